Context: an optimization exercise on an open-source flow, tuned for small area, a short achievable clock period and few clock cycles. The choices shown serve that exercise and are no tape-out recipe.
RTL that was checked went through simulation tests only; none was proved equivalent to the original.
Runs are listed by start time; runs that overlapped did not see each other's results, and the first one shown may already differ from the original design.
Not every run is shown, and edits may drop behaviour that the tests do not exercise.
Only the layout flow was run in runs 2 to 6 and 11 to 15; the RTL was not checked for function there.

===== flow/config.mk =====
export PLATFORM = sky130hd
export DESIGN_NAME = nmcu
export DESIGN_NICKNAME = nmcu
export VERILOG_FILES = /design/flow/design.v
export SDC_FILE = /design/flow/constraint.sdc
export NUM_CORES = 8
export LEC_CHECK = 0
export CAP_MARGIN = 20
export CORE_MARGIN = 2
export CORE_UTILIZATION = 25
export PLACE_DENSITY = 0.3
export SLEW_MARGIN = 20

===== flow/constraint.sdc =====
create_clock -name core_clock -period 16.0 [get_ports {clk}]
set_input_delay 3.2000 -clock core_clock [delete_from_list [all_inputs] [get_ports {clk}]]
set_output_delay 3.2000 -clock core_clock [all_outputs]
set_load 0.01 [all_outputs]

===== flow/design.v =====
module relu #(
    parameter DATA_WIDTH = 8
)(
    input  signed [DATA_WIDTH-1:0] in,
    output signed [DATA_WIDTH-1:0] out
);
    assign out = (in > 0) ? in : 0;
endmodule
module maxpool2 #(
    parameter DATA_WIDTH = 8
)(
    input  wire [4*DATA_WIDTH-1:0] in,
    output wire [DATA_WIDTH-1:0] out
);
    wire [DATA_WIDTH-1:0] in00 = in[0*DATA_WIDTH +: DATA_WIDTH];
    wire [DATA_WIDTH-1:0] in01 = in[1*DATA_WIDTH +: DATA_WIDTH];
    wire [DATA_WIDTH-1:0] in10 = in[2*DATA_WIDTH +: DATA_WIDTH];
    wire [DATA_WIDTH-1:0] in11 = in[3*DATA_WIDTH +: DATA_WIDTH];
    wire [DATA_WIDTH-1:0] max_ab;
    wire [DATA_WIDTH-1:0] max_cd;
    assign max_ab = (in00 > in01) ? in00 : in01;
    assign max_cd = (in10 > in11) ? in10 : in11;
    assign out = (max_ab > max_cd) ? max_ab : max_cd;
endmodule
module conv_for_nmcu #(
    parameter MAX_INPUT_DIM=4,
    parameter MAX_KERNEL_DIM=3,
    parameter DATABUS_WIDTH=32
)(
    input wire clk,
    input wire rst,
    input wire start,
    output reg done,
    input wire [$clog2(MAX_INPUT_DIM):0] input_width,
    input wire [$clog2(MAX_INPUT_DIM):0] input_height,
    input wire [$clog2(MAX_KERNEL_DIM):0] kernel_size,
    input wire [MAX_KERNEL_DIM*MAX_KERNEL_DIM*DATABUS_WIDTH-1:0] local_kernel,
    input wire [MAX_INPUT_DIM*MAX_INPUT_DIM*DATABUS_WIDTH-1:0] local_activation_in,
    output wire [MAX_INPUT_DIM*MAX_INPUT_DIM*DATABUS_WIDTH-1:0] local_activation_out
);
    localparam W  = DATABUS_WIDTH;
    localparam M  = MAX_INPUT_DIM;
    localparam KD = MAX_KERNEL_DIM;
    wire [DATABUS_WIDTH-1:0] local_kernel_a [0:MAX_KERNEL_DIM-1][0:MAX_KERNEL_DIM-1];
    wire [DATABUS_WIDTH-1:0] local_activation_in_a [0:MAX_INPUT_DIM-1][0:MAX_INPUT_DIM-1];
    (* mem2reg *) reg [DATABUS_WIDTH-1:0] local_activation_out_a [0:MAX_INPUT_DIM-1][0:MAX_INPUT_DIM-1];
    genvar gr, gc;
    generate
        for (gr = 0; gr < KD; gr = gr + 1) begin : UNPACK_K
            for (gc = 0; gc < KD; gc = gc + 1) begin : UNPACK_KC
                assign local_kernel_a[gr][gc] = local_kernel[(gr*KD + gc)*W +: W];
            end
        end
        for (gr = 0; gr < M; gr = gr + 1) begin : UNPACK_A
            for (gc = 0; gc < M; gc = gc + 1) begin : UNPACK_AC
                assign local_activation_in_a[gr][gc] = local_activation_in[(gr*M + gc)*W +: W];
                assign local_activation_out[(gr*M + gc)*W +: W] = local_activation_out_a[gr][gc];
            end
        end
    endgenerate
    wire [$clog2(MAX_INPUT_DIM):0] out_width  = input_width  - kernel_size + 1;
    wire [$clog2(MAX_INPUT_DIM):0] out_height = input_height - kernel_size + 1;
    reg [$clog2(MAX_KERNEL_DIM):0] i, j;
    reg [$clog2(MAX_INPUT_DIM):0] x, y;
    reg signed [DATABUS_WIDTH-1:0] acc;
    typedef enum logic [1:0] {
        IDLE,
        COMPUTE,
        NEXT,
        FINISHED
    } state_t;
    (* fsm_encoding = "none" *) state_t state;
    always @(posedge clk) begin
        if (rst) begin
            state     <= IDLE;
            x         <= 0;
            y         <= 0;
            i         <= 0;
            j         <= 0;
            acc       <= 0;
            done      <= 0;
        end else begin
            case (state)
                IDLE: begin
                    done      <= 0;
                    if (start) begin
                        x <= 0;
                        y <= 0;
                        acc <= 0;
                        state <= COMPUTE;
                    end
                end
                COMPUTE: begin
                    acc <= acc + local_activation_in_a[y+i][x+j] * local_kernel_a[i][j];
                    if (i == kernel_size-1 & j == kernel_size-1) begin
                        i <= 0;
                        j <= 0;
                        local_activation_out_a[y][x] <= acc + local_activation_in_a[y+i][x+j] * local_kernel_a[i][j];
                        state <= NEXT;
                    end else if (j == kernel_size-1) begin
                        i <= i + 1;
                        j <= 0;
                    end else begin
                        j <= j + 1;
                    end
                end
                NEXT: begin
                    acc <= 0;
                    if (x < out_width - 1) begin
                        x <= x + 1;
                        state <= COMPUTE;
                    end else begin
                        x <= 0;
                        if (y < out_height - 1) begin
                            y <= y + 1;
                            state <= COMPUTE;
                        end else begin
                            state <= FINISHED;
                        end
                    end
                end
                FINISHED: begin
                    done <= 1;
                end
            endcase
        end
    end
endmodule
module nmcu #(
    parameter ADDR_WIDTH = 16,
    parameter DATABUS_WIDTH = 32,
    parameter MAX_DESCS = 4,
    parameter MAX_INPUT_DIM=4,
    parameter MAX_KERNEL_DIM=3
) (
    input wire clk,
    input wire rst,
    input wire start,
    output reg done,
    input wire [ADDR_WIDTH-1:0] nmcu_desc,  
    input wire [ADDR_WIDTH-1:0] input_addr,  
    input wire [ADDR_WIDTH-1:0] output_addr,  
    input wire [$clog2(MAX_INPUT_DIM):0] full_input_width,
    input wire [$clog2(MAX_INPUT_DIM):0] full_input_height,
    input wire [$clog2(MAX_INPUT_DIM):0] full_output_width,
    input wire [$clog2(MAX_INPUT_DIM):0] full_output_height,
    output reg mem_w,
    output reg mem_sel,
    output wire [ADDR_WIDTH-1:0] address_bus,
    input wire [DATABUS_WIDTH-1:0] data_bus_in,
    output wire [DATABUS_WIDTH-1:0] data_bus_out,
    input wire ready
);
    localparam W  = DATABUS_WIDTH;
    localparam M  = MAX_INPUT_DIM;
    localparam KD = MAX_KERNEL_DIM;
    typedef enum logic [3:0] {
        IDLE,
        READ_DESCS,
        READ_INPUTS,
        READ_KERNELS,
        NOP,
        CONV,
        MAXP,
        RELU,
        FINISHED
    } state_t;
    typedef enum logic [1:0] {
        NOP_TYPE,
        CONV_TYPE,
        MAXP_TYPE,
        RELU_TYPE
    } layer_type_t;
    (* fsm_encoding = "none" *) state_t state;
    reg [31:0] descriptors [0:MAX_DESCS-1];
    reg [$clog2(MAX_DESCS):0] desc_iter;
    wire [31:0] curr_desc = descriptors[desc_iter];
    wire [1:0] layer_type = curr_desc[1:0];
    wire [3:0] inp_width = curr_desc[5:2];
    wire [3:0] inp_height = curr_desc[9:6];
    wire [2:0] kernel_size = curr_desc[12:10];
    wire [15:0] kernel_addr = curr_desc[31:16];
    wire [31:0] next_desc = descriptors[desc_iter+1];
    wire [1:0] next_layer_type = next_desc[1:0];
    wire [3:0] next_inp_width = next_desc[5:2];
    wire [3:0] next_inp_height = next_desc[9:6];
    wire [2:0] next_kernel_size = next_desc[12:10];
    wire [15:0] next_kernel_addr = next_desc[31:16];
    reg [$clog2(MAX_INPUT_DIM)-1:0] x, y;
    reg [$clog2(MAX_KERNEL_DIM)-1:0] i, j;
    reg mem_stall;
    reg [ADDR_WIDTH-1:0] address;
    assign address_bus = address;
    reg [DATABUS_WIDTH-1:0] data;
    assign data_bus_out = data;
    (* mem2reg *) reg [DATABUS_WIDTH-1:0] local_kernels [0:MAX_DESCS-1][0:MAX_KERNEL_DIM-1][0:MAX_KERNEL_DIM-1];
    reg local_activation_inp_ind;
    (* mem2reg *) reg [DATABUS_WIDTH-1:0] local_activations [0:1][0:MAX_INPUT_DIM-1][0:MAX_INPUT_DIM-1];
    reg conv_pe_rst;
    reg conv_pe_start;
    wire conv_pe_done;
    reg [$clog2(MAX_INPUT_DIM):0] conv_pe_input_width;
    reg [$clog2(MAX_INPUT_DIM):0] conv_pe_input_height;
    reg [$clog2(MAX_KERNEL_DIM):0] conv_pe_kernel_size;
    (* mem2reg *) reg [DATABUS_WIDTH-1:0] conv_pe_local_kernel [0:MAX_KERNEL_DIM-1][0:MAX_KERNEL_DIM-1];
    (* mem2reg *) reg [DATABUS_WIDTH-1:0] conv_pe_local_activation_in [0:MAX_INPUT_DIM-1][0:MAX_INPUT_DIM-1];
    wire [KD*KD*W-1:0] conv_pe_local_kernel_p;
    wire [M*M*W-1:0] conv_pe_local_activation_in_p;
    wire [M*M*W-1:0] conv_pe_local_activation_out;
    genvar gr, gc;
    generate
        for (gr = 0; gr < KD; gr = gr + 1) begin : PACK_K
            for (gc = 0; gc < KD; gc = gc + 1) begin : PACK_KC
                assign conv_pe_local_kernel_p[(gr*KD + gc)*W +: W] = conv_pe_local_kernel[gr][gc];
            end
        end
        for (gr = 0; gr < M; gr = gr + 1) begin : PACK_A
            for (gc = 0; gc < M; gc = gc + 1) begin : PACK_AC
                assign conv_pe_local_activation_in_p[(gr*M + gc)*W +: W] = conv_pe_local_activation_in[gr][gc];
            end
        end
    endgenerate
    conv_for_nmcu #(
        .MAX_INPUT_DIM(MAX_INPUT_DIM),
        .MAX_KERNEL_DIM(MAX_KERNEL_DIM),
        .DATABUS_WIDTH(DATABUS_WIDTH)
    ) conv_pe (
        .clk(clk),
        .rst(conv_pe_rst),
        .start(conv_pe_start),
        .done(conv_pe_done),
        .input_width(conv_pe_input_width),
        .input_height(conv_pe_input_height),
        .kernel_size(conv_pe_kernel_size),
        .local_kernel(conv_pe_local_kernel_p),
        .local_activation_in(conv_pe_local_activation_in_p),
        .local_activation_out(conv_pe_local_activation_out)
    );
    reg [4*DATABUS_WIDTH-1:0] maxp_pe_in;
    wire [DATABUS_WIDTH-1:0] maxp_pe_out;
    reg maxp_stall;
    maxpool2 #(
        .DATA_WIDTH(DATABUS_WIDTH)
    ) maxp_pe (
        .in(maxp_pe_in),
        .out(maxp_pe_out)
    );
    reg [DATABUS_WIDTH-1:0] relu_pe_in;
    wire [DATABUS_WIDTH-1:0] relu_pe_out;
    reg relu_stall;
    relu #(
        .DATA_WIDTH(DATABUS_WIDTH)
    ) relu_pe (
        .in(relu_pe_in),
        .out(relu_pe_out)
    );
    wire la_w_buf = (state == READ_INPUTS) ? local_activation_inp_ind : ~local_activation_inp_ind;
    wire [DATABUS_WIDTH-1:0] la_w_data = (state == READ_INPUTS) ? data_bus_in :
                                         (state == MAXP) ? maxp_pe_out : relu_pe_out;
    integer kd, ki, kj, xi, yj;
    always @(posedge clk or posedge rst) begin 
        if (rst) begin
            state <= IDLE;
            desc_iter <= 0;
            x <= 0;
            y <= 0;
            i <= 0;
            j <= 0;
            mem_sel <= 0;
            mem_w <= 0;
            mem_stall <= 0;
            address <= 0;
            data <= 0;
            local_activation_inp_ind <= 0;
            done <= 0;
            conv_pe_rst <= 0;
            conv_pe_start <= 0;
            maxp_stall <= 0;
            relu_stall <= 0;
       end else begin
            if (mem_stall) begin 
                mem_sel <= 0;
                mem_w <= 0;
                mem_stall <= 0;
            end else begin
                case (state)
                    IDLE: begin 
                        state <= IDLE;
                        done <= 0;
                        i <= 0;
                        if (start) begin 
                            i <= 0;
                            address <= nmcu_desc;
                            state <= READ_DESCS;
                        end
                    end
                    READ_DESCS: begin 
                        mem_sel <= 1;
                        mem_w <= 0;
                        if (ready) begin 
                            descriptors[desc_iter] <= data_bus_in;
                            mem_stall <= 1;
                            if (desc_iter == MAX_DESCS-1 || data_bus_in[1:0] == NOP_TYPE) begin
                                state <= READ_INPUTS;
                                desc_iter <= 0;
                                address <= input_addr;
                            end else begin
                                address <= address + 1;
                                desc_iter <= desc_iter + 1;
                            end
                        end
                    end
                    READ_INPUTS: begin 
                        mem_sel <= 1;
                        mem_w <= 0;
                        if (ready) begin
                            local_activations[la_w_buf][x][y] <= la_w_data;
                            mem_stall <= 1;
                            if (x == inp_height - 1 && y == inp_width - 1) begin
                                x <= 0;
                                y <= 0;
                                mem_sel <= 0;
                                mem_w <= 0;
                                address <= kernel_addr;
                                state <= READ_KERNELS;
                            end else if (y == inp_width - 1) begin
                                x <= x + 1;
                                y <= 0;
                                address <= address + (full_input_width - inp_width + 1);
                            end else begin 
                                y <= y+1;
                                address <= address + 1;
                            end
                        end
                    end
                    READ_KERNELS: begin 
                        if (layer_type == CONV_TYPE) begin 
                            mem_sel <= 1;
                            mem_w <= 0;
                            if (ready) begin
                                local_kernels[desc_iter][i][j] <= data_bus_in;
                                mem_stall <= 1;
                                if (i == kernel_size - 1 && j == kernel_size - 1) begin 
                                    i <= 0;
                                    j <= 0;
                                    mem_sel <= 0;
                                    mem_w <= 0;
                                    desc_iter <= desc_iter + 1;
                                    address <= next_kernel_addr;  
                                end else if (j == kernel_size - 1) begin 
                                    i <= i + 1;
                                    j <= 0;
                                    address <= address + 1;
                                end else begin 
                                    j <= j + 1;
                                    address <= address + 1;
                                end
                            end
                        end
                        if (layer_type == NOP_TYPE || desc_iter == MAX_DESCS-1) begin 
                            desc_iter <= 0;
                            mem_sel <= 0;
                            mem_w <= 0;
                            x <= 0;
                            y <= 0;
                            case (descriptors[0][1:0])
                                NOP_TYPE: begin 
                                    state <= NOP;
                                    address <= output_addr;
                                end
                                CONV_TYPE: state <= CONV;
                                MAXP_TYPE: state <= MAXP;
                                RELU_TYPE: state <= RELU;
                            endcase
                        end else if (layer_type != CONV_TYPE) begin 
                            desc_iter <= desc_iter + 1;
                            address <= next_kernel_addr;  
                        end
                    end
                    NOP: begin
                        mem_sel <= 1;
                        mem_w <= 1;
                        data <= local_activations[local_activation_inp_ind][x][y];
                        if (ready) begin 
                            mem_stall <= 1;
                            if (x == inp_height - 1 && y == inp_width - 1) begin 
                                x <= 0;
                                y <= 0;
                                state <= FINISHED;
                            end else if (y == inp_width - 1) begin 
                                x <= x + 1;
                                y <= 0;
                                address <= address + 1;
                            end else begin 
                                y <= y + 1;
                                address <= address + 1;
                            end
                        end
                    end
                    CONV: begin
                        conv_pe_input_width   <= inp_width;
                        conv_pe_input_height  <= inp_height;
                        conv_pe_kernel_size   <= kernel_size;
                        if (conv_pe_rst == 0  && conv_pe_start == 0) begin
                            for (kd = 0; kd < MAX_DESCS; kd = kd + 1) begin
                                for (ki = 0; ki < KD; ki = ki + 1) begin
                                    for (kj = 0; kj < KD; kj = kj + 1) begin
                                        if (desc_iter == kd && ki < kernel_size && kj < kernel_size)
                                            conv_pe_local_kernel[ki][kj] <=
                                                local_kernels[kd][ki][kj];
                                    end
                                end
                            end
                            for (xi = 0; xi < M; xi = xi + 1) begin
                                for (yj = 0; yj < M; yj = yj + 1) begin
                                    if (xi < inp_height && yj < inp_width)
                                        conv_pe_local_activation_in[xi][yj] <=
                                            local_activation_inp_ind ? local_activations[1][xi][yj]
                                                                     : local_activations[0][xi][yj];
                                end
                            end
                            conv_pe_rst   <= 1;
                            conv_pe_start <= 0;
                        end else if (conv_pe_rst == 1 && conv_pe_start == 0) begin 
                            conv_pe_rst   <= 0;
                            conv_pe_start <= 1;
                        end else if (conv_pe_rst == 0 && conv_pe_start == 1) begin
                            if (conv_pe_done == 1) begin 
                                for (xi = 0; xi < M; xi = xi + 1)
                                    for (yj = 0; yj < M; yj = yj + 1)
                                        if (local_activation_inp_ind)
                                            local_activations[0][xi][yj] <=
                                                conv_pe_local_activation_out[(xi*M + yj)*W +: W];
                                        else
                                            local_activations[1][xi][yj] <=
                                                conv_pe_local_activation_out[(xi*M + yj)*W +: W];
                                local_activation_inp_ind <= ~local_activation_inp_ind;
                                conv_pe_start <= 0;
                                desc_iter <= desc_iter + 1;
                                x <= 0;
                                y <= 0;
                                case (next_layer_type)
                                    NOP_TYPE: begin 
                                        state <= NOP;
                                        address <= output_addr;
                                    end
                                    CONV_TYPE: state <= CONV;
                                    MAXP_TYPE: state <= MAXP;
                                    RELU_TYPE: state <= RELU;
                                endcase
                            end
                        end
                    end
                    MAXP: begin 
                        if (maxp_stall == 0) begin
                            maxp_pe_in[0*W +: W] <= local_activations[local_activation_inp_ind][x << 1][y << 1];
                            maxp_pe_in[1*W +: W] <= local_activations[local_activation_inp_ind][x << 1][(y << 1) + 1];
                            maxp_pe_in[2*W +: W] <= local_activations[local_activation_inp_ind][(x << 1) + 1][y << 1];
                            maxp_pe_in[3*W +: W] <= local_activations[local_activation_inp_ind][(x << 1) + 1][(y << 1) + 1];
                            maxp_stall <= 1;
                        end else begin
                            local_activations[la_w_buf][x][y] <= la_w_data;
                            maxp_stall <= 0;
                            if (x == next_inp_height - 1 && y == next_inp_width - 1) begin 
                                local_activation_inp_ind <= ~local_activation_inp_ind;
                                desc_iter <= desc_iter + 1;
                                x <= 0;
                                y <= 0;
                                case (next_layer_type)
                                    NOP_TYPE: begin 
                                        state <= NOP;
                                        address <= output_addr;
                                    end
                                    CONV_TYPE: state <= CONV;
                                    MAXP_TYPE: state <= MAXP;
                                    RELU_TYPE: state <= RELU;
                                endcase
                            end else if (y == next_inp_width - 1) begin 
                                x <= x + 1;
                                y <= 0;
                            end else begin 
                                y <= y + 1;
                            end
                        end
                    end
                    RELU: begin 
                        if (relu_stall == 0) begin
                            relu_pe_in <= local_activations[local_activation_inp_ind][x][y];
                            relu_stall <= 1;
                        end else begin
                            local_activations[la_w_buf][x][y] <= la_w_data;
                            relu_stall <= 0;
                            if (x == next_inp_height - 1 && y == next_inp_width - 1) begin
                                local_activation_inp_ind <= ~local_activation_inp_ind;
                                desc_iter <= desc_iter + 1;
                                x <= 0;
                                y <= 0;
                                case (next_layer_type)
                                    NOP_TYPE: begin 
                                        state <= NOP;
                                        address <= output_addr;
                                    end
                                    CONV_TYPE: state <= CONV;
                                    MAXP_TYPE: state <= MAXP;
                                    RELU_TYPE: state <= RELU;
                                endcase
                            end else if (y == next_inp_width - 1) begin 
                                x <= x + 1;
                                y <= 0;
                            end else begin
                                y <= y + 1;
                            end
                        end
                    end
                    FINISHED: begin 
                        mem_sel <= 0;
                        mem_w <= 0;
                        done <= 1;
                    end
                endcase
            end
        end
    end
endmodule

===== flow/run.sh =====
#!/bin/bash
# synth_recipe.tcl (not shown) runs the flow's synth.tcl, then flattens the netlist and writes it again
# the make line also repeats each setting of config.mk as NAME=value (left out here)
make -C /OpenROAD-flow-scripts/flow DESIGN_CONFIG=/design/flow/config.mk WORK_HOME=/design/flow/orfs CLKGATE_MAP_FILE= SYNTH_SCRIPT=/design/flow/synth_recipe.tcl finish

==> parameters.txt, run 1 <==
Parameter                              Value

Detailed routing
  WL/cell    ~46 µm
  Number of design rule violations left after detail routing    0
  Antenna Violating Nets Remaining    0
  Total via count after detailed routing    143908
  Wire length reported by the detailed router    around 1100 mm
  Vias/cell    5.80
  Number of optimization iterations in the first detailed-route pass    14
  DRC marker count from the first detailed-route iteration    about 25000

STA
  Final Skew    around 0.18 ns
  Highest clock rate    72.8 MHz
  RSZ-0062 raised after global routing    false
  Sum of negative setup slack    0 ns
  Final number of max-transition violations    0
  Fin crit share    0.859
  Fin. Hold Viols    0
  # setup viols final    0
  Worst slew margin relative to its limit    0.0845
  Final critical delay including setup and external delays    13.75 ns
  Worst-margin pin slew    1.37 ns

Synth
  Share of synthesized area occupied by flip-flops and latches    0.621
  Asr flop ratio synth    0.0185
  Simple-gate share of the synthesized area    0.0665
  Mean post-synth cell area    13.3 µm²
  Synthesized-area fraction occupied by adder cells    0.0690
  Total of flip-flops plus latches after synthesis    between 3000 and 4000
  Primary FF master, synth    edfxtp_1
  Gate count after technology mapping    14027
  Compound-Gate Fraction of Synth Area    0.139
  Dominant combinational cell family by area after synthesis    compound AO/OA/AOI/OAI gates
  Xor-xnor portion of the synthesized cell area    0.00825
  Post-synth EDFFs    3773
  Warnings from Yosys    3
  Synthesized area    187000 µm²
  Net Count, Synth    roughly 15000
  Number of unique standard cell types used by synthesis    roughly 110
  Multiplexer share of the synthesized area    0.0622

Layout
  Area growth from synthesis to layout    17.8%
  Share of post-route cells with drive strength above 1    0.171
  Number of nets at the end of the flow    15281
  Multi-input gate area in the final layout    66700 µm²
  Final-layout fill cell count    roughly 75000
  Seq. cell area    ~120000 µm²

Clocking
  Number of setup buffers added after CTS    0
  H-tree depth    5
  CTS tree    done
  Number of hold buffers added after CTS    0
  Post-CTS sizing    0
  CTS clk-pin slew, worst paths    0.06 ns
  Max Buffers Root-to-Sink    4
  Root Buffer Master    clkbuf_16
  Number of CTS-inserted buffers    473
  Number of clock sinks seen by CTS    3892
  Worst-skew pair later-pin latency    1.14 ns

GRT
  Largest net degree at the start of global routing    100
  Leftover overflow at the end of global routing    0
  Global-route track usage on met1    0.392
  Antenna violations before repair    190
  Via count of the first global-routing pass    139295
  First-pass GRT wire length    1460 mm
  Busiest layer in global routing    met2
  Overall routing resource usage    0.293
  Met3 routing resource usage after global routing    0.0803
  Grt met2 use    0.442

Min path
  Path type of the worst min-delay path    flip-flop to flip-flop
  Hold Startpoint    conv_pe.acc[2]$_SDFFE_PP0P_
  Worst hold stages    2
  Hold EP    conv_pe.acc[2]$_SDFFE_PP0P_

Die
  Area of the placeable core    745000 µm²
  # rows    317
  Initial core utilization    0.251
  Vertical die dimension    868 µm
  Die Footprint    approximately 750000 µm²
  # IOs    147
  DIE WIDTH    868 µm

Worst setup path
  Critical Setup Path Class    flip-flop to flip-flop
  Reg-to-reg setup timing slack    2.25 ns
  Maximum fanout along the worst path    17
  Worst-case reg-to-reg path depth    36
  CP bufs+invs    9
  Critical path capture point type    flip-flop
  Family with the most delay on the worst path    adder cells
  Cell type with the highest occurrence count on the critical path    fa_1
  Slowest cell on the critical path    a222oi_1
  Peak per-stage delay on the critical path    between 0.9 and 1 ns
  Startpoint of the lowest-slack register-to-register path    conv_pe.i[1]$_SDFFE_PP0P_
  CP required    16.78 ns
  Critical path data arrival time    14.52 ns
  Worst reg2reg path endpoint    conv_pe.local_activation_out_a[15][25]$_DFFE_PP_
  Kind of launch point of the worst setup path    flip-flop

Job
  Max-cap check violation count    0

Outcome
  Outcome  no timing/DRC/antenna violations

Place
  GP Congestion    0.914
  Number of buffers inserted by port buffering    137
  Placed wire-length estimate after detailed placement    745 mm
-- per-layer routing --
metal | part of all wire | wire [µm]
met1 | 0.42 | 475000
met2 | 0.43 | 497000
met3 | 0.096 | 110000
met4 | 0.052 | 59900
met5 | 0.00056 | 645
-- tightest hold or removal path, cell delays in order (launching register included) --
cell and delay, ns:
dfxtp_1 0.30, nand2_1 0.06, a21oi_1 0.05
-- how the worst max path moves through the flow --
stage	start	to	slack, ns	depth (start not counted)
after floorplan	rst	maxp_pe_in[0]$_DFFE_PP_	5.23	1
after global placement	conv_pe.j[1]$_SDFFE_PP0P_	conv_pe.local_activation_out_a[1][25]$_DFFE_PP_	2.08	36
after detailed placement	conv_pe.i[1]$_SDFFE_PP0P_	conv_pe.local_activation_out_a[7][25]$_DFFE_PP_	2.15	36
after CTS	conv_pe.i[1]$_SDFFE_PP0P_	conv_pe.local_activation_out_a[8][25]$_DFFE_PP_	2.03	36
after global routing	conv_pe.i[1]$_SDFFE_PP0P_	conv_pe.acc[25]$_SDFFE_PP0P_	1.75	38
final	conv_pe.i[1]$_SDFFE_PP0P_	conv_pe.local_activation_out_a[15][25]$_DFFE_PP_	2.25	36
-- cell usage after synthesis (55+ instances only) --
cell / n / area share
and2_1: 55 / 0.0018
nand2b_1: 91 / 0.0030
a21oi_1: 369 / 0.0099
a221oi_1: 240 / 0.011
nand2_1: 1123 / 0.023
and3_1: 92 / 0.0031
clkbuf_1: 768 / 0.015
buf_1: 94 / 0.0019
inv_1: 717 / 0.014
nand4_1: 161 / 0.0054
dfrtp_1: 72 / 0.0096
ha_1: 313 / 0.021
a22oi_1: 1067 / 0.043
xnor2_1: 120 / 0.0056
o21ai_0: 988 / 0.026
mux2i_1: 380 / 0.020
nor3_1: 91 / 0.0024
nor2_1: 804 / 0.016
a222oi_1: 219 / 0.012
buf_2: 63 / 0.0017
nand3_1: 182 / 0.0049
a211oi_1: 96 / 0.0039
a31oi_1: 69 / 0.0023
a22o_1: 248 / 0.012
fa_1: 448 / 0.048
mux2_2: 640 / 0.039
edfxtp_1: 3773 / 0.61
-- stage by stage --
step,setup WS (ns),hold slack [ns],instance area [µm²],cells,util
floorplan,5.23,0.432,187000,14027,-
global placement,2.08,0.448,205000,23826,0.275
detailed placement,2.15,0.447,205000,23834,0.275
CTS,2.03,0.454,220000,24712,0.295
global route,1.75,0.491,220000,24724,0.295
finish,2.25,0.456,220000,24817,0.295
-- flip-flops by register name, summed over array words and instances (netlist names), 3 cells and up --
name / cells
address: 16
conv_pe.acc: 32
conv_pe.i: 3
conv_pe.j: 3
conv_pe.local_activation_out_a: 512
conv_pe.x: 3
conv_pe.y: 3
conv_pe_input_height: 3
conv_pe_input_width: 3
conv_pe_kernel_size: 3
conv_pe_local_activation_in: 512
conv_pe_local_kernel: 288
data: 32
desc_iter: 3
descriptors: 116
local_activations: 1024
local_kernels: 1152
maxp_pe_in: 128
relu_pe_in: 32
state: 4
-- cells by family (layout without fill, tap and decap cells) --
family | Yosys count | count (layout)
AOI/OAI and AO/OA | 3708 | 3708
xor gates and xnor gates | 166 | 166
adders and majority gates | 761 | 761
buffers and inverters | 1664 | 2464
DFF | 3892 | 3892
muxes | 1049 | 1049
other | 0 | 101
and+or+nand+nor | 2787 | 2787
-- cell type report --
cell class	count	area share
Clock inverter	278	0.0114
Multi-Input combinational cell	8471	0.303
Timing Repair Buffer	867	0.0319
Clock buffer	600	0.0569
Sequential cell	3892	0.527
Tap cell	9889	0.0562
Antenna cell	101	0.00115
Inverter	719	0.0123
-- cells in the final DEF, fill, tap and decap left out, drive strengths merged, types with 380 or more instances in the layout --
master and instances:
o21ai 1007, nand2 1124, clkbuf 601, nor2 806, a22oi 1067, buf 761
edfxtp 3773, inv 741, fa 448, mux2 644, mux2i 380
Testbench counts, summed over its fixed seeds: cycles 22,676.
Power of run 1 is left out: the tool's default activity adds up to more than one toggle a clock period on the data nets, which glitch-free logic cannot reach.
==> inputs of run 2 (changes only) <==
==> flow/design.v (replaced) <==
module relu #(
    parameter DATA_WIDTH = 32
)(
    input  wire                  en,
    input  wire [DATA_WIDTH-1:0] in,
    output wire [DATA_WIDTH-1:0] out
);
    assign out = (en && in[DATA_WIDTH-1]) ? {DATA_WIDTH{1'b0}} : in;
endmodule
module maxpool2 #(
    parameter DATA_WIDTH = 32
)(
    input  wire                  first,
    input  wire [DATA_WIDTH-1:0] acc,
    input  wire [DATA_WIDTH-1:0] in,
    output wire [DATA_WIDTH-1:0] out
);
    assign out = (first || in > acc) ? in : acc;
endmodule
module conv_for_nmcu #(
    parameter DATABUS_WIDTH = 32,
    parameter DIGIT = 8
)(
    input  wire [DATABUS_WIDTH-1:0] s_in,
    input  wire [DATABUS_WIDTH-1:0] c_in,
    input  wire [DATABUS_WIDTH-1:0] a,
    input  wire [DIGIT-1:0]         d,
    output wire [DATABUS_WIDTH-1:0] s_out,
    output wire [DATABUS_WIDTH-1:0] c_out
);
    localparam W = DATABUS_WIDTH;
    function automatic [2*W-1:0] csa(input [W-1:0] x, input [W-1:0] y, input [W-1:0] z);
        reg [W-1:0] maj;
        begin
            maj = (x & y) | (x & z) | (y & z);
            csa = {x ^ y ^ z, maj[W-2:0], 1'b0};
        end
    endfunction
    wire [W-1:0] pp [0:7];
    genvar g;
    generate
        for (g = 0; g < 8; g = g + 1) begin : PP
            assign pp[g] = (a << g) & {W{d[g]}};
        end
    endgenerate
    wire [W-1:0] a1, b1, a2, b2, a3, b3;
    assign {a1, b1} = csa(s_in, c_in, pp[0]);
    assign {a2, b2} = csa(pp[1], pp[2], pp[3]);
    assign {a3, b3} = csa(pp[4], pp[5], pp[6]);
    wire [W-1:0] c1, d1, c2, d2;
    assign {c1, d1} = csa(a1, b1, a2);
    assign {c2, d2} = csa(b2, a3, b3);
    wire [W-1:0] e1, f1;
    assign {e1, f1} = csa(c1, d1, c2);
    wire [W-1:0] g1, h1;
    assign {g1, h1} = csa(e1, f1, d2);
    assign {s_out, c_out} = csa(g1, h1, pp[7]);
endmodule
module nmcu #(
    parameter ADDR_WIDTH = 16,
    parameter DATABUS_WIDTH = 32,
    parameter MAX_DESCS = 4,
    parameter MAX_INPUT_DIM=4,
    parameter MAX_KERNEL_DIM=3
) (
    input wire clk,
    input wire rst,
    input wire start,
    output reg done,
    input wire [ADDR_WIDTH-1:0] nmcu_desc,
    input wire [ADDR_WIDTH-1:0] input_addr,
    input wire [ADDR_WIDTH-1:0] output_addr,
    input wire [$clog2(MAX_INPUT_DIM):0] full_input_width,
    input wire [$clog2(MAX_INPUT_DIM):0] full_input_height,
    input wire [$clog2(MAX_INPUT_DIM):0] full_output_width,
    input wire [$clog2(MAX_INPUT_DIM):0] full_output_height,
    output reg mem_w,
    output reg mem_sel,
    output wire [ADDR_WIDTH-1:0] address_bus,
    input wire [DATABUS_WIDTH-1:0] data_bus_in,
    output wire [DATABUS_WIDTH-1:0] data_bus_out,
    input wire ready
);
    localparam [2:0] S_IDLE  = 3'd0,
                     S_DESC  = 3'd1,    
                     S_KLOAD = 3'd2,    
                     S_CONV  = 3'd3,    
                     S_LOAD  = 3'd4,    
                     S_MAXP  = 3'd5,    
                     S_WB    = 3'd6,    
                     S_FIN   = 3'd7;
    localparam [1:0] T_NOP = 2'd0, T_CONV = 2'd1, T_MAXP = 2'd2, T_RELU = 2'd3;
    (* fsm_encoding = "none" *) reg [2:0] st;
    reg        got;        
    reg        l0;         
    reg  [1:0] typ;        
    reg  [2:0] hh, ww;     
    reg  [1:0] kk;         
    reg  [2:0] fiw;        
    reg        pend;       
    reg  [1:0] r, c, i, j;
    reg  [15:0] address, ptr;
    reg  [31:0] xin;       
    reg  [31:0] bd;        
    reg  [31:0] s, cy;     
    (* mem2reg *) reg [31:0] buf_q [0:15];
    reg        run;        
    reg  [1:0] stp;
    reg        mlast;      
    reg  [3:0] opos;       
    reg        fin;        
    reg  [3:0] wpos;
    reg        mx_v, mx_first, mx_last;
    reg  [3:0] mx_pos;
    assign address_bus  = address;
    assign data_bus_out = bd;
    wire [1:0] kb = (st == S_CONV || st == S_KLOAD) ? kk - 2'd1 :
                    (st == S_MAXP) ? 2'd1 : 2'd0;
    wire [2:0] hk = hh - {1'b0, kk};
    wire [2:0] wk = ww - {1'b0, kk};
    wire [1:0] rb = (st == S_CONV)  ? hk[1:0] :
                    (st == S_KLOAD) ? 2'd0 :
                    (st == S_MAXP)  ? hh[2:1] - 2'd1 : hh[1:0] - 2'd1;
    wire [1:0] cb = (st == S_CONV)  ? wk[1:0] :
                    (st == S_KLOAD) ? 2'd0 :
                    (st == S_MAXP)  ? ww[2:1] - 2'd1 : ww[1:0] - 2'd1;
    wire j_end = (j == kb);
    wire i_end = (i == kb);
    wire c_end = (c == cb);
    wire r_end = (r == rb);
    wire iter_end = j_end && i_end && c_end && r_end;
    wire [1:0] nj = j_end ? 2'd0 : j + 2'd1;
    wire [1:0] ni = j_end ? (i_end ? 2'd0 : i + 2'd1) : i;
    wire [1:0] nc = (j_end && i_end) ? (c_end ? 2'd0 : c + 2'd1) : c;
    wire [1:0] nr = (j_end && i_end && c_end) ? (r_end ? 2'd0 : r + 2'd1) : r;
    wire [3:0] k2 = (kk == 2'd1) ? 4'd1 : (kk == 2'd2) ? 4'd4 : 4'd9;
    wire kwalk = (st == S_KLOAD) || (st == S_CONV && !l0);
    wire [2:0] m = (st == S_WB) ? ww : fiw;
    wire [3:0] kbm = (kb == 2'd0) ? 4'd0 : (kb == 2'd1) ? {1'b0, m} : {m, 1'b0};
    wire [5:0] d_i = kwalk ? 6'd1 : {3'd0, m} - {4'd0, kb};
    wire [5:0] d_c = kwalk ? 6'd1 - {2'd0, k2} : 6'd1 - {2'd0, kbm} - {4'd0, kb};
    wire [5:0] d_r = kwalk ? 6'd1 - {2'd0, k2} : {3'd0, m} - {2'd0, kbm} - {4'd0, cb} - {4'd0, kb};
    wire [5:0] delta = !j_end ? 6'd1 : !i_end ? d_i : !c_end ? d_c : d_r;
    wire [15:0] addr_step = address + ((st == S_DESC) ? 16'd1 : {{10{delta[5]}}, delta});
    wire [3:0] kpos = 4'd0 - k2 + i * kk + j;
    wire [1:0] rrow = ((st == S_MAXP) ? {r[0], 1'b0} : r) + i;
    wire [1:0] rcol = ((st == S_MAXP) ? {c[0], 1'b0} : c) + j;
    wire [3:0] rpos = (st == S_CONV && l0) ? kpos : {rrow, rcol};
    wire [31:0] rd_raw = buf_q[rpos];
    wire [31:0] rd;
    relu #(.DATA_WIDTH(32)) u_relu (.en(pend), .in(rd_raw), .out(rd));
    wire step0    = (st == S_CONV) && got;
    wire stepping = step0 || run;
    wire mfirst0  = (i == 2'd0) && (j == 2'd0);
    wire gate     = step0 && mfirst0;
    wire [31:0] s_o, c_o;
    conv_for_nmcu u_mac (
        .s_in (gate ? 32'd0 : s),
        .c_in (gate ? 32'd0 : cy),
        .a    (xin),
        .d    (bd[7:0]),
        .s_out(s_o),
        .c_out(c_o)
    );
    wire [31:0] mx_o;
    maxpool2 #(.DATA_WIDTH(32)) u_max (.first(mx_first), .acc(s), .in(bd), .out(mx_o));
    wire [31:0] sum = s + cy;
    always @(posedge clk) begin
        if (ready)
            xin <= data_bus_in;
        else
            xin <= {xin[23:0], 8'd0};
        if (stepping && !(run && stp == 2'd3))
            bd <= {8'd0, bd[31:8]};
        else
            bd <= rd;
        if (stepping) begin
            s  <= s_o;
            cy <= c_o;
        end else if (mx_v) begin
            s  <= mx_o;
            cy <= 32'd0;
        end
        if (got && st == S_KLOAD)
            buf_q[kpos] <= xin;
        else if (got && st == S_LOAD)
            buf_q[{r, c}] <= xin;
        else if (fin)
            buf_q[wpos] <= sum;
    end
    always @(posedge clk or posedge rst) begin
        if (rst) begin
            st <= S_IDLE;
            done <= 1'b0;
            mem_sel <= 1'b0;
            mem_w <= 1'b0;
            got <= 1'b0;
            l0 <= 1'b1;
            typ <= T_NOP;
            hh <= 3'd0;
            ww <= 3'd0;
            kk <= 2'd0;
            fiw <= 3'd0;
            pend <= 1'b0;
            r <= 2'd0;
            c <= 2'd0;
            i <= 2'd0;
            j <= 2'd0;
            address <= 16'd0;
            ptr <= 16'd0;
            run <= 1'b0;
            stp <= 2'd0;
            mlast <= 1'b0;
            opos <= 4'd0;
            fin <= 1'b0;
            wpos <= 4'd0;
            mx_v <= 1'b0;
            mx_first <= 1'b0;
            mx_last <= 1'b0;
            mx_pos <= 4'd0;
        end else begin
            got <= mem_sel && ready;
            if (mem_sel && ready)
                mem_sel <= 1'b0;
            if (st == S_WB && mem_sel && ready && iter_end)
                done <= 1'b1;
            fin <= 1'b0;
            if (step0) begin
                run <= 1'b1;
                stp <= 2'd1;
                mlast <= i_end && j_end;
                opos <= {r, c};
            end else if (run) begin
                stp <= stp + 2'd1;
                if (stp == 2'd3) begin
                    run <= 1'b0;
                    if (mlast) begin
                        fin <= 1'b1;
                        wpos <= opos;
                    end
                end
            end
            mx_v <= 1'b0;
            if (mx_v && mx_last) begin
                fin <= 1'b1;
                wpos <= mx_pos;
            end
            case (st)
                S_IDLE: begin
                    if (start) begin
                        address <= nmcu_desc;
                        fiw <= full_input_width;
                        mem_sel <= 1'b1;
                        st <= S_DESC;
                    end
                end
                S_DESC: begin
                    if (got) begin
                        typ <= xin[1:0];
                        ww <= xin[4:2];
                        hh <= xin[8:6];
                        kk <= xin[11:10];
                        ptr <= addr_step;
                        r <= 2'd0;
                        c <= 2'd0;
                        i <= 2'd0;
                        j <= 2'd0;
                        if (xin[1:0] == T_CONV) begin
                            address <= xin[31:16];
                            mem_sel <= 1'b1;
                            st <= l0 ? S_KLOAD : S_CONV;
                        end else if (l0) begin
                            address <= input_addr;
                            mem_sel <= 1'b1;
                            st <= S_LOAD;
                            if (xin[1:0] == T_RELU)
                                pend <= 1'b1;
                        end else if (xin[1:0] == T_NOP) begin
                            address <= output_addr;
                            mem_w <= 1'b1;
                            mem_sel <= 1'b1;
                            st <= S_WB;
                        end else if (xin[1:0] == T_RELU) begin
                            pend <= 1'b1;
                            address <= addr_step;
                            mem_sel <= 1'b1;
                        end else begin
                            st <= S_MAXP;
                        end
                    end
                end
                S_KLOAD: begin
                    if (got) begin
                        mem_sel <= 1'b1;
                        if (iter_end) begin
                            address <= input_addr;
                            i <= 2'd0;
                            j <= 2'd0;
                            st <= S_CONV;
                        end else begin
                            address <= addr_step;
                            i <= ni;
                            j <= nj;
                        end
                    end
                end
                S_CONV: begin
                    if (got) begin
                        mem_sel <= 1'b1;
                        if (iter_end) begin
                            address <= ptr;
                            l0 <= 1'b0;
                            pend <= 1'b0;
                            st <= S_DESC;
                        end else begin
                            address <= addr_step;
                        end
                        r <= nr;
                        c <= nc;
                        i <= ni;
                        j <= nj;
                    end
                end
                S_LOAD: begin
                    if (got) begin
                        r <= nr;
                        c <= nc;
                        if (iter_end) begin
                            if (typ == T_MAXP) begin
                                st <= S_MAXP;
                            end else if (typ == T_NOP) begin
                                address <= output_addr;
                                mem_w <= 1'b1;
                                mem_sel <= 1'b1;
                                st <= S_WB;
                            end else begin
                                address <= ptr;
                                l0 <= 1'b0;
                                mem_sel <= 1'b1;
                                st <= S_DESC;
                            end
                        end else begin
                            address <= addr_step;
                            mem_sel <= 1'b1;
                        end
                    end
                end
                S_MAXP: begin
                    mx_v <= 1'b1;
                    mx_first <= (i == 2'd0) && (j == 2'd0);
                    mx_last <= i_end && j_end;
                    mx_pos <= {r, c};
                    r <= nr;
                    c <= nc;
                    i <= ni;
                    j <= nj;
                    if (iter_end) begin
                        address <= ptr;
                        l0 <= 1'b0;
                        pend <= 1'b0;
                        mem_sel <= 1'b1;
                        st <= S_DESC;
                    end
                end
                S_WB: begin
                    if (got) begin
                        r <= nr;
                        c <= nc;
                        address <= addr_step;
                        if (iter_end)
                            st <= S_FIN;
                        else
                            mem_sel <= 1'b1;
                    end
                end
                default: begin
                    mem_sel <= 1'b0;
                end
            endcase
        end
    end
endmodule
==> parameters.txt, run 2 <==
Parameter                              Value

Outcome
  Outcome  no timing/DRC/antenna violations

Clocking
  Max Buffers Root-to-Sink    3 (-1)
  Number of clock sinks seen by CTS    717 (-82%)
  CTS tree    done
  Post-CTS sizing    0 (unchanged)
  Worst-skew pair later-pin latency    0.71 ns (-0.43 ns)
  Root Buffer Master    clkbuf_16
  Number of setup buffers added after CTS    0 (unchanged)
  Number of CTS-inserted buffers    90 (-81%)
  Number of hold buffers added after CTS    0 (unchanged)
  CTS clk-pin slew, worst paths    0.06 ns (about the same)
  H-tree depth    3 (-2)

Layout
  Number of flip-flops in the largest register    512 (-56%)
  Share of post-route cells with drive strength above 1    0.103 (-0.0686)
  Register bank with the most flops    buf_q
  Final-layout fill cell count    16205 (-78%)
  Number of nets at the end of the flow    3998 (-74%)
  Area growth from synthesis to layout    17.9% (about the same)
  Leading cell type in the layout, fill and taps excluded    edfxtp_1
  Most used cells in the layout excluding fill and tap cells    571 x edfxtp_1, 353 x nand2_1, 244 x inv_1, 220 x fa_1, 199 x a22oi_1
  Filler-free cell count of the finished design    5712 (-77%)

Die
  Die Footprint    163000 µm² (-78%)
  # rows    146 (-54%)
  DIE WIDTH    404 µm (-54%)
  Vertical die dimension    404 µm (-54%)
  Initial core utilization    0.252 (+0.00108)
  # IOs    147 (unchanged)
  Area of the placeable core    159000 µm² (-79%)

STA
  Fin crit share    0.444 (-0.415)
  Worst-case hold slack    0.483 ns (+0.0268 ns)
  RSZ-0062 raised after global routing    false
  Final critical delay including setup and external delays    7.11 ns (-6.63 ns)
  # setup viols final    0 (unchanged)
  Final Skew    0.0401 ns (-0.137 ns)
  Sum of negative setup slack    0 ns (unchanged)
  Fin. Hold Viols    0 (unchanged)
  Worst-margin pin slew    1.21 ns (-0.161 ns)
  Highest clock rate    141 MHz (+93%)
  Worst slew margin relative to its limit    0.193 (+0.109)
  Final number of max-transition violations    0 (unchanged)

GRT
  First-pass GRT wire length    235 mm (-84%)
  Busiest layer in global routing    met2
  Via count of the first global-routing pass    29823 (-79%)
  Grt met2 use    0.330 (-0.111)
  Antenna violations before repair    16 (-92%)
  Global-route track usage on met1    0.292 (-0.100)
  Met3 routing resource usage after global routing    0.0248 (-0.0555)
  Largest net degree at the start of global routing    68 (-32%)
  Overall routing resource usage    0.203 (-0.0896)
  Leftover overflow at the end of global routing    0 (unchanged)

Place
  GP Congestion    0.799 (-13%)
  Number of buffers inserted by port buffering    137 (unchanged)
  Placed wire-length estimate after detailed placement    105 mm (-86%)
  Dpl cells    5543 (-77%)

Worst setup path
  Worst-case reg-to-reg path depth    21 (-42%)
  Kind of launch point of the worst setup path    flip-flop
  Launching instance or port of the critical path    st[2]$_DFFE_PP0P_
  Critical path capture point type    flip-flop
  Startpoint of the lowest-slack register-to-register path    st[2]$_DFFE_PP0P_
  CP required    16.57 ns (-0.21 ns)
  Worst reg2reg path endpoint    address[15]$_DFFE_PP0P_
  Critical path data arrival time    7.68 ns (-6.84 ns)
  Reg-to-reg setup timing slack    8.89 ns (+6.63 ns)
  Critical Setup Path Class    flip-flop to flip-flop
  Maximum fanout along the worst path    33 (+16)

Synth
  Most repeated cell in the gate-level netlist after synthesis    edfxtp_1
  Total of flip-flops plus latches after synthesis    717 (-82%)
  Warnings from Yosys    2 (-1)
  Synthesized area    39900 µm² (-79%)
  Share of synthesized area occupied by flip-flops and latches    0.513 (-0.108)
  Post-synth EDFFs    571 (-85%)
  Gate count after technology mapping    3422 (-76%)
  Most used standard cells in the synthesized netlist    571 x edfxtp_1, 354 x nand2_1, 245 x inv_1
  Mean post-synth cell area    11.7 µm² (-12%)
  Number of unique standard cell types used by synthesis    92 (-14%)
  Most area-consuming cells after synthesis    edfxtp_1 43%, fa_1 11%, dfrtp_1 5.1%, a22oi_1 3.7%, ha_1 3.7%
  Primary FF master, synth    edfxtp_1
  Cell accounting for the most synthesized area    edfxtp_1
  Portion of synthesized cell area occupied by the leading cell type    0.429 (-0.177)
  Asr flop ratio synth    0.114 (+0.0959)
  Net Count, Synth    3857 (-74%)

Detailed routing
  Vias/cell    4.98 (-14%)
  Antenna Violating Nets Remaining    0 (unchanged)
  Number of optimization iterations in the first detailed-route pass    7 (-7)
  Total via count after detailed routing    28433 (-80%)
  Number of design rule violations left after detail routing    0 (unchanged)
  Wire length reported by the detailed router    166 mm (-85%)
  WL/cell    29.1 µm (-37%)
  DRC marker count from the first detailed-route iteration    2096 (-92%)

Min path
  Hold EP    done$_DFFE_PP0P_
  Hold Startpoint    done$_DFFE_PP0P_
  Worst hold stages    1 (-1)
  Path type of the worst min-delay path    flip-flop to flip-flop

Job
  Max-cap check violation count    0 (unchanged)
## run 2: cell count changes in the layout (fill, tap and decap cells not counted), moves of 520 or more
cell,delta
edfxtp_1,-3202
nand2_1,-764
buf_4,-608
o21ai_0,-858
nor2_1,-520
mux2_2,-587
a22oi_1,-868
## run 2: kinds of logic after synthesis
group	synth area share
and+or+nand+nor	0.122
AOI/OAI and AO/OA	0.135
DFF	0.513
buffers and inverters	0.0448
adders and majority gates	0.148
xor gates and xnor gates	0.0181
muxes	0.0192
other	0.0000939
## run 2: area by class of cell
class | count | area [µm²] | share of cell area
Antenna cell | 1 | 2.50 | 0.0000531
Tap cell | 2072 | 2590 | 0.0551
Clock buffer | 131 | 2620 | 0.0556
Clock inverter | 37 | 345 | 0.00733
Sequential cell | 717 | 20500 | 0.435
Multi-Input combinational cell | 2258 | 17900 | 0.380
Timing Repair Buffer | 248 | 2200 | 0.0468
Inverter | 248 | 933 | 0.0198
## run 2: critical path, cell delays in order, from the launching register on
cell and delay, ns:
dfrtp_1 0.35, buf_4 0.34, nand3b_1 0.66, mux2i_1 0.73, o22a_1 0.25, inv_1 0.11, fa_1 0.52, fa_1 0.50
a21oi_1 0.22, nor2_1 0.06, a2111oi_0 0.44, buf_4 0.21, ha_1 0.22, a21oi_1 0.30, o211ai_1 0.23, o311ai_0 0.56
nand3_1 0.18, a41oi_1 0.48, o21ai_0 0.21, a21oi_1 0.20, o21ba_2 0.14, o22ai_1 0.06
## run 2: worst max-delay path by stage
stage / end / cells after the start
3_3_place_gp: address[15]$_DFFE_PP0P_ / 21
3_5_place_dp: address[15]$_DFFE_PP0P_ / 23
5_1_grt: address[15]$_DFFE_PP0P_ / 21
4_1_cts: address[15]$_DFFE_PP0P_ / 23
6_report: address[15]$_DFFE_PP0P_ / 21
2_1_floorplan: ptr[15]$_DFFE_PP0P_ / 19
## run 2: through the flow
step,utilization,worst slack [ns],area (µm²)
6_report,0.297,8.89,47100
5_1_grt,0.297,8.39,47100
4_1_cts,0.297,8.89,47100
3_5_place_dp,0.278,8.92,44100
3_3_place_gp,0.278,8.98,44100
2_1_floorplan,-,10.61,39900
## run 2: routing by layer
| layer | vias up | share of wire |
|---|---|---|
| met3 | 157 | 0.040 |
| met1 | 14950 | 0.48 |
| met5 | - | 0 |
| met4 | 0 | 0.016 |
| met2 | 699 | 0.46 |
| li1 | 12627 | - |
Power of run 2 is not shown: the default activity estimate is doubtful for this run.
==> inputs of run 3 (changes only) <==
--- a/flow/design.v
+++ b/flow/design.v
@@ -92,11 +92,11 @@
     localparam [1:0] T_NOP = 2'd0, T_CONV = 2'd1, T_MAXP = 2'd2, T_RELU = 2'd3;
     (* fsm_encoding = "none" *) reg [2:0] st;
-    reg        got;        
     reg        l0;         
+    reg        pend;       
+    reg        got;        
     reg  [1:0] typ;        
     reg  [2:0] hh, ww;     
     reg  [1:0] kk;         
     reg  [2:0] fiw;        
-    reg        pend;       
     reg  [1:0] r, c, i, j;
     reg  [15:0] address, ptr;
@@ -105,14 +105,17 @@
     reg  [31:0] s, cy;     
     (* mem2reg *) reg [31:0] buf_q [0:15];
-    reg        run;        
-    reg  [1:0] stp;
+    reg        step0;      
+    reg        gate;       
+    reg  [3:1] ph;         
     reg        mlast;      
     reg  [3:0] opos;       
-    reg        fin;        
-    reg  [3:0] wpos;
     reg        mx_v, mx_first, mx_last;
     reg  [3:0] mx_pos;
+    reg        we_q;       
+    reg  [3:0] wa_q;
+    reg  [5:0] delta_q;
     assign address_bus  = address;
     assign data_bus_out = bd;
+    wire xfer = mem_sel && ready;
     wire [1:0] kb = (st == S_CONV || st == S_KLOAD) ? kk - 2'd1 :
                     (st == S_MAXP) ? 2'd1 : 2'd0;
@@ -141,6 +144,6 @@
     wire [5:0] d_c = kwalk ? 6'd1 - {2'd0, k2} : 6'd1 - {2'd0, kbm} - {4'd0, kb};
     wire [5:0] d_r = kwalk ? 6'd1 - {2'd0, k2} : {3'd0, m} - {2'd0, kbm} - {4'd0, cb} - {4'd0, kb};
-    wire [5:0] delta = !j_end ? 6'd1 : !i_end ? d_i : !c_end ? d_c : d_r;
-    wire [15:0] addr_step = address + ((st == S_DESC) ? 16'd1 : {{10{delta[5]}}, delta});
+    wire [5:0] delta = (st == S_DESC || !j_end) ? 6'd1 : !i_end ? d_i : !c_end ? d_c : d_r;
+    wire [15:0] addr_step = address + {{10{delta_q[5]}}, delta_q};
     wire [3:0] kpos = 4'd0 - k2 + i * kk + j;
     wire [1:0] rrow = ((st == S_MAXP) ? {r[0], 1'b0} : r) + i;
@@ -150,8 +153,5 @@
     wire [31:0] rd;
     relu #(.DATA_WIDTH(32)) u_relu (.en(pend), .in(rd_raw), .out(rd));
-    wire step0    = (st == S_CONV) && got;
-    wire stepping = step0 || run;
-    wire mfirst0  = (i == 2'd0) && (j == 2'd0);
-    wire gate     = step0 && mfirst0;
+    wire stepping = step0 || (|ph);
     wire [31:0] s_o, c_o;
     conv_for_nmcu u_mac (
@@ -167,9 +167,11 @@
     wire [31:0] sum = s + cy;
     always @(posedge clk) begin
+        got <= xfer;
+        delta_q <= delta;
         if (ready)
             xin <= data_bus_in;
         else
             xin <= {xin[23:0], 8'd0};
-        if (stepping && !(run && stp == 2'd3))
+        if (stepping && !ph[3])
             bd <= {8'd0, bd[31:8]};
         else
@@ -182,10 +184,98 @@
             cy <= 32'd0;
         end
-        if (got && st == S_KLOAD)
-            buf_q[kpos] <= xin;
-        else if (got && st == S_LOAD)
-            buf_q[{r, c}] <= xin;
-        else if (fin)
-            buf_q[wpos] <= sum;
+        if (we_q)
+            buf_q[wa_q] <= (st == S_KLOAD || st == S_LOAD) ? xin : sum;
+        step0 <= xfer && st == S_CONV;
+        gate  <= xfer && st == S_CONV && i == 2'd0 && j == 2'd0;
+        ph    <= {ph[2:1], step0};
+        if (step0) begin
+            mlast <= i_end && j_end;
+            opos  <= {r, c};
+        end
+        mx_v     <= st == S_MAXP;
+        mx_first <= (i == 2'd0) && (j == 2'd0);
+        mx_last  <= i_end && j_end;
+        mx_pos   <= {r, c};
+        we_q <= 1'b0;
+        if (xfer && st == S_KLOAD) begin
+            we_q <= 1'b1;
+            wa_q <= kpos;
+        end else if (xfer && st == S_LOAD) begin
+            we_q <= 1'b1;
+            wa_q <= {r, c};
+        end else if (ph[3] && mlast) begin
+            we_q <= 1'b1;
+            wa_q <= opos;
+        end else if (mx_v && mx_last) begin
+            we_q <= 1'b1;
+            wa_q <= mx_pos;
+        end
+        case (st)
+            S_IDLE: begin
+                address <= nmcu_desc;
+                fiw <= full_input_width;
+            end
+            S_DESC: begin
+                if (got) begin
+                    typ <= xin[1:0];
+                    ww <= xin[4:2];
+                    hh <= xin[8:6];
+                    kk <= xin[11:10];
+                    ptr <= addr_step;
+                    r <= 2'd0;
+                    c <= 2'd0;
+                    i <= 2'd0;
+                    j <= 2'd0;
+                    if (xin[1:0] == T_CONV)
+                        address <= xin[31:16];
+                    else if (l0)
+                        address <= input_addr;
+                    else if (xin[1:0] == T_NOP)
+                        address <= output_addr;
+                    else
+                        address <= addr_step;
+                end
+            end
+            S_KLOAD: begin
+                if (got) begin
+                    i <= ni;
+                    j <= nj;
+                    address <= iter_end ? input_addr : addr_step;
+                end
+            end
+            S_CONV: begin
+                if (got) begin
+                    r <= nr;
+                    c <= nc;
+                    i <= ni;
+                    j <= nj;
+                    address <= iter_end ? ptr : addr_step;
+                end
+            end
+            S_LOAD: begin
+                if (got) begin
+                    r <= nr;
+                    c <= nc;
+                    address <= !iter_end ? addr_step :
+                               (typ == T_NOP) ? output_addr : ptr;
+                end
+            end
+            S_MAXP: begin
+                r <= nr;
+                c <= nc;
+                i <= ni;
+                j <= nj;
+                if (iter_end)
+                    address <= ptr;
+            end
+            S_WB: begin
+                if (got) begin
+                    r <= nr;
+                    c <= nc;
+                    address <= addr_step;
+                end
+            end
+            default: ;
+        endcase
     end
     always @(posedge clk or posedge rst) begin
@@ -195,60 +285,14 @@
             mem_sel <= 1'b0;
             mem_w <= 1'b0;
-            got <= 1'b0;
             l0 <= 1'b1;
-            typ <= T_NOP;
-            hh <= 3'd0;
-            ww <= 3'd0;
-            kk <= 2'd0;
-            fiw <= 3'd0;
             pend <= 1'b0;
-            r <= 2'd0;
-            c <= 2'd0;
-            i <= 2'd0;
-            j <= 2'd0;
-            address <= 16'd0;
-            ptr <= 16'd0;
-            run <= 1'b0;
-            stp <= 2'd0;
-            mlast <= 1'b0;
-            opos <= 4'd0;
-            fin <= 1'b0;
-            wpos <= 4'd0;
-            mx_v <= 1'b0;
-            mx_first <= 1'b0;
-            mx_last <= 1'b0;
-            mx_pos <= 4'd0;
         end else begin
-            got <= mem_sel && ready;
-            if (mem_sel && ready)
+            if (xfer)
                 mem_sel <= 1'b0;
-            if (st == S_WB && mem_sel && ready && iter_end)
+            if (st == S_WB && xfer && iter_end)
                 done <= 1'b1;
-            fin <= 1'b0;
-            if (step0) begin
-                run <= 1'b1;
-                stp <= 2'd1;
-                mlast <= i_end && j_end;
-                opos <= {r, c};
-            end else if (run) begin
-                stp <= stp + 2'd1;
-                if (stp == 2'd3) begin
-                    run <= 1'b0;
-                    if (mlast) begin
-                        fin <= 1'b1;
-                        wpos <= opos;
-                    end
-                end
-            end
-            mx_v <= 1'b0;
-            if (mx_v && mx_last) begin
-                fin <= 1'b1;
-                wpos <= mx_pos;
-            end
             case (st)
                 S_IDLE: begin
                     if (start) begin
-                        address <= nmcu_desc;
-                        fiw <= full_input_width;
                         mem_sel <= 1'b1;
                         st <= S_DESC;
@@ -257,19 +301,8 @@
                 S_DESC: begin
                     if (got) begin
-                        typ <= xin[1:0];
-                        ww <= xin[4:2];
-                        hh <= xin[8:6];
-                        kk <= xin[11:10];
-                        ptr <= addr_step;
-                        r <= 2'd0;
-                        c <= 2'd0;
-                        i <= 2'd0;
-                        j <= 2'd0;
                         if (xin[1:0] == T_CONV) begin
-                            address <= xin[31:16];
                             mem_sel <= 1'b1;
                             st <= l0 ? S_KLOAD : S_CONV;
                         end else if (l0) begin
-                            address <= input_addr;
                             mem_sel <= 1'b1;
                             st <= S_LOAD;
@@ -277,5 +310,4 @@
                                 pend <= 1'b1;
                         end else if (xin[1:0] == T_NOP) begin
-                            address <= output_addr;
                             mem_w <= 1'b1;
                             mem_sel <= 1'b1;
@@ -283,5 +315,4 @@
                         end else if (xin[1:0] == T_RELU) begin
                             pend <= 1'b1;
-                            address <= addr_step;
                             mem_sel <= 1'b1;
                         end else begin
@@ -293,14 +324,6 @@
                     if (got) begin
                         mem_sel <= 1'b1;
-                        if (iter_end) begin
-                            address <= input_addr;
-                            i <= 2'd0;
-                            j <= 2'd0;
+                        if (iter_end)
                             st <= S_CONV;
-                        end else begin
-                            address <= addr_step;
-                            i <= ni;
-                            j <= nj;
-                        end
                     end
                 end
@@ -309,31 +332,20 @@
                         mem_sel <= 1'b1;
                         if (iter_end) begin
-                            address <= ptr;
                             l0 <= 1'b0;
                             pend <= 1'b0;
                             st <= S_DESC;
-                        end else begin
-                            address <= addr_step;
                         end
-                        r <= nr;
-                        c <= nc;
-                        i <= ni;
-                        j <= nj;
                     end
                 end
                 S_LOAD: begin
                     if (got) begin
-                        r <= nr;
-                        c <= nc;
                         if (iter_end) begin
                             if (typ == T_MAXP) begin
                                 st <= S_MAXP;
                             end else if (typ == T_NOP) begin
-                                address <= output_addr;
                                 mem_w <= 1'b1;
                                 mem_sel <= 1'b1;
                                 st <= S_WB;
                             end else begin
-                                address <= ptr;
                                 l0 <= 1'b0;
                                 mem_sel <= 1'b1;
@@ -341,5 +353,4 @@
                             end
                         end else begin
-                            address <= addr_step;
                             mem_sel <= 1'b1;
                         end
@@ -347,14 +358,5 @@
                 end
                 S_MAXP: begin
-                    mx_v <= 1'b1;
-                    mx_first <= (i == 2'd0) && (j == 2'd0);
-                    mx_last <= i_end && j_end;
-                    mx_pos <= {r, c};
-                    r <= nr;
-                    c <= nc;
-                    i <= ni;
-                    j <= nj;
                     if (iter_end) begin
-                        address <= ptr;
                         l0 <= 1'b0;
                         pend <= 1'b0;
@@ -365,7 +367,4 @@
                 S_WB: begin
                     if (got) begin
-                        r <= nr;
-                        c <= nc;
-                        address <= addr_step;
                         if (iter_end)
                             st <= S_FIN;
@@ -374,7 +373,5 @@
                     end
                 end
-                default: begin
-                    mem_sel <= 1'b0;
-                end
+                default: ;
             endcase
         end
--- a/flow/config.mk
+++ b/flow/config.mk
@@ -6,4 +6,5 @@
 export NUM_CORES = 8
 export LEC_CHECK = 0
+export ABC_CLOCK_PERIOD_IN_PS = 3500
 export CAP_MARGIN = 20
 export CORE_MARGIN = 2
==> parameters.txt, run 3 <==
Parameter                              Value

Detailed routing
  Highest metal used    met5
  M1 WL    77.4 mm (-3.1%)
  WL/cell    29.1 µm (+0.21%)
  Total via count after detailed routing    27634 (-2.8%)
  Number of optimization iterations in the first detailed-route pass    5 (-2)
  DRC marker count from the first detailed-route iteration    1965 (-6.3%)
  Met3 routed wirelength    5.50 mm (-18%)
  Met2 Wirelength    77.7 mm (+1.2%)
  Wire length reported by the detailed router    164 mm (-1.2%)
  Number of design rule violations left after detail routing    0 (unchanged)
  Antenna Violating Nets Remaining    0 (unchanged)
  Vias/cell    4.91 (-1.4%)

GRT
  Overall routing resource usage    0.203 (about the same)
  First-pass GRT wire length    232 mm (-1.2%)
  Via count of the first global-routing pass    29251 (-1.9%)
  Largest net degree at the start of global routing    64 (-5.9%)
  Antenna violations before repair    13 (-3)
  Leftover overflow at the end of global routing    0 (unchanged)

STA
  Worst slew margin relative to its limit    0.207 (+0.0139)
  RSZ-0062 raised after global routing    false
  Worst-margin pin slew    1.18 ns (-0.0286 ns)
  Final number of max-transition violations    0 (unchanged)
  # setup viols final    0 (unchanged)
  Fin crit share    0.371 (-0.0735)
  Final Skew    0.0544 ns (+0.0143 ns)
  Worst-case hold slack    0.374 ns (-0.109 ns)
  Highest clock rate    168 MHz (+20%)
  Fin. Hold Viols    0 (unchanged)
  Sum of negative setup slack    0 ns (unchanged)
  Final critical delay including setup and external delays    5.94 ns (-1.18 ns)

Layout
  Most used cells in the layout excluding fill and tap cells    633 x edfxtp_1, 400 x nand2_1, 246 x inv_1, 221 x fa_1, 195 x and2_1
  Share of post-route cells with drive strength above 1    0.0992 (-0.00326)
  Number of flip-flops in the largest register    512 (unchanged)
  Area growth from synthesis to layout    19.1%
  Leading cell type in the layout, fill and taps excluded    edfxtp_1
  Number of nets at the end of the flow    3918 (-2.0%)
  Final-layout fill cell count    15960 (-1.5%)
  Register bank with the most flops    buf_q

Worst setup path
  CP required    16.55 ns (-0.02 ns)
  Critical Setup Path Class    flip-flop to flip-flop
  CP cell instances    nand2_1 > ha_1 > fa_1 > inv_1 > ha_1 > inv_1 > fa_1 > inv_1 > mux2i_4 > buf_4 > nor2_1 > and4_1 > buf_4 > a22oi_1 > and3_1 > a21oi_4 > buf_4 > a2bb2oi_1 > a31oi_1
  Kind of launch point of the worst setup path    flip-flop
  Peak per-stage delay on the critical path    0.64 ns (-0.09 ns)
  Critical path data arrival time    6.48 ns (-1.20 ns)
  Critical path capture point type    flip-flop
  Family with the most delay on the worst path    buffers and inverters
  Slowest cell on the critical path    edfxtp_1
  CP bufs+invs    6 (+3)
  Maximum fanout along the worst path    33 (unchanged)

Die
  # rows    145 (-0.68%)
  Area of the placeable core    156000 µm² (-1.4%)
  # IOs    147 (unchanged)
  Initial core utilization    0.252 (about the same)
  Die Footprint    161000 µm² (-1.4%)
  DIE WIDTH    401 µm (-0.69%)
  Vertical die dimension    401 µm (-0.69%)

Clocking
  Root Buffer Master    clkbuf_16
  H-tree depth    3 (unchanged)
  Number of CTS-inserted buffers    90 (unchanged)
  CTS tree    done
  CTS clk-pin slew, worst paths    0.06 ns (about the same)
  Max Buffers Root-to-Sink    3 (unchanged)
  Number of hold buffers added after CTS    0 (unchanged)
  Number of setup buffers added after CTS    0 (unchanged)
  Worst-skew pair later-pin latency    0.72 ns (about the same)
  Post-CTS sizing    0 (unchanged)
  Number of clock sinks seen by CTS    725 (+1.1%)

Synth
  Post-synth EDFFs    633 (+11%)
  Most used standard cells in the synthesized netlist    633 x edfxtp_1, 401 x nand2_1, 246 x inv_1
  Asr flop ratio synth    0.0110 (-0.103)
  Number of unique standard cell types used by synthesis    92 (unchanged)
  Net Count, Synth    3757 (-2.6%)
  Gate count after technology mapping    3328 (-2.7%)
  Primary FF master, synth    edfxtp_1
  Synthesized area    39400 µm² (-1.4%)
  Cell accounting for the most synthesized area    edfxtp_1
  Share of synthesized area occupied by flip-flops and latches    0.530 (+0.0176)
  Most area-consuming cells after synthesis    edfxtp_1 48%, fa_1 11%, dfxtp_1 4.3%, nand2_1 3.8%, ha_1 3.6%
  Portion of synthesized cell area occupied by the leading cell type    0.483 (+0.0533)
  Warnings from Yosys    2 (unchanged)
  Most repeated cell in the gate-level netlist after synthesis    edfxtp_1
  Mean post-synth cell area    11.8 µm² (+1.4%)
  Total of flip-flops plus latches after synthesis    725 (+1.1%)

Place
  Placed wire-length estimate after detailed placement    105 mm (about the same)
  GP Congestion    0.809 (+1.4%)
  Number of buffers inserted by port buffering    137 (unchanged)

Min path
  Path type of the worst min-delay path    flip-flop to flip-flop

Outcome
  Outcome  no timing/DRC/antenna violations

Job
  Max-cap check violation count    0 (unchanged)
[run 3: changes by cell type after synthesis, sizes merged, moves of 19 or more]
cell,change
dfxtp,+20
mux2,-26
edfxtp,+62
dfrtp,-74
clkbuf,-20
mux2i,+26
nor2b,-30
a22oi,-111
o31ai,-19
nand2,+47
[run 3: path summary, 6_finish.rpt]
kind	start	endpoint	slack, ns	cells past startpoint
worst min register to register	ph[1]$_DFF_P_	ph[2]$_DFF_P_	0.37	0
worst max register to register	kk[0]$_DFFE_PP_	bd[14]$_DFF_P_	10.06	19
min in group asynchronous	rst	done$_DFFE_PP0P_	2.78	2
worst max-delay path	kk[0]$_DFFE_PP_	bd[14]$_DFF_P_	10.06	19
worst min-delay path	ph[1]$_DFF_P_	ph[2]$_DFF_P_	0.37	0
max in group asynchronous	rst	l0$_DFFE_PP1P_	12.89	2
[run 3: cell type report]
type / instances / area (µm²) / area share
inverter: 250 / 938 / 0.0200
clock inverter: 36 / 415 / 0.00886
sequential: 725 / 20900 / 0.445
timing repair buffer: 243 / 2170 / 0.0463
multi-input combinational: 2179 / 17200 / 0.367
antenna: 6 / 15.0 / 0.000320
clock buffer: 134 / 2690 / 0.0573
tap: 2058 / 2570 / 0.0549
[run 3: worst register-to-register path, delay by kind of cell, from the launching register on]
family	cells	cell delay, ns
AO/OA/AOI/OAI	4	0.95
flip-flops	1	0.64
multiplexers	1	0.08
buffers and inverters	6	1.43
adder cells (fa/ha/maj)	4	1.39
AND/OR/NAND/NOR	4	1.30
[run 3: cell families after synthesis]
group / share of synthesized area
XOR/XNOR: 0.0161
multiplexers: 0.0196
adder cells (fa/ha/maj): 0.148
buffers and inverters: 0.0417
AND/OR/NAND/NOR: 0.126
flip-flops: 0.530
AO/OA/AOI/OAI: 0.118
[run 3: layer usage]
layer,up-vias,track usage
li1,12300,-
met1,14505,0.286
met2,655,0.335
met3,172,0.0226
met4,2,0.0455
met5,-,0
[run 3: metrics by stage]
step	cells	cell area [µm²]	setup slack, ns	utilization
CTS	5625	46900	10.04	0.300
detailed placement	5455	43800	10.09	0.280
floorplan	3328	39400	11.64	-
finish	5631	46900	10.06	0.300
global placement	5454	43800	10.02	0.280
global route	5625	46900	9.86	0.300
Power of run 3 is not shown: the default activity estimate is doubtful for this run.
==> inputs of run 4 (changes only) <==
--- a/flow/config.mk
+++ b/flow/config.mk
@@ -9,5 +9,6 @@
 export CAP_MARGIN = 20
 export CORE_MARGIN = 2
-export CORE_UTILIZATION = 25
-export PLACE_DENSITY = 0.3
+export CORE_UTILIZATION = 55
+export CTS_BUF_LIST = sky130_fd_sc_hd__clkbuf_8
+export PLACE_DENSITY = 0.65
 export SLEW_MARGIN = 20
==> parameters.txt, run 4 <==
Parameter                              Value

Clocking
  H-tree depth    3 (unchanged)
  Post-CTS sizing    0 (unchanged)
  Number of CTS-inserted buffers    115 (+28%)
  Worst-skew pair later-pin latency    0.78 ns (+0.06 ns)
  CTS clk-pin slew, worst paths    0.06 ns (about the same)
  CTS tree    done
  Number of hold buffers added after CTS    0 (unchanged)
  Max Buffers Root-to-Sink    3 (unchanged)
  Root Buffer Master    clkbuf_8
  Number of clock sinks seen by CTS    725 (unchanged)
  Number of setup buffers added after CTS    0 (unchanged)

Place
  Placed standard-cell area    42200 µm² (-3.6%)
  Number of buffers inserted by port buffering    137 (unchanged)
  Placed wire-length estimate after detailed placement    81.9 mm (-22%)
  GP Congestion    0.936 (+16%)
  Place WS    10.01 ns (-0.0792 ns)
  Dpl cells    4324 (-21%)

Worst setup path
  Critical path capture point type    flip-flop
  Cell type with the highest occurrence count on the critical path    inv_1
  Peak per-stage delay on the critical path    0.91 ns (+0.27 ns)
  Slowest cell on the critical path    a21oi_4
  CP required    16.59 ns (+0.04 ns)
  Critical path data arrival time    6.65 ns (+0.17 ns)
  Critical Setup Path Class    flip-flop to flip-flop
  Family with the most delay on the worst path    adder cells
  Kind of launch point of the worst setup path    flip-flop
  CP bufs+invs    5 (-1)
  Maximum fanout along the worst path    33 (unchanged)
  CP cell instances    nand2_1 > ha_1 > fa_1 > inv_1 > ha_1 > inv_1 > fa_1 > inv_1 > mux2i_4 > buf_4 > nor2_1 > and4_1 > buf_4 > a22oi_1 > and3_1 > a21oi_4 > a2bb2oi_1 > a21oi_1

STA
  Worst slew margin relative to its limit    0.218 (+0.0105)
  Fin. Hold Viols    0 (unchanged)
  Fin crit share    0.379 (+0.00766)
  Final Worst Setup Slack    9.94 ns (-0.123 ns)
  Highest clock rate    165 MHz (-2.0%)
  Worst-margin pin slew    1.17 ns (-0.00924 ns)
  Sum of negative setup slack    0 ns (unchanged)
  Final number of max-transition violations    0 (unchanged)
  RSZ-0062 raised after global routing    false
  Final critical delay including setup and external delays    6.06 ns (+0.123 ns)
  Final Skew    0.0786 ns (+0.0242 ns)
  # setup viols final    0 (unchanged)

GRT
  Leftover overflow at the end of global routing    0 (unchanged)
  Overall routing resource usage    0.346 (+0.143)
  First-pass GRT wire length    188 mm (-19%)
  Antenna violations before repair    2 (-11)
  Largest net degree at the start of global routing    64 (unchanged)
  Via count of the first global-routing pass    28821 (-1.5%)

Synth
  Multiplexer share of the synthesized area    0.0196 (unchanged)
  Gate count after technology mapping    3328 (unchanged)
  Primary FF master, synth    edfxtp_1
  Simple-gate share of the synthesized area    0.126 (unchanged)
  Cell accounting for the most synthesized area    edfxtp_1
  Total of flip-flops plus latches after synthesis    725 (unchanged)
  Share of synthesized area occupied by flip-flops and latches    0.530 (unchanged)
  Xor-xnor portion of the synthesized cell area    0.0161 (unchanged)
  Asr flop ratio synth    0.0110 (unchanged)
  Mean post-synth cell area    11.8 µm² (unchanged)
  Most area-consuming cells after synthesis    edfxtp_1 48%, fa_1 11%, dfxtp_1 4.3%, nand2_1 3.8%, ha_1 3.6%
  Most repeated cell in the gate-level netlist after synthesis    edfxtp_1
  Net Count, Synth    3757 (unchanged)
  Dominant combinational cell family by area after synthesis    adder cells
  Synthesized-area fraction occupied by adder cells    0.148 (unchanged)
  Portion of synthesized cell area occupied by the leading cell type    0.483 (unchanged)
  Synthesized area    39400 µm² (unchanged)
  Number of unique standard cell types used by synthesis    92 (unchanged)
  Warnings from Yosys    2 (unchanged)
  Compound-Gate Fraction of Synth Area    0.118 (unchanged)
  Post-synth EDFFs    633 (unchanged)
  Most used standard cells in the synthesized netlist    633 x edfxtp_1, 401 x nand2_1, 246 x inv_1

Detailed routing
  Antenna Violating Nets Remaining    0 (unchanged)
  Wire length reported by the detailed router    127 mm (-23%)
  Total via count after detailed routing    28786 (+4.2%)
  DRC marker count from the first detailed-route iteration    3351 (+71%)
  Number of design rule violations left after detail routing    0 (unchanged)
  Vias/cell    6.33 (+29%)
  WL/cell    27.8 µm (-4.4%)
  Number of optimization iterations in the first detailed-route pass    8 (+3)

Die
  Vertical die dimension    272 µm (-32%)
  Initial core utilization    0.553 (+0.301)
  Die Footprint    73800 µm² (-54%)
  Area of the placeable core    71200 µm² (-54%)
  DIE WIDTH    272 µm (-32%)
  # rows    98 (-32%)
  # IOs    147 (unchanged)

Layout
  Area growth from synthesis to layout    13.4%
  Number of flip-flops in the largest register    512 (unchanged)
  Number of nets at the end of the flow    3921 (+0.077%)
  Share of post-route cells with drive strength above 1    0.0999 (+0.000646)
  Post-route cell area    44700 µm² (-4.7%)
  Most used cells in the layout excluding fill and tap cells    633 x edfxtp_1, 400 x nand2_1, 285 x inv_1, 221 x fa_1, 194 x and2_1
  Filler-free cell count of the finished design    4550 (-19%)
  Leading cell type in the layout, fill and taps excluded    edfxtp_1
  Register bank with the most flops    buf_q

Min path
  Path type of the worst min-delay path    flip-flop to flip-flop

Job
  Max-cap check violation count    0 (unchanged)

Outcome
  Outcome  no timing/DRC/antenna violations
## run 4: final timing paths
kind / start / endpoint / slack, ns / cells after the start
max in group asynchronous: rst / l0$_DFFE_PP1P_ / 12.95 / 2
min in group asynchronous: rst / st[0]$_DFFE_PP0P_ / 2.73 / 2
min: ph[1]$_DFF_P_ / ph[2]$_DFF_P_ / 0.38 / 0
min reg2reg: ph[1]$_DFF_P_ / ph[2]$_DFF_P_ / 0.38 / 0
max reg2reg: kk[0]$_DFFE_PP_ / bd[4]$_DFF_P_ / 9.94 / 18
max: kk[0]$_DFFE_PP_ / bd[4]$_DFF_P_ / 9.94 / 18
## run 4: final cells by class
| class | count | area (µm²) |
|---|---|---|
| inverters | 250 | 938 |
| clock inverters | 85 | 563 |
| repair buffers | 221 | 2010 |
| diodes | 6 | 15.0 |
| fillers | 5583 | 26600 |
| well taps | 950 | 1190 |
| clock buffers | 134 | 1840 |
| multi-input cells | 2179 | 17200 |
| flip-flops and latches | 725 | 20900 |
## run 4: routing by layer
| metal | wire length [µm] | vias up | global-route usage |
|---|---|---|---|
| met5 | 0 | - | 0 |
| met1 | 51100 | 14500 | 0.490 |
| met4 | 4710 | 0 | 0.122 |
| li1 | - | 12318 | - |
| met2 | 58700 | 1665 | 0.548 |
| met3 | 12200 | 303 | 0.0548 |
## run 4: logic make-up (layout without fill, tap and decap cells)
kind of cell | after synthesis | in the layout
xor+xnor | 71 | 71
compound gates | 676 | 676
fa+ha+maj | 333 | 333
buf+inv | 424 | 690
mux | 71 | 71
flops | 725 | 725
simple gates | 1028 | 1028
other cells | 0 | 6
## run 4: stage by stage
step | util | hold WS [ns]
2_1_floorplan | - | 0.344
4_1_cts | 0.626 | 0.378
5_1_grt | 0.627 | 0.381
3_5_place_dp | 0.592 | 0.370
3_3_place_gp | 0.592 | 0.361
6_report | 0.627 | 0.378
## run 4: worst register-to-register path, delay by kind of cell (launching register included)
family / cells / cell delay [ns]
flip-flops: 1 / 0.58
AND/OR/NAND/NOR: 4 / 1.40
AO/OA/AOI/OAI: 4 / 1.35
buffers and inverters: 5 / 1.08
adder cells (fa/ha/maj): 4 / 1.40
multiplexers: 1 / 0.08
Power of run 4 is not shown: the default activity estimate is doubtful for this run.
==> inputs of run 5 (changes only) <==
--- a/flow/design.v
+++ b/flow/design.v
@@ -110,6 +110,10 @@
     reg        mlast;      
     reg  [3:0] opos;       
+    reg        ma_v, ma_first, ma_last;
+    reg  [3:0] ma_pos;
     reg        mx_v, mx_first, mx_last;
     reg  [3:0] mx_pos;
+    reg        mgo;        
+    reg        mend;       
     reg        we_q;       
     reg  [3:0] wa_q;
@@ -118,14 +122,17 @@
     assign data_bus_out = bd;
     wire xfer = mem_sel && ready;
-    wire [1:0] kb = (st == S_CONV || st == S_KLOAD) ? kk - 2'd1 :
-                    (st == S_MAXP) ? 2'd1 : 2'd0;
     wire [2:0] hk = hh - {1'b0, kk};
     wire [2:0] wk = ww - {1'b0, kk};
-    wire [1:0] rb = (st == S_CONV)  ? hk[1:0] :
-                    (st == S_KLOAD) ? 2'd0 :
-                    (st == S_MAXP)  ? hh[2:1] - 2'd1 : hh[1:0] - 2'd1;
-    wire [1:0] cb = (st == S_CONV)  ? wk[1:0] :
-                    (st == S_KLOAD) ? 2'd0 :
-                    (st == S_MAXP)  ? ww[2:1] - 2'd1 : ww[1:0] - 2'd1;
+    reg  [1:0] kb, rb, cb;
+    always @(posedge clk) begin
+        kb <= (st == S_CONV || st == S_KLOAD) ? kk - 2'd1 :
+              (st == S_MAXP) ? 2'd1 : 2'd0;
+        rb <= (st == S_CONV)  ? hk[1:0] :
+              (st == S_KLOAD) ? 2'd0 :
+              (st == S_MAXP)  ? hh[2:1] - 2'd1 : hh[1:0] - 2'd1;
+        cb <= (st == S_CONV)  ? wk[1:0] :
+              (st == S_KLOAD) ? 2'd0 :
+              (st == S_MAXP)  ? ww[2:1] - 2'd1 : ww[1:0] - 2'd1;
+    end
     wire j_end = (j == kb);
     wire i_end = (i == kb);
@@ -150,5 +157,8 @@
     wire [1:0] rcol = ((st == S_MAXP) ? {c[0], 1'b0} : c) + j;
     wire [3:0] rpos = (st == S_CONV && l0) ? kpos : {rrow, rcol};
-    wire [31:0] rd_raw = buf_q[rpos];
+    reg  [3:0] rpos_q;
+    always @(posedge clk)
+        rpos_q <= rpos;
+    wire [31:0] rd_raw = buf_q[rpos_q];
     wire [31:0] rd;
     relu #(.DATA_WIDTH(32)) u_relu (.en(pend), .in(rd_raw), .out(rd));
@@ -193,26 +203,23 @@
             opos  <= {r, c};
         end
-        mx_v     <= st == S_MAXP;
-        mx_first <= (i == 2'd0) && (j == 2'd0);
-        mx_last  <= i_end && j_end;
-        mx_pos   <= {r, c};
-        we_q <= 1'b0;
-        if (xfer && st == S_KLOAD) begin
-            we_q <= 1'b1;
-            wa_q <= kpos;
-        end else if (xfer && st == S_LOAD) begin
-            we_q <= 1'b1;
-            wa_q <= {r, c};
-        end else if (ph[3] && mlast) begin
-            we_q <= 1'b1;
-            wa_q <= opos;
-        end else if (mx_v && mx_last) begin
-            we_q <= 1'b1;
-            wa_q <= mx_pos;
-        end
+        ma_v     <= st == S_MAXP && mgo;
+        mend     <= st == S_MAXP && mgo && iter_end;
+        ma_first <= (i == 2'd0) && (j == 2'd0);
+        ma_last  <= i_end && j_end;
+        ma_pos   <= {r, c};
+        mx_v     <= ma_v;
+        mx_first <= ma_first;
+        mx_last  <= ma_last;
+        mx_pos   <= ma_pos;
+        we_q <= (xfer && (st == S_KLOAD || st == S_LOAD)) ||
+                (ph[3] && mlast) || (mx_v && mx_last);
+        wa_q <= (st == S_KLOAD) ? kpos :
+                (st == S_LOAD)  ? {r, c} :
+                ph[3] ? opos : mx_pos;
         case (st)
             S_IDLE: begin
                 address <= nmcu_desc;
                 fiw <= full_input_width;
+                mgo <= 1'b0;
             end
             S_DESC: begin
@@ -262,10 +269,15 @@
             end
             S_MAXP: begin
-                r <= nr;
-                c <= nc;
-                i <= ni;
-                j <= nj;
-                if (iter_end)
-                    address <= ptr;
+                mgo <= 1'b1;
+                if (mgo) begin
+                    r <= nr;
+                    c <= nc;
+                    i <= ni;
+                    j <= nj;
+                    if (iter_end) begin
+                        address <= ptr;
+                        mgo <= 1'b0;
+                    end
+                end
             end
             S_WB: begin
@@ -288,4 +300,6 @@
             pend <= 1'b0;
         end else begin
+            if (mend)
+                pend <= 1'b0;    
             if (xfer)
                 mem_sel <= 1'b0;
@@ -358,7 +372,6 @@
                 end
                 S_MAXP: begin
-                    if (iter_end) begin
+                    if (mgo && iter_end) begin
                         l0 <= 1'b0;
-                        pend <= 1'b0;
                         mem_sel <= 1'b1;
                         st <= S_DESC;
--- a/flow/config.mk
+++ b/flow/config.mk
@@ -10,5 +10,7 @@
 export CORE_MARGIN = 2
 export CORE_UTILIZATION = 55
-export CTS_BUF_LIST = sky130_fd_sc_hd__clkbuf_8
+export CTS_BUF_LIST = sky130_fd_sc_hd__clkbuf_16
+export CTS_CLUSTER_DIAMETER = 80
+export CTS_CLUSTER_SIZE = 20
 export PLACE_DENSITY = 0.65
 export SLEW_MARGIN = 20
==> parameters.txt, run 5 <==
Parameter                              Value

Layout
  Number of flip-flops in the largest register    512 (unchanged)
  Share of post-route cells with drive strength above 1    0.0730 (-0.0269)
  Area growth from synthesis to layout    10.9%
  Leading cell type in the layout, fill and taps excluded    edfxtp_1
  Register bank with the most flops    buf_q
  Number of nets at the end of the flow    3797 (-3.2%)
  Most used cells in the layout excluding fill and tap cells    630 x edfxtp_1, 265 x nand2_1, 222 x inv_1, 221 x fa_1, 190 x and2_1
  Final-layout fill cell count    5656 (+1.3%)

Worst setup path
  Maximum fanout along the worst path    33 (unchanged)
  Critical path data arrival time    2.02 ns (-4.63 ns)
  Worst-case reg-to-reg path depth    15 (-3)
  Critical path capture point type    output port
  Critical Setup Path Class    flip-flop to output port
  CP required    12.80 ns (-3.79 ns)
  Launching instance or port of the critical path    bd[0]$_DFF_P_
  Startpoint of the lowest-slack register-to-register path    st[2]$_DFFE_PP0P_
  Kind of launch point of the worst setup path    flip-flop

GRT
  Met3 routing resource usage after global routing    0.0579 (+0.00317)
  Global-route track usage on met1    0.477 (-0.0130)
  Largest net degree at the start of global routing    63 (-1.6%)
  Via count of the first global-routing pass    27930 (-3.1%)
  Grt met2 use    0.530 (-0.0181)
  Leftover overflow at the end of global routing    0 (unchanged)
  Busiest layer in global routing    met2
  First-pass GRT wire length    183 mm (-2.4%)
  Antenna violations before repair    4 (+2)
  Overall routing resource usage    0.334 (-0.0122)

Synth
  Asr flop ratio synth    0.0108 (-0.000282)
  Portion of synthesized cell area occupied by the leading cell type    0.478 (-0.00494)
  Gate count after technology mapping    3271 (-1.7%)
  Primary FF master, synth    edfxtp_1
  Total of flip-flops plus latches after synthesis    744 (+2.6%)
  Post-synth EDFFs    630 (-0.47%)
  Number of unique standard cell types used by synthesis    87 (-5.4%)
  Warnings from Yosys    2 (unchanged)
  Synthesized area    39600 µm² (+0.56%)
  Most repeated cell in the gate-level netlist after synthesis    edfxtp_1
  Cell accounting for the most synthesized area    edfxtp_1
  Most used standard cells in the synthesized netlist    630 x edfxtp_1, 265 x nand2_1, 221 x fa_1
  Mean post-synth cell area    12.1 µm² (+2.3%)
  Most area-consuming cells after synthesis    edfxtp_1 48%, fa_1 11%, dfxtp_1 5.4%, ha_1 3.5%, and2_1 3.0%
  Net Count, Synth    3699 (-1.5%)
  Share of synthesized area occupied by flip-flops and latches    0.536 (+0.00591)

Clocking
  Number of hold buffers added after CTS    0 (unchanged)
  Post-CTS sizing    0 (unchanged)
  Number of CTS-inserted buffers    49 (-57%)
  Worst-skew pair later-pin latency    0.66 ns (-0.12 ns)
  Number of setup buffers added after CTS    0 (unchanged)
  Number of clock sinks seen by CTS    744 (+2.6%)
  Max Buffers Root-to-Sink    3 (unchanged)
  CTS clk-pin slew, worst paths    0.08 ns (+0.02 ns)
  CTS tree    done
  H-tree depth    2 (-1)
  Root Buffer Master    clkbuf_16

Detailed routing
  Number of optimization iterations in the first detailed-route pass    9 (+1)
  Vias/cell    6.50 (+2.7%)
  WL/cell    28.5 µm (+2.2%)
  Total via count after detailed routing    28327 (-1.6%)
  Wire length reported by the detailed router    124 mm (-2.0%)
  Antenna Violating Nets Remaining    0 (unchanged)
  Number of design rule violations left after detail routing    0 (unchanged)
  DRC marker count from the first detailed-route iteration    3296 (-1.6%)

Min path
  Path type of the worst min-delay path    flip-flop to flip-flop
  Worst hold stages    0 (unchanged)
  Hold Startpoint    ma_pos[2]$_DFF_P_

STA
  Fin. Hold Viols    0 (unchanged)
  RSZ-0062 raised after global routing    false
  Final number of max-transition violations    0 (unchanged)
  Sum of negative setup slack    0 ns (unchanged)
  Final critical delay including setup and external delays    5.22 ns (-0.834 ns)
  Worst slew margin relative to its limit    0.256 (+0.0386)
  Final Skew    0.0568 ns (-0.0218 ns)
  Fin crit share    0.327 (-0.0521)
  # setup viols final    0 (unchanged)
  Highest clock rate    191 MHz (+16%)
  Worst-margin pin slew    1.11 ns (-0.0655 ns)

Die
  Initial core utilization    0.555 (+0.00212)
  DIE WIDTH    272 µm (+0.27%)
  Die Footprint    74200 µm² (+0.55%)
  # rows    98 (unchanged)
  Area of the placeable core    71400 µm² (+0.17%)
  Vertical die dimension    272 µm (+0.27%)
  # IOs    147 (unchanged)

Job
  Max-cap check violation count    0 (unchanged)

Place
  GP Congestion    0.931 (-0.61%)
  Number of buffers inserted by port buffering    137 (unchanged)
  Placed wire-length estimate after detailed placement    80.0 mm (-2.4%)

Outcome
  Outcome  no timing/DRC/antenna violations
run 5: changes by cell type after synthesis, sizes merged, moves of 22 or more:
cell    previous run  this run
nor2             169       211
inv              248       196
o21ai            129       158
a21oi            142       169
nand3             68        44
a22oi             89       117
nand2b            12        66
nand2            401       265
dfxtp             84       106
run 5: worst paths after layout:
kind,to,slack (ns)
worst max-delay path,data_bus_out[0],10.78
worst min-delay path,mx_pos[2]$_DFF_P_,0.33
worst max register to register,delta_q[4]$_SDFF_PP0_,11.28
worst min register to register,mx_pos[2]$_DFF_P_,0.33
max in group asynchronous,l0$_DFFE_PP1P_,12.77
min in group asynchronous,mem_sel$_DFF_PP0_,2.93
run 5: per-layer routing:
metal	wire, µm	up-vias
li1	-	12064
met3	13000	244
met5	0	-
met1	49200	14356
met4	3680	0
met2	58200	1663
run 5: kinds of logic (layout without fill, tap and decap cells):
kind of cell | after synthesis | count (layout) | synth area share
other | 0 | 1 | 0
DFF | 744 | 744 | 0.536
xor gates and xnor gates | 68 | 68 | 0.0152
and+or+nand+nor | 911 | 911 | 0.114
adders and majority gates | 332 | 332 | 0.147
buffers and inverters | 372 | 511 | 0.0366
muxes | 77 | 77 | 0.0205
AOI/OAI and AO/OA | 767 | 767 | 0.131
run 5: stage by stage:
step | utilization | hold slack [ns] | worst slack (ns) | cells | instance area, µm²
after global placement | 0.593 | 0.311 | 10.94 | 4267 | 42300
after global routing | 0.615 | 0.333 | 10.73 | 4361 | 43900
final | 0.615 | 0.331 | 10.78 | 4361 | 43900
after floorplan | - | 0.310 | 11.56 | 3271 | 39600
after detailed placement | 0.593 | 0.312 | 10.93 | 4267 | 42300
after CTS | 0.615 | 0.328 | 10.77 | 4359 | 43900
run 5: layout make-up:
class                   count  area (µm²)  area share
clock inverters            42         285     0.00650
clock buffers              50        1250      0.0285
repair buffers            221        2010      0.0458
well taps                 950        1190      0.0271
diodes                      1        2.50   0.0000570
flip-flops and latches    744       21200       0.484
multi-input cells        2155       17200       0.392
inverters                 198         743      0.0169
run 5: worst max-delay path: stages, from the launching register on:
cell	delay, ns
dfxtp_1	0.32
buf_4	0.40
clkdlybuf4s50_1	0.63
Power of run 5 is not shown: the default activity estimate is doubtful for this run.
==> inputs of run 6 (changes only) <==
--- a/flow/config.mk
+++ b/flow/config.mk
@@ -10,7 +10,7 @@
 export CORE_MARGIN = 2
 export CORE_UTILIZATION = 55
-export CTS_BUF_LIST = sky130_fd_sc_hd__clkbuf_16
-export CTS_CLUSTER_DIAMETER = 80
-export CTS_CLUSTER_SIZE = 20
+export CTS_BUF_LIST = sky130_fd_sc_hd__clkbuf_8
+export CTS_CLUSTER_DIAMETER = 60
+export CTS_CLUSTER_SIZE = 14
 export PLACE_DENSITY = 0.65
 export SLEW_MARGIN = 20
==> parameters.txt, run 6 <==
Parameter                              Value

Worst setup path
  Peak per-stage delay on the critical path    0.63 ns (about the same)
  Worst-case reg-to-reg path depth    15 (unchanged)
  Startpoint of the lowest-slack register-to-register path    st[2]$_DFFE_PP0P_
  Kind of launch point of the worst setup path    flip-flop
  Worst reg2reg path endpoint    delta_q[4]$_SDFF_PP0_
  Launching instance or port of the critical path    bd[1]$_DFF_P_
  Capture point of the worst path    data_bus_out[1]
  Critical path data arrival time    2.11 ns (+0.09 ns)
  Critical Setup Path Class    flip-flop to output port
  Maximum fanout along the worst path    34 (+3.0%)
  CP cell instances    buf_4 > clkdlybuf4s50_1
  Critical path capture point type    output port
  Reg-to-reg setup timing slack    11.21 ns (-0.07 ns)
  CP required    12.80 ns (about the same)
  Slowest cell on the critical path    clkdlybuf4s50_1

GRT
  Antenna violations before repair    8 (+4)
  Leftover overflow at the end of global routing    0 (unchanged)
  Via count of the first global-routing pass    28294 (+1.3%)
  Overall routing resource usage    0.337 (+0.00269)
  First-pass GRT wire length    184 mm (+0.56%)
  Largest net degree at the start of global routing    63 (unchanged)

STA
  Sum of negative setup slack    0 ns (unchanged)
  Final critical delay including setup and external delays    5.31 ns (+0.0829 ns)
  Final number of max-transition violations    0 (unchanged)
  Fin crit share    0.332 (+0.00518)
  RSZ-0062 raised after global routing    false
  Final Skew    0.0511 ns (-0.00575 ns)
  Worst slew margin relative to its limit    0.234 (-0.0223)
  Highest clock rate    188 MHz (-1.6%)
  # setup viols final    0 (unchanged)
  Worst-margin pin slew    1.14 ns (+0.0394 ns)
  Worst-case hold slack    0.310 ns (-0.0202 ns)
  Fin. Hold Viols    0 (unchanged)

Min path
  Path type of the worst min-delay path    flip-flop to flip-flop
  Worst hold stages    0 (unchanged)

Synth
  Dominant combinational cell family by area after synthesis    adder cells
  Most used standard cells in the synthesized netlist    630 x edfxtp_1, 265 x nand2_1, 221 x fa_1
  Multiplexer share of the synthesized area    0.0205 (unchanged)
  Total of flip-flops plus latches after synthesis    744 (unchanged)
  Number of unique standard cell types used by synthesis    87 (unchanged)
  Asr flop ratio synth    0.0108 (unchanged)
  Primary FF master, synth    edfxtp_1
  Compound-Gate Fraction of Synth Area    0.131 (unchanged)
  Xor-xnor portion of the synthesized cell area    0.0152 (unchanged)
  Share of synthesized area occupied by flip-flops and latches    0.536 (unchanged)
  Net Count, Synth    3699 (unchanged)
  Simple-gate share of the synthesized area    0.114 (unchanged)
  Post-synth EDFFs    630 (unchanged)
  Most area-consuming cells after synthesis    edfxtp_1 48%, fa_1 11%, dfxtp_1 5.4%, ha_1 3.5%, and2_1 3.0%
  Warnings from Yosys    2 (unchanged)
  Cell accounting for the most synthesized area    edfxtp_1
  Most repeated cell in the gate-level netlist after synthesis    edfxtp_1
  Gate count after technology mapping    3271 (unchanged)
  Portion of synthesized cell area occupied by the leading cell type    0.478 (unchanged)
  Synthesized-area fraction occupied by adder cells    0.147 (unchanged)
  Mean post-synth cell area    12.1 µm² (unchanged)
  Synthesized area    39600 µm² (unchanged)

Layout
  Area growth from synthesis to layout    10.7%
  Post-layout utilization of the core    0.615 (-0.000859)
  Leading cell type in the layout, fill and taps excluded    edfxtp_1
  Register bank with the most flops    buf_q
  Share of post-route cells with drive strength above 1    0.0837 (+0.0107)
  Final-layout fill cell count    5669 (+0.23%)
  Most used cells in the layout excluding fill and tap cells    630 x edfxtp_1, 265 x nand2_1, 221 x fa_1, 215 x inv_1, 190 x and2_1
  Number of nets at the end of the flow    3823 (+0.68%)
  Number of flip-flops in the largest register    512 (unchanged)

Clocking
  CTS clk-pin slew, worst paths    0.10 ns (+0.02 ns)
  CTS tree    done
  Number of clock sinks seen by CTS    744 (unchanged)
  Max Buffers Root-to-Sink    3 (unchanged)
  Number of hold buffers added after CTS    0 (unchanged)
  Post-CTS sizing    0 (unchanged)
  Number of CTS-inserted buffers    74 (+51%)
  Worst-skew pair later-pin latency    0.73 ns (+0.07 ns)
  Number of setup buffers added after CTS    0 (unchanged)
  H-tree depth    3 (+1)
  Root Buffer Master    clkbuf_8

Detailed routing
  Antenna Violating Nets Remaining    0 (unchanged)
  DRC marker count from the first detailed-route iteration    3358 (+1.9%)
  Wire length reported by the detailed router    125 mm (+0.67%)
  Total via count after detailed routing    28378 (+0.18%)
  Number of optimization iterations in the first detailed-route pass    6 (-3)
  WL/cell    28.4 µm (about the same)
  Number of design rule violations left after detail routing    0 (unchanged)
  Vias/cell    6.46 (-0.55%)

Die
  # rows    98 (unchanged)
  Area of the placeable core    71400 µm² (unchanged)
  # IOs    147 (unchanged)
  Vertical die dimension    272 µm (unchanged)
  Die Footprint    74200 µm² (unchanged)
  Initial core utilization    0.555 (unchanged)
  DIE WIDTH    272 µm (unchanged)

Job
  Max-cap check violation count    0 (unchanged)

Place
  Placed wire-length estimate after detailed placement    80.0 mm (unchanged)
  Number of buffers inserted by port buffering    137 (unchanged)
  GP Congestion    0.931 (unchanged)

Outcome
  Outcome  no timing/DRC/antenna violations
run 6: cell count changes in the layout (fill, tap and decap cells not counted), moves of 2 or more:
cell / before / now
clkinv_8: 0 / 2
inv_16: 2 / 0
inv_1: 222 / 215
clkinv_2: 3 / 1
inv_8: 1 / 4
clkinvlp_4: 1 / 5
buf_6: 0 / 2
clkbuf_8: 0 / 76
clkinv_4: 1 / 3
bufinv_16: 1 / 5
clkbuf_16: 50 / 0
run 6: through the flow:
stage	worst slack, ns	instance area [µm²]	cells
5_1_grt	10.66	43900	4393
3_5_place_dp	10.93	42300	4267
4_1_cts	10.67	43800	4389
2_1_floorplan	11.56	39600	3271
6_report	10.69	43900	4393
3_3_place_gp	10.94	42300	4267
run 6: area by class of cell:
type	count	area, µm²	share of cell area
Timing Repair Buffer	222	2020	0.0460
Sequential cell	744	21200	0.484
Clock inverter	46	424	0.00967
Inverter	198	743	0.0169
Tap cell	950	1190	0.0271
Clock buffer	76	1050	0.0239
Antenna cell	2	5.00	0.000114
Multi-Input combinational cell	2155	17200	0.392
run 6: metal layers:
layer | GRT usage | wire length, µm | share of wire | vias up
met2 | 0.530 | 58000 | 0.46 | 1695
met1 | 0.478 | 49600 | 0.40 | 14301
met5 | 0 | 13 | 0.00010 | -
met3 | 0.0621 | 13400 | 0.11 | 284
li1 | - | - | - | 12096
met4 | 0.106 | 3970 | 0.032 | 2
run 6: how the worst min path moves through the flow:
stage / start / end / slack, ns
floorplan: ma_first$_DFF_P_ / mx_first$_DFF_P_ / 0.31
global placement: ma_pos[3]$_DFF_P_ / mx_pos[3]$_DFF_P_ / 0.31
detailed placement: ma_pos[1]$_DFF_P_ / mx_pos[1]$_DFF_P_ / 0.31
CTS: ma_pos[2]$_DFF_P_ / mx_pos[2]$_DFF_P_ / 0.32
global route: ma_pos[2]$_DFF_P_ / mx_pos[2]$_DFF_P_ / 0.32
finish: ma_pos[2]$_DFF_P_ / mx_pos[2]$_DFF_P_ / 0.31
run 6: critical path: cells and delay by family (launching register included):
| family | cells | cell delay (ns) |
|---|---|---|
| buffers and inverters | 2 | 1.05 |
| DFF | 1 | 0.32 |
run 6: logic make-up (layout without fill, tap and decap cells):
family	after synthesis	after routing
other cells	0	2
buf+inv	372	542
xor+xnor	68	68
flops	744	744
mux	77	77
simple gates	911	911
compound gates	767	767
fa+ha+maj	332	332
Power of run 6 is not shown: the default activity estimate is doubtful for this run.
==> inputs of run 7 (changes only) <==
--- a/flow/design.v
+++ b/flow/design.v
@@ -157,8 +157,14 @@
     wire [1:0] rcol = ((st == S_MAXP) ? {c[0], 1'b0} : c) + j;
     wire [3:0] rpos = (st == S_CONV && l0) ? kpos : {rrow, rcol};
-    reg  [3:0] rpos_q;
+    reg  [15:0] rsel;
     always @(posedge clk)
-        rpos_q <= rpos;
-    wire [31:0] rd_raw = buf_q[rpos_q];
+        rsel <= 16'd1 << rpos;
+    reg  [31:0] rd_raw;
+    integer q;
+    always @(*) begin
+        rd_raw = 32'd0;
+        for (q = 0; q < 16; q = q + 1)
+            rd_raw = rd_raw | (buf_q[q] & {32{rsel[q]}});
+    end
     wire [31:0] rd;
     relu #(.DATA_WIDTH(32)) u_relu (.en(pend), .in(rd_raw), .out(rd));
--- a/flow/config.mk
+++ b/flow/config.mk
@@ -10,7 +10,7 @@
 export CORE_MARGIN = 2
 export CORE_UTILIZATION = 55
-export CTS_BUF_LIST = sky130_fd_sc_hd__clkbuf_8
-export CTS_CLUSTER_DIAMETER = 60
-export CTS_CLUSTER_SIZE = 14
+export CTS_BUF_LIST = sky130_fd_sc_hd__clkbuf_16
+export CTS_CLUSTER_DIAMETER = 80
+export CTS_CLUSTER_SIZE = 20
 export PLACE_DENSITY = 0.65
 export SLEW_MARGIN = 20
==> parameters.txt, run 7 <==
Parameter                              Value

Outcome
  Outcome  no timing/DRC/antenna violations

Synth
  Asr flop ratio synth    0.0106 (-0.000171)
  Total of flip-flops plus latches after synthesis    756 (+1.6%)
  Synthesized area    39000 µm² (-1.4%)
  Most repeated cell in the gate-level netlist after synthesis    edfxtp_1
  Mean post-synth cell area    12.4 µm² (+2.4%)
  Share of synthesized area occupied by flip-flops and latches    0.550 (+0.0140)
  Portion of synthesized cell area occupied by the leading cell type    0.485 (+0.00697)
  Most area-consuming cells after synthesis    edfxtp_1 48%, fa_1 11%, dfxtp_1 6.1%, ha_1 3.6%, and2_1 2.9%
  Post-synth EDFFs    630 (unchanged)
  Warnings from Yosys    2 (unchanged)
  Most used standard cells in the synthesized netlist    630 x edfxtp_1, 250 x nand2_1, 221 x fa_1
  Primary FF master, synth    edfxtp_1
  Cell accounting for the most synthesized area    edfxtp_1
  Number of unique standard cell types used by synthesis    84 (-3.4%)
  Net Count, Synth    3575 (-3.4%)
  Gate count after technology mapping    3147 (-3.8%)

STA
  Final Worst Setup Slack    10.81 ns (+0.118 ns)
  Final Skew    0.0632 ns (+0.0121 ns)
  Highest clock rate    193 MHz (+2.3%)
  Fin. Hold Viols    0 (unchanged)
  Worst-margin pin slew    1.19 ns (+0.0465 ns)
  Worst slew margin relative to its limit    0.200 (-0.0343)
  Final number of max-transition violations    0 (unchanged)
  Sum of negative setup slack    0 ns (unchanged)
  # setup viols final    0 (unchanged)
  Final critical delay including setup and external delays    5.19 ns (-0.118 ns)
  RSZ-0062 raised after global routing    false
  Fin crit share    0.324 (-0.00739)

Die
  Vertical die dimension    270 µm (-0.71%)
  # rows    97 (-1.0%)
  # IOs    147 (unchanged)
  Area of the placeable core    70100 µm² (-1.7%)
  DIE WIDTH    270 µm (-0.71%)
  Initial core utilization    0.557 (+0.00149)
  Die Footprint    73100 µm² (-1.4%)

Clocking
  Number of CTS-inserted buffers    47 (-36%)
  Root Buffer Master    clkbuf_16
  CTS clk-pin slew, worst paths    0.09 ns (about the same)
  CTS tree    done
  Post-CTS sizing    0 (unchanged)
  Max Buffers Root-to-Sink    3 (unchanged)
  Number of setup buffers added after CTS    0 (unchanged)
  Worst-skew pair later-pin latency    0.66 ns (-0.07 ns)
  Number of hold buffers added after CTS    0 (unchanged)
  Number of clock sinks seen by CTS    756 (+1.6%)
  H-tree depth    2 (-1)

Layout
  Leading cell type in the layout, fill and taps excluded    edfxtp_1
  Antenna cell count    0 (-2)
  Post-layout utilization of the core    0.617 (+0.00207)
  Number of nets at the end of the flow    3683 (-3.7%)
  Area growth from synthesis to layout    10.8% (about the same)
  Share of post-route cells with drive strength above 1    0.0698 (-0.0139)
  Filler-free cell count of the finished design    4234 (-3.6%)
  Most used cells in the layout excluding fill and tap cells    630 x edfxtp_1, 250 x nand2_1, 221 x fa_1, 212 x inv_1, 182 x nor2_1
  Number of flip-flops in the largest register    512 (unchanged)
  Register bank with the most flops    buf_q

Place
  Place WS    10.74 ns (-0.194 ns)
  GP Congestion    0.947 (+1.8%)
  Dpl cells    4146 (-2.8%)
  Number of buffers inserted by port buffering    137 (unchanged)
  Placed wire-length estimate after detailed placement    73.7 mm (-7.9%)

Detailed routing
  Antenna Violating Nets Remaining    0 (unchanged)
  Vias/cell    6.38 (-1.2%)
  DRC marker count from the first detailed-route iteration    2994 (-11%)
  WL/cell    27.6 µm (-3.1%)
  Wire length reported by the detailed router    117 mm (-6.6%)
  Total via count after detailed routing    27026 (-4.8%)
  Number of optimization iterations in the first detailed-route pass    8 (+2)
  Number of design rule violations left after detail routing    0 (unchanged)

Min path
  Hold EP    mx_last$_DFF_P_
  Hold Startpoint    ma_last$_DFF_P_
  Path type of the worst min-delay path    flip-flop to flip-flop
  Worst hold stages    0 (unchanged)

Worst setup path
  Slowest cell on the critical path    clkdlybuf4s50_1
  Critical path capture point type    output port
  Worst-case reg-to-reg path depth    12 (-3)
  Peak per-stage delay on the critical path    0.63 ns (about the same)
  Critical path data arrival time    1.99 ns (-0.12 ns)
  CP cell instances    buf_4 > clkdlybuf4s50_1
  Maximum fanout along the worst path    28 (-18%)
  Critical Setup Path Class    flip-flop to output port
  Reg-to-reg setup timing slack    11.71 ns (+0.50 ns)
  Startpoint of the lowest-slack register-to-register path    st[0]$_DFFE_PP0P_
  CP required    12.80 ns (about the same)
  Worst reg2reg path endpoint    delta_q[4]$_SDFF_PP0_
  Kind of launch point of the worst setup path    flip-flop

GRT
  Via count of the first global-routing pass    27326 (-3.4%)
  Largest net degree at the start of global routing    65 (+3.2%)
  Leftover overflow at the end of global routing    0 (unchanged)
  First-pass GRT wire length    173 mm (-6.1%)
  Antenna violations before repair    1 (-7)
  Overall routing resource usage    0.318 (-0.0191)

Job
  Max-cap check violation count    0 (unchanged)
## run 7: cell count changes in the layout (fill, tap and decap cells not counted), moves of 27 or more
cell,before,now
o22ai_1,38,10
a21oi_1,166,127
clkbuf_16,0,47
a22oi_1,117,144
a22o_1,22,60
clkbuf_8,76,0
## run 7: routing by layer
layer  wire length (µm)  GRT usage  vias up
li1                   -          -    11600
met1              46700      0.446    13782
met2              55500      0.514     1391
met3              10500     0.0466      253
met4               3940      0.101        0
met5                  0          0        -
## run 7: worst max path at each step
stage | from | to
after CTS | bd[24]$_SDFF_PP0_ | data_bus_out[24]
final | bd[7]$_DFF_P_ | data_bus_out[7]
after detailed placement | ready | mem_sel$_DFF_PP0_
after floorplan | ready | mem_sel$_DFF_PP0_
after global placement | ready | mem_sel$_DFF_PP0_
after global routing | bd[7]$_DFF_P_ | data_bus_out[7]
## run 7: layout make-up
| class | instances | area [µm²] |
|---|---|---|
| fill | 5530 | 26900 |
| sequential | 756 | 21500 |
| multi-input combinational | 2032 | 16400 |
| timing repair buffer | 230 | 2070 |
| clock buffer | 47 | 1180 |
| tap | 940 | 1180 |
| inverter | 188 | 706 |
| clock inverter | 41 | 295 |
## run 7: kinds of logic (layout without fill, tap and decap cells)
family / after synthesis / in the layout / share of synthesized area
simple gates: 863 / 863 / 0.109
compound gates: 709 / 709 / 0.125
xor+xnor: 78 / 78 / 0.0175
mux: 50 / 50 / 0.0138
buf+inv: 359 / 506 / 0.0348
fa+ha+maj: 332 / 332 / 0.149
flops: 756 / 756 / 0.550
## run 7: stage by stage
stage               hold slack, ns  instance area, µm²
floorplan                    0.310               39000
detailed placement           0.312               41800
finish                       0.332               43300
CTS                          0.331               43300
global route                 0.335               43300
global placement             0.310               41800
## run 7: critical path: cells and delay by family, from the launching register on
family	cells	cell delay, ns
flip-flops	1	0.31
buffers and inverters	2	1.02
Testbench counts for the RTL of run 7, summed over its fixed seeds: cycles 16,367.
Power of run 7 is not shown: the default activity estimate is doubtful for this run.
==> inputs of run 8 (changes only) <==
==> flow/flow/run.sh (new file) <==
#!/bin/bash
# Layout flow: the standard flow, with the port buffers chosen
# explicitly and timing repair aiming for more setup slack.
set -e
export BUFFER_PORTS_ARGS="-buffer_cell sky130_fd_sc_hd__buf_2"
bash standard.sh SETUP_SLACK_MARGIN=11.3 finish > standard.log 2>&1
==> flow/standard.sh (new file) <==
#!/bin/bash
# synth_recipe.tcl (not shown) runs the flow's synth.tcl, then flattens the netlist and writes it again
# the make line also repeats each setting of config.mk as NAME=value (left out here)
make -C /OpenROAD-flow-scripts/flow DESIGN_CONFIG=/design/flow/config.mk WORK_HOME=/design/flow/orfs CLKGATE_MAP_FILE= SYNTH_SCRIPT=/design/flow/synth_recipe.tcl "${@:-finish}"
removed: flow/run.sh
==> parameters.txt, run 8 <==
Parameter                              Value

Layout
  Number of flip-flops in the largest register    512 (unchanged)
  Number of nets at the end of the flow    3678 (-0.14%)
  Area growth from synthesis to layout    9.31%
  Share of post-route cells with drive strength above 1    0.112 (+0.0427)
  Leading cell type in the layout, fill and taps excluded    edfxtp_1
  Most used cells in the layout excluding fill and tap cells    630 x edfxtp_1, 250 x nand2_1, 221 x fa_1, 211 x inv_1, 182 x nor2_1
  Register bank with the most flops    buf_q
  Filler-free cell count of the finished design    4230 (-0.094%)

Worst setup path
  Peak per-stage delay on the critical path    0.63 ns (about the same)
  CP bufs+invs    1 (-1)
  Startpoint of the lowest-slack register-to-register path    st[2]$_DFFE_PP0P_
  Capture point of the worst path    data_bus_out[8]
  Reg-to-reg setup timing slack    11.75 ns (+0.04 ns)
  Launching instance or port of the critical path    bd[8]$_DFF_P_
  Kind of launch point of the worst setup path    flip-flop
  Critical path data arrival time    1.51 ns (-0.48 ns)
  Slowest cell on the critical path    dfxtp_1
  Crit path depth    1 (-1)
  Worst reg2reg path endpoint    delta_q[4]$_SDFF_PP0_
  CP cell instances    buf_2
  Worst-case reg-to-reg path depth    12 (unchanged)
  Maximum fanout along the worst path    4 (-86%)
  Family with the most delay on the worst path    flip-flops
  Critical path capture point type    output port
  Critical Setup Path Class    flip-flop to output port
  CP required    12.80 ns (about the same)

Synth
  Total of flip-flops plus latches after synthesis    756 (unchanged)
  Synthesized area    39000 µm² (unchanged)
  Post-synth EDFFs    630 (unchanged)
  Share of synthesized area occupied by flip-flops and latches    0.550 (unchanged)
  Most used standard cells in the synthesized netlist    630 x edfxtp_1, 250 x nand2_1, 221 x fa_1
  Cell accounting for the most synthesized area    edfxtp_1
  Warnings from Yosys    2 (unchanged)
  Net Count, Synth    3575 (unchanged)
  Gate count after technology mapping    3147 (unchanged)
  Most repeated cell in the gate-level netlist after synthesis    edfxtp_1
  Most area-consuming cells after synthesis    edfxtp_1 48%, fa_1 11%, dfxtp_1 6.1%, ha_1 3.6%, and2_1 2.9%
  Asr flop ratio synth    0.0106 (unchanged)
  Mean post-synth cell area    12.4 µm² (unchanged)
  Primary FF master, synth    edfxtp_1
  Number of unique standard cell types used by synthesis    84 (unchanged)
  Portion of synthesized cell area occupied by the leading cell type    0.485 (unchanged)

Clocking
  Number of hold buffers added after CTS    0 (unchanged)
  Number of clock sinks seen by CTS    756 (unchanged)
  Root Buffer Master    clkbuf_16
  Number of CTS-inserted buffers    47 (unchanged)
  CTS tree    done
  Number of setup buffers added after CTS    0 (unchanged)
  Post-CTS sizing    12 (+12)
  CTS clk-pin slew, worst paths    0.08 ns (about the same)
  Worst-skew pair later-pin latency    0.64 ns (-0.02 ns)
  H-tree depth    2 (unchanged)
  Max Buffers Root-to-Sink    3 (unchanged)

STA
  Final Skew    0.0283 ns (-0.0349 ns)
  Final critical delay including setup and external delays    4.71 ns (-0.481 ns)
  Fin crit share    0.294 (-0.0301)
  Highest clock rate    212 MHz (+10%)
  Sum of negative setup slack    0 ns (unchanged)
  Final number of max-transition violations    0 (unchanged)
  # setup viols final    0 (unchanged)
  Fin. Hold Viols    0 (unchanged)
  Worst-margin pin slew    1.04 ns (-0.153 ns)
  RSZ-0062 raised after global routing    false
  Worst slew margin relative to its limit    0.305 (+0.105)
  Final Worst Setup Slack    11.29 ns (+0.481 ns)

Die
  Area of the placeable core    70100 µm² (unchanged)
  Initial core utilization    0.557 (unchanged)
  Vertical die dimension    270 µm (unchanged)
  Die Footprint    73100 µm² (unchanged)
  # rows    97 (unchanged)
  DIE WIDTH    270 µm (unchanged)
  # IOs    147 (unchanged)

Place
  Place WS    10.96 ns (+0.219 ns)
  Placed wire-length estimate after detailed placement    72.9 mm (-1.1%)
  GP Congestion    0.913 (-3.6%)
  Number of buffers inserted by port buffering    137 (unchanged)
  Dpl cells    4141 (-0.12%)

GRT
  Overall routing resource usage    0.316 (-0.00170)
  Leftover overflow at the end of global routing    0 (unchanged)
  Antenna violations before repair    4 (+3)
  First-pass GRT wire length    171 mm (-0.93%)
  Largest net degree at the start of global routing    65 (unchanged)
  Via count of the first global-routing pass    27175 (-0.55%)

Detailed routing
  Total via count after detailed routing    26973 (-0.20%)
  Number of optimization iterations in the first detailed-route pass    5 (-3)
  Antenna Violating Nets Remaining    0 (unchanged)
  WL/cell    27.4 µm (-0.49%)
  Number of design rule violations left after detail routing    0 (unchanged)
  Vias/cell    6.38 (-0.10%)
  Wire length reported by the detailed router    116 mm (-0.58%)
  DRC marker count from the first detailed-route iteration    2916 (-2.6%)

Job
  Max-cap check violation count    0 (unchanged)

Min path
  Path type of the worst min-delay path    flip-flop to flip-flop

Outcome
  Outcome  no timing/DRC/antenna violations
-- run 8: metal layers --
metal,up-vias,part of all wire,track usage
li1,11602,-,-
met1,13734,0.40,0.442
met2,1367,0.47,0.503
met3,270,0.090,0.0470
met4,0,0.043,0.123
met5,-,0,0
-- run 8: worst reg2reg max path, delay by kind of cell, from the launching register on --
kind            cells  cell delay [ns]
simple gates        4             1.03
fa+ha+maj           2             1.00
compound gates      2             0.63
buf+inv             2             0.52
mux                 1             0.47
flops               1             0.34
xor+xnor            1             0.14
-- run 8: worst min-delay path by stage --
stage / slack (ns) / from / endpoint / cells after the start
floorplan: 0.31 / ma_first$_DFF_P_ / mx_first$_DFF_P_ / 0
CTS: 0.33 / ma_pos[3]$_DFF_P_ / mx_pos[3]$_DFF_P_ / 0
global route: 0.34 / ma_pos[3]$_DFF_P_ / mx_pos[3]$_DFF_P_ / 0
detailed placement: 0.31 / ma_pos[1]$_DFF_P_ / mx_pos[1]$_DFF_P_ / 0
finish: 0.31 / ma_pos[3]$_DFF_P_ / mx_pos[3]$_DFF_P_ / 0
global placement: 0.31 / ma_pos[2]$_DFF_P_ / mx_pos[2]$_DFF_P_ / 0
-- run 8: cell families after synthesis --
kind of cell               count (synthesis)  share of synthesized area
and+or+nand+nor                          863                      0.109
DFF                                      756                      0.550
AOI/OAI and AO/OA                        709                      0.125
buffers and inverters                    359                     0.0348
adders and majority gates                332                      0.149
xor gates and xnor gates                  78                     0.0175
muxes                                     50                     0.0138
-- run 8: area by class of cell --
type,count,area [µm²]
fill,5630,27500
sequential,756,21500
multi-input combinational,2032,16400
timing repair buffer,225,1390
clock buffer,50,1250
tap,940,1180
inverter,188,706
clock inverter,38,290
antenna,1,2.50
-- run 8: through the flow --
step,util,cell area [µm²],hold WS [ns]
final,0.608,42700,0.314
after global routing,0.608,42700,0.336
after CTS,0.608,42700,0.326
after detailed placement,0.586,41100,0.312
after global placement,0.585,41100,0.311
after floorplan,-,39000,0.310
Power of run 8 is not shown: the default activity estimate is doubtful for this run.
==> inputs of run 9 (changes only) <==
--- a/flow/flow/run.sh
+++ b/flow/flow/run.sh
@@ -4,3 +4,3 @@
 set -e
 export BUFFER_PORTS_ARGS="-buffer_cell sky130_fd_sc_hd__buf_2"
-bash standard.sh SETUP_SLACK_MARGIN=11.3 finish > standard.log 2>&1
+bash standard.sh SETUP_SLACK_MARGIN=11.8 finish > standard.log 2>&1
==> parameters.txt, run 9 <==
Parameter                              Value

Layout
  Number of nets at the end of the flow    3746 (+1.8%)
  Share of post-route cells with drive strength above 1    0.141 (+0.0281)
  Post-route cell area    43800 µm² (+2.6%)
  Filler-free cell count of the finished design    4300 (+1.7%)
  Leading cell type in the layout, fill and taps excluded    edfxtp_1
  Register bank with the most flops    buf_q
  Most used cells in the layout excluding fill and tap cells    630 x edfxtp_1, 250 x nand2_1, 221 x fa_1, 210 x inv_1, 182 x nor2_1
  Area growth from synthesis to layout    12.1%
  Number of flip-flops in the largest register    512 (unchanged)

Worst setup path
  CP bufs+invs    1 (unchanged)
  Slowest cell on the critical path    edfxtp_1
  Peak per-stage delay on the critical path    0.45 ns (-0.18 ns)
  Critical path capture point type    output port
  Critical Setup Path Class    flip-flop to output port
  Maximum fanout along the worst path    2 (-2)
  CP required    12.80 ns (about the same)
  Kind of launch point of the worst setup path    flip-flop
  Family with the most delay on the worst path    flip-flops
  Critical path data arrival time    1.27 ns (-0.24 ns)
  CP cell instances    buf_2

STA
  Final critical delay including setup and external delays    4.47 ns (-0.241 ns)
  Fin crit share    0.279 (-0.0151)
  Worst-margin pin slew    1.13 ns (+0.0916 ns)
  Final number of max-transition violations    0 (unchanged)
  Final Worst Setup Slack    11.53 ns (+0.241 ns)
  RSZ-0062 raised after global routing    true
  Highest clock rate    224 MHz (+5.4%)
  Final Skew    0.0493 ns (+0.0210 ns)
  # setup viols final    0 (unchanged)
  Worst slew margin relative to its limit    0.242 (-0.0626)
  Sum of negative setup slack    0 ns (unchanged)
  Fin. Hold Viols    0 (unchanged)

Die
  Vertical die dimension    270 µm (unchanged)
  # IOs    147 (unchanged)
  # rows    97 (unchanged)
  DIE WIDTH    270 µm (unchanged)
  Initial core utilization    0.557 (unchanged)
  Area of the placeable core    70100 µm² (unchanged)
  Die Footprint    73100 µm² (unchanged)

Detailed routing
  Wire length reported by the detailed router    121 mm (+4.3%)
  Vias/cell    6.41 (+0.50%)
  DRC marker count from the first detailed-route iteration    3153 (+8.1%)
  Antenna Violating Nets Remaining    0 (unchanged)
  Number of optimization iterations in the first detailed-route pass    8 (+3)
  Number of design rule violations left after detail routing    0 (unchanged)
  WL/cell    28.1 µm (+2.6%)
  Total via count after detailed routing    27557 (+2.2%)

GRT
  Leftover overflow at the end of global routing    0 (unchanged)
  Antenna violations before repair    1 (-3)
  Via count of the first global-routing pass    27684 (+1.9%)
  Largest net degree at the start of global routing    65 (unchanged)
  First-pass GRT wire length    177 mm (+3.2%)
  Overall routing resource usage    0.329 (+0.0127)

Place
  Dpl cells    4142 (+0.024%)
  Placed wire-length estimate after detailed placement    72.0 mm (-1.2%)
  Placed standard-cell area    41100 µm² (about the same)
  Place WS    10.96 ns (+0.00520 ns)
  GP Congestion    0.936 (+2.6%)
  Number of buffers inserted by port buffering    137 (unchanged)

Synth
  Most used standard cells in the synthesized netlist    630 x edfxtp_1, 250 x nand2_1, 221 x fa_1
  Mean post-synth cell area    12.4 µm² (unchanged)
  Synthesized area    39000 µm² (unchanged)
  Warnings from Yosys    2 (unchanged)
  Asr flop ratio synth    0.0106 (unchanged)
  Share of synthesized area occupied by flip-flops and latches    0.550 (unchanged)
  Most repeated cell in the gate-level netlist after synthesis    edfxtp_1
  Post-synth EDFFs    630 (unchanged)
  Net Count, Synth    3575 (unchanged)
  Portion of synthesized cell area occupied by the leading cell type    0.485 (unchanged)
  Cell accounting for the most synthesized area    edfxtp_1
  Total of flip-flops plus latches after synthesis    756 (unchanged)
  Most area-consuming cells after synthesis    edfxtp_1 48%, fa_1 11%, dfxtp_1 6.1%, ha_1 3.6%, and2_1 2.9%
  Gate count after technology mapping    3147 (unchanged)
  Primary FF master, synth    edfxtp_1
  Number of unique standard cell types used by synthesis    84 (unchanged)

Clocking
  H-tree depth    2 (unchanged)
  Number of hold buffers added after CTS    0 (unchanged)
  CTS tree    done
  CTS clk-pin slew, worst paths    0.09 ns (about the same)
  Worst-skew pair later-pin latency    0.67 ns (+0.03 ns)
  Root Buffer Master    clkbuf_16
  Number of clock sinks seen by CTS    756 (unchanged)
  Max Buffers Root-to-Sink    3 (unchanged)
  Number of CTS-inserted buffers    48 (+2.1%)

Outcome
  Outcome  no timing/DRC/antenna violations

Job
  Max-cap check violation count    0 (unchanged)

Min path
  Path type of the worst min-delay path    flip-flop to flip-flop
-- run 9: cell count changes in the layout (fill, tap and decap cells not counted), sizes merged --
cell    delta
buf       +59
inv        +5
bufinv     -1
bufbuf     +8
clkbuf     -2
diode      +1
-- run 9: kinds of logic after synthesis --
family | after synthesis | share of synthesized area
DFF | 756 | 0.550
and+or+nand+nor | 863 | 0.109
AOI/OAI and AO/OA | 709 | 0.125
buffers and inverters | 359 | 0.0348
muxes | 50 | 0.0138
xor gates and xnor gates | 78 | 0.0175
adders and majority gates | 332 | 0.149
-- run 9: final timing paths --
path,end,cells past startpoint,start,slack [ns]
max,address_bus[4],1,address[4]$_DFFE_PP_,11.53
min,mx_pos[2]$_DFF_P_,0,ma_pos[2]$_DFF_P_,0.33
max reg2reg,s[12]$_DFFE_PP_,8,xin[7]$_SDFF_PN0_,11.91
min reg2reg,mx_pos[2]$_DFF_P_,0,ma_pos[2]$_DFF_P_,0.33
max in group asynchronous,l0$_DFFE_PP1P_,2,rst,13.16
min in group asynchronous,st[2]$_DFFE_PP0P_,2,rst,2.53
-- run 9: layer usage --
metal	global-route usage	up-vias	share of wire
li1	-	11765	-
met1	0.443	13873	0.38
met2	0.535	1597	0.47
met3	0.0549	322	0.097
met4	0.131	0	0.046
met5	0	-	0
-- run 9: per-stage QoR --
step / hold slack [ns] / util
after floorplan: 0.310 / -
after global placement: 0.310 / 0.586
after detailed placement: 0.312 / 0.586
after CTS: 0.331 / 0.623
after global routing: 0.337 / 0.624
final: 0.333 / 0.624
-- run 9: area by class of cell --
class                      count  area, µm²
timing repair buffer         292       2380
clock buffer                  48       1200
fill                        5492      26400
inverter                     188        706
antenna                        2       5.00
multi-input combinational   2032      16400
clock inverter                42        308
sequential                   756      21600
tap                          940       1180
-- run 9: repair_timing --
item                       CTS  global route
buffers inserted            54             4
cloned                       8             0
setup endpoints to repair   52            56
resized for setup          120             9
Power of run 9 is not shown: the default activity estimate is doubtful for this run.
==> inputs of run 10 (changes only) <==
--- a/flow/design.v
+++ b/flow/design.v
@@ -174,6 +174,6 @@
         .s_in (gate ? 32'd0 : s),
         .c_in (gate ? 32'd0 : cy),
-        .a    (xin),
-        .d    (bd[7:0]),
+        .a    (bd),
+        .d    (xin[7:0]),
         .s_out(s_o),
         .c_out(c_o)
@@ -188,7 +188,7 @@
             xin <= data_bus_in;
         else
-            xin <= {xin[23:0], 8'd0};
+            xin <= {8'd0, xin[31:8]};
         if (stepping && !ph[3])
-            bd <= {8'd0, bd[31:8]};
+            bd <= {bd[23:0], 8'd0};
         else
             bd <= rd;
==> parameters.txt, run 10 <==
Parameter                              Value

Outcome
  Outcome  no timing/DRC/antenna violations

Synth
  Most used standard cells in the synthesized netlist    630 x edfxtp_1, 241 x nand2_1, 221 x fa_1
  Warnings from Yosys    2 (unchanged)
  Most area-consuming cells after synthesis    edfxtp_1 49%, fa_1 11%, dfxtp_1 6.1%, ha_1 3.6%, a22oi_1 3.2%
  Primary FF master, synth    edfxtp_1
  Mean post-synth cell area    12.4 µm² (+0.22%)
  Post-synth EDFFs    630 (unchanged)
  Most repeated cell in the gate-level netlist after synthesis    edfxtp_1
  Simple-gate share of the synthesized area    0.107 (-0.00238)
  Cell accounting for the most synthesized area    edfxtp_1
  Xor-xnor portion of the synthesized cell area    0.0171 (-0.000415)
  Total of flip-flops plus latches after synthesis    756 (unchanged)
  Synthesized-area fraction occupied by adder cells    0.149 (+0.000553)
  Share of synthesized area occupied by flip-flops and latches    0.551 (+0.00110)
  Asr flop ratio synth    0.0106 (unchanged)
  Dominant combinational cell family by area after synthesis    adder cells
  Synthesized area    39000 µm² (-0.20%)
  Portion of synthesized cell area occupied by the leading cell type    0.486 (+0.000965)
  Number of unique standard cell types used by synthesis    84 (unchanged)
  Compound-Gate Fraction of Synth Area    0.126 (+0.000699)
  Gate count after technology mapping    3134 (-0.41%)
  Multiplexer share of the synthesized area    0.0130 (-0.000808)
  Net Count, Synth    3562 (-0.36%)

Detailed routing
  DRC marker count from the first detailed-route iteration    2930 (-7.1%)
  Number of optimization iterations in the first detailed-route pass    5 (-3)
  Vias/cell    6.37 (-0.57%)
  WL/cell    28.5 µm (+1.1%)
  Total via count after detailed routing    27247 (-1.1%)
  Number of design rule violations left after detail routing    0 (unchanged)
  Antenna Violating Nets Remaining    0 (unchanged)
  Wire length reported by the detailed router    122 mm (+0.51%)

Die
  Vertical die dimension    270 µm (about the same)
  Area of the placeable core    70000 µm² (-0.17%)
  # IOs    147 (unchanged)
  Initial core utilization    0.556 (about the same)
  Die Footprint    73000 µm² (-0.20%)
  # rows    97 (unchanged)
  DIE WIDTH    270 µm (about the same)

Worst setup path
  Peak per-stage delay on the critical path    0.48 ns (+0.03 ns)
  Launching instance or port of the critical path    address[0]$_DFFE_PP_
  Critical path data arrival time    1.30 ns (+0.03 ns)
  CP required    12.80 ns (about the same)
  Startpoint of the lowest-slack register-to-register path    bd[9]$_DFF_P_
  CP cell instances    buf_2
  Kind of launch point of the worst setup path    flip-flop
  Critical Setup Path Class    flip-flop to output port
  Maximum fanout along the worst path    2 (unchanged)
  Family with the most delay on the worst path    flip-flops
  Slowest cell on the critical path    edfxtp_1
  CP bufs+invs    1 (unchanged)
  Critical path capture point type    output port

Layout
  Post-route cell area    43300 µm² (-1.0%)
  Area growth from synthesis to layout    11.2%
  Most used cells in the layout excluding fill and tap cells    630 x edfxtp_1, 241 x nand2_1, 221 x fa_1, 215 x inv_1, 186 x and2_1
  Register bank with the most flops    buf_q
  Share of post-route cells with drive strength above 1    0.139 (-0.00139)
  Leading cell type in the layout, fill and taps excluded    edfxtp_1
  Number of flip-flops in the largest register    512 (unchanged)
  Number of nets at the end of the flow    3723 (-0.61%)

Clocking
  CTS tree    done
  CTS clk-pin slew, worst paths    0.09 ns (about the same)
  Worst-skew pair later-pin latency    0.66 ns (about the same)
  H-tree depth    2 (unchanged)
  Max Buffers Root-to-Sink    3 (unchanged)
  Number of hold buffers added after CTS    0 (unchanged)
  Root Buffer Master    clkbuf_16
  Number of clock sinks seen by CTS    756 (unchanged)
  Number of CTS-inserted buffers    47 (-2.1%)

Place
  GP Congestion    1.00 (+7.0%)
  Placed standard-cell area    40900 µm² (-0.35%)
  Placed wire-length estimate after detailed placement    75.3 mm (+4.6%)
  Number of buffers inserted by port buffering    137 (unchanged)

STA
  RSZ-0062 raised after global routing    true
  Final Skew    0.0505 ns (+0.00126 ns)
  Sum of negative setup slack    0 ns (unchanged)
  Highest clock rate    222 MHz (-0.84%)
  Final critical delay including setup and external delays    4.50 ns (+0.0377 ns)
  Worst-margin pin slew    1.11 ns (-0.0211 ns)
  Fin. Hold Viols    0 (unchanged)
  Worst slew margin relative to its limit    0.256 (+0.0141)
  # setup viols final    0 (unchanged)
  Final number of max-transition violations    0 (unchanged)
  Fin crit share    0.281 (+0.00236)

GRT
  First-pass GRT wire length    178 mm (+0.76%)
  Largest net degree at the start of global routing    62 (-4.6%)
  Antenna violations before repair    2 (+1)
  Leftover overflow at the end of global routing    0 (unchanged)
  Overall routing resource usage    0.332 (+0.00358)
  Via count of the first global-routing pass    27296 (-1.4%)

Job
  Max-cap check violation count    0 (unchanged)

Min path
  Path type of the worst min-delay path    flip-flop to flip-flop
  Hold Startpoint    ma_last$_DFF_P_
[run 10: cell types whose count changed after synthesis, sizes merged, moves of 6 or more]
cell and change:
nand4 +6, buf +18, a221oi -7, or2 -6, nand2 -10, xnor2 -8, xor2 +6, mux2i -6
a22oi +21, o21ai -7, clkbuf -18, a21o +13, and2 +6
[run 10: final cells by class]
type,instances,area [µm²]
antenna,2,5.00
timing repair buffer,283,2070
inverter,191,719
sequential,756,21600
tap,940,1180
multi-input combinational,2016,16300
fill,5468,26700
clock buffer,47,1180
clock inverter,41,303
[run 10: worst paths after layout]
| check | cells past startpoint | slack, ns | to |
|---|---|---|---|
| min reg2reg | 0 | 0.33 | mx_last$_DFF_P_ |
| min | 0 | 0.33 | mx_last$_DFF_P_ |
| min in group asynchronous | 2 | 2.52 | pend$_DFF_PP0_ |
| max in group asynchronous | 2 | 13.15 | l0$_DFFE_PP1P_ |
| max reg2reg | 11 | 11.99 | s[15]$_DFFE_PP_ |
| max | 1 | 11.50 | address_bus[0] |
[run 10: through the flow]
step	hold slack [ns]	cells	util	worst slack (ns)
after floorplan	0.310	3134	-	11.63
after global placement	0.311	4124	0.585	11.38
after detailed placement	0.314	4124	0.585	11.37
after CTS	0.330	4264	0.617	11.50
after global routing	0.335	4274	0.619	11.47
final	0.330	4276	0.619	11.50
[run 10: kinds of logic after synthesis]
family                   after synthesis
multiplexers                          45
flip-flops                           756
buffers and inverters                362
XOR/XNOR                              76
AND/OR/NAND/NOR                      850
AO/OA/AOI/OAI                        712
adder cells (fa/ha/maj)              333
[run 10: worst reg2reg max path: stages, from the launching register on]
cell,delay (ns)
dfxtp_2,0.33
buf_8,0.13
buf_4,0.12
buf_4,0.19
and2_1,0.19
fa_1,0.55
fa_1,0.55
inv_1,0.06
fa_1,0.55
fa_1,0.42
fa_1,0.54
a21oi_1,0.07
[run 10: per-layer routing]
layer	part of all wire	global-route usage
met5	0	0
met4	0.044	0.130
met3	0.092	0.0504
met2	0.46	0.528
met1	0.40	0.464
[run 10: repair_timing]
item,in CTS,in global routing
resized for setup,113,7
setup endpoints to repair,53,54
setup buffers,52,9
hold endpoints to repair,0,0
Testbench counts for the RTL of run 10, summed over its fixed seeds: cycles 16,367.
Power of run 10 is not shown: the default activity estimate is doubtful for this run.
==> inputs of run 11 (changes only) <==
==> flow/design.v (replaced) <==
module relu #(
    parameter DATA_WIDTH = 8
)(
    input  wire                  zero,
    input  wire [DATA_WIDTH-1:0] in,
    output wire [DATA_WIDTH-1:0] out
);
    assign out = zero ? {DATA_WIDTH{1'b0}} : in;
endmodule
module maxpool2 #(
    parameter DATA_WIDTH = 8
)(
    input  wire                  first,
    input  wire                  gt_in,
    input  wire [DATA_WIDTH-1:0] acc,
    input  wire [DATA_WIDTH-1:0] in,
    output wire                  gt_out
);
    assign gt_out = (in > acc) || (in == acc && gt_in && !first);
endmodule
module conv_for_nmcu #(
    parameter DATABUS_WIDTH = 32
)(
    input  wire [DATABUS_WIDTH-9:0] s_in,
    input  wire [DATABUS_WIDTH-9:0] c_in,
    input  wire [7:0]               p_in,
    input  wire [DATABUS_WIDTH-1:0] a,
    input  wire [7:0]               d,
    output wire [DATABUS_WIDTH-1:0] u,
    output wire [DATABUS_WIDTH-1:0] v
);
    localparam W = DATABUS_WIDTH;
    function automatic [2*W-1:0] csa(input [W-1:0] x, input [W-1:0] y, input [W-1:0] z);
        reg [W-1:0] maj;
        begin
            maj = (x & y) | (x & z) | (y & z);
            csa = {x ^ y ^ z, maj[W-2:0], 1'b0};
        end
    endfunction
    wire [W-1:0] pp [0:7];
    genvar g;
    generate
        for (g = 0; g < 8; g = g + 1) begin : PP
            assign pp[g] = (a << g) & {W{d[g]}};
        end
    endgenerate
    wire [W-1:0] rs = {8'd0, s_in};
    wire [W-1:0] rc = {8'd0, c_in};
    wire [W-1:0] rp = {{(W-8){1'b0}}, p_in};
    wire [W-1:0] a1, b1, a2, b2, a3, b3;
    assign {a1, b1} = csa(rs, rc, rp);
    assign {a2, b2} = csa(pp[0], pp[1], pp[2]);
    assign {a3, b3} = csa(pp[3], pp[4], pp[5]);
    wire [W-1:0] c1, d1, c2, d2;
    assign {c1, d1} = csa(a1, b1, a2);
    assign {c2, d2} = csa(b2, a3, b3);
    wire [W-1:0] e1, f1, e2, f2;
    assign {e1, f1} = csa(c1, d1, c2);
    assign {e2, f2} = csa(d2, pp[6], pp[7]);
    wire [W-1:0] g1, h1;
    assign {g1, h1} = csa(e1, f1, e2);
    assign {u, v} = csa(g1, h1, f2);
endmodule
module nmcu #(
    parameter ADDR_WIDTH = 16,
    parameter DATABUS_WIDTH = 32,
    parameter MAX_DESCS = 4,
    parameter MAX_INPUT_DIM=4,
    parameter MAX_KERNEL_DIM=3
) (
    input wire clk,
    input wire rst,
    input wire start,
    output reg done,
    input wire [ADDR_WIDTH-1:0] nmcu_desc,
    input wire [ADDR_WIDTH-1:0] input_addr,
    input wire [ADDR_WIDTH-1:0] output_addr,
    input wire [$clog2(MAX_INPUT_DIM):0] full_input_width,
    input wire [$clog2(MAX_INPUT_DIM):0] full_input_height,
    input wire [$clog2(MAX_INPUT_DIM):0] full_output_width,
    input wire [$clog2(MAX_INPUT_DIM):0] full_output_height,
    output reg mem_w,
    output reg mem_sel,
    output wire [ADDR_WIDTH-1:0] address_bus,
    input wire [DATABUS_WIDTH-1:0] data_bus_in,
    output wire [DATABUS_WIDTH-1:0] data_bus_out,
    input wire ready
);
    localparam [2:0] S_IDLE  = 3'd0,
                     S_DESC  = 3'd1,    
                     S_KLOAD = 3'd2,    
                     S_CONV  = 3'd3,    
                     S_LOAD  = 3'd4,    
                     S_MAXP  = 3'd5,    
                     S_WB    = 3'd6,    
                     S_FIN   = 3'd7;
    localparam [1:0] T_NOP = 2'd0, T_CONV = 2'd1, T_MAXP = 2'd2, T_RELU = 2'd3;
    (* fsm_encoding = "none" *) reg [2:0] st;
    reg  [1:0] ph;         
    reg        ph0;        
    reg        l0;         
    reg        pend;       
    reg        got;        
    reg        pnd;        
    reg  [1:0] typ;        
    reg  [2:0] hh, ww;     
    reg  [1:0] kk;         
    reg  [2:0] fiw;        
    reg  [1:0] r, c, i, j;
    reg  [15:0] address, ptr;
    reg  [31:0] xin;       
    reg  [31:0] bd;        
    reg  [7:0] bq [0:15][0:3];
    reg  [7:0] rq [0:3];   
    reg  [23:0] s, cy;     
    reg        cb;         
    reg  [5:0] delta_q;
    reg  [7:0] ob;
    reg        we_q;
    reg  [15:0] wsel_q;
    reg        rins, rzero;
    reg  [15:0] rsel;
    reg  [7:0] hbq;
    reg        zq;         
    reg        mrun, mfirst, mlast;      
    reg  [3:0] opos;
    reg        lrun;                     
    reg  [3:0] lpos;
    reg        xact, xfirst, xhasprev;   
    reg        xcommit, xdone, hasout, take, gt;
    reg  [3:0] xpos, xprev;
    reg        wb_go, wb_full, wasm_done, wr_out, wlast;    
    assign address_bus  = address;
    assign data_bus_out = bd;
    wire xfer = mem_sel && ready;
    wire rdst = (st == S_DESC) || (st == S_KLOAD) || (st == S_CONV) || (st == S_LOAD);
    reg  proc;
    wire [2:0] hk = hh - {1'b0, kk};
    wire [2:0] wk = ww - {1'b0, kk};
    reg  [1:0] kb, rb, cb_;
    always @(posedge clk) begin
        kb <= (st == S_CONV || st == S_KLOAD) ? kk - 2'd1 :
              (st == S_MAXP) ? 2'd1 : 2'd0;
        rb <= (st == S_CONV)  ? hk[1:0] :
              (st == S_KLOAD) ? 2'd0 :
              (st == S_MAXP)  ? hh[2:1] - 2'd1 : hh[1:0] - 2'd1;
        cb_ <= (st == S_CONV)  ? wk[1:0] :
               (st == S_KLOAD) ? 2'd0 :
               (st == S_MAXP)  ? ww[2:1] - 2'd1 : ww[1:0] - 2'd1;
    end
    wire j_end = (j == kb);
    wire i_end = (i == kb);
    wire c_end = (c == cb_);
    wire r_end = (r == rb);
    wire iter_end = j_end && i_end && c_end && r_end;
    wire [1:0] nj = j_end ? 2'd0 : j + 2'd1;
    wire [1:0] ni = j_end ? (i_end ? 2'd0 : i + 2'd1) : i;
    wire [1:0] nc = (j_end && i_end) ? (c_end ? 2'd0 : c + 2'd1) : c;
    wire [1:0] nr = (j_end && i_end && c_end) ? (r_end ? 2'd0 : r + 2'd1) : r;
    wire [3:0] k2 = (kk == 2'd1) ? 4'd1 : (kk == 2'd2) ? 4'd4 : 4'd9;
    wire kwalk = (st == S_KLOAD) || (st == S_CONV && !l0);
    wire [2:0] m = fiw;
    wire [3:0] kbm = (kb == 2'd0) ? 4'd0 : (kb == 2'd1) ? {1'b0, m} : {m, 1'b0};
    wire [5:0] d_i = kwalk ? 6'd1 : {3'd0, m} - {4'd0, kb};
    wire [5:0] d_c = kwalk ? 6'd1 - {2'd0, k2} : 6'd1 - {2'd0, kbm} - {4'd0, kb};
    wire [5:0] d_r = kwalk ? 6'd1 - {2'd0, k2} : {3'd0, m} - {2'd0, kbm} - {4'd0, cb_} - {4'd0, kb};
    wire [5:0] delta = (st == S_DESC || !j_end) ? 6'd1 : !i_end ? d_i : !c_end ? d_c : d_r;
    wire [15:0] addr_step = address + {{10{delta_q[5]}}, delta_q};
    wire [3:0] kpos = 4'd0 - k2 + i * kk + j;
    wire [1:0] rrow = ((st == S_MAXP) ? {r[0], 1'b0} : r) + i;
    wire [1:0] rcol = ((st == S_MAXP) ? {c[0], 1'b0} : c) + j;
    wire [3:0] rp_next = (st == S_CONV && l0) ? kpos :
                         (st == S_WB && wb_go) ? {nr, nc} : {rrow, rcol};
    wire [15:0] rsel_next = 16'd1 << rp_next;
    reg  [7:0] hb_c;       
    reg        sg_c;       
    integer w;
    always @(*) begin
        hb_c = 8'd0;
        sg_c = 1'b0;
        for (w = 0; w < 16; w = w + 1) begin
            hb_c = hb_c | (bq[w][1] & {8{rsel[w]}});
            sg_c = sg_c | (bq[w][0][7] & rsel[w]);
        end
    end
    wire [7:0] hb;
    relu #(.DATA_WIDTH(8)) u_relu (.zero(zq), .in(hbq), .out(hb));
    always @(posedge clk) begin
        for (w = 0; w < 16; w = w + 1) begin
            bq[w][0] <= bq[w][1];
            bq[w][1] <= bq[w][2];
            bq[w][2] <= (we_q && wsel_q[w]) ? wdata : bq[w][3];
            bq[w][3] <= bq[w][0];
        end
        rq[0] <= rq[1];
        rq[1] <= rq[2];
        rq[2] <= rins ? (rzero ? 8'd0 : wdata) : rq[3];
        rq[3] <= rq[0];
        hbq <= hb_c;
        if (ph == 2'd2)
            rsel <= rsel_next;
        if (ph == 2'd3)
            zq <= pend && sg_c;
    end
    wire mac0  = (st == S_CONV) && proc;
    wire mstep = mac0 || mrun;
    reg  first_q;          
    wire first_now = ph0 ? first_q : mfirst;
    wire last_now  = mac0 ? (i_end && j_end) : mlast;
    wire [3:0] opos_now = mac0 ? {r, c} : opos;
    wire [31:0] mu, mv;
    conv_for_nmcu u_mac (
        .s_in (ph0 ? 24'd0 : s),
        .c_in (ph0 ? 24'd0 : cy),
        .p_in (first_now ? 8'd0 : rq[0]),
        .a    (xin),
        .d    (hb),
        .u    (mu),
        .v    (mv)
    );
    reg  [7:0] ul, vl;
    reg        mac_q;      
    reg        ph1;
    wire [8:0] mbyte = {1'b0, ul} + {1'b0, vl} + {8'd0, cb && !ph1};
    wire [7:0] wdata = mac_q ? mbyte[7:0] : ob;
    wire lw0  = (st == S_KLOAD || st == S_LOAD) && proc;
    wire lstep = lw0 || lrun;
    wire [3:0] lpos_now = lw0 ? ((st == S_KLOAD) ? kpos : {r, c}) : lpos;
    wire [7:0] xbyte = xin[{ph, 3'b000} +: 8];
    wire xs0  = (st == S_DESC) && proc && xin[1:0] == T_MAXP && !l0;
    wire xstep = xs0 || xact;
    wire xfirst_now = xs0 || xfirst;
    wire xhasprev_now = !xs0 && xhasprev;
    wire [7:0] fbyte = take ? bd[7:0] : rq[0];      
    wire [7:0] rn = xfirst_now ? 8'd0 : fbyte;
    wire gt_new;
    maxpool2 #(.DATA_WIDTH(8)) u_max (.first(ph == 2'd0), .gt_in(gt), .acc(rn), .in(hbq), .gt_out(gt_new));
    wire wstart = (st == S_WB) && ph == 2'd0 && !wasm_done && (!wb_full || xfer);
    wire bshift = (st == S_DESC) || xstep || xcommit || wstart || (st == S_WB && wb_go);
    always @(posedge clk) begin
        proc <= rdst && (xfer || got || pnd) && ph == 2'd3;
        first_q <= (i == 2'd0 && j == 2'd0);
        got <= xfer;
        pnd <= rdst && (got || pnd) && ph != 2'd0;
        delta_q <= delta;
        if (ready)
            xin <= data_bus_in;
        if (bshift)
            bd <= (st == S_WB && wb_go && ph == 2'd3 && pend && hbq[7]) ? 32'd0 :
                  {hbq, bd[31:8]};
        s  <= mu[31:8];
        cy <= mv[31:8];
        ul <= mu[7:0];
        vl <= mv[7:0];
        cb <= mbyte[8];
        mac_q <= mstep;
        ph1 <= ph0;
        rins  <= 1'b0;
        rzero <= 1'b0;
        we_q  <= 1'b0;
        wsel_q <= 16'd1 << opos_now;
        if (mstep) begin
            rins <= 1'b1;
            we_q <= last_now;
            wsel_q <= 16'd1 << opos_now;
        end else if (lstep) begin
            ob <= xbyte;
            we_q <= 1'b1;
            wsel_q <= 16'd1 << lpos_now;
        end else if (xstep) begin
            ob <= xfirst_now ? fbyte : rn;
            rins <= 1'b1;
            rzero <= xfirst_now;
            we_q <= xfirst_now && xhasprev_now;
            wsel_q <= 16'd1 << xprev;
        end else if (xcommit) begin
            ob <= fbyte;
            we_q <= 1'b1;
            wsel_q <= 16'd1 << xpos;
        end
        if (ph0)
            mfirst <= first_q;
        if (mac0) begin
            mrun <= 1'b1;
            mlast <= last_now;
            opos <= {r, c};
        end else if (ph == 2'd3) begin
            mrun <= 1'b0;
        end
        if (lw0) begin
            lrun <= 1'b1;
            lpos <= lpos_now;
        end else if (ph == 2'd3) begin
            lrun <= 1'b0;
        end
        if (xstep) begin
            gt <= gt_new;
            if (ph == 2'd3)
                take <= gt_new && !(pend && hbq[7]);    
        end
        if (ph == 2'd3)
            xcommit <= xact && xdone;
        if (xs0) begin
            xact <= 1'b1;       
            xfirst <= 1'b1;
            xhasprev <= 1'b0;
            xpos <= 4'd0;
            hasout <= 1'b1;
            xdone <= 1'b0;
        end
        if (xfer)
            wb_full <= 1'b0;
        if (wstart)
            wb_go <= 1'b1;
        if (st == S_WB && wb_go && ph == 2'd3) begin
            wb_go <= 1'b0;
            wb_full <= 1'b1;
        end
        if (xfer)
            wr_out <= 1'b0;
        case (st)
            S_IDLE: begin
                address <= nmcu_desc;
                fiw <= full_input_width;
            end
            S_DESC: begin
                if (proc) begin
                    typ <= xin[1:0];
                    ww <= xin[4:2];
                    hh <= xin[8:6];
                    kk <= xin[11:10];
                    ptr <= addr_step;
                    r <= 2'd0;
                    c <= 2'd0;
                    i <= 2'd0;
                    j <= (xin[1:0] == T_MAXP && !l0) ? 2'd1 : 2'd0;
                    if (xin[1:0] == T_CONV)
                        address <= xin[31:16];
                    else if (l0)
                        address <= input_addr;
                    else if (xin[1:0] == T_NOP)
                        address <= output_addr;
                    else
                        address <= addr_step;
                    wb_go <= 1'b1;        
                    wb_full <= 1'b0;
                    wasm_done <= 1'b0;
                    wr_out <= 1'b0;
                end
            end
            S_KLOAD: begin
                if (proc) begin
                    i <= ni;
                    j <= nj;
                    address <= iter_end ? input_addr : addr_step;
                end
            end
            S_CONV: begin
                if (proc) begin
                    r <= nr;
                    c <= nc;
                    i <= ni;
                    j <= nj;
                    address <= iter_end ? ptr : addr_step;
                end
            end
            S_LOAD: begin
                if (proc) begin
                    r <= nr;
                    c <= nc;
                    address <= !iter_end ? addr_step :
                               (typ == T_NOP) ? output_addr : ptr;
                    hasout <= 1'b0;
                    xdone <= 1'b0;
                    wb_go <= 1'b0;
                    wb_full <= 1'b0;
                    wasm_done <= 1'b0;
                    wr_out <= 1'b0;
                end
            end
            S_MAXP: begin
                if (ph == 2'd3) begin
                    xact <= !xdone;
                    if (!xdone) begin
                        xfirst <= (i == 2'd0) && (j == 2'd0);
                        if (i == 2'd0 && j == 2'd0) begin
                            xhasprev <= hasout;
                            xprev <= xpos;
                            xpos <= {r, c};
                            hasout <= 1'b1;
                        end
                        r <= nr;
                        c <= nc;
                        i <= ni;
                        j <= nj;
                        if (iter_end)
                            xdone <= 1'b1;
                    end
                end
                if (xcommit && ph == 2'd0)
                    address <= ptr;
            end
            S_WB: begin
                if (wb_go && ph == 2'd3) begin
                    r <= nr;
                    c <= nc;
                    wlast <= iter_end;
                    if (iter_end)
                        wasm_done <= 1'b1;
                end
                if (wb_go && ph == 2'd1 && !wr_out)
                    wr_out <= 1'b1;
                if (got)
                    address <= address + 16'd1;
            end
            default: ;
        endcase
        if (st != S_MAXP && !xs0)
            xact <= 1'b0;
        if (st == S_IDLE) begin
            mrun <= 1'b0;
            lrun <= 1'b0;
            xcommit <= 1'b0;
        end
    end
    always @(posedge clk or posedge rst) begin
        if (rst) begin
            st <= S_IDLE;
            ph <= 2'd0;
            ph0 <= 1'b1;
            done <= 1'b0;
            mem_sel <= 1'b0;
            mem_w <= 1'b0;
            l0 <= 1'b1;
            pend <= 1'b0;
        end else begin
            ph <= (st == S_IDLE && !start) ? 2'd0 : ph + 2'd1;
            ph0 <= (st == S_IDLE && !start) || ph == 2'd3;
            if (xfer)
                mem_sel <= 1'b0;
            if (st == S_WB && xfer && wlast)
                done <= 1'b1;
            case (st)
                S_IDLE: begin
                    if (start) begin
                        mem_sel <= 1'b1;
                        st <= S_DESC;
                    end
                end
                S_DESC: begin
                    if (proc) begin
                        if (xin[1:0] == T_CONV) begin
                            mem_sel <= 1'b1;
                            st <= l0 ? S_KLOAD : S_CONV;
                        end else if (l0) begin
                            mem_sel <= 1'b1;
                            st <= S_LOAD;
                            if (xin[1:0] == T_RELU)
                                pend <= 1'b1;
                        end else if (xin[1:0] == T_NOP) begin
                            mem_w <= 1'b1;
                            st <= S_WB;
                        end else if (xin[1:0] == T_RELU) begin
                            pend <= 1'b1;
                            mem_sel <= 1'b1;
                        end else begin
                            st <= S_MAXP;
                        end
                    end
                end
                S_KLOAD: begin
                    if (proc) begin
                        mem_sel <= 1'b1;
                        if (iter_end)
                            st <= S_CONV;
                    end
                end
                S_CONV: begin
                    if (proc) begin
                        mem_sel <= 1'b1;
                        if (iter_end) begin
                            l0 <= 1'b0;
                            pend <= 1'b0;
                            st <= S_DESC;
                        end
                    end
                end
                S_LOAD: begin
                    if (proc) begin
                        if (iter_end) begin
                            if (typ == T_MAXP) begin
                                st <= S_MAXP;
                            end else if (typ == T_NOP) begin
                                mem_w <= 1'b1;
                                st <= S_WB;
                            end else begin
                                l0 <= 1'b0;
                                mem_sel <= 1'b1;
                                st <= S_DESC;
                            end
                        end else begin
                            mem_sel <= 1'b1;
                        end
                    end
                end
                S_MAXP: begin
                    if (xcommit && ph == 2'd0) begin
                        l0 <= 1'b0;
                        pend <= 1'b0;
                        mem_sel <= 1'b1;
                        st <= S_DESC;
                    end
                end
                S_WB: begin
                    if (wb_go && ph == 2'd1 && !wr_out)
                        mem_sel <= 1'b1;
                    if (got && wlast)
                        st <= S_FIN;
                end
                default: ;
            endcase
        end
    end
endmodule
==> parameters.txt, run 11 <==
Parameter                              Value

Outcome
  Outcome  no timing/DRC/antenna violations

Min path
  Hold EP    bq[63][7]$_DFF_P_
  Hold Startpoint    bq[60][7]$_DFF_P_
  Path type of the worst min-delay path    flip-flop to flip-flop
  Worst hold stages    0 (unchanged)

Synth
  Post-synth EDFFs    155 (-75%)
  Cell accounting for the most synthesized area    dfxtp_1
  Asr flop ratio synth    0.0132 (+0.00258)
  Synthesized area    35400 µm² (-9.1%)
  Warnings from Yosys    4 (+2)
  Most repeated cell in the gate-level netlist after synthesis    dfxtp_1
  Most area-consuming cells after synthesis    dfxtp_1 38%, edfxtp_1 13%, fa_1 12%, nand2_1 3.7%, and2_1 3.5%
  Primary FF master, synth    dfxtp_1
  Mean post-synth cell area    11.1 µm² (-11%)
  Portion of synthesized cell area occupied by the leading cell type    0.379 (-0.107)
  Total of flip-flops plus latches after synthesis    836 (+11%)
  Gate count after technology mapping    3201 (+2.1%)
  Most used standard cells in the synthesized netlist    670 x dfxtp_1, 347 x nand2_1, 276 x inv_1
  Number of unique standard cell types used by synthesis    95 (+13%)
  Net Count, Synth    3609 (+1.3%)
  Share of synthesized area occupied by flip-flops and latches    0.518 (-0.0332)

STA
  Fin crit share    0.284 (+0.00231)
  Worst slew margin relative to its limit    0.228 (-0.0280)
  Sum of negative setup slack    0 ns (unchanged)
  Fin. Hold Viols    0 (unchanged)
  Final Skew    0.0723 ns (+0.0218 ns)
  RSZ-0062 raised after global routing    true
  # setup viols final    0 (unchanged)
  Worst-margin pin slew    1.15 ns (+0.0438 ns)
  Final critical delay including setup and external delays    4.54 ns (+0.0369 ns)
  Highest clock rate    220 MHz (-0.81%)
  Final number of max-transition violations    0 (unchanged)

GRT
  Leftover overflow at the end of global routing    0 (unchanged)
  Largest net degree at the start of global routing    51 (-18%)
  Antenna violations before repair    1 (-1)
  First-pass GRT wire length    141 mm (-21%)
  Via count of the first global-routing pass    24511 (-10%)
  Overall routing resource usage    0.274 (-0.0582)

Layout
  Number of nets at the end of the flow    3727 (+0.11%)
  Most used cells in the layout excluding fill and tap cells    670 x dfxtp_1, 347 x nand2_1, 286 x inv_1, 219 x fa_1, 208 x o21ai_0
  Leading cell type in the layout, fill and taps excluded    dfxtp_1
  Register bank with the most flops    bq
  Share of post-route cells with drive strength above 1    0.102 (-0.0371)
  Number of flip-flops in the largest register    512 (unchanged)
  Area growth from synthesis to layout    9.71%

Die
  Initial core utilization    0.553 (-0.00318)
  Die Footprint    66400 µm² (-9.0%)
  # IOs    147 (unchanged)
  Area of the placeable core    64000 µm² (-8.6%)
  Vertical die dimension    258 µm (-4.6%)
  DIE WIDTH    258 µm (-4.6%)
  # rows    93 (-4.1%)

Worst setup path
  Critical path capture point type    output port
  Worst reg2reg path endpoint    s[15]$_DFF_P_
  CP cell instances    buf_2
  Critical path data arrival time    1.34 ns (+0.04 ns)
  Peak per-stage delay on the critical path    0.48 ns (about the same)
  Maximum fanout along the worst path    2 (unchanged)
  CP required    12.80 ns (about the same)
  CP bufs+invs    1 (unchanged)
  Kind of launch point of the worst setup path    flip-flop
  Reg-to-reg setup timing slack    11.92 ns (-0.07 ns)
  Startpoint of the lowest-slack register-to-register path    zq$_DFFE_PP_
  Worst-case reg-to-reg path depth    10 (-1)
  Family with the most delay on the worst path    flip-flops
  Critical Setup Path Class    flip-flop to output port
  Slowest cell on the critical path    edfxtp_1
  Launching instance or port of the critical path    address[5]$_DFFE_PP_

Clocking
  Number of CTS-inserted buffers    52 (+11%)
  Root Buffer Master    clkbuf_16
  H-tree depth    2 (unchanged)
  CTS tree    done
  Number of clock sinks seen by CTS    836 (+11%)
  Worst-skew pair later-pin latency    0.67 ns (about the same)
  Max Buffers Root-to-Sink    3 (unchanged)
  CTS clk-pin slew, worst paths    0.10 ns (about the same)

Detailed routing
  Number of optimization iterations in the first detailed-route pass    7 (+2)
  Number of design rule violations left after detail routing    0 (unchanged)
  WL/cell    21.6 µm (-24%)
  Vias/cell    5.65 (-11%)
  Antenna Violating Nets Remaining    0 (unchanged)
  DRC marker count from the first detailed-route iteration    1854 (-37%)
  Wire length reported by the detailed router    90.8 mm (-25%)
  Total via count after detailed routing    23727 (-13%)

Job
  Max-cap check violation count    0 (unchanged)

Place
  GP Congestion    0.931 (-7.1%)
  Placed wire-length estimate after detailed placement    63.9 mm (-15%)
  Number of buffers inserted by port buffering    137 (unchanged)
==> run 11: worst max-delay path by stage <==
stage	to	slack, ns	depth (start not counted)
global route	address_bus[3]	11.43	1
CTS	address_bus[3]	11.45	1
detailed placement	bd[12]$_SDFFCE_PP0P_	11.32	5
floorplan	address[13]$_DFFE_PP_	11.76	5
global placement	bd[2]$_SDFFCE_PP0P_	11.36	5
finish	address_bus[5]	11.46	1
==> run 11: metrics by stage <==
| stage | cells | hold WS, ns | instance area, µm² | setup slack, ns | util |
|---|---|---|---|---|---|
| after floorplan | 3201 | 0.310 | 35400 | 11.76 | - |
| after global placement | 4080 | 0.310 | 36900 | 11.36 | 0.576 |
| after detailed placement | 4080 | 0.312 | 36900 | 11.32 | 0.576 |
| after CTS | 4188 | 0.310 | 38700 | 11.45 | 0.605 |
| after global routing | 4197 | 0.319 | 38800 | 11.43 | 0.607 |
| final | 4198 | 0.309 | 38800 | 11.46 | 0.607 |
==> run 11: metal layers <==
metal	track usage	wire, µm	up-vias
met5	0	0	-
met4	0.101	3440	0
met3	0.0380	4870	197
met2	0.462	43700	744
met1	0.362	38700	11784
li1	-	-	11002
==> run 11: layout make-up <==
| type | instances | area (µm²) |
|---|---|---|
| Antenna cell | 1 | 2.50 |
| Clock buffer | 55 | 1380 |
| Clock inverter | 22 | 239 |
| Fill cell | 5290 | 25200 |
| Inverter | 281 | 1050 |
| Multi-Input combinational cell | 1942 | 15500 |
| Sequential cell | 836 | 18400 |
| Tap cell | 855 | 1070 |
| Timing Repair Buffer | 206 | 1260 |
==> run 11: timing repair <==
item | 4_1_cts | 5_1_grt
hold buffers | 0 | 0
endpoints found under the setup margin | 56 | 55
setup buffers | 31 | 9
resized for setup | 7 | 3
==> run 11: logic make-up after synthesis <==
family,synth area share
compound gates,0.112
xor+xnor,0.0176
fa+ha+maj,0.157
buf+inv,0.0462
flops,0.518
mux,0.0143
simple gates,0.135
Power of run 11 is not shown: the default activity estimate is doubtful for this run.
==> inputs of run 12 (changes only) <==
--- a/flow/flow/run.sh
+++ b/flow/flow/run.sh
@@ -4,3 +4,3 @@
 set -e
 export BUFFER_PORTS_ARGS="-buffer_cell sky130_fd_sc_hd__buf_2"
-bash standard.sh SETUP_SLACK_MARGIN=11.8 finish > standard.log 2>&1
+bash standard.sh SETUP_SLACK_MARGIN=11.8 SYNTH_ARGS=-noabc finish > standard.log 2>&1
==> parameters.txt, run 12 <==
Parameter                              Value

Worst setup path
  CP cell instances    buf_2
  Critical path data arrival time    1.33 ns (about the same)
  Reg-to-reg setup timing slack    11.96 ns (+0.04 ns)
  Critical path capture point type    output port
  Worst-case reg-to-reg path depth    8 (-2)
  CP bufs+invs    1 (unchanged)
  Critical Setup Path Class    flip-flop to output port
  Startpoint of the lowest-slack register-to-register path    ph0$_DFF_PP1_
  Crit path depth    1 (unchanged)
  CP required    12.80 ns (about the same)
  Capture point of the worst path    address_bus[4]
  Peak per-stage delay on the critical path    0.49 ns (about the same)
  Slowest cell on the critical path    edfxtp_1
  Family with the most delay on the worst path    flip-flops
  Launching instance or port of the critical path    address[4]$_DFFE_PP_
  Kind of launch point of the worst setup path    flip-flop
  Worst reg2reg path endpoint    ul[7]$_DFF_P_
  Maximum fanout along the worst path    2 (unchanged)

Clocking
  Root Buffer Master    clkbuf_16
  Max Buffers Root-to-Sink    3 (unchanged)
  Worst-skew pair later-pin latency    0.66 ns (about the same)
  CTS clk-pin slew, worst paths    0.08 ns (-0.02 ns)
  CTS tree    done
  H-tree depth    2 (unchanged)
  Number of hold buffers added after CTS    0 (unchanged)
  Number of clock sinks seen by CTS    836 (unchanged)
  Number of CTS-inserted buffers    51 (-1.9%)

Die
  Vertical die dimension    255 µm (-0.89%)
  DIE WIDTH    255 µm (-0.89%)
  Die Footprint    65200 µm² (-1.8%)
  # IOs    147 (unchanged)
  # rows    92 (-1.1%)
  Area of the placeable core    62700 µm² (-2.0%)
  Initial core utilization    0.554 (+0.000971)

STA
  RSZ-0062 raised after global routing    true
  Final Skew    0.0407 ns (-0.0317 ns)
  Sum of negative setup slack    0 ns (unchanged)
  Worst slew margin relative to its limit    0.180 (-0.0486)
  Fin. Hold Viols    0 (unchanged)
  Final number of max-transition violations    0 (unchanged)
  # setup viols final    0 (unchanged)
  Highest clock rate    221 MHz (+0.28%)
  Worst-margin pin slew    1.23 ns (+0.0772 ns)
  Final critical delay including setup and external delays    4.53 ns (-0.0124 ns)
  Fin crit share    0.283 (-0.000775)

Detailed routing
  WL/cell    23.0 µm (+6.3%)
  Antenna Violating Nets Remaining    0 (unchanged)
  Number of optimization iterations in the first detailed-route pass    6 (-1)
  Vias/cell    5.79 (+2.4%)
  Total via count after detailed routing    23043 (-2.9%)
  DRC marker count from the first detailed-route iteration    1880 (+1.4%)
  Wire length reported by the detailed router    91.5 mm (+0.86%)
  Number of design rule violations left after detail routing    0 (unchanged)

Synth
  Post-synth EDFFs    155 (unchanged)
  Portion of synthesized cell area occupied by the leading cell type    0.386 (+0.00695)
  Number of unique standard cell types used by synthesis    89 (-6.3%)
  Most area-consuming cells after synthesis    dfxtp_1 39%, edfxtp_1 13%, fa_1 13%, and2_1 4.8%, ha_1 3.6%
  Asr flop ratio synth    0.0132 (unchanged)
  Gate count after technology mapping    3001 (-6.2%)
  Most used standard cells in the synthesized netlist    670 x dfxtp_1, 278 x nand2_1, 269 x and2_1
  Share of synthesized area occupied by flip-flops and latches    0.528 (+0.00951)
  Net Count, Synth    3416 (-5.3%)
  Synthesized area    34800 µm² (-1.8%)
  Most repeated cell in the gate-level netlist after synthesis    dfxtp_1
  Primary FF master, synth    dfxtp_1
  Mean post-synth cell area    11.6 µm² (+4.7%)
  Total of flip-flops plus latches after synthesis    836 (unchanged)
  Warnings from Yosys    4 (unchanged)
  Cell accounting for the most synthesized area    dfxtp_1

Layout
  Number of flip-flops in the largest register    512 (unchanged)
  Share of post-route cells with drive strength above 1    0.106 (+0.00415)
  Area growth from synthesis to layout    9.50%
  Number of nets at the end of the flow    3529 (-5.3%)
  Register bank with the most flops    bq
  Most used cells in the layout excluding fill and tap cells    669 x dfxtp_1, 276 x nand2_1, 269 x and2_1, 219 x fa_1, 210 x o21ai_0
  Leading cell type in the layout, fill and taps excluded    dfxtp_1
  Antenna cell count    0 (-1)

GRT
  Via count of the first global-routing pass    23648 (-3.5%)
  Leftover overflow at the end of global routing    0 (unchanged)
  First-pass GRT wire length    142 mm (+0.35%)
  Overall routing resource usage    0.280 (+0.00583)
  Antenna violations before repair    2 (+1)
  Largest net degree at the start of global routing    58 (+14%)

Job
  Max-cap check violation count    0 (unchanged)

Outcome
  Outcome  no timing/DRC/antenna violations

Place
  Placed wire-length estimate after detailed placement    64.3 mm (+0.69%)
  Number of buffers inserted by port buffering    137 (unchanged)
  GP Congestion    0.951 (+2.1%)

Min path
  Path type of the worst min-delay path    flip-flop to flip-flop
## run 12: logic make-up after synthesis
| family | share of synthesized area |
|---|---|
| AOI/OAI and AO/OA | 0.113 |
| xor gates and xnor gates | 0.0190 |
| adders and majority gates | 0.162 |
| buffers and inverters | 0.0250 |
| DFF | 0.528 |
| muxes | 0.0167 |
| and+or+nand+nor | 0.137 |
## run 12: how the worst min path moves through the flow
stage                                 start                 to  depth (start not counted)
after global routing       rq[2][5]$_DFF_P_   rq[1][5]$_DFF_P_                          0
after CTS                  rq[2][5]$_DFF_P_   rq[1][5]$_DFF_P_                          0
after floorplan            bq[8][0]$_DFF_P_  bq[11][0]$_DFF_P_                          0
after global placement    bq[28][3]$_DFF_P_  bq[31][3]$_DFF_P_                          0
after detailed placement  bq[12][4]$_DFF_P_  bq[15][4]$_DFF_P_                          0
final                      rq[2][5]$_DFF_P_   rq[1][5]$_DFF_P_                          0
## run 12: per-layer routing
layer  vias up  wire length, µm  global-route usage
li1      10594                -                   -
met1     11451            39200               0.376
met2       812            43900               0.464
met3       186             5210              0.0427
met4         0             3210              0.0984
met5         -                0                   0
## run 12: layout make-up
class	instances	area [µm²]
fillers	5070	24700
flip-flops and latches	836	18300
multi-input cells	1943	15600
clock buffers	52	1300
repair buffers	206	1240
well taps	846	1060
inverters	76	288
clock inverters	23	203
## run 12: per-stage QoR
stage           util  hold slack, ns  setup WS, ns  std cells  instance area [µm²]
2_1_floorplan      -           0.310         11.04       3001                34800
3_3_place_gp   0.577           0.310         10.92       3867                36200
3_5_place_dp   0.577           0.312         10.87       3867                36200
4_1_cts        0.605           0.318         11.47       3971                37900
5_1_grt        0.607           0.313         11.49       3982                38100
6_report       0.607           0.313         11.47       3982                38100
## run 12: timing repair
action	4_1_cts	5_1_grt
setup endpoints to repair	120	90
endpoints found under the hold margin	0	0
buffers inserted	29	11
resized for setup	8	7
gates cloned	0	0
Power of run 12 is not shown: the default activity estimate is doubtful for this run.
==> inputs of run 13 (changes only) <==
--- a/flow/config.mk
+++ b/flow/config.mk
@@ -11,6 +11,6 @@
 export CORE_UTILIZATION = 55
 export CTS_BUF_LIST = sky130_fd_sc_hd__clkbuf_16
-export CTS_CLUSTER_DIAMETER = 80
-export CTS_CLUSTER_SIZE = 20
+export CTS_CLUSTER_DIAMETER = 60
+export CTS_CLUSTER_SIZE = 28
 export PLACE_DENSITY = 0.65
 export SLEW_MARGIN = 20
==> parameters.txt, run 13 <==
Parameter                              Value

STA
  Final Skew    0.0354 ns (-0.00526 ns)
  Final number of max-transition violations    0 (unchanged)
  Fin. Hold Viols    0 (unchanged)
  Final critical delay including setup and external delays    4.45 ns (-0.0745 ns)
  Fin crit share    0.278 (-0.00466)
  Sum of negative setup slack    0 ns (unchanged)
  Highest clock rate    225 MHz (+1.7%)
  Worst slew margin relative to its limit    0.189 (+0.00919)
  # setup viols final    0 (unchanged)
  RSZ-0062 raised after global routing    true
  Worst-margin pin slew    1.22 ns (-0.0138 ns)

Worst setup path
  Kind of launch point of the worst setup path    flip-flop
  CP required    12.80 ns (about the same)
  CP cell instances    buf_2
  Crit path depth    1 (unchanged)
  Critical path data arrival time    1.25 ns (-0.08 ns)
  CP bufs+invs    1 (unchanged)
  Critical Setup Path Class    flip-flop to output port
  Maximum fanout along the worst path    2 (unchanged)
  Critical path capture point type    output port
  Worst-case reg-to-reg path depth    8 (unchanged)
  Peak per-stage delay on the critical path    0.46 ns (-0.03 ns)
  Family with the most delay on the worst path    flip-flops
  Slowest cell on the critical path    edfxtp_1

Outcome
  Outcome  no timing/DRC/antenna violations

Die
  DIE WIDTH    255 µm (unchanged)
  # rows    92 (unchanged)
  Initial core utilization    0.554 (unchanged)
  Die Footprint    65200 µm² (unchanged)
  Area of the placeable core    62700 µm² (unchanged)
  # IOs    147 (unchanged)
  Vertical die dimension    255 µm (unchanged)

Place
  GP Congestion    0.951 (unchanged)
  Number of buffers inserted by port buffering    137 (unchanged)
  Dpl cells    3867 (unchanged)
  Placed wire-length estimate after detailed placement    64.3 mm (unchanged)

Clocking
  CTS clk-pin slew, worst paths    0.10 ns (+0.02 ns)
  CTS tree    done
  Number of CTS-inserted buffers    50 (-2.0%)
  Max Buffers Root-to-Sink    3 (unchanged)
  Number of hold buffers added after CTS    0 (unchanged)
  Number of clock sinks seen by CTS    836 (unchanged)
  H-tree depth    2 (unchanged)
  Worst-skew pair later-pin latency    0.64 ns (-0.02 ns)
  Root Buffer Master    clkbuf_16

Detailed routing
  Number of optimization iterations in the first detailed-route pass    5 (-1)
  WL/cell    22.8 µm (-0.70%)
  Wire length reported by the detailed router    91.1 mm (-0.50%)
  Vias/cell    5.75 (-0.59%)
  Antenna Violating Nets Remaining    0 (unchanged)
  DRC marker count from the first detailed-route iteration    1813 (-3.6%)
  Number of design rule violations left after detail routing    0 (unchanged)
  Total via count after detailed routing    22954 (-0.39%)

GRT
  Antenna violations before repair    2 (unchanged)
  Met3 routing resource usage after global routing    0.0408 (-0.00188)
  Largest net degree at the start of global routing    58 (unchanged)
  Busiest layer in global routing    met2
  Leftover overflow at the end of global routing    0 (unchanged)
  Via count of the first global-routing pass    23603 (-0.19%)
  Global-route track usage on met1    0.374 (-0.00175)
  Overall routing resource usage    0.279 (-0.00124)
  First-pass GRT wire length    141 mm (-0.48%)
  Grt met2 use    0.464 (unchanged)

Synth
  Most repeated cell in the gate-level netlist after synthesis    dfxtp_1
  Portion of synthesized cell area occupied by the leading cell type    0.386 (unchanged)
  Warnings from Yosys    4 (unchanged)
  Simple-gate share of the synthesized area    0.137 (unchanged)
  Asr flop ratio synth    0.0132 (unchanged)
  Mean post-synth cell area    11.6 µm² (unchanged)
  Compound-Gate Fraction of Synth Area    0.113 (unchanged)
  Net Count, Synth    3416 (unchanged)
  Dominant combinational cell family by area after synthesis    adder cells
  Most area-consuming cells after synthesis    dfxtp_1 39%, edfxtp_1 13%, fa_1 13%, and2_1 4.8%, ha_1 3.6%
  Cell accounting for the most synthesized area    dfxtp_1
  Synthesized area    34800 µm² (unchanged)
  Gate count after technology mapping    3001 (unchanged)
  Total of flip-flops plus latches after synthesis    836 (unchanged)
  Synthesized-area fraction occupied by adder cells    0.162 (unchanged)
  Number of unique standard cell types used by synthesis    89 (unchanged)
  Share of synthesized area occupied by flip-flops and latches    0.528 (unchanged)
  Xor-xnor portion of the synthesized cell area    0.0190 (unchanged)
  Primary FF master, synth    dfxtp_1
  Most used standard cells in the synthesized netlist    670 x dfxtp_1, 278 x nand2_1, 269 x and2_1
  Post-synth EDFFs    155 (unchanged)
  Multiplexer share of the synthesized area    0.0167 (unchanged)

Layout
  Final-layout fill cell count    5066 (-0.079%)
  Multi-input gate area in the final layout    15600 µm² (unchanged)
  Antenna cell count    0 (unchanged)
  Filler-free cell count of the finished design    3990 (+0.20%)
  Number of nets at the end of the flow    3529 (unchanged)
  Number of flip-flops in the largest register    512 (unchanged)
  Register bank with the most flops    bq
  Leading cell type in the layout, fill and taps excluded    dfxtp_1
  Seq. cell area    18400 µm² (about the same)
  Share of post-route cells with drive strength above 1    0.111 (+0.00482)
  Most used cells in the layout excluding fill and tap cells    668 x dfxtp_1, 276 x nand2_1, 269 x and2_1, 219 x fa_1, 210 x o21ai_0
  Area growth from synthesis to layout    9.93%

Job
  Max-cap check violation count    0 (unchanged)

Min path
  Worst hold stages    0 (unchanged)
  Path type of the worst min-delay path    flip-flop to flip-flop
## run 13: timing repair
item / CTS / global route
resized for setup: 7 / 8
buffers inserted: 29 / 12
pin swaps: 0 / 0
endpoints found under the setup margin: 124 / 98
cloned: 0 / 0
## run 13: final timing paths
kind                                            from           endpoint  slack (ns)
worst max-delay path            address[4]$_DFFE_PP_     address_bus[4]       11.55
worst min-delay path               bq[24][4]$_DFF_P_  bq[27][4]$_DFF_P_        0.32
worst max register to register        hbq[3]$_DFF_P_      s[13]$_DFF_P_       11.91
worst min register to register     bq[24][4]$_DFF_P_  bq[27][4]$_DFF_P_        0.32
max in group asynchronous                        rst  st[2]$_DFFE_PP0P_       12.94
min in group asynchronous                        rst    ph[1]$_DFF_PP0_        2.63
## run 13: layout make-up
| cell class | instances | share of cell area |
|---|---|---|
| sequential | 836 | 0.480 |
| tap | 846 | 0.0277 |
| inverter | 76 | 0.00753 |
| multi-input combinational | 1943 | 0.409 |
| timing repair buffer | 207 | 0.0325 |
| clock inverter | 32 | 0.0103 |
| clock buffer | 50 | 0.0327 |
## run 13: cell families after synthesis
| family | count (synthesis) |
|---|---|
| AND/OR/NAND/NOR | 901 |
| AO/OA/AOI/OAI | 603 |
| buffers and inverters | 222 |
| adder cells (fa/ha/maj) | 319 |
| multiplexers | 46 |
| flip-flops | 836 |
| XOR/XNOR | 74 |
## run 13: metrics by stage
| stage | hold slack, ns | instance area, µm² | worst slack (ns) | util |
|---|---|---|---|---|
| final | 0.316 | 38200 | 11.55 | 0.609 |
| after global routing | 0.327 | 38200 | 11.53 | 0.609 |
| after CTS | 0.324 | 38100 | 11.49 | 0.607 |
| after detailed placement | 0.312 | 36200 | 10.87 | 0.577 |
| after global placement | 0.310 | 36200 | 10.92 | 0.577 |
| after floorplan | 0.310 | 34800 | 11.04 | - |
## run 13: layer usage
layer,part of all wire,vias to the layer above
met5,0,-
met1,0.43,11402
li1,-,10614
met2,0.48,755
met4,0.035,0
met3,0.058,183
Power of run 13 is not shown: the default activity estimate is doubtful for this run.
==> inputs of run 14 (changes only) <==
--- a/flow/config.mk
+++ b/flow/config.mk
@@ -9,8 +9,8 @@
 export CAP_MARGIN = 20
 export CORE_MARGIN = 2
-export CORE_UTILIZATION = 55
+export CORE_UTILIZATION = 65
 export CTS_BUF_LIST = sky130_fd_sc_hd__clkbuf_16
-export CTS_CLUSTER_DIAMETER = 60
-export CTS_CLUSTER_SIZE = 28
-export PLACE_DENSITY = 0.65
+export CTS_CLUSTER_DIAMETER = 80
+export CTS_CLUSTER_SIZE = 20
+export PLACE_DENSITY = 0.75
 export SLEW_MARGIN = 20
==> parameters.txt, run 14 <==
Parameter                              Value

Die
  Die Footprint    55300 µm² (-15%)
  # IOs    147 (unchanged)
  Initial core utilization    0.659 (+0.105)
  DIE WIDTH    235 µm (-7.9%)
  Vertical die dimension    235 µm (-7.9%)
  # rows    84 (-8.7%)
  Area of the placeable core    52800 µm² (-16%)

STA
  Worst slew margin relative to its limit    0.266 (+0.0774)
  Sum of negative setup slack    0 ns (unchanged)
  Fin crit share    0.283 (+0.00466)
  Final critical delay including setup and external delays    4.53 ns (+0.0746 ns)
  Highest clock rate    221 MHz (-1.6%)
  # setup viols final    0 (unchanged)
  RSZ-0062 raised after global routing    true
  Worst-margin pin slew    1.10 ns (-0.116 ns)
  Final Skew    0.0213 ns (-0.0142 ns)
  Final number of max-transition violations    0 (unchanged)
  Fin. Hold Viols    0 (unchanged)

Worst setup path
  CP cell instances    buf_2
  Maximum fanout along the worst path    2 (unchanged)
  CP bufs+invs    1 (unchanged)
  Family with the most delay on the worst path    flip-flops
  Critical path capture point type    output port
  Slowest cell on the critical path    edfxtp_1
  Critical path data arrival time    1.33 ns (+0.08 ns)
  Worst-case reg-to-reg path depth    7 (-1)
  CP required    12.80 ns (about the same)
  Peak per-stage delay on the critical path    0.49 ns (+0.03 ns)
  Crit path depth    1 (unchanged)
  Critical Setup Path Class    flip-flop to output port
  Kind of launch point of the worst setup path    flip-flop

Clocking
  Number of hold buffers added after CTS    0 (unchanged)
  Number of clock sinks seen by CTS    836 (unchanged)
  H-tree depth    2 (unchanged)
  Worst-skew pair later-pin latency    0.65 ns (about the same)
  Number of CTS-inserted buffers    50 (unchanged)
  CTS clk-pin slew, worst paths    0.09 ns (about the same)
  Root Buffer Master    clkbuf_16
  CTS tree    done
  Max Buffers Root-to-Sink    3 (unchanged)

Synth
  Most repeated cell in the gate-level netlist after synthesis    dfxtp_1
  Portion of synthesized cell area occupied by the leading cell type    0.386 (unchanged)
  Synthesized area    34800 µm² (unchanged)
  Mean post-synth cell area    11.6 µm² (unchanged)
  Total of flip-flops plus latches after synthesis    836 (unchanged)
  Warnings from Yosys    4 (unchanged)
  Most used standard cells in the synthesized netlist    670 x dfxtp_1, 278 x nand2_1, 269 x and2_1
  Gate count after technology mapping    3001 (unchanged)
  Primary FF master, synth    dfxtp_1
  Most area-consuming cells after synthesis    dfxtp_1 39%, edfxtp_1 13%, fa_1 13%, and2_1 4.8%, ha_1 3.6%
  Share of synthesized area occupied by flip-flops and latches    0.528 (unchanged)
  Asr flop ratio synth    0.0132 (unchanged)
  Number of unique standard cell types used by synthesis    89 (unchanged)
  Post-synth EDFFs    155 (unchanged)
  Net Count, Synth    3416 (unchanged)
  Cell accounting for the most synthesized area    dfxtp_1

Detailed routing
  DRC marker count from the first detailed-route iteration    2378 (+31%)
  Total via count after detailed routing    23664 (+3.1%)
  Wire length reported by the detailed router    90.2 mm (-1.0%)
  Vias/cell    6.19 (+7.6%)
  WL/cell    23.6 µm (+3.3%)
  Number of optimization iterations in the first detailed-route pass    6 (+1)
  Antenna Violating Nets Remaining    0 (unchanged)
  Number of design rule violations left after detail routing    0 (unchanged)

GRT
  Antenna violations before repair    4 (+2)
  Largest net degree at the start of global routing    58 (unchanged)
  Leftover overflow at the end of global routing    0 (unchanged)
  Via count of the first global-routing pass    24461 (+3.6%)
  First-pass GRT wire length    141 mm (about the same)
  Overall routing resource usage    0.330 (+0.0510)

Layout
  Number of flip-flops in the largest register    512 (unchanged)
  Share of post-route cells with drive strength above 1    0.104 (-0.00667)
  Most used cells in the layout excluding fill and tap cells    669 x dfxtp_1, 276 x nand2_1, 269 x and2_1, 219 x fa_1, 210 x o21ai_0
  Antenna cell count    0 (unchanged)
  Area growth from synthesis to layout    8.89%
  Number of nets at the end of the flow    3528 (-0.028%)
  Leading cell type in the layout, fill and taps excluded    dfxtp_1
  Register bank with the most flops    bq
  Final-layout fill cell count    3778 (-25%)

Outcome
  Outcome  no timing/DRC/antenna violations

Place
  Placed wire-length estimate after detailed placement    62.4 mm (-3.0%)
  GP Congestion    0.969 (+1.9%)
  Number of buffers inserted by port buffering    137 (unchanged)

Job
  Max-cap check violation count    0 (unchanged)

Min path
  Path type of the worst min-delay path    flip-flop to flip-flop
  Worst hold stages    0 (unchanged)
[run 14: cell counts after synthesis]
No cell type changed its count.
[run 14: cells by family after synthesis]
logic type,share of synthesized area
simple gates,0.137
flops,0.528
compound gates,0.113
fa+ha+maj,0.162
buf+inv,0.0250
xor+xnor,0.0190
mux,0.0167
[run 14: area by class of cell]
| class | instances | area, µm² | share of cell area |
|---|---|---|---|
| flip-flops and latches | 836 | 18400 | 0.485 |
| inverters | 76 | 288 | 0.00760 |
| multi-input cells | 1943 | 15600 | 0.413 |
| well taps | 688 | 861 | 0.0227 |
| clock buffers | 52 | 1300 | 0.0344 |
| clock inverters | 21 | 183 | 0.00483 |
| repair buffers | 206 | 1250 | 0.0330 |
[run 14: through the flow]
step	setup WS (ns)	cells	util	hold WS (ns)	area, µm²
floorplan	11.04	3001	-	0.310	34800
global placement	10.97	3711	0.683	0.310	36000
detailed placement	10.93	3711	0.683	0.312	36000
CTS	11.45	3816	0.716	0.330	37800
global route	11.44	3822	0.717	0.329	37900
finish	11.47	3822	0.717	0.325	37900
[run 14: what timing repair did]
item / CTS / global route
pin swaps: 0 / 0
setup buffers: 32 / 6
endpoints found under the setup margin: 100 / 100
resized for setup: 7 / 6
[run 14: path summary, 6_finish.rpt]
check / slack, ns / from / endpoint
max in group asynchronous: 13.05 / rst / mem_sel$_DFF_PP0_
max: 11.47 / address[10]$_DFFE_PP_ / address_bus[10]
min: 0.33 / rq[2][6]$_DFF_P_ / rq[1][6]$_DFF_P_
max reg2reg: 12.02 / ph0$_DFF_PP1_ / ul[7]$_DFF_P_
min in group asynchronous: 2.58 / rst / st[0]$_DFFE_PP0P_
min reg2reg: 0.33 / rq[2][6]$_DFF_P_ / rq[1][6]$_DFF_P_
[run 14: metal layers]
layer / global-route usage / part of all wire / up-vias
li1: - / - / 10582
met1: 0.445 / 0.41 / 11712
met4: 0.150 / 0.048 / 4
met3: 0.0518 / 0.072 / 250
met5: 0 / 0.00031 / -
met2: 0.531 / 0.47 / 1116
Power of run 14 is not shown: the default activity estimate is doubtful for this run.
==> inputs of run 15 (changes only) <==
--- a/flow/config.mk
+++ b/flow/config.mk
@@ -6,11 +6,11 @@
 export NUM_CORES = 8
 export LEC_CHECK = 0
-export ABC_CLOCK_PERIOD_IN_PS = 3500
+export ABC_AREA = 1
 export CAP_MARGIN = 20
 export CORE_MARGIN = 2
-export CORE_UTILIZATION = 65
+export CORE_UTILIZATION = 55
 export CTS_BUF_LIST = sky130_fd_sc_hd__clkbuf_16
 export CTS_CLUSTER_DIAMETER = 80
 export CTS_CLUSTER_SIZE = 20
-export PLACE_DENSITY = 0.75
+export PLACE_DENSITY = 0.65
 export SLEW_MARGIN = 20
==> parameters.txt, run 15 <==
Parameter                              Value

Worst setup path
  Critical path data arrival time    1.24 ns (-0.09 ns)
  CP cell instances    buf_2
  Family with the most delay on the worst path    flip-flops
  Slowest cell on the critical path    edfxtp_1
  Launching instance or port of the critical path    bd[12]$_SDFFCE_PP0P_
  Worst reg2reg path endpoint    s[11]$_DFF_P_
  Critical path capture point type    output port
  Capture point of the worst path    data_bus_out[12]
  Startpoint of the lowest-slack register-to-register path    zq$_DFFE_PN_
  Maximum fanout along the worst path    2 (unchanged)
  Worst-case reg-to-reg path depth    9 (+2)
  Crit path depth    1 (unchanged)
  Critical Setup Path Class    flip-flop to output port
  CP bufs+invs    1 (unchanged)
  Kind of launch point of the worst setup path    flip-flop
  Peak per-stage delay on the critical path    0.42 ns (-0.07 ns)
  Reg-to-reg setup timing slack    11.90 ns (-0.12 ns)
  CP required    12.80 ns (about the same)

Layout
  Area growth from synthesis to layout    10.1%
  Seq. cell area    18400 µm² (about the same)
  Number of nets at the end of the flow    4067 (+15%)
  Most used cells in the layout excluding fill and tap cells    670 x dfxtp_1, 631 x nand2_1, 484 x nor2_1, 305 x inv_1, 247 x o21ai_0
  Multi-input gate area in the final layout    14600 µm² (-6.5%)
  Share of post-route cells with drive strength above 1    0.101 (-0.00358)
  Antenna cell count    0 (unchanged)
  Final-layout fill cell count    5345 (+41%)
  Filler-free cell count of the finished design    4518 (+18%)
  Number of flip-flops in the largest register    512 (unchanged)
  Leading cell type in the layout, fill and taps excluded    dfxtp_1
  Register bank with the most flops    bq

Place
  Placed wire-length estimate after detailed placement    64.2 mm (+3.0%)
  Dpl cells    4394 (+18%)
  GP Congestion    0.907 (-6.3%)
  Number of buffers inserted by port buffering    137 (unchanged)

GRT
  Via count of the first global-routing pass    24914 (+1.9%)
  Antenna violations before repair    1 (-3)
  Overall routing resource usage    0.280 (-0.0494)
  Leftover overflow at the end of global routing    0 (unchanged)
  First-pass GRT wire length    140 mm (-0.98%)
  Largest net degree at the start of global routing    34 (-41%)

Synth
  Mean post-synth cell area    9.91 µm² (-14%)
  Dominant combinational cell family by area after synthesis    adder cells
  Share of synthesized area occupied by flip-flops and latches    0.529 (+0.00145)
  Most area-consuming cells after synthesis    dfxtp_1 39%, edfxtp_1 13%, fa_1 13%, nand2_1 6.9%, nor2_1 5.2%
  Asr flop ratio synth    0.0132 (unchanged)
  Compound-Gate Fraction of Synth Area    0.0861 (-0.0266)
  Warnings from Yosys    4 (unchanged)
  Gate count after technology mapping    3500 (+17%)
  Number of unique standard cell types used by synthesis    63 (-29%)
  Primary FF master, synth    dfxtp_1
  Cell accounting for the most synthesized area    dfxtp_1
  Simple-gate share of the synthesized area    0.158 (+0.0215)
  Most used standard cells in the synthesized netlist    670 x dfxtp_1, 633 x nand2_1, 484 x nor2_1
  Total of flip-flops plus latches after synthesis    836 (unchanged)
  Portion of synthesized cell area occupied by the leading cell type    0.387 (+0.00106)
  Synthesized-area fraction occupied by adder cells    0.163 (+0.000445)
  Net Count, Synth    3915 (+15%)
  Post-synth EDFFs    155 (unchanged)
  Xor-xnor portion of the synthesized cell area    0.0126 (-0.00641)
  Synthesized area    34700 µm² (-0.27%)
  Most repeated cell in the gate-level netlist after synthesis    dfxtp_1
  Multiplexer share of the synthesized area    0.000325 (-0.0164)

Clocking
  Root Buffer Master    clkbuf_16
  Number of CTS-inserted buffers    51 (+2.0%)
  CTS tree    done
  Number of clock sinks seen by CTS    836 (unchanged)
  H-tree depth    2 (unchanged)
  Number of hold buffers added after CTS    0 (unchanged)
  Max Buffers Root-to-Sink    3 (unchanged)
  Worst-skew pair later-pin latency    0.65 ns (about the same)
  CTS clk-pin slew, worst paths    0.09 ns (about the same)

Die
  # rows    92 (+9.5%)
  Initial core utilization    0.553 (-0.106)
  Area of the placeable core    62700 µm² (+19%)
  # IOs    147 (unchanged)
  Die Footprint    65100 µm² (+18%)
  DIE WIDTH    255 µm (+8.4%)
  Vertical die dimension    255 µm (+8.4%)

Detailed routing
  Number of design rule violations left after detail routing    0 (unchanged)
  Number of optimization iterations in the first detailed-route pass    7 (+1)
  Total via count after detailed routing    24814 (+4.9%)
  Antenna Violating Nets Remaining    0 (unchanged)
  DRC marker count from the first detailed-route iteration    1965 (-17%)
  Vias/cell    5.49 (-11%)
  Wire length reported by the detailed router    90.9 mm (+0.84%)
  WL/cell    20.1 µm (-15%)

STA
  Worst-margin pin slew    0.963 ns (-0.138 ns)
  RSZ-0062 raised after global routing    true
  Worst slew margin relative to its limit    0.358 (+0.0919)
  # setup viols final    0 (unchanged)
  Fin. Hold Viols    0 (unchanged)
  Final number of max-transition violations    0 (unchanged)
  Final critical delay including setup and external delays    4.44 ns (-0.0899 ns)
  Worst-case hold slack    0.308 ns (-0.0173 ns)
  Highest clock rate    225 MHz (+2.0%)
  Final Skew    0.0423 ns (+0.0210 ns)
  Fin crit share    0.277 (-0.00562)
  Sum of negative setup slack    0 ns (unchanged)

Min path
  Path type of the worst min-delay path    flip-flop to flip-flop
  Worst hold stages    0 (unchanged)

Job
  Max-cap check violation count    0 (unchanged)

Outcome
  Outcome  no timing/DRC/antenna violations
[run 15: changes by cell type after synthesis, moves of 37 or more]
cell / change
nand2_1: +355
and2_1: -266
clkbuf_1: -37
inv_1: +229
nor2_1: +399
nand3_1: +73
nor2b_1: -70
[run 15: logic make-up (layout without fill, tap and decap cells)]
logic type | after synthesis | in the layout
flip-flops | 836 | 836
adder cells (fa/ha/maj) | 319 | 319
XOR/XNOR | 50 | 50
AND/OR/NAND/NOR | 1328 | 1329
multiplexers | 1 | 1
buffers and inverters | 458 | 629
AO/OA/AOI/OAI | 508 | 508
[run 15: cell type report]
| class | count | area share |
|---|---|---|
| Clock inverter | 19 | 0.00515 |
| Inverter | 352 | 0.0351 |
| Tap cell | 846 | 0.0277 |
| Multi-Input combinational cell | 2207 | 0.382 |
| Timing Repair Buffer | 204 | 0.0335 |
| Sequential cell | 836 | 0.481 |
| Clock buffer | 54 | 0.0354 |
[run 15: what timing repair did]
item                       4_1_cts  5_1_grt
pin swaps                        0        1
hold endpoints to repair         0        0
setup endpoints to repair      136       93
setup buffers                   32       18
cloned                           0        1
resized for setup                9        9
[run 15: how the worst min path moves through the flow]
stage                 startpoint                end  slack, ns
2_1_floorplan   bq[8][0]$_DFF_P_  bq[11][0]$_DFF_P_       0.31
3_3_place_gp   bq[38][0]$_DFF_P_  bq[37][0]$_DFF_P_       0.31
3_5_place_dp   bq[50][2]$_DFF_P_  bq[49][2]$_DFF_P_       0.31
4_1_cts         bq[0][0]$_DFF_P_   bq[3][0]$_DFF_P_       0.31
5_1_grt         bq[0][0]$_DFF_P_   bq[3][0]$_DFF_P_       0.32
6_report        bq[0][0]$_DFF_P_   bq[3][0]$_DFF_P_       0.31
[run 15: layer usage]
metal	track usage	part of all wire	routed length, µm	vias up
met1	0.374	0.43	39000	12143
met2	0.469	0.47	43000	933
li1	-	-	-	11552
met4	0.101	0.034	3110	2
met5	0	0.000099	9	-
met3	0.0398	0.063	5770	184
[run 15: metrics by stage]
| step | instance area, µm² | util | setup slack [ns] |
|---|---|---|---|
| 4_1_cts | 38000 | 0.605 | 11.53 |
| 3_5_place_dp | 36200 | 0.576 | 10.95 |
| 3_3_place_gp | 36100 | 0.576 | 11.02 |
| 2_1_floorplan | 34700 | - | 11.08 |
| 6_report | 38200 | 0.609 | 11.56 |
| 5_1_grt | 38200 | 0.609 | 11.52 |
Power of run 15 is not shown: the default activity estimate is doubtful for this run.
==> inputs of run 16 (changes only) <==
--- a/flow/design.v
+++ b/flow/design.v
@@ -110,5 +110,4 @@
     reg  [15:0] address, ptr;
     reg  [31:0] xin;       
-    reg  [31:0] bd;        
     reg  [7:0] bq [0:15][0:3];
     reg  [7:0] rq [0:3];   
@@ -132,5 +131,5 @@
     reg        wb_go, wb_full, wasm_done, wr_out, wlast;    
     assign address_bus  = address;
-    assign data_bus_out = bd;
+    assign data_bus_out = xin;
     wire xfer = mem_sel && ready;
     wire rdst = (st == S_DESC) || (st == S_KLOAD) || (st == S_CONV) || (st == S_LOAD);
@@ -232,10 +231,11 @@
     wire xfirst_now = xs0 || xfirst;
     wire xhasprev_now = !xs0 && xhasprev;
-    wire [7:0] fbyte = take ? bd[7:0] : rq[0];      
+    wire [7:0] fbyte = take ? xin[7:0] : rq[0];      
     wire [7:0] rn = xfirst_now ? 8'd0 : fbyte;
     wire gt_new;
     maxpool2 #(.DATA_WIDTH(8)) u_max (.first(ph == 2'd0), .gt_in(gt), .acc(rn), .in(hbq), .gt_out(gt_new));
     wire wstart = (st == S_WB) && ph == 2'd0 && !wasm_done && (!wb_full || xfer);
-    wire bshift = (st == S_DESC) || xstep || xcommit || wstart || (st == S_WB && wb_go);
+    wire wb0 = (st == S_DESC) && proc && xin[1:0] == T_NOP && !l0;
+    wire bshift = wb0 || xstep || xcommit || wstart || (st == S_WB && wb_go);
     always @(posedge clk) begin
         proc <= rdst && (xfer || got || pnd) && ph == 2'd3;
@@ -244,9 +244,9 @@
         pnd <= rdst && (got || pnd) && ph != 2'd0;
         delta_q <= delta;
-        if (ready)
+        if (ready && !mem_w)
             xin <= data_bus_in;
-        if (bshift)
-            bd <= (st == S_WB && wb_go && ph == 2'd3 && pend && hbq[7]) ? 32'd0 :
-                  {hbq, bd[31:8]};
+        else if (bshift)
+            xin <= (st == S_WB && wb_go && ph == 2'd3 && pend && hbq[7]) ? 32'd0 :
+                   {hbq, xin[31:8]};
         s  <= mu[31:8];
         cy <= mv[31:8];
--- a/flow/config.mk
+++ b/flow/config.mk
@@ -6,11 +6,11 @@
 export NUM_CORES = 8
 export LEC_CHECK = 0
-export ABC_AREA = 1
+export ABC_CLOCK_PERIOD_IN_PS = 3500
 export CAP_MARGIN = 20
 export CORE_MARGIN = 2
 export CORE_UTILIZATION = 55
 export CTS_BUF_LIST = sky130_fd_sc_hd__clkbuf_16
-export CTS_CLUSTER_DIAMETER = 80
-export CTS_CLUSTER_SIZE = 20
+export CTS_CLUSTER_DIAMETER = 60
+export CTS_CLUSTER_SIZE = 28
 export PLACE_DENSITY = 0.65
 export SLEW_MARGIN = 20
==> parameters.txt, run 16 <==
Parameter                              Value

STA
  RSZ-0062 raised after global routing    true
  Final Skew    0.0507 ns (+0.00840 ns)
  Fin. Hold Viols    0 (unchanged)
  Fin crit share    0.285 (+0.00776)
  # setup viols final    0 (unchanged)
  Worst slew margin relative to its limit    0.163 (-0.195)
  Final number of max-transition violations    0 (unchanged)
  Highest clock rate    219 MHz (-2.7%)
  Final critical delay including setup and external delays    4.56 ns (+0.124 ns)
  Sum of negative setup slack    0 ns (unchanged)
  Worst-margin pin slew    1.24 ns (+0.280 ns)

Synth
  Most repeated cell in the gate-level netlist after synthesis    dfxtp_1
  Most used standard cells in the synthesized netlist    670 x dfxtp_1, 258 x nand2_1, 243 x and2_1
  Share of synthesized area occupied by flip-flops and latches    0.518 (-0.0114)
  Synthesized area    33600 µm² (-3.1%)
  Mean post-synth cell area    11.4 µm² (+15%)
  Cell accounting for the most synthesized area    dfxtp_1
  Total of flip-flops plus latches after synthesis    804 (-3.8%)
  Warnings from Yosys    4 (unchanged)
  Portion of synthesized cell area occupied by the leading cell type    0.399 (+0.0126)
  Most area-consuming cells after synthesis    dfxtp_1 40%, fa_1 13%, edfxtp_1 11%, and2_1 4.5%, ha_1 3.7%
  Gate count after technology mapping    2944 (-16%)
  Asr flop ratio synth    0.0137 (+0.000524)
  Net Count, Synth    3359 (-14%)
  Primary FF master, synth    dfxtp_1
  Post-synth EDFFs    123 (-21%)
  Number of unique standard cell types used by synthesis    79 (+25%)

Job
  Max-cap check violation count    0 (unchanged)

Die
  DIE WIDTH    251 µm (-1.6%)
  # IOs    147 (unchanged)
  # rows    90 (-2.2%)
  Vertical die dimension    251 µm (-1.6%)
  Die Footprint    63000 µm² (-3.1%)
  Area of the placeable core    60400 µm² (-3.8%)
  Initial core utilization    0.556 (+0.00369)

Clocking
  H-tree depth    2 (unchanged)
  Number of CTS-inserted buffers    48 (-5.9%)
  Root Buffer Master    clkbuf_16
  Number of hold buffers added after CTS    0 (unchanged)
  Number of clock sinks seen by CTS    804 (-3.8%)
  Worst-skew pair later-pin latency    0.65 ns (about the same)
  CTS tree    done
  CTS clk-pin slew, worst paths    0.10 ns (about the same)
  Max Buffers Root-to-Sink    3 (unchanged)

Detailed routing
  Total via count after detailed routing    23107 (-6.9%)
  WL/cell    24.3 µm (+21%)
  Vias/cell    5.91 (+7.5%)
  Number of design rule violations left after detail routing    0 (unchanged)
  Wire length reported by the detailed router    95.2 mm (+4.7%)
  DRC marker count from the first detailed-route iteration    1833 (-6.7%)
  Antenna Violating Nets Remaining    0 (unchanged)
  Number of optimization iterations in the first detailed-route pass    8 (+1)

Worst setup path
  Slowest cell on the critical path    edfxtp_1
  Maximum fanout along the worst path    2 (unchanged)
  Worst-case reg-to-reg path depth    7 (-2)
  Worst reg2reg path endpoint    ul[7]$_DFF_P_
  CP required    12.80 ns (about the same)
  Family with the most delay on the worst path    flip-flops
  Reg-to-reg setup timing slack    12.04 ns (+0.14 ns)
  Critical Setup Path Class    flip-flop to output port
  Kind of launch point of the worst setup path    flip-flop
  CP cell instances    buf_2
  CP bufs+invs    1 (unchanged)
  Peak per-stage delay on the critical path    0.52 ns (+0.10 ns)
  Critical path capture point type    output port
  Startpoint of the lowest-slack register-to-register path    ph0$_DFF_PP1_
  Critical path data arrival time    1.36 ns (+0.12 ns)

Layout
  Registers with the highest flip-flop counts    bq x512, rq x32, xin x32
  Number of flip-flops in the largest register    512 (unchanged)
  Number of nets at the end of the flow    3511 (-14%)
  Final-layout fill cell count    4857 (-9.1%)
  Share of post-route cells with drive strength above 1    0.122 (+0.0208)
  Register bank with the most flops    bq
  Area growth from synthesis to layout    11.3%
  Most used cells in the layout excluding fill and tap cells    669 x dfxtp_1, 258 x nand2_1, 243 x and2_1, 219 x fa_1, 211 x o21ai_0
  Leading cell type in the layout, fill and taps excluded    dfxtp_1

Outcome
  Outcome  no timing/DRC/antenna violations

Min path
  Path type of the worst min-delay path    flip-flop to flip-flop
  Hold Startpoint    bq[32][0]$_DFF_P_
  Worst hold stages    0 (unchanged)
  Hold EP    bq[35][0]$_DFF_P_

Place
  Placed wire-length estimate after detailed placement    64.3 mm (about the same)
  Number of buffers inserted by port buffering    137 (unchanged)
  GP Congestion    0.953 (+5.1%)

GRT
  Overall routing resource usage    0.303 (+0.0228)
  Largest net degree at the start of global routing    51 (+50%)
  Leftover overflow at the end of global routing    0 (unchanged)
  Via count of the first global-routing pass    23803 (-4.5%)
  Antenna violations before repair    6 (+5)
  First-pass GRT wire length    144 mm (+3.4%)
==> run 16: cell types whose count changed after synthesis, moves of 60 or more <==
cell     delta
nand3_1    -70
a22o_1     +60
nor2b_1    +74
inv_1     -219
and2_1    +240
nand2_1   -375
nor2_1    -355
==> run 16: per-stage QoR <==
step	util	cell area (µm²)	setup slack, ns	hold slack, ns	instances
floorplan	-	33600	11.59	0.310	2944
global placement	0.580	35000	10.95	0.310	3750
detailed placement	0.580	35000	10.92	0.312	3750
CTS	0.616	37200	11.43	0.308	3887
global route	0.619	37400	11.41	0.316	3909
finish	0.619	37400	11.44	0.306	3912
==> run 16: logic make-up after synthesis <==
kind of cell	after synthesis	share of synthesized area
adders and majority gates	319	0.168
xor gates and xnor gates	71	0.0185
buffers and inverters	225	0.0257
AOI/OAI and AO/OA	608	0.119
DFF	804	0.518
muxes	52	0.0190
and+or+nand+nor	865	0.132
==> run 16: layout make-up <==
cell class	count	area, µm²	area share
Antenna cell	3	7.51	0.000201
Clock buffer	48	1200	0.0321
Clock inverter	33	407	0.0109
Inverter	79	309	0.00827
Multi-Input combinational cell	1916	15400	0.413
Sequential cell	804	17400	0.465
Tap cell	782	978	0.0262
Timing Repair Buffer	247	1650	0.0440
==> run 16: worst register-to-register path, delay by kind of cell (launching register included) <==
kind / cells / cell delay (ns)
simple gates: 1 / 0.21
mux: 1 / 0.43
flops: 1 / 0.83
fa+ha+maj: 5 / 2.37
==> run 16: per-layer routing <==
metal  track usage  vias up  part of all wire
met4         0.123        8             0.043
met3        0.0508      211             0.065
met1         0.390    11568              0.41
li1              -    10463                 -
met5             0        -           0.00058
met2         0.512      857              0.48
==> run 16: worst max path at each step <==
stage	end	slack [ns]	depth (start not counted)	start
global route	data_bus_out[28]	11.41	1	xin[28]$_DFFE_PP_
global placement	xin[28]$_DFFE_PP_	10.95	5	ready
floorplan	address[7]$_DFFE_PP_	11.59	5	output_addr[7]
detailed placement	xin[14]$_DFFE_PP_	10.92	5	ready
finish	data_bus_out[29]	11.44	1	xin[29]$_DFFE_PP_
CTS	data_bus_out[1]	11.43	2	xin[1]$_DFFE_PP_
==> run 16: what timing repair did <==
item	CTS	global route
gates cloned	3	0
buffers inserted	53	22
pin swaps	1	1
gates resized for setup	20	2
endpoints found under the setup margin	127	72
Testbench counts for the RTL of run 16, summed over its fixed seeds: cycles 17,188.
Power of run 16 is not shown: the default activity estimate is doubtful for this run.
==> inputs of run 17 (changes only) <==
--- a/flow/design.v
+++ b/flow/design.v
@@ -117,7 +117,7 @@
     reg  [7:0] ob;
     reg        we_q;
-    reg  [15:0] wsel_q;
+    reg  [3:0] wa_q;       
     reg        rins, rzero;
-    reg  [15:0] rsel;
+    reg  [3:0] ra_q;       
     reg  [7:0] hbq;
     reg        zq;         
@@ -171,5 +171,6 @@
     wire [3:0] rp_next = (st == S_CONV && l0) ? kpos :
                          (st == S_WB && wb_go) ? {nr, nc} : {rrow, rcol};
-    wire [15:0] rsel_next = 16'd1 << rp_next;
+    wire [15:0] rsel = 16'd1 << ra_q;
+    wire [15:0] wsel = 16'd1 << wa_q;
     reg  [7:0] hb_c;       
     reg        sg_c;       
@@ -189,5 +190,5 @@
             bq[w][0] <= bq[w][1];
             bq[w][1] <= bq[w][2];
-            bq[w][2] <= (we_q && wsel_q[w]) ? wdata : bq[w][3];
+            bq[w][2] <= (we_q && wsel[w]) ? wdata : bq[w][3];
             bq[w][3] <= bq[w][0];
         end
@@ -198,5 +199,5 @@
         hbq <= hb_c;
         if (ph == 2'd2)
-            rsel <= rsel_next;
+            ra_q <= rp_next;
         if (ph == 2'd3)
             zq <= pend && sg_c;
@@ -235,18 +236,25 @@
     wire gt_new;
     maxpool2 #(.DATA_WIDTH(8)) u_max (.first(ph == 2'd0), .gt_in(gt), .acc(rn), .in(hbq), .gt_out(gt_new));
-    wire wstart = (st == S_WB) && ph == 2'd0 && !wasm_done && (!wb_full || xfer);
+    reg  wst_a;            
+    wire wstart = wst_a && (!wb_full || ready);
     wire wb0 = (st == S_DESC) && proc && xin[1:0] == T_NOP && !l0;
-    wire bshift = wb0 || xstep || xcommit || wstart || (st == S_WB && wb_go);
+    wire wshift = wstart || (st == S_WB && wb_go);
+    wire bshift = wb0 || xstep || xcommit || wshift;
     always @(posedge clk) begin
         proc <= rdst && (xfer || got || pnd) && ph == 2'd3;
         first_q <= (i == 2'd0 && j == 2'd0);
         got <= xfer;
+        wst_a <= (st == S_WB) && ph == 2'd2 && !(wb_go && iter_end) && !wasm_done;
         pnd <= rdst && (got || pnd) && ph != 2'd0;
         delta_q <= delta;
         if (ready && !mem_w)
             xin <= data_bus_in;
+        else if (wb0)
+            xin <= {hb_c, hbq, xin[31:16]};
+        else if (wshift)
+            xin <= (wb_go && ph == 2'd2 && pend && hb_c[7]) ? 32'd0 :
+                   {hb_c, xin[31:8]};
         else if (bshift)
-            xin <= (st == S_WB && wb_go && ph == 2'd3 && pend && hbq[7]) ? 32'd0 :
-                   {hbq, xin[31:8]};
+            xin <= {hbq, xin[31:8]};
         s  <= mu[31:8];
         cy <= mv[31:8];
@@ -259,13 +267,13 @@
         rzero <= 1'b0;
         we_q  <= 1'b0;
-        wsel_q <= 16'd1 << opos_now;
+        wa_q <= opos_now;
         if (mstep) begin
             rins <= 1'b1;
             we_q <= last_now;
-            wsel_q <= 16'd1 << opos_now;
+            wa_q <= opos_now;
         end else if (lstep) begin
             ob <= xbyte;
             we_q <= 1'b1;
-            wsel_q <= 16'd1 << lpos_now;
+            wa_q <= lpos_now;
         end else if (xstep) begin
             ob <= xfirst_now ? fbyte : rn;
@@ -273,9 +281,9 @@
             rzero <= xfirst_now;
             we_q <= xfirst_now && xhasprev_now;
-            wsel_q <= 16'd1 << xprev;
+            wa_q <= xprev;
         end else if (xcommit) begin
             ob <= fbyte;
             we_q <= 1'b1;
-            wsel_q <= 16'd1 << xpos;
+            wa_q <= xpos;
         end
         if (ph0)
@@ -313,5 +321,5 @@
         if (wstart)
             wb_go <= 1'b1;
-        if (st == S_WB && wb_go && ph == 2'd3) begin
+        if (st == S_WB && wb_go && ph == 2'd2) begin
             wb_go <= 1'b0;
             wb_full <= 1'b1;
@@ -346,5 +354,5 @@
                     wb_full <= 1'b0;
                     wasm_done <= 1'b0;
-                    wr_out <= 1'b0;
+                    wr_out <= (xin[1:0] == T_NOP);    
                 end
             end
@@ -402,5 +410,5 @@
             end
             S_WB: begin
-                if (wb_go && ph == 2'd3) begin
+                if (wb_go && ph == 2'd2) begin
                     r <= nr;
                     c <= nc;
@@ -409,5 +417,5 @@
                         wasm_done <= 1'b1;
                 end
-                if (wb_go && ph == 2'd1 && !wr_out)
+                if (wb_go && ph == 2'd0 && !wr_out)
                     wr_out <= 1'b1;
                 if (got)
@@ -460,4 +468,5 @@
                         end else if (xin[1:0] == T_NOP) begin
                             mem_w <= 1'b1;
+                            mem_sel <= 1'b1;
                             st <= S_WB;
                         end else if (xin[1:0] == T_RELU) begin
@@ -513,5 +522,5 @@
                 end
                 S_WB: begin
-                    if (wb_go && ph == 2'd1 && !wr_out)
+                    if (wb_go && ph == 2'd0 && !wr_out)
                         mem_sel <= 1'b1;
                     if (got && wlast)
==> flow/flow/run.sh (replaced) <==
#!/bin/bash
# Layout flow: the standard flow (standard.sh), with three changes:
#  - synthesis skips the early "abc -fast" of Yosys's synth command, so that
#    the carry-save adder tree maps to full adders without inverters between
#    them (the registers are the same);
#  - the port buffers are buf_2 cells;
#  - timing repair aims for 11.8 ns of setup slack instead of 0.
# The make run's output goes to standard.log; ORFS keeps each step's log.
set -e
export BUFFER_PORTS_ARGS="-buffer_cell sky130_fd_sc_hd__buf_2"
bash standard.sh SETUP_SLACK_MARGIN=11.8 SYNTH_ARGS=-noabc finish > standard.log 2>&1
==> parameters.txt, run 17 <==
Parameter                              Value

Synth
  Asr flop ratio synth    0.0141 (+0.000403)
  Share of synthesized area occupied by flip-flops and latches    0.503 (-0.0146)
  Gate count after technology mapping    2973 (+0.99%)
  Most used standard cells in the synthesized netlist    659 x dfxtp_1, 275 x nand2_1, 242 x and2_1
  Warnings from Yosys    4 (unchanged)
  Post-synth EDFFs    111 (-9.8%)
  Net Count, Synth    3387 (+0.83%)
  Primary FF master, synth    dfxtp_1
  Mean post-synth cell area    11.2 µm² (-1.5%)
  Most repeated cell in the gate-level netlist after synthesis    dfxtp_1
  Synthesized area    33400 µm² (-0.53%)
  Cell accounting for the most synthesized area    dfxtp_1
  Most area-consuming cells after synthesis    dfxtp_1 39%, fa_1 13%, edfxtp_1 10%, and2_1 4.5%, ha_1 3.7%
  Number of unique standard cell types used by synthesis    84 (+6.3%)
  Portion of synthesized cell area occupied by the leading cell type    0.395 (-0.00445)
  Total of flip-flops plus latches after synthesis    781 (-2.9%)

STA
  Sum of negative setup slack    0 ns (unchanged)
  Worst-margin pin slew    1.06 ns (-0.183 ns)
  # setup viols final    0 (unchanged)
  RSZ-0062 raised after global routing    true
  Final number of max-transition violations    0 (unchanged)
  Highest clock rate    220 MHz (+0.28%)
  Final Skew    0.0301 ns (-0.0205 ns)
  Final critical delay including setup and external delays    4.55 ns (-0.0128 ns)
  Worst slew margin relative to its limit    0.291 (+0.128)
  Fin crit share    0.284 (-0.000800)
  Fin. Hold Viols    0 (unchanged)

Place
  Number of buffers inserted by port buffering    137 (unchanged)
  GP Congestion    0.912 (-4.3%)
  Placed wire-length estimate after detailed placement    60.8 mm (-5.4%)

Layout
  Number of flip-flops in the largest register    512 (unchanged)
  Area growth from synthesis to layout    11.5%
  Most used cells in the layout excluding fill and tap cells    659 x dfxtp_1, 273 x nand2_1, 242 x and2_1, 219 x fa_1, 217 x o21ai_0
  Leading cell type in the layout, fill and taps excluded    dfxtp_1
  Share of post-route cells with drive strength above 1    0.137 (+0.0153)
  Number of nets at the end of the flow    3533 (+0.63%)
  Multi-input gate area in the final layout    15800 µm² (+2.3%)
  Final-layout fill cell count    4848 (-0.19%)
  Registers with the highest flip-flop counts    bq x512, rq x32, xin x32
  Register bank with the most flops    bq
  Seq. cell area    16800 µm² (-3.4%)

Worst setup path
  Reg-to-reg setup timing slack    11.91 ns (-0.13 ns)
  Peak per-stage delay on the critical path    0.52 ns (about the same)
  Kind of launch point of the worst setup path    flip-flop
  Slowest cell on the critical path    edfxtp_1
  Family with the most delay on the worst path    flip-flops
  Critical path data arrival time    1.35 ns (about the same)
  Startpoint of the lowest-slack register-to-register path    hbq[3]$_DFF_P_
  Critical Setup Path Class    flip-flop to output port
  Worst reg2reg path endpoint    s[15]$_DFF_P_
  CP cell instances    buf_2
  Maximum fanout along the worst path    2 (unchanged)
  Worst-case reg-to-reg path depth    8 (+1)
  CP required    12.80 ns (about the same)
  CP bufs+invs    1 (unchanged)
  Critical path capture point type    output port

Clocking
  Root Buffer Master    clkbuf_16
  Worst-skew pair later-pin latency    0.65 ns (about the same)
  H-tree depth    2 (unchanged)
  Number of CTS-inserted buffers    48 (unchanged)
  Number of clock sinks seen by CTS    781 (-2.9%)
  Max Buffers Root-to-Sink    3 (unchanged)
  Number of hold buffers added after CTS    0 (unchanged)
  CTS tree    done
  CTS clk-pin slew, worst paths    0.10 ns (about the same)

Detailed routing
  WL/cell    23.1 µm (-5.0%)
  Antenna Violating Nets Remaining    0 (unchanged)
  Total via count after detailed routing    22936 (-0.74%)
  Number of design rule violations left after detail routing    0 (unchanged)
  DRC marker count from the first detailed-route iteration    1923 (+4.9%)
  Wire length reported by the detailed router    90.9 mm (-4.5%)
  Vias/cell    5.83 (-1.2%)
  Number of optimization iterations in the first detailed-route pass    6 (-2)

Min path
  Hold EP    rq[0][2]$_DFF_P_
  Hold Startpoint    rq[1][2]$_DFF_P_
  Path type of the worst min-delay path    flip-flop to flip-flop
  Worst hold stages    0 (unchanged)

Die
  DIE WIDTH    250 µm (-0.26%)
  # rows    90 (unchanged)
  # IOs    147 (unchanged)
  Area of the placeable core    60200 µm² (-0.19%)
  Die Footprint    62700 µm² (-0.53%)
  Initial core utilization    0.554 (-0.00193)
  Vertical die dimension    250 µm (-0.26%)

GRT
  Overall routing resource usage    0.291 (-0.0117)
  Largest net degree at the start of global routing    53 (+3.9%)
  Leftover overflow at the end of global routing    0 (unchanged)
  Antenna violations before repair    1 (-5)
  Via count of the first global-routing pass    23022 (-3.3%)
  First-pass GRT wire length    140 mm (-3.3%)

Job
  Max-cap check violation count    0 (unchanged)

Outcome
  Outcome  no timing/DRC/antenna violations
==> run 17: worst max path at each step <==
stage,startpoint,slack (ns),depth (start not counted),end
2_1_floorplan,ready,11.75,4,xin[0]$_DFFE_PP_
3_3_place_gp,ready,10.81,5,xin[13]$_DFFE_PP_
3_5_place_dp,ready,10.80,5,xin[13]$_DFFE_PP_
4_1_cts,xin[17]$_DFFE_PP_,11.43,1,data_bus_out[17]
5_1_grt,xin[17]$_DFFE_PP_,11.44,1,data_bus_out[17]
6_report,xin[17]$_DFFE_PP_,11.45,1,data_bus_out[17]
==> run 17: cells by family (layout without fill, tap and decap cells) <==
family	after synthesis	after routing	synth area share
other	0	1	0
xor gates and xnor gates	73	73	0.0191
DFF	781	781	0.503
adders and majority gates	318	318	0.168
muxes	82	82	0.0294
buffers and inverters	228	402	0.0277
and+or+nand+nor	918	919	0.139
AOI/OAI and AO/OA	573	574	0.114
==> run 17: final cells by class <==
cell class	count	share of cell area
Tap cell	782	0.0263
Multi-Input combinational cell	1966	0.425
Sequential cell	781	0.451
Antenna cell	1	0.0000672
Clock buffer	49	0.0329
Timing Repair Buffer	248	0.0457
Clock inverter	31	0.0115
Inverter	74	0.00746
==> run 17: layer usage <==
metal,up-vias,track usage,share of wire
met4,0,0.116,0.040
met2,900,0.476,0.48
met1,11433,0.396,0.42
met3,181,0.0384,0.066
li1,10422,-,-
met5,-,0,0
==> run 17: what timing repair did <==
item                                    CTS  global route
gates resized for setup                  34             9
cloned                                    3             0
setup buffers                            48            14
endpoints found under the setup margin  143           120
pin swaps                                 1             2
endpoints found under the hold margin     0             0
==> run 17: stage by stage <==
| step | util | hold WS, ns | setup slack [ns] | cell area [µm²] | std cells |
|---|---|---|---|---|---|
| 2_1_floorplan | - | 0.310 | 11.75 | 33500 | 2973 |
| 3_3_place_gp | 0.578 | 0.310 | 10.81 | 34800 | 3784 |
| 5_1_grt | 0.618 | 0.304 | 11.44 | 37200 | 3932 |
| 3_5_place_dp | 0.578 | 0.312 | 10.80 | 34800 | 3784 |
| 4_1_cts | 0.615 | 0.301 | 11.43 | 37000 | 3915 |
| 6_report | 0.618 | 0.311 | 11.45 | 37200 | 3932 |
Testbench counts for the RTL of run 17, summed over its fixed seeds: cycles 16,996.
Power of run 17 is not shown: the default activity estimate is doubtful for this run.
==> inputs of run 18 (changes only) <==
--- a/flow/config.mk
+++ b/flow/config.mk
@@ -12,5 +12,5 @@
 export CTS_BUF_LIST = sky130_fd_sc_hd__clkbuf_16
 export CTS_CLUSTER_DIAMETER = 60
-export CTS_CLUSTER_SIZE = 28
+export CTS_CLUSTER_SIZE = 35
 export PLACE_DENSITY = 0.65
 export SLEW_MARGIN = 20
==> parameters.txt, run 18 <==
Parameter                              Value

Detailed routing
  DRC marker count from the first detailed-route iteration    1936 (+0.68%)
  Number of optimization iterations in the first detailed-route pass    8 (+2)
  Vias/cell    5.86 (+0.39%)
  Wire length reported by the detailed router    90.8 mm (about the same)
  Total via count after detailed routing    23031 (+0.41%)
  Number of design rule violations left after detail routing    0 (unchanged)
  Antenna Violating Nets Remaining    0 (unchanged)
  WL/cell    23.1 µm (about the same)

Synth
  Most repeated cell in the gate-level netlist after synthesis    dfxtp_1
  Most used standard cells in the synthesized netlist    659 x dfxtp_1, 275 x nand2_1, 242 x and2_1
  Most area-consuming cells after synthesis    dfxtp_1 39%, fa_1 13%, edfxtp_1 10%, and2_1 4.5%, ha_1 3.7%
  Post-synth EDFFs    111 (unchanged)
  Cell accounting for the most synthesized area    dfxtp_1
  Net Count, Synth    3387 (unchanged)
  Asr flop ratio synth    0.0141 (unchanged)
  Number of unique standard cell types used by synthesis    84 (unchanged)
  Share of synthesized area occupied by flip-flops and latches    0.503 (unchanged)
  Synthesized area    33400 µm² (unchanged)
  Total of flip-flops plus latches after synthesis    781 (unchanged)
  Warnings from Yosys    4 (unchanged)
  Mean post-synth cell area    11.2 µm² (unchanged)
  Primary FF master, synth    dfxtp_1
  Gate count after technology mapping    2973 (unchanged)
  Portion of synthesized cell area occupied by the leading cell type    0.395 (unchanged)

Layout
  Final-layout fill cell count    4854 (+0.12%)
  Registers with the highest flip-flop counts    bq x512, rq x32, xin x32
  Most used cells in the layout excluding fill and tap cells    659 x dfxtp_1, 273 x nand2_1, 242 x and2_1, 219 x fa_1, 217 x o21ai_0
  Area growth from synthesis to layout    11.4% (about the same)
  Number of nets at the end of the flow    3529 (-0.11%)
  Number of flip-flops in the largest register    512 (unchanged)
  Share of post-route cells with drive strength above 1    0.138 (+0.000635)
  Leading cell type in the layout, fill and taps excluded    dfxtp_1
  Register bank with the most flops    bq

STA
  Final number of max-transition violations    0 (unchanged)
  Sum of negative setup slack    0 ns (unchanged)
  Worst-margin pin slew    1.04 ns (-0.0221 ns)
  Final critical delay including setup and external delays    4.53 ns (-0.0179 ns)
  Final Skew    0.0565 ns (+0.0264 ns)
  Fin crit share    0.283 (-0.00112)
  Highest clock rate    221 MHz (+0.40%)
  Fin. Hold Viols    0 (unchanged)
  # setup viols final    0 (unchanged)
  RSZ-0062 raised after global routing    true
  Worst slew margin relative to its limit    0.307 (+0.0154)

Worst setup path
  Slowest cell on the critical path    edfxtp_1
  Startpoint of the lowest-slack register-to-register path    hbq[3]$_DFF_P_
  Worst-case reg-to-reg path depth    8 (unchanged)
  Kind of launch point of the worst setup path    flip-flop
  Reg-to-reg setup timing slack    11.93 ns (+0.02 ns)
  Worst reg2reg path endpoint    s[6]$_DFF_P_
  Critical Setup Path Class    flip-flop to output port
  CP cell instances    buf_2
  CP required    12.80 ns (about the same)
  CP bufs+invs    1 (unchanged)
  Peak per-stage delay on the critical path    0.52 ns (about the same)
  Maximum fanout along the worst path    2 (unchanged)
  Family with the most delay on the worst path    flip-flops
  Critical path capture point type    output port
  Critical path data arrival time    1.33 ns (-0.02 ns)

Die
  Die Footprint    62700 µm² (unchanged)
  # rows    90 (unchanged)
  Vertical die dimension    250 µm (unchanged)
  Area of the placeable core    60200 µm² (unchanged)
  # IOs    147 (unchanged)
  DIE WIDTH    250 µm (unchanged)
  Initial core utilization    0.554 (unchanged)

Clocking
  Root Buffer Master    clkbuf_16
  Max Buffers Root-to-Sink    3 (unchanged)
  Number of clock sinks seen by CTS    781 (unchanged)
  Number of CTS-inserted buffers    45 (-6.3%)
  CTS tree    done
  Worst-skew pair later-pin latency    0.66 ns (about the same)
  CTS clk-pin slew, worst paths    0.11 ns (about the same)
  H-tree depth    2 (unchanged)
  Number of hold buffers added after CTS    0 (unchanged)

Min path
  Worst hold stages    0 (unchanged)
  Hold EP    bq[47][0]$_DFF_P_
  Hold Startpoint    bq[44][0]$_DFF_P_
  Path type of the worst min-delay path    flip-flop to flip-flop

Outcome
  Outcome  no timing/DRC/antenna violations

GRT
  Overall routing resource usage    0.291 (-0.000329)
  Antenna violations before repair    2 (+1)
  Leftover overflow at the end of global routing    0 (unchanged)
  Via count of the first global-routing pass    23064 (+0.18%)
  First-pass GRT wire length    139 mm (about the same)
  Largest net degree at the start of global routing    53 (unchanged)

Job
  Max-cap check violation count    0 (unchanged)

Place
  Placed wire-length estimate after detailed placement    60.8 mm (unchanged)
  GP Congestion    0.912 (unchanged)
  Number of buffers inserted by port buffering    137 (unchanged)
-- run 18: cell counts after synthesis --
No cell type changed its count.
-- run 18: repair_timing --
action,CTS,global route
setup buffers,50,11
pin swaps,3,1
hold endpoints to repair,0,0
endpoints found under the setup margin,144,108
gates resized for setup,34,8
cloned,3,0
-- run 18: layout make-up --
cell class,count,area (µm²),share of cell area
antenna,2,5.00,0.000135
clock buffer,46,1150,0.0309
clock inverter,35,474,0.0127
inverter,74,278,0.00747
multi-input combinational,1966,15800,0.425
sequential,781,16800,0.452
tap,782,978,0.0263
timing repair buffer,247,1700,0.0456
-- run 18: cells by family after synthesis --
group                    Yosys count  synth area share
adder cells (fa/ha/maj)          318             0.168
AO/OA/AOI/OAI                    573             0.114
AND/OR/NAND/NOR                  918             0.139
XOR/XNOR                          73            0.0191
multiplexers                      82            0.0294
buffers and inverters            228            0.0277
flip-flops                       781             0.503
-- run 18: per-stage QoR --
stage | instance area [µm²] | setup WS (ns) | utilization | instances | hold slack, ns
3_3_place_gp | 34800 | 10.81 | 0.578 | 3784 | 0.310
5_1_grt | 37200 | 11.45 | 0.617 | 3932 | 0.307
3_5_place_dp | 34800 | 10.80 | 0.578 | 3784 | 0.312
2_1_floorplan | 33500 | 11.75 | - | 2973 | 0.310
6_report | 37200 | 11.47 | 0.617 | 3933 | 0.307
4_1_cts | 37000 | 11.45 | 0.615 | 3918 | 0.296
-- run 18: worst max path at each step --
stage,to,depth (start not counted),startpoint
2_1_floorplan,xin[0]$_DFFE_PP_,4,ready
3_3_place_gp,xin[13]$_DFFE_PP_,5,ready
3_5_place_dp,xin[13]$_DFFE_PP_,5,ready
4_1_cts,data_bus_out[17],1,xin[17]$_DFFE_PP_
5_1_grt,data_bus_out[1],2,xin[1]$_DFFE_PP_
6_report,data_bus_out[17],1,xin[17]$_DFFE_PP_
-- run 18: per-layer routing --
metal	part of all wire	global-route usage
met5	0.00014	0
met4	0.042	0.120
met3	0.070	0.0377
met2	0.47	0.472
met1	0.42	0.397
Power of run 18 is not shown: the default activity estimate is doubtful for this run.
==> inputs of run 19 (changes only) <==
--- a/flow/flow/run.sh
+++ b/flow/flow/run.sh
@@ -9,3 +9,3 @@
 set -e
 export BUFFER_PORTS_ARGS="-buffer_cell sky130_fd_sc_hd__buf_2"
-bash standard.sh SETUP_SLACK_MARGIN=11.8 SYNTH_ARGS=-noabc finish > standard.log 2>&1
+bash standard.sh SETUP_SLACK_MARGIN=12.1 SYNTH_ARGS=-noabc finish > standard.log 2>&1
--- a/flow/config.mk
+++ b/flow/config.mk
@@ -12,5 +12,5 @@
 export CTS_BUF_LIST = sky130_fd_sc_hd__clkbuf_16
 export CTS_CLUSTER_DIAMETER = 60
-export CTS_CLUSTER_SIZE = 35
+export CTS_CLUSTER_SIZE = 28
 export PLACE_DENSITY = 0.65
 export SLEW_MARGIN = 20
==> parameters.txt, run 19 <==
Parameter                              Value

Detailed routing
  Antenna Violating Nets Remaining    0 (unchanged)
  Vias/cell    5.87 (+0.21%)
  Number of design rule violations left after detail routing    0 (unchanged)
  Number of optimization iterations in the first detailed-route pass    6 (-2)
  Wire length reported by the detailed router    95.1 mm (+4.7%)
  WL/cell    23.9 µm (+3.5%)
  DRC marker count from the first detailed-route iteration    2079 (+7.4%)
  Total via count after detailed routing    23332 (+1.3%)

Worst setup path
  CP bufs+invs    1 (unchanged)
  Kind of launch point of the worst setup path    flip-flop
  Family with the most delay on the worst path    flip-flops
  Slowest cell on the critical path    edfxtp_1
  CP cell instances    buf_2
  Critical path capture point type    output port
  Critical path data arrival time    1.34 ns (about the same)
  Peak per-stage delay on the critical path    0.52 ns (about the same)
  CP required    12.80 ns (about the same)
  Critical Setup Path Class    flip-flop to output port
  Maximum fanout along the worst path    2 (unchanged)

STA
  Highest clock rate    220 MHz (-0.16%)
  Worst-margin pin slew    1.09 ns (+0.0509 ns)
  Final critical delay including setup and external delays    4.54 ns (+0.00730 ns)
  # setup viols final    0 (unchanged)
  Worst slew margin relative to its limit    0.272 (-0.0347)
  Fin crit share    0.284 (+0.000456)
  RSZ-0062 raised after global routing    true
  Final number of max-transition violations    0 (unchanged)
  Final Skew    0.0392 ns (-0.0173 ns)
  Worst-case hold slack    0.318 ns (+0.0108 ns)
  Fin. Hold Viols    0 (unchanged)
  Sum of negative setup slack    0 ns (unchanged)

Die
  DIE WIDTH    250 µm (unchanged)
  Die Footprint    62700 µm² (unchanged)
  # IOs    147 (unchanged)
  Area of the placeable core    60200 µm² (unchanged)
  # rows    90 (unchanged)
  Initial core utilization    0.554 (unchanged)
  Vertical die dimension    250 µm (unchanged)

Clocking
  Max Buffers Root-to-Sink    3 (unchanged)
  Worst-skew pair later-pin latency    0.64 ns (-0.02 ns)
  H-tree depth    2 (unchanged)
  Number of CTS-inserted buffers    49 (+8.9%)
  Root Buffer Master    clkbuf_16
  Number of hold buffers added after CTS    0 (unchanged)
  CTS clk-pin slew, worst paths    0.09 ns (-0.02 ns)
  CTS tree    done
  Number of clock sinks seen by CTS    781 (unchanged)

GRT
  Overall routing resource usage    0.299 (+0.00837)
  First-pass GRT wire length    143 mm (+2.4%)
  Via count of the first global-routing pass    23862 (+3.5%)
  Leftover overflow at the end of global routing    0 (unchanged)
  Largest net degree at the start of global routing    53 (unchanged)
  Antenna violations before repair    2 (unchanged)

Synth
  Synthesized area    33400 µm² (unchanged)
  Post-synth EDFFs    111 (unchanged)
  Number of unique standard cell types used by synthesis    84 (unchanged)
  Cell accounting for the most synthesized area    dfxtp_1
  Warnings from Yosys    4 (unchanged)
  Most used standard cells in the synthesized netlist    659 x dfxtp_1, 275 x nand2_1, 242 x and2_1
  Portion of synthesized cell area occupied by the leading cell type    0.395 (unchanged)
  Net Count, Synth    3387 (unchanged)
  Mean post-synth cell area    11.2 µm² (unchanged)
  Most repeated cell in the gate-level netlist after synthesis    dfxtp_1
  Primary FF master, synth    dfxtp_1
  Total of flip-flops plus latches after synthesis    781 (unchanged)
  Most area-consuming cells after synthesis    dfxtp_1 39%, fa_1 13%, edfxtp_1 10%, and2_1 4.5%, ha_1 3.7%
  Asr flop ratio synth    0.0141 (unchanged)
  Share of synthesized area occupied by flip-flops and latches    0.503 (unchanged)
  Gate count after technology mapping    2973 (unchanged)

Place
  Placed wire-length estimate after detailed placement    61.4 mm (+0.99%)
  Number of buffers inserted by port buffering    137 (unchanged)
  GP Congestion    0.956 (+4.8%)

Layout
  Multi-input gate area in the final layout    15900 µm² (+0.89%)
  Seq. cell area    16800 µm² (about the same)
  Leading cell type in the layout, fill and taps excluded    dfxtp_1
  Most used cells in the layout excluding fill and tap cells    656 x dfxtp_1, 271 x nand2_1, 242 x and2_1, 217 x fa_1, 207 x o21ai_0
  Number of flip-flops in the largest register    512 (unchanged)
  Number of nets at the end of the flow    3574 (+1.3%)
  Area growth from synthesis to layout    13.3%
  Registers with the highest flip-flop counts    bq x512, rq x32, xin x32
  Share of post-route cells with drive strength above 1    0.157 (+0.0197)
  Final-layout fill cell count    4762 (-1.9%)
  Register bank with the most flops    bq

Min path
  Path type of the worst min-delay path    flip-flop to flip-flop

Job
  Max-cap check violation count    0 (unchanged)

Outcome
  Outcome  no timing/DRC/antenna violations
## run 19: cells by family after synthesis
logic type      count (synthesis)  share of synthesized area
simple gates                  918                      0.139
fa+ha+maj                     318                      0.168
mux                            82                     0.0294
buf+inv                       228                     0.0277
flops                         781                      0.503
compound gates                573                      0.114
xor+xnor                       73                     0.0191
## run 19: stage by stage
step / util / worst slack, ns / instances / area [µm²]
finish: 0.628 / 11.46 / 3976 / 37900
global route: 0.628 / 11.43 / 3976 / 37900
CTS: 0.623 / 11.44 / 3947 / 37500
detailed placement: 0.580 / 10.66 / 3785 / 34900
global placement: 0.580 / 10.73 / 3785 / 34900
floorplan: - / 11.75 / 2973 / 33600
## run 19: repair_timing
action,CTS,global route
gates cloned,4,5
setup endpoints to repair,173,131
pin swaps,5,11
hold endpoints to repair,0,0
resized for setup,59,32
buffers inserted,74,23
## run 19: path summary, 6_finish.rpt
kind / from / to / slack [ns] / depth (start not counted)
worst max-delay path: xin[20]$_DFFE_PP_ / data_bus_out[20] / 11.46 / 1
worst min-delay path: bq[62][4]$_DFF_P_ / bq[61][4]$_DFF_P_ / 0.32 / 0
worst max register to register: zq$_DFFE_PN_ / s[1]$_DFF_P_ / 12.12 / 9
worst min register to register: bq[62][4]$_DFF_P_ / bq[61][4]$_DFF_P_ / 0.32 / 0
max in group asynchronous: rst / mem_sel$_DFF_PP0_ / 12.93 / 2
min in group asynchronous: rst / done$_DFFE_PP0P_ / 2.65 / 2
## run 19: layout make-up
class                   count  share of cell area
repair buffers            288              0.0571
flip-flops and latches    781               0.444
diodes                      1           0.0000661
clock buffers              50              0.0331
well taps                 782              0.0258
inverters                  74             0.00744
clock inverters            34              0.0111
multi-input cells        1966               0.421
## run 19: metal layers
layer / part of all wire / global-route usage
met4: 0.049 / 0.129
met2: 0.46 / 0.488
met5: 0.00014 / 0
met3: 0.076 / 0.0471
met1: 0.41 / 0.398
Power of run 19 is not shown: the default activity estimate is doubtful for this run.
==> inputs of run 20 (changes only) <==
--- a/flow/design.v
+++ b/flow/design.v
@@ -165,5 +165,4 @@
     wire [5:0] d_r = kwalk ? 6'd1 - {2'd0, k2} : {3'd0, m} - {2'd0, kbm} - {4'd0, cb_} - {4'd0, kb};
     wire [5:0] delta = (st == S_DESC || !j_end) ? 6'd1 : !i_end ? d_i : !c_end ? d_c : d_r;
-    wire [15:0] addr_step = address + {{10{delta_q[5]}}, delta_q};
     wire [3:0] kpos = 4'd0 - k2 + i * kk + j;
     wire [1:0] rrow = ((st == S_MAXP) ? {r[0], 1'b0} : r) + i;
@@ -241,5 +240,51 @@
     wire wshift = wstart || (st == S_WB && wb_go);
     wire bshift = wb0 || xstep || xcommit || wshift;
+    reg        aload, astep;
+    reg [15:0] asrc;
+    always @(*) begin
+        aload = 1'b0;
+        astep = 1'b0;
+        asrc = ptr;
+        case (st)
+            S_IDLE: begin
+                aload = 1'b1;
+                asrc = nmcu_desc;
+            end
+            S_DESC: if (proc) begin
+                astep = 1'b1;            
+                if (xin[1:0] == T_CONV) begin
+                    aload = 1'b1;
+                    asrc = xin[31:16];
+                end else if (l0) begin
+                    aload = 1'b1;
+                    asrc = input_addr;
+                end else if (xin[1:0] == T_NOP) begin
+                    aload = 1'b1;
+                    asrc = output_addr;
+                end
+            end
+            S_KLOAD: if (proc) begin
+                astep = !iter_end;
+                aload = iter_end;
+                asrc = input_addr;
+            end
+            S_CONV: if (proc) begin
+                astep = !iter_end;
+                aload = iter_end;
+            end
+            S_LOAD: if (proc) begin
+                astep = !iter_end;
+                aload = iter_end;
+                asrc = (typ == T_NOP) ? output_addr : ptr;
+            end
+            S_MAXP: aload = xcommit && ph == 2'd0;
+            S_WB: astep = got;
+            default: ;
+        endcase
+    end
+    wire [15:0] dstep = (st == S_WB) ? 16'd1 : {{10{delta_q[5]}}, delta_q};
+    wire [15:0] asum = address + (dstep & {16{astep}});
     always @(posedge clk) begin
+        address <= aload ? asrc : asum;
         proc <= rdst && (xfer || got || pnd) && ph == 2'd3;
         first_q <= (i == 2'd0 && j == 2'd0);
@@ -329,5 +374,4 @@
         case (st)
             S_IDLE: begin
-                address <= nmcu_desc;
                 fiw <= full_input_width;
             end
@@ -338,17 +382,9 @@
                     hh <= xin[8:6];
                     kk <= xin[11:10];
-                    ptr <= addr_step;
+                    ptr <= asum;
                     r <= 2'd0;
                     c <= 2'd0;
                     i <= 2'd0;
                     j <= (xin[1:0] == T_MAXP && !l0) ? 2'd1 : 2'd0;
-                    if (xin[1:0] == T_CONV)
-                        address <= xin[31:16];
-                    else if (l0)
-                        address <= input_addr;
-                    else if (xin[1:0] == T_NOP)
-                        address <= output_addr;
-                    else
-                        address <= addr_step;
                     wb_go <= 1'b1;        
                     wb_full <= 1'b0;
@@ -361,5 +397,4 @@
                     i <= ni;
                     j <= nj;
-                    address <= iter_end ? input_addr : addr_step;
                 end
             end
@@ -370,5 +405,4 @@
                     i <= ni;
                     j <= nj;
-                    address <= iter_end ? ptr : addr_step;
                 end
             end
@@ -377,6 +411,4 @@
                     r <= nr;
                     c <= nc;
-                    address <= !iter_end ? addr_step :
-                               (typ == T_NOP) ? output_addr : ptr;
                     hasout <= 1'b0;
                     xdone <= 1'b0;
@@ -406,6 +438,4 @@
                     end
                 end
-                if (xcommit && ph == 2'd0)
-                    address <= ptr;
             end
             S_WB: begin
@@ -419,6 +449,4 @@
                 if (wb_go && ph == 2'd0 && !wr_out)
                     wr_out <= 1'b1;
-                if (got)
-                    address <= address + 16'd1;
             end
             default: ;
--- a/flow/flow/run.sh
+++ b/flow/flow/run.sh
@@ -9,3 +9,3 @@
 set -e
 export BUFFER_PORTS_ARGS="-buffer_cell sky130_fd_sc_hd__buf_2"
-bash standard.sh SETUP_SLACK_MARGIN=12.1 SYNTH_ARGS=-noabc finish > standard.log 2>&1
+bash standard.sh SETUP_SLACK_MARGIN=11.8 SYNTH_ARGS=-noabc finish > standard.log 2>&1
==> parameters.txt, run 20 <==
Parameter                              Value

Outcome
  Outcome  no timing/DRC/antenna violations

Synth
  Post-synth EDFFs    95 (-14%)
  Synthesized area    32900 µm² (-1.5%)
  Gate count after technology mapping    2873 (-3.4%)
  Asr flop ratio synth    0.0141 (unchanged)
  Net Count, Synth    3286 (-3.0%)
  Portion of synthesized cell area occupied by the leading cell type    0.411 (+0.0157)
  Dominant combinational cell family by area after synthesis    adder cells
  Mean post-synth cell area    11.5 µm² (+1.9%)
  Most repeated cell in the gate-level netlist after synthesis    dfxtp_1
  Simple-gate share of the synthesized area    0.129 (-0.00940)
  Multiplexer share of the synthesized area    0.0297 (+0.000289)
  Compound-Gate Fraction of Synth Area    0.118 (+0.00475)
  Xor-xnor portion of the synthesized cell area    0.0175 (-0.00165)
  Warnings from Yosys    4 (unchanged)
  Cell accounting for the most synthesized area    dfxtp_1
  Number of unique standard cell types used by synthesis    92 (+9.5%)
  Primary FF master, synth    dfxtp_1
  Total of flip-flops plus latches after synthesis    781 (unchanged)
  Most used standard cells in the synthesized netlist    675 x dfxtp_1, 240 x and2_1, 233 x nand2_1
  Share of synthesized area occupied by flip-flops and latches    0.506 (+0.00269)
  Synthesized-area fraction occupied by adder cells    0.171 (+0.00245)
  Most area-consuming cells after synthesis    dfxtp_1 41%, fa_1 13%, edfxtp_1 8.7%, and2_1 4.6%, ha_1 3.7%

Layout
  Registers with the highest flip-flop counts    bq x512, rq x32, xin x32
  Register bank with the most flops    bq
  Number of nets at the end of the flow    3424 (-4.2%)
  Leading cell type in the layout, fill and taps excluded    dfxtp_1
  Post-layout utilization of the core    0.622 (-0.00660)
  Multi-input gate area in the final layout    15500 µm² (-2.5%)
  Share of post-route cells with drive strength above 1    0.144 (-0.0130)
  Number of flip-flops in the largest register    512 (unchanged)
  Final-layout fill cell count    4719 (-0.90%)
  Area growth from synthesis to layout    11.7%
  Most used cells in the layout excluding fill and tap cells    657 x dfxtp_1, 240 x and2_1, 233 x nand2_1, 219 x fa_1, 203 x o21ai_0
  Seq. cell area    16700 µm² (-0.77%)

GRT
  Largest net degree at the start of global routing    52 (-1.9%)
  Overall routing resource usage    0.285 (-0.0144)
  Leftover overflow at the end of global routing    0 (unchanged)
  Via count of the first global-routing pass    23166 (-2.9%)
  Antenna violations before repair    5 (+3)
  First-pass GRT wire length    136 mm (-4.9%)

STA
  Final number of max-transition violations    0 (unchanged)
  Fin. Hold Viols    0 (unchanged)
  Fin crit share    0.284 (about the same)
  RSZ-0062 raised after global routing    true
  Final critical delay including setup and external delays    4.54 ns (+0.00100 ns)
  Highest clock rate    220 MHz (about the same)
  Sum of negative setup slack    0 ns (unchanged)
  Worst slew margin relative to its limit    0.317 (+0.0455)
  Worst-margin pin slew    1.02 ns (-0.0680 ns)
  Worst-case hold slack    0.319 ns (+0.000562 ns)
  Final Skew    0.0231 ns (-0.0161 ns)
  # setup viols final    0 (unchanged)

Die
  # rows    89 (-1.1%)
  # IOs    147 (unchanged)
  Area of the placeable core    59100 µm² (-1.9%)
  Die Footprint    61800 µm² (-1.5%)
  Vertical die dimension    249 µm (-0.73%)
  DIE WIDTH    249 µm (-0.73%)
  Initial core utilization    0.556 (+0.00209)

Detailed routing
  Wire length reported by the detailed router    88.1 mm (-7.3%)
  Vias/cell    5.80 (-1.2%)
  WL/cell    23.1 µm (-3.5%)
  Total via count after detailed routing    22135 (-5.1%)
  DRC marker count from the first detailed-route iteration    1613 (-22%)
  Antenna Violating Nets Remaining    0 (unchanged)
  Number of optimization iterations in the first detailed-route pass    7 (+1)
  Number of design rule violations left after detail routing    0 (unchanged)

Worst setup path
  CP required    12.80 ns (about the same)
  CP cell instances    buf_8 > buf_6
  Maximum fanout along the worst path    2 (unchanged)
  Critical path data arrival time    1.34 ns (about the same)
  Peak per-stage delay on the critical path    0.44 ns (-0.08 ns)
  Critical Setup Path Class    flip-flop to output port
  Kind of launch point of the worst setup path    flip-flop
  Slowest cell on the critical path    edfxtp_1
  Critical path capture point type    output port

Clocking
  CTS tree    done
  Worst-skew pair later-pin latency    0.63 ns (about the same)
  Number of clock sinks seen by CTS    781 (unchanged)
  CTS clk-pin slew, worst paths    0.10 ns (about the same)
  Number of CTS-inserted buffers    45 (-8.2%)
  H-tree depth    2 (unchanged)
  Number of hold buffers added after CTS    0 (unchanged)
  Root Buffer Master    clkbuf_16
  Max Buffers Root-to-Sink    3 (unchanged)

Job
  Max-cap check violation count    0 (unchanged)

Place
  Number of buffers inserted by port buffering    137 (unchanged)
  Placed wire-length estimate after detailed placement    58.3 mm (-5.0%)
  GP Congestion    0.902 (-5.7%)

Min path
  Path type of the worst min-delay path    flip-flop to flip-flop
-- run 20: final timing paths --
path	startpoint	to	slack [ns]	cells after the start
max	xin[8]$_DFFE_PP_	data_bus_out[8]	11.46	2
min	bq[2][3]$_DFF_P_	bq[1][3]$_DFF_P_	0.32	0
max reg2reg	ph0$_DFF_PP1_	ul[7]$_DFF_P_	11.94	7
min reg2reg	bq[2][3]$_DFF_P_	bq[1][3]$_DFF_P_	0.32	0
max in group asynchronous	rst	st[2]$_DFFE_PP0P_	12.89	2
min in group asynchronous	rst	ph[0]$_DFF_PP0_	2.65	2
-- run 20: kinds of logic after synthesis --
| kind of cell | count (synthesis) |
|---|---|
| buffers and inverters | 227 |
| AO/OA/AOI/OAI | 599 |
| flip-flops | 781 |
| AND/OR/NAND/NOR | 807 |
| multiplexers | 77 |
| adder cells (fa/ha/maj) | 318 |
| XOR/XNOR | 64 |
-- run 20: worst max-delay path, delay by kind of cell (launching register included) --
kind	cells	cell delay, ns
DFF	1	0.44
buffers and inverters	2	0.28
-- run 20: cell type report --
| cell class | instances | share of cell area |
|---|---|---|
| Tap cell | 773 | 0.0263 |
| Clock inverter | 33 | 0.0118 |
| Multi-Input combinational cell | 1869 | 0.423 |
| Antenna cell | 3 | 0.000204 |
| Clock buffer | 46 | 0.0313 |
| Timing Repair Buffer | 241 | 0.0461 |
| Sequential cell | 781 | 0.454 |
| Inverter | 73 | 0.00759 |
-- run 20: through the flow --
step,area (µm²),worst slack (ns),instances
3_3_place_gp,34200,10.46,3661
4_1_cts,36600,11.44,3802
2_1_floorplan,33000,11.46,2873
3_5_place_dp,34200,10.45,3662
6_report,36800,11.46,3819
5_1_grt,36800,11.45,3818
-- run 20: routing by layer --
layer / vias to the layer above / track usage / part of all wire
met3: 217 / 0.0590 / 0.074
li1: 10127 / - / -
met5: - / 0 / 0.00024
met2: 855 / 0.468 / 0.47
met4: 4 / 0.129 / 0.049
met1: 10932 / 0.365 / 0.41
-- run 20: what timing repair did --
item,CTS,global route
setup buffers,57,14
resized for setup,67,21
endpoints found under the hold margin,0,0
pin swaps,4,6
endpoints found under the setup margin,156,120
gates cloned,4,0
Testbench counts for the RTL of run 20, summed over its fixed seeds: cycles 16,996.
Power of run 20 is not shown: the default activity estimate is doubtful for this run.
==> inputs of run 21 (changes only) <==
--- a/flow/config.mk
+++ b/flow/config.mk
@@ -10,7 +10,7 @@
 export CORE_MARGIN = 2
 export CORE_UTILIZATION = 55
-export CTS_BUF_LIST = sky130_fd_sc_hd__clkbuf_16
+export CTS_BUF_LIST = sky130_fd_sc_hd__clkbuf_8 sky130_fd_sc_hd__clkbuf_16
 export CTS_CLUSTER_DIAMETER = 60
-export CTS_CLUSTER_SIZE = 28
+export CTS_CLUSTER_SIZE = 20
 export PLACE_DENSITY = 0.65
 export SLEW_MARGIN = 20
==> parameters.txt, run 21 <==
Parameter                              Value

Outcome
  Outcome  no timing/DRC/antenna violations

Worst setup path
  CP cell instances    buf_2
  Critical path data arrival time    1.36 ns (+0.02 ns)
  CP required    12.80 ns (about the same)
  Critical path capture point type    output port
  Family with the most delay on the worst path    flip-flops
  Maximum fanout along the worst path    2 (unchanged)
  Slowest cell on the critical path    edfxtp_1
  Peak per-stage delay on the critical path    0.53 ns (+0.09 ns)
  Kind of launch point of the worst setup path    flip-flop
  CP bufs+invs    1 (-1)
  Critical Setup Path Class    flip-flop to output port

Layout
  Number of nets at the end of the flow    3440 (+0.47%)
  Area growth from synthesis to layout    12.0%
  Register bank with the most flops    bq
  Leading cell type in the layout, fill and taps excluded    dfxtp_1
  Most used cells in the layout excluding fill and tap cells    657 x dfxtp_1, 240 x and2_1, 233 x nand2_1, 219 x fa_1, 203 x o21ai_0
  Registers with the highest flip-flop counts    bq x512, rq x32, xin x32
  Number of flip-flops in the largest register    512 (unchanged)
  Share of post-route cells with drive strength above 1    0.147 (+0.00262)

GRT
  Grt met2 use    0.477 (+0.00955)
  Antenna violations before repair    4 (-1)
  Overall routing resource usage    0.285 (+0.000352)
  Busiest layer in global routing    met2
  Met3 routing resource usage after global routing    0.0528 (-0.00628)
  Leftover overflow at the end of global routing    0 (unchanged)
  Via count of the first global-routing pass    23256 (+0.39%)
  Global-route track usage on met1    0.367 (+0.00217)
  Largest net degree at the start of global routing    52 (unchanged)
  First-pass GRT wire length    137 mm (+0.62%)

Place
  Number of buffers inserted by port buffering    137 (unchanged)
  Placed wire-length estimate after detailed placement    58.3 mm (unchanged)
  GP Congestion    0.902 (unchanged)

STA
  Worst-margin pin slew    1.05 ns (+0.0314 ns)
  Final number of max-transition violations    0 (unchanged)
  Sum of negative setup slack    0 ns (unchanged)
  Final Skew    0.0201 ns (-0.00306 ns)
  Fin crit share    0.285 (+0.00107)
  Fin. Hold Viols    0 (unchanged)
  Highest clock rate    219 MHz (-0.38%)
  Worst slew margin relative to its limit    0.296 (-0.0210)
  Final critical delay including setup and external delays    4.56 ns (+0.0171 ns)
  # setup viols final    0 (unchanged)
  RSZ-0062 raised after global routing    true

Detailed routing
  Vias/cell    5.80 (+0.11%)
  WL/cell    23.1 µm (+0.17%)
  Total via count after detailed routing    22195 (+0.27%)
  Number of optimization iterations in the first detailed-route pass    8 (+1)
  Wire length reported by the detailed router    88.4 mm (+0.33%)
  DRC marker count from the first detailed-route iteration    1572 (-2.5%)
  Number of design rule violations left after detail routing    0 (unchanged)
  Antenna Violating Nets Remaining    0 (unchanged)

Synth
  Primary FF master, synth    dfxtp_1
  Warnings from Yosys    4 (unchanged)
  Mean post-synth cell area    11.5 µm² (unchanged)
  Number of unique standard cell types used by synthesis    92 (unchanged)
  Synthesized area    32900 µm² (unchanged)
  Cell accounting for the most synthesized area    dfxtp_1
  Net Count, Synth    3286 (unchanged)
  Most area-consuming cells after synthesis    dfxtp_1 41%, fa_1 13%, edfxtp_1 8.7%, and2_1 4.6%, ha_1 3.7%
  Asr flop ratio synth    0.0141 (unchanged)
  Total of flip-flops plus latches after synthesis    781 (unchanged)
  Most repeated cell in the gate-level netlist after synthesis    dfxtp_1
  Portion of synthesized cell area occupied by the leading cell type    0.411 (unchanged)
  Share of synthesized area occupied by flip-flops and latches    0.506 (unchanged)
  Gate count after technology mapping    2873 (unchanged)
  Post-synth EDFFs    95 (unchanged)
  Most used standard cells in the synthesized netlist    675 x dfxtp_1, 240 x and2_1, 233 x nand2_1

Clocking
  Number of CTS-inserted buffers    52 (+16%)
  Root Buffer Master    clkbuf_16
  CTS clk-pin slew, worst paths    0.08 ns (-0.02 ns)
  Worst-skew pair later-pin latency    0.64 ns (about the same)
  Number of clock sinks seen by CTS    781 (unchanged)
  CTS tree    done
  H-tree depth    2 (unchanged)
  Max Buffers Root-to-Sink    3 (unchanged)

Die
  # rows    89 (unchanged)
  Vertical die dimension    249 µm (unchanged)
  # IOs    147 (unchanged)
  DIE WIDTH    249 µm (unchanged)
  Initial core utilization    0.556 (unchanged)
  Die Footprint    61800 µm² (unchanged)
  Area of the placeable core    59100 µm² (unchanged)

Job
  Max-cap check violation count    0 (unchanged)

Min path
  Path type of the worst min-delay path    flip-flop to flip-flop
run 21: final timing paths:
check                                    from  cells past startpoint  slack (ns)                  end
max in group asynchronous                 rst                      2       12.90    st[2]$_DFFE_PP0P_
max reg2reg                j[1]$_SDFFCE_PP0P_                     14       11.94  address[12]$_DFF_P_
min in group asynchronous                 rst                      2        2.65     pend$_DFFE_PP0P_
min reg2reg                  bq[0][4]$_DFF_P_                      0        0.33     bq[3][4]$_DFF_P_
max                         xin[14]$_DFFE_PP_                      1       11.44     data_bus_out[14]
min                          bq[0][4]$_DFF_P_                      0        0.33     bq[3][4]$_DFF_P_
run 21: routing by layer:
metal | part of all wire | up-vias
met5 | 0.00024 | -
li1 | - | 10148
met1 | 0.42 | 11009
met2 | 0.47 | 823
met4 | 0.043 | 4
met3 | 0.067 | 211
run 21: per-stage QoR:
step | instance area, µm² | hold WS (ns) | std cells | util | worst slack, ns
2_1_floorplan | 33000 | 0.310 | 2873 | - | 11.46
3_3_place_gp | 34200 | 0.310 | 3661 | 0.579 | 10.46
3_5_place_dp | 34200 | 0.312 | 3662 | 0.579 | 10.45
4_1_cts | 36600 | 0.328 | 3797 | 0.618 | 11.43
5_1_grt | 36900 | 0.327 | 3825 | 0.623 | 11.45
6_report | 36900 | 0.326 | 3825 | 0.623 | 11.44
run 21: cell type report:
cell class	instances	area, µm²
Multi-Input combinational cell	1870	15600
Antenna cell	2	5.00
Timing Repair Buffer	249	1730
Inverter	73	279
Sequential cell	781	16700
Clock inverter	22	280
Clock buffer	55	1350
Fill cell	4728	22300
Tap cell	773	967
run 21: cells by family after synthesis:
group,count (synthesis),share of synthesized area
compound gates,599,0.118
xor+xnor,64,0.0175
fa+ha+maj,318,0.171
buf+inv,227,0.0286
flops,781,0.506
mux,77,0.0297
simple gates,807,0.129
run 21: repair_timing:
action,4_1_cts,5_1_grt
cloned,4,1
gates resized for setup,67,22
endpoints found under the setup margin,155,119
setup buffers,54,25
pin swaps,4,4
hold buffers,0,0
Power of run 21 is not shown: the default activity estimate is doubtful for this run.
==> inputs of run 22 (changes only) <==
--- a/flow/config.mk
+++ b/flow/config.mk
@@ -10,7 +10,7 @@
 export CORE_MARGIN = 2
 export CORE_UTILIZATION = 55
-export CTS_BUF_LIST = sky130_fd_sc_hd__clkbuf_8 sky130_fd_sc_hd__clkbuf_16
-export CTS_CLUSTER_DIAMETER = 60
-export CTS_CLUSTER_SIZE = 20
+export CTS_BUF_LIST = sky130_fd_sc_hd__clkbuf_16
+export CTS_CLUSTER_DIAMETER = 50
+export CTS_CLUSTER_SIZE = 24
 export PLACE_DENSITY = 0.65
 export SLEW_MARGIN = 20
==> parameters.txt, run 22 <==
Parameter                              Value

Detailed routing
  Total via count after detailed routing    22369 (+0.78%)
  Antenna Violating Nets Remaining    0 (unchanged)
  Wire length reported by the detailed router    88.8 mm (+0.45%)
  Vias/cell    5.81 (about the same)
  Number of design rule violations left after detail routing    0 (unchanged)
  WL/cell    23.1 µm (-0.28%)
  DRC marker count from the first detailed-route iteration    1667 (+6.0%)
  Number of optimization iterations in the first detailed-route pass    6 (-2)

Synth
  Primary FF master, synth    dfxtp_1
  Post-synth EDFFs    95 (unchanged)
  Cell accounting for the most synthesized area    dfxtp_1
  Mean post-synth cell area    11.5 µm² (unchanged)
  Total of flip-flops plus latches after synthesis    781 (unchanged)
  Number of unique standard cell types used by synthesis    92 (unchanged)
  Asr flop ratio synth    0.0141 (unchanged)
  Gate count after technology mapping    2873 (unchanged)
  Most used standard cells in the synthesized netlist    675 x dfxtp_1, 240 x and2_1, 233 x nand2_1
  Synthesized area    32900 µm² (unchanged)
  Most area-consuming cells after synthesis    dfxtp_1 41%, fa_1 13%, edfxtp_1 8.7%, and2_1 4.6%, ha_1 3.7%
  Portion of synthesized cell area occupied by the leading cell type    0.411 (unchanged)
  Share of synthesized area occupied by flip-flops and latches    0.506 (unchanged)
  Most repeated cell in the gate-level netlist after synthesis    dfxtp_1
  Warnings from Yosys    4 (unchanged)
  Net Count, Synth    3286 (unchanged)

Die
  Area of the placeable core    59100 µm² (unchanged)
  # rows    89 (unchanged)
  Initial core utilization    0.556 (unchanged)
  Vertical die dimension    249 µm (unchanged)
  Die Footprint    61800 µm² (unchanged)
  DIE WIDTH    249 µm (unchanged)
  # IOs    147 (unchanged)

Worst setup path
  Startpoint of the lowest-slack register-to-register path    i[1]$_SDFFCE_PN0P_
  Family with the most delay on the worst path    flip-flops
  CP cell instances    buf_2
  Kind of launch point of the worst setup path    flip-flop
  CP required    12.80 ns (about the same)
  Critical Setup Path Class    flip-flop to output port
  Maximum fanout along the worst path    2 (unchanged)
  Reg-to-reg setup timing slack    11.93 ns (about the same)
  Worst-case reg-to-reg path depth    14 (unchanged)
  Peak per-stage delay on the critical path    0.50 ns (-0.03 ns)
  Worst reg2reg path endpoint    address[12]$_DFF_P_
  Slowest cell on the critical path    edfxtp_1
  CP bufs+invs    1 (unchanged)
  Critical path capture point type    output port
  Critical path data arrival time    1.35 ns (about the same)

GRT
  Antenna violations before repair    4 (unchanged)
  First-pass GRT wire length    137 mm (+0.56%)
  Overall routing resource usage    0.287 (+0.00186)
  Largest net degree at the start of global routing    52 (unchanged)
  Via count of the first global-routing pass    23399 (+0.61%)
  Leftover overflow at the end of global routing    0 (unchanged)

Layout
  Final-layout fill cell count    4653 (-1.6%)
  Registers with the highest flip-flop counts    bq x512, rq x32, xin x32
  Register bank with the most flops    bq
  Share of post-route cells with drive strength above 1    0.154 (+0.00744)
  Most used cells in the layout excluding fill and tap cells    657 x dfxtp_1, 240 x and2_1, 233 x nand2_1, 219 x fa_1, 204 x o21ai_0
  Leading cell type in the layout, fill and taps excluded    dfxtp_1
  Number of nets at the end of the flow    3441 (+0.029%)
  Multi-input gate area in the final layout    15600 µm² (about the same)
  Number of flip-flops in the largest register    512 (unchanged)
  Seq. cell area    16700 µm² (unchanged)
  Area growth from synthesis to layout    13.6%

Min path
  Path type of the worst min-delay path    flip-flop to flip-flop
  Worst hold stages    0 (unchanged)
  Hold EP    bq[41][2]$_DFF_P_
  Hold Startpoint    bq[42][2]$_DFF_P_

Clocking
  CTS tree    done
  Worst-skew pair later-pin latency    0.66 ns (+0.02 ns)
  Number of CTS-inserted buffers    61 (+17%)
  Max Buffers Root-to-Sink    3 (unchanged)
  H-tree depth    2 (unchanged)
  Number of clock sinks seen by CTS    781 (unchanged)
  Number of hold buffers added after CTS    0 (unchanged)
  CTS clk-pin slew, worst paths    0.09 ns (about the same)
  Root Buffer Master    clkbuf_16

STA
  Final number of max-transition violations    0 (unchanged)
  Final Skew    0.0249 ns (+0.00484 ns)
  Highest clock rate    220 MHz (+0.16%)
  Worst-margin pin slew    1.05 ns (+0.00175 ns)
  Worst slew margin relative to its limit    0.295 (-0.00117)
  Final critical delay including setup and external delays    4.55 ns (-0.00710 ns)
  RSZ-0062 raised after global routing    true
  # setup viols final    0 (unchanged)
  Fin. Hold Viols    0 (unchanged)
  Sum of negative setup slack    0 ns (unchanged)
  Fin crit share    0.284 (-0.000444)

Outcome
  Outcome  no timing/DRC/antenna violations

Place
  GP Congestion    0.902 (unchanged)
  Number of buffers inserted by port buffering    137 (unchanged)
  Placed wire-length estimate after detailed placement    58.3 mm (unchanged)

Job
  Max-cap check violation count    0 (unchanged)
run 22: area by class of cell:
cell class | instances | area share
Multi-Input combinational cell | 1870 | 0.416
Inverter | 73 | 0.00746
Tap cell | 773 | 0.0259
Clock buffer | 62 | 0.0415
Timing Repair Buffer | 241 | 0.0447
Clock inverter | 51 | 0.0175
Antenna cell | 2 | 0.000134
Sequential cell | 781 | 0.446
run 22: cell families after synthesis:
| logic type | after synthesis | synth area share |
|---|---|---|
| buffers and inverters | 227 | 0.0286 |
| XOR/XNOR | 64 | 0.0175 |
| adder cells (fa/ha/maj) | 318 | 0.171 |
| flip-flops | 781 | 0.506 |
| multiplexers | 77 | 0.0297 |
| AND/OR/NAND/NOR | 807 | 0.129 |
| AO/OA/AOI/OAI | 599 | 0.118 |
run 22: what timing repair did:
action	CTS	global route
gates cloned	4	1
buffers inserted	53	18
pin swaps	4	4
endpoints found under the setup margin	155	111
resized for setup	68	21
run 22: worst max-delay path by stage:
stage                      startpoint                end  cells after the start
floorplan                       ready   xin[0]$_DFFE_PP_                      4
CTS                  xin[9]$_DFFE_PP_    data_bus_out[9]                      1
global placement                ready  xin[28]$_DFFE_PP_                      5
detailed placement              ready  xin[28]$_DFFE_PP_                      5
finish              xin[31]$_DFFE_PP_   data_bus_out[31]                      1
global route        xin[31]$_DFFE_PP_   data_bus_out[31]                      1
run 22: metal layers:
layer	global-route usage	wire (µm)
met1	0.375	36900
met2	0.476	41900
met3	0.0443	5880
met5	0	8
met4	0.125	4110
run 22: worst reg2reg max path, stage by stage, from the launching register on:
cell	delay, ns
edfxtp_1	0.48
or3_1	0.41
a22o_2	0.33
or2_4	0.34
a22oi_1	0.17
nor2_1	0.06
o22a_1	0.22
ha_1	0.22
fa_1	0.42
a211o_1	0.39
a31oi_4	0.19
o211ai_1	0.16
a31oi_1	0.26
xnor2_1	0.11
o21a_1	0.18
run 22: metrics by stage:
step / hold slack, ns / setup WS, ns / utilization / instances / cell area, µm²
after global routing: 0.312 / 11.42 / 0.632 / 3853 / 37400
after global placement: 0.310 / 10.46 / 0.579 / 3661 / 34200
after detailed placement: 0.312 / 10.45 / 0.579 / 3662 / 34200
after floorplan: 0.310 / 11.46 / - / 2873 / 33000
after CTS: 0.306 / 11.42 / 0.628 / 3832 / 37100
final: 0.317 / 11.45 / 0.632 / 3853 / 37400
Power of run 22 is not shown: the default activity estimate is doubtful for this run.
==> inputs of run 23 (changes only) <==
--- a/flow/flow/run.sh
+++ b/flow/flow/run.sh
@@ -9,3 +9,3 @@
 set -e
 export BUFFER_PORTS_ARGS="-buffer_cell sky130_fd_sc_hd__buf_2"
-bash standard.sh SETUP_SLACK_MARGIN=11.8 SYNTH_ARGS=-noabc finish > standard.log 2>&1
+bash standard.sh SETUP_SLACK_MARGIN=11.4 SYNTH_ARGS=-noabc finish > standard.log 2>&1
--- a/flow/config.mk
+++ b/flow/config.mk
@@ -11,6 +11,6 @@
 export CORE_UTILIZATION = 55
 export CTS_BUF_LIST = sky130_fd_sc_hd__clkbuf_16
-export CTS_CLUSTER_DIAMETER = 50
-export CTS_CLUSTER_SIZE = 24
+export CTS_CLUSTER_DIAMETER = 60
+export CTS_CLUSTER_SIZE = 28
 export PLACE_DENSITY = 0.65
 export SLEW_MARGIN = 20
==> parameters.txt, run 23 <==
Parameter                              Value

Outcome
  Outcome  no timing/DRC/antenna violations

Die
  Initial core utilization    0.556 (unchanged)
  Vertical die dimension    249 µm (unchanged)
  DIE WIDTH    249 µm (unchanged)
  Die Footprint    61800 µm² (unchanged)
  # rows    89 (unchanged)
  Area of the placeable core    59100 µm² (unchanged)
  # IOs    147 (unchanged)

Synth
  Net Count, Synth    3286 (unchanged)
  Asr flop ratio synth    0.0141 (unchanged)
  Xor-xnor portion of the synthesized cell area    0.0175 (unchanged)
  Synthesized area    32900 µm² (unchanged)
  Most used standard cells in the synthesized netlist    675 x dfxtp_1, 240 x and2_1, 233 x nand2_1
  Mean post-synth cell area    11.5 µm² (unchanged)
  Primary FF master, synth    dfxtp_1
  Post-synth EDFFs    95 (unchanged)
  Synthesized-area fraction occupied by adder cells    0.171 (unchanged)
  Warnings from Yosys    4 (unchanged)
  Cell accounting for the most synthesized area    dfxtp_1
  Multiplexer share of the synthesized area    0.0297 (unchanged)
  Most repeated cell in the gate-level netlist after synthesis    dfxtp_1
  Dominant combinational cell family by area after synthesis    adder cells
  Simple-gate share of the synthesized area    0.129 (unchanged)
  Share of synthesized area occupied by flip-flops and latches    0.506 (unchanged)
  Most area-consuming cells after synthesis    dfxtp_1 41%, fa_1 13%, edfxtp_1 8.7%, and2_1 4.6%, ha_1 3.7%
  Number of unique standard cell types used by synthesis    92 (unchanged)
  Total of flip-flops plus latches after synthesis    781 (unchanged)
  Portion of synthesized cell area occupied by the leading cell type    0.411 (unchanged)
  Gate count after technology mapping    2873 (unchanged)
  Compound-Gate Fraction of Synth Area    0.118 (unchanged)

GRT
  Via count of the first global-routing pass    22629 (-3.3%)
  Largest net degree at the start of global routing    51 (-1.9%)
  First-pass GRT wire length    134 mm (-2.3%)
  Leftover overflow at the end of global routing    0 (unchanged)
  Antenna violations before repair    0 (-4)
  Overall routing resource usage    0.281 (-0.00653)

Worst setup path
  Worst-case reg-to-reg path depth    11 (-3)
  Worst reg2reg path endpoint    ptr[15]$_DFFE_PP_
  Family with the most delay on the worst path    flip-flops
  Slowest cell on the critical path    edfxtp_1
  Peak per-stage delay on the critical path    0.54 ns (+0.04 ns)
  Critical Setup Path Class    flip-flop to output port
  Critical path data arrival time    1.37 ns (+0.02 ns)
  CP bufs+invs    1 (unchanged)
  Critical path capture point type    output port
  Launching instance or port of the critical path    xin[11]$_DFFE_PP_
  CP required    12.80 ns (about the same)
  Startpoint of the lowest-slack register-to-register path    st[1]$_DFFE_PP0P_
  Kind of launch point of the worst setup path    flip-flop
  Reg-to-reg setup timing slack    11.55 ns (-0.38 ns)
  Maximum fanout along the worst path    2 (unchanged)
  CP cell instances    buf_2

Layout
  Register bank with the most flops    bq
  Post-layout utilization of the core    0.611 (-0.0210)
  Most used cells in the layout excluding fill and tap cells    674 x dfxtp_1, 240 x and2_1, 233 x nand2_1, 219 x fa_1, 206 x o21ai_0
  Registers with the highest flip-flop counts    bq x512, rq x32, xin x32
  Number of flip-flops in the largest register    512 (unchanged)
  Number of nets at the end of the flow    3388 (-1.5%)
  Multi-input gate area in the final layout    15400 µm² (-1.0%)
  Area growth from synthesis to layout    9.82%
  Final-layout fill cell count    4765 (+2.4%)
  Post-route cell area    36100 µm² (-3.3%)
  Seq. cell area    16600 µm² (-0.23%)
  Leading cell type in the layout, fill and taps excluded    dfxtp_1
  Share of post-route cells with drive strength above 1    0.122 (-0.0319)

Clocking
  H-tree depth    2 (unchanged)
  Root Buffer Master    clkbuf_16
  CTS clk-pin slew, worst paths    0.10 ns (about the same)
  Number of hold buffers added after CTS    0 (unchanged)
  CTS tree    done
  Number of clock sinks seen by CTS    781 (unchanged)
  Number of CTS-inserted buffers    48 (-21%)
  Worst-skew pair later-pin latency    0.66 ns (about the same)
  Max Buffers Root-to-Sink    3 (unchanged)

Detailed routing
  Vias/cell    5.86 (+0.96%)
  WL/cell    23.0 µm (-0.45%)
  Antenna Violating Nets Remaining    0 (unchanged)
  Number of optimization iterations in the first detailed-route pass    5 (-1)
  Number of design rule violations left after detail routing    0 (unchanged)
  Wire length reported by the detailed router    86.8 mm (-2.3%)
  Total via count after detailed routing    22161 (-0.93%)
  DRC marker count from the first detailed-route iteration    1766 (+5.9%)

Place
  Placed wire-length estimate after detailed placement    58.6 mm (+0.55%)
  Number of buffers inserted by port buffering    137 (unchanged)
  Place WS    10.39 ns (-0.0600 ns)
  Placed standard-cell area    34200 µm² (about the same)
  GP Congestion    0.894 (-0.93%)

Min path
  Hold EP    rq[1][4]$_DFF_P_
  Path type of the worst min-delay path    flip-flop to flip-flop
  Hold Startpoint    rq[2][4]$_DFF_P_
  Worst hold stages    0 (unchanged)

STA
  Highest clock rate    219 MHz (-0.49%)
  Final critical delay including setup and external delays    4.57 ns (+0.0223 ns)
  Final number of max-transition violations    0 (unchanged)
  Fin. Hold Viols    0 (unchanged)
  Worst-margin pin slew    1.08 ns (+0.0237 ns)
  Fin crit share    0.286 (+0.00139)
  Final Skew    0.0535 ns (+0.0286 ns)
  Final Worst Setup Slack    11.43 ns (-0.0223 ns)
  # setup viols final    0 (unchanged)
  Worst slew margin relative to its limit    0.279 (-0.0158)
  RSZ-0062 raised after global routing    true
  Sum of negative setup slack    0 ns (unchanged)

Job
  Max-cap check violation count    0 (unchanged)
run 23: cell counts after synthesis:
Identical to the previous run, type by type.
run 23: repair_timing:
action,CTS,global route
endpoints found under the setup margin,61,44
resized for setup,1,4
buffers inserted,24,2
cloned,1,1
run 23: worst max-delay path by stage:
stage	depth (start not counted)	slack [ns]	to
floorplan	5	11.38	xin[30]$_DFFE_PP_
global placement	5	10.52	xin[30]$_DFFE_PP_
detailed placement	5	10.39	xin[25]$_DFFE_PP_
CTS	1	11.42	data_bus_out[11]
global route	13	11.39	ptr[15]$_DFFE_PP_
finish	1	11.43	data_bus_out[11]
run 23: logic make-up after synthesis:
kind of cell	Yosys count
xor gates and xnor gates	64
muxes	77
AOI/OAI and AO/OA	599
and+or+nand+nor	807
DFF	781
adders and majority gates	318
buffers and inverters	227
run 23: area by class of cell:
class	count	area share
sequential	781	0.461
multi-input combinational	1867	0.426
clock buffer	49	0.0339
timing repair buffer	204	0.0333
tap	773	0.0268
clock inverter	33	0.0111
inverter	73	0.00772
antenna	1	0.0000692
run 23: through the flow:
| stage | std cells | hold slack (ns) |
|---|---|---|
| detailed placement | 3668 | 0.312 |
| global route | 3780 | 0.276 |
| global placement | 3668 | 0.310 |
| floorplan | 2873 | 0.310 |
| finish | 3781 | 0.273 |
| CTS | 3775 | 0.270 |
run 23: metal layers:
metal / vias up / routed length, µm / global-route usage / part of all wire
met4: 0 / 3710 / 0.118 / 0.043
met1: 11048 / 36400 / 0.373 / 0.42
met3: 190 / 5820 / 0.0398 / 0.067
met5: - / 0 / 0 / 0
li1: 10041 / - / - / -
met2: 882 / 40900 / 0.463 / 0.47
Power of run 23 is not shown: the default activity estimate is doubtful for this run.
==> inputs of run 24 (changes only) <==
--- a/flow/flow/run.sh
+++ b/flow/flow/run.sh
@@ -9,3 +9,3 @@
 set -e
 export BUFFER_PORTS_ARGS="-buffer_cell sky130_fd_sc_hd__buf_2"
-bash standard.sh SETUP_SLACK_MARGIN=11.4 SYNTH_ARGS=-noabc finish > standard.log 2>&1
+bash standard.sh SETUP_SLACK_MARGIN=11.0 SYNTH_ARGS=-noabc finish > standard.log 2>&1
==> parameters.txt, run 24 <==
Parameter                              Value

GRT
  Largest net degree at the start of global routing    52 (+2.0%)
  Via count of the first global-routing pass    22421 (-0.92%)
  Leftover overflow at the end of global routing    0 (unchanged)
  First-pass GRT wire length    133 mm (-1.2%)
  Overall routing resource usage    0.277 (-0.00397)
  Antenna violations before repair    2 (+2)

Detailed routing
  Total via count after detailed routing    21544 (-2.8%)
  Number of design rule violations left after detail routing    0 (unchanged)
  Wire length reported by the detailed router    85.1 mm (-1.9%)
  WL/cell    22.7 µm (-0.93%)
  Antenna Violating Nets Remaining    0 (unchanged)
  Vias/cell    5.76 (-1.8%)
  Number of optimization iterations in the first detailed-route pass    5 (unchanged)
  DRC marker count from the first detailed-route iteration    1515 (-14%)

STA
  Sum of negative setup slack    0 ns (unchanged)
  # setup viols final    0 (unchanged)
  Worst slew margin relative to its limit    0.239 (-0.0404)
  Final Skew    0.0439 ns (-0.00961 ns)
  Worst-margin pin slew    1.14 ns (+0.0609 ns)
  Final number of max-transition violations    0 (unchanged)
  Fin. Hold Viols    0 (unchanged)
  Highest clock rate    205 MHz (-6.3%)
  Final critical delay including setup and external delays    4.88 ns (+0.306 ns)
  Fin crit share    0.305 (+0.0191)
  RSZ-0062 raised after global routing    false

Layout
  Register bank with the most flops    bq
  Most used cells in the layout excluding fill and tap cells    675 x dfxtp_1, 240 x and2_1, 233 x nand2_1, 219 x fa_1, 206 x o21ai_0
  Leading cell type in the layout, fill and taps excluded    dfxtp_1
  Registers with the highest flip-flop counts    bq x512, rq x32, xin x32
  Final-layout fill cell count    4853 (+1.8%)
  Number of nets at the end of the flow    3354 (-1.0%)
  Area growth from synthesis to layout    8.65%
  Share of post-route cells with drive strength above 1    0.111 (-0.0112)
  Number of flip-flops in the largest register    512 (unchanged)

Synth
  Synthesized-area fraction occupied by adder cells    0.171 (unchanged)
  Asr flop ratio synth    0.0141 (unchanged)
  Net Count, Synth    3286 (unchanged)
  Share of synthesized area occupied by flip-flops and latches    0.506 (unchanged)
  Most repeated cell in the gate-level netlist after synthesis    dfxtp_1
  Gate count after technology mapping    2873 (unchanged)
  Compound-Gate Fraction of Synth Area    0.118 (unchanged)
  Warnings from Yosys    4 (unchanged)
  Multiplexer share of the synthesized area    0.0297 (unchanged)
  Most area-consuming cells after synthesis    dfxtp_1 41%, fa_1 13%, edfxtp_1 8.7%, and2_1 4.6%, ha_1 3.7%
  Cell accounting for the most synthesized area    dfxtp_1
  Simple-gate share of the synthesized area    0.129 (unchanged)
  Synthesized area    32900 µm² (unchanged)
  Most used standard cells in the synthesized netlist    675 x dfxtp_1, 240 x and2_1, 233 x nand2_1
  Total of flip-flops plus latches after synthesis    781 (unchanged)
  Dominant combinational cell family by area after synthesis    adder cells
  Post-synth EDFFs    95 (unchanged)
  Primary FF master, synth    dfxtp_1
  Number of unique standard cell types used by synthesis    92 (unchanged)
  Xor-xnor portion of the synthesized cell area    0.0175 (unchanged)
  Mean post-synth cell area    11.5 µm² (unchanged)
  Portion of synthesized cell area occupied by the leading cell type    0.411 (unchanged)

Worst setup path
  CP required    12.80 ns (about the same)
  CP cell instances    buf_2
  Critical path data arrival time    1.68 ns (+0.31 ns)
  Kind of launch point of the worst setup path    flip-flop
  Crit path depth    1 (unchanged)
  Slowest cell on the critical path    edfxtp_1
  Critical Setup Path Class    flip-flop to output port
  Peak per-stage delay on the critical path    0.81 ns (+0.27 ns)
  Maximum fanout along the worst path    13 (+11)
  Critical path capture point type    output port
  CP bufs+invs    1 (unchanged)
  Worst-case reg-to-reg path depth    8 (-3)
  Family with the most delay on the worst path    flip-flops

Die
  Area of the placeable core    59100 µm² (unchanged)
  # IOs    147 (unchanged)
  Initial core utilization    0.556 (unchanged)
  DIE WIDTH    249 µm (unchanged)
  Die Footprint    61800 µm² (unchanged)
  # rows    89 (unchanged)
  Vertical die dimension    249 µm (unchanged)

Clocking
  CTS clk-pin slew, worst paths    0.10 ns (about the same)
  Worst-skew pair later-pin latency    0.64 ns (-0.02 ns)
  Number of clock sinks seen by CTS    781 (unchanged)
  Max Buffers Root-to-Sink    3 (unchanged)
  Root Buffer Master    clkbuf_16
  H-tree depth    2 (unchanged)
  Number of hold buffers added after CTS    0 (unchanged)
  Number of setup buffers added after CTS    0 (-100%)
  CTS tree    done
  Number of CTS-inserted buffers    46 (-4.2%)

Place
  Placed wire-length estimate after detailed placement    58.5 mm (-0.17%)
  Number of buffers inserted by port buffering    137 (unchanged)
  GP Congestion    0.880 (-1.5%)

Job
  Max-cap check violation count    0 (unchanged)

Outcome
  Outcome  no timing/DRC/antenna violations

Min path
  Path type of the worst min-delay path    flip-flop to flip-flop
  Worst hold stages    0 (unchanged)
[run 24: cell count changes in the layout (fill, tap and decap cells not counted), sizes merged]
| cell | delta |
|---|---|
| clkbuf | -2 |
| buf | -31 |
| nand3 | -1 |
| diode | +1 |
| inv | -11 |
| clkinv | +3 |
| clkinvlp | +3 |
[run 24: worst paths after layout]
path                                   start                end  slack, ns
min reg2reg                 bq[2][5]$_DFF_P_   bq[1][5]$_DFF_P_       0.32
max in group asynchronous                rst  st[1]$_DFFE_PP0P_      12.99
max reg2reg                    ph0$_DFF_PP1_      ul[7]$_DFF_P_      11.47
min in group asynchronous                rst   done$_DFFE_PP0P_       2.64
max                        xin[22]$_DFFE_PP_   data_bus_out[22]      11.12
min                         bq[2][5]$_DFF_P_   bq[1][5]$_DFF_P_       0.32
[run 24: area by class of cell]
class	count	area (µm²)	area share
antenna	2	5.00	0.000140
clock buffer	47	1180	0.0329
clock inverter	28	348	0.00973
inverter	73	279	0.00780
multi-input combinational	1866	15400	0.430
sequential	781	16600	0.466
tap	773	967	0.0271
timing repair buffer	173	960	0.0268
[run 24: metal layers]
metal	vias up	global-route usage	share of wire
li1	9945	-	-
met3	154	0.0358	0.053
met4	0	0.0894	0.031
met2	714	0.468	0.48
met1	10731	0.371	0.44
met5	-	0	0
[run 24: stage by stage]
stage	utilization	cell area [µm²]	cells	worst slack, ns	hold slack [ns]
floorplan	-	32900	2873	11.07	0.310
global placement	0.578	34200	3664	10.29	0.311
detailed placement	0.578	34200	3664	10.27	0.312
CTS	0.604	35700	3739	11.07	0.325
global route	0.605	35800	3742	11.09	0.326
finish	0.605	35800	3743	11.12	0.321
[run 24: logic make-up after synthesis]
| family | count (synthesis) |
|---|---|
| xor gates and xnor gates | 64 |
| DFF | 781 |
| muxes | 77 |
| and+or+nand+nor | 807 |
| buffers and inverters | 227 |
| adders and majority gates | 318 |
| AOI/OAI and AO/OA | 599 |
[run 24: what timing repair did]
item | 4_1_cts | 5_1_grt
pin swaps | 0 | 0
hold endpoints to repair | 0 | 0
resized for setup | 1 | 0
gates cloned | 0 | 1
endpoints found under the setup margin | 32 | 8
Power of run 24 is not shown: the default activity estimate is doubtful for this run.

[re-timing with driven ports]
How much do the figures lean on ideal ports? The routed layouts below were timed once more, with nothing changed but the port constraints.
Step 1 (the two cells are an assumption about what drives the block):
set clk [get_ports {clk}]
set_driving_cell -lib_cell sky130_fd_sc_hd__clkbuf_16 $clk
set_driving_cell -lib_cell sky130_fd_sc_hd__buf_2 [delete_from_list [all_inputs] $clk]
Step 2, shift: input delay + t, output delay - t, t = (earliest + latest rising clock arrival at the registers) / 2. This alone moves slack from input paths to output paths.
Three values: ideal ports, drivers, drivers and shift; two values: the first two.
run | shift t [ns] | setup WS [ns] | slew at the worst register clock pin (ns)
run 1 | 1.192 | 2.255 / 2.255 / 2.255 | 0.07 / 0.07
run 2 | 0.768 | 8.888 / 8.888 / 8.888 | 0.06 / 0.06
run 3 | 0.772 | 10.064 / 10.064 / 10.064 | 0.07 / 0.07
run 4 | 0.811 | 9.942 / 9.942 / 9.942 | 0.07 / 0.07
run 5 | 0.703 | 10.776 / 10.703 / 10.886 | 0.09 / 0.09
run 6 | 0.774 | 10.693 / 10.625 / 10.889 | 0.10 / 0.10
run 7 | 0.694 | 10.811 / 10.742 / 10.723 | 0.09 / 0.09
run 8 | 0.701 | 11.293 / 11.223 / 10.846 | 0.09 / 0.09
run 9 | 0.712 | 11.534 / 11.462 / 11.225 | 0.09 / 0.09
run 10 | 0.698 | 11.496 / 11.431 / 11.371 | 0.10 / 0.10
run 11 | 0.700 | 11.459 / 11.397 / 11.289 | 0.10 / 0.10
run 12 | 0.702 | 11.472 / 11.408 / 11.293 | 0.10 / 0.10
run 13 | 0.694 | 11.546 / 11.479 / 11.313 | 0.10 / 0.10
run 14 | 0.701 | 11.472 / 11.409 / 11.270 | 0.09 / 0.09
run 15 | 0.698 | 11.562 / 11.496 / 11.286 | 0.09 / 0.09
run 16 | 0.695 | 11.437 / 11.372 / 11.272 | 0.11 / 0.11
run 17 | 0.698 | 11.450 / 11.384 / 11.232 | 0.11 / 0.11
run 18 | 0.693 | 11.468 / 11.405 / 11.259 | 0.12 / 0.12
run 19 | 0.684 | 11.461 / 11.396 / 11.388 | 0.10 / 0.10
run 20 | 0.686 | 11.460 / 11.393 / 11.158 | 0.11 / 0.11
run 21 | 0.692 | 11.443 / 11.376 / 11.124 | 0.09 / 0.09
run 22 | 0.716 | 11.450 / 11.384 / 11.106 | 0.09 / 0.09
run 23 | 0.693 | 11.428 / 11.363 / 10.788 | 0.10 / 0.10
run 24 | 0.686 | 11.122 / 11.053 / 10.511 | 0.10 / 0.10
After both steps setup and hold are still met in every run listed. For run 23, which loses most, drivers alone change the setup slack by -0.065 ns; drivers and shift together by -0.640 ns.
